From an optimization exercise on the open Yosys and OpenROAD flow, aimed at small area, a short achievable clock period and few clock cycles; shortcuts taken in it are not production practice. The RTL was checked by simulation tests, not by an equivalence proof against the original design. Order is by start time. A run may have started before the one above it ended, and the first run may already hold edits. Not every run is shown, and edits may drop behaviour that the tests do not exercise. Power is estimated from default activity; no workload was simulated.

==> design/flow/design.v <==
`timescale 1ns/1ps
module vector_element_alu #(
        parameter BITS = 8,
        parameter N = 16,
        parameter MULT_SHIFT = 0
    )(
        input  logic [BITS*N-1:0] A,
        input  logic [BITS*N-1:0] B,
        input  logic [BITS-1:0]   scalar,
        input  logic [2:0]        op_sel,
        input  logic              scalar_sel,
        output logic [BITS*N-1:0] S
    );
    genvar i;
    generate
        for (i = 0; i < N; i++) begin : lane
            logic [BITS-1:0] b_inter;
            assign b_inter = scalar_sel ? scalar : B[i*BITS +: BITS];
            single_element_alu #(
                .BITS(BITS),
                .MULT_SHIFT(MULT_SHIFT)
            ) alu (
                .A(A[i*BITS +: BITS]),
                .B(b_inter),
                .sel(op_sel),
                .S(S[i*BITS +: BITS])
            );
        end
    endgenerate
endmodule
module single_element_alu #(
        parameter BITS = 8,
        parameter MULT_SHIFT = 0
    )(
        input  logic [BITS-1:0] A,
        input  logic [BITS-1:0] B,
        input  logic [2:0]      sel,
        output logic [BITS-1:0] S
    );
    logic [BITS-1:0] add_sub_out;
    logic [BITS-1:0] mult_out;
    logic [BITS-1:0] cmp_out;
    always_comb begin
        if (sel[2]) begin  
            case (sel[1:0])
                2'b00: S = A & B;
                2'b01: S = A | B;
                2'b10: S = A ^ B;
                2'b11: S = ~A;
            endcase
        end else begin  
            if (sel[1]) begin  
                if (sel[0])
                    S = cmp_out;
                else
                    S = mult_out;
            end else begin  
                S = add_sub_out;
            end
        end
    end
    assign cmp_out[BITS-1:1] = { (BITS-1) {add_sub_out[BITS-1]} };
    assign cmp_out[0] = |add_sub_out;
    single_add_sub #(
        .BITS(BITS)
    ) adder (
        .A(A),
        .B(B),
        .sub(sel[0]),
        .S(add_sub_out)
    );
    single_multiplier #(
        .BITS(BITS),
        .OUT_SHIFT(MULT_SHIFT)
    ) mult (
        .A(A),
        .B(B),
        .P(mult_out)
    );
endmodule
module single_add_sub #(
        parameter BITS = 8
    )(
        input  logic [BITS-1:0] A,
        input  logic [BITS-1:0] B,
        input  logic            sub,
        output logic [BITS-1:0] S
    );
    logic [BITS-1:0] B_int;
    assign B_int = B ^ {BITS{sub}};
    assign S = A + B_int + {{(BITS-1){1'b0}}, sub};
endmodule
module single_multiplier #(
        parameter BITS = 8,
        parameter OUT_SHIFT = 0
    )(
        input  logic signed [BITS-1:0] A,
        input  logic signed [BITS-1:0] B,
        output logic        [BITS-1:0] P
    );
    logic signed [2*BITS-1:0] temp_P;
    assign temp_P = A * B;
    assign P = temp_P[OUT_SHIFT +: BITS];
endmodule
`timescale 1ns/1ps
module vec_accel #(
        parameter N = 16,
        parameter MULT_SHIFT = 0
    )(
        input  logic       clk,
        input  logic       rst_l,
        input  logic [7:0] in_data,
        input  logic       in_valid,
        output logic       in_ready,
        output logic [7:0] out_data,
        output logic       out_valid
    );
    localparam W  = 8*N;
    localparam IW = $clog2(N) + 1;
    typedef enum logic [3:0] {
        FET_lo, FET_hi, DEC, IMM_len, IMM_scal, IMM_vec,
        EX, WB, RED, RED_done, RET
    } state_t;
    state_t state;
    logic [W-1:0] vreg  [15:0];
    logic [7:0]   vlen  [15:0];
    logic [7:0]   scal_acc;
    logic [15:0]  inst;
    logic [W-1:0] imm_vec;
    logic [7:0]   imm_len;
    logic [7:0]   imm_scal;
    logic [IW-1:0] index;
    logic [W-1:0] alu_res;
    logic [7:0]   alu_res_len;
    logic signed [7:0] red_sum, red_or, red_min, red_max;
    logic [3:0] sel_a, sel_b;
    logic [2:0] alu_op;
    assign sel_a  = inst[3:0];
    assign sel_b  = inst[11:8];
    assign alu_op = inst[6:4];
    logic nop_inst, ld_vec_inst, ld_scal_inst, ret_vec_inst, mov_inst;
    logic vv_imm_inst, vv_inst, vs_imm_inst, vs_acc_inst, red_ret_inst, red_acc_inst;
    assign nop_inst     = inst[7:0] == 8'h00;
    assign ld_vec_inst  = !inst[7] && inst[6:4] == 3'b001;
    assign ld_scal_inst = !inst[7] && inst[6:4] == 3'b010;
    assign ret_vec_inst = inst[7] && inst[15:12] == 4'b0001;
    assign mov_inst     = inst[7] && inst[15:12] == 4'b0010;
    assign vv_imm_inst  = inst[7] && inst[15:12] == 4'b1110;
    assign vv_inst      = inst[7] && inst[15:12] == 4'b1010;
    assign vs_imm_inst  = inst[7] && inst[15:12] == 4'b1111;
    assign vs_acc_inst  = inst[7] && inst[15:12] == 4'b1011;
    assign red_ret_inst = inst[7] && inst[15:12] == 4'b1001;
    assign red_acc_inst = inst[7] && inst[15:12] == 4'b1000;
    logic [W-1:0] vec_a, vec_b;
    logic [7:0]   len_a, len_b;
    assign vec_a = vreg[sel_a];
    assign vec_b = vreg[sel_b];
    assign len_a = vlen[sel_a];
    assign len_b = vlen[sel_b];
    logic [7:0] elem_a, elem_b;
    assign elem_a = vec_a[index[IW-2:0]*8 +: 8];
    assign elem_b = vec_b[index[IW-2:0]*8 +: 8];
    logic          alu_scal_sel;
    logic [W-1:0]  alu_b;
    logic [7:0]    alu_scal;
    logic [W-1:0]  alu_out;
    logic [7:0]    alu_b_len;
    assign alu_scal_sel = vs_imm_inst || vs_acc_inst;
    assign alu_b        = vv_imm_inst ? imm_vec : vec_b;
    assign alu_b_len    = vv_imm_inst ? imm_len : len_b;
    assign alu_scal     = vs_imm_inst ? imm_scal : scal_acc;
    vector_element_alu #(
        .BITS(8),
        .N(N),
        .MULT_SHIFT(MULT_SHIFT)
    ) VecAlu (
        .A(vec_a),
        .B(alu_b),
        .scalar(alu_scal),
        .op_sel(alu_op),
        .scalar_sel(alu_scal_sel),
        .S(alu_out)
    );
    logic [7:0] red_result;
    always_comb begin
        case (inst[5:4])
            2'b00: red_result = red_sum;
            2'b01: red_result = red_or;
            2'b10: red_result = red_min;
            2'b11: red_result = red_max;
        endcase
    end
    logic [W-1:0] wb_vec;
    logic [7:0]   wb_len;
    always_comb begin
        if (mov_inst) begin
            wb_vec = vec_b;
            wb_len = len_b;
        end else if (ld_vec_inst || ld_scal_inst) begin
            wb_vec = imm_vec;
            wb_len = imm_len;
        end else begin
            wb_vec = alu_res;
            wb_len = alu_res_len;
        end
    end
    assign in_ready = (state == FET_lo) || (state == FET_hi) || (state == IMM_len) ||
                      (state == IMM_scal) || (state == IMM_vec);
    logic in_take;
    assign in_take = in_valid && in_ready;
    always_ff @(posedge clk, negedge rst_l) begin
        if (!rst_l) begin
            state     <= FET_lo;
            inst      <= 16'h0000;
            index     <= '0;
            out_valid <= 1'b0;
            out_data  <= 8'h00;
        end else begin
            out_valid <= 1'b0;
            case (state)
                FET_lo: begin
                    if (in_take) begin
                        inst[7:0] <= in_data;
                        state <= FET_hi;
                    end
                end
                FET_hi: begin
                    if (in_take) begin
                        inst[15:8] <= in_data;
                        state <= DEC;
                    end
                end
                DEC: begin
                    index <= '0;
                    if (nop_inst)
                        state <= FET_lo;
                    else if (ld_vec_inst || ld_scal_inst || vv_imm_inst)
                        state <= IMM_len;
                    else if (vs_imm_inst)
                        state <= IMM_scal;
                    else if (vv_inst || vs_acc_inst)
                        state <= EX;
                    else if (mov_inst)
                        state <= WB;
                    else if (red_ret_inst || red_acc_inst)
                        state <= RED;
                    else if (ret_vec_inst)
                        state <= RET;
                    else
                        state <= FET_lo;
                end
                IMM_len: begin
                    if (in_take) begin
                        if (ld_scal_inst)
                            state <= IMM_scal;
                        else if (in_data == 8'h00)
                            state <= ld_vec_inst ? WB : EX;
                        else
                            state <= IMM_vec;
                    end
                end
                IMM_scal: begin
                    if (in_take)
                        state <= ld_scal_inst ? WB : EX;
                end
                IMM_vec: begin
                    if (in_take) begin
                        index <= index + 1'b1;
                        if ({{(8-IW){1'b0}}, index} == imm_len - 8'd1)
                            state <= ld_vec_inst ? WB : EX;
                    end
                end
                EX: begin
                    state <= WB;
                end
                WB: begin
                    state <= FET_lo;
                end
                RED: begin
                    if ({{(8-IW){1'b0}}, index} < len_a)
                        index <= index + 1'b1;
                    else
                        state <= RED_done;
                end
                RED_done: begin
                    if (red_ret_inst) begin
                        out_valid <= 1'b1;
                        out_data  <= red_result;
                    end
                    state <= FET_lo;
                end
                RET: begin
                    if ({{(8-IW){1'b0}}, index} < len_b) begin
                        out_valid <= 1'b1;
                        out_data  <= elem_b;
                        index <= index + 1'b1;
                    end else begin
                        state <= FET_lo;
                    end
                end
                default: state <= FET_lo;
            endcase
        end
    end
    always_ff @(posedge clk) begin
        if (state == IMM_len && in_take) begin
            imm_len <= in_data;
            imm_vec <= '0;
        end
        if (state == IMM_scal && in_take) begin
            imm_scal <= in_data;
            if (ld_scal_inst) begin
                for (int i = 0; i < N; i++)
                    if (i < imm_len)
                        imm_vec[i*8 +: 8] <= in_data;
            end
        end
        if (state == IMM_vec && in_take)
            imm_vec[index[IW-2:0]*8 +: 8] <= in_data;
        if (state == EX) begin
            alu_res     <= alu_out;
            alu_res_len <= alu_scal_sel ? len_a : ((len_a > alu_b_len) ? len_a : alu_b_len);
        end
        if (state == WB) begin
            vreg[sel_a] <= wb_vec;
            vlen[sel_a] <= wb_len;
        end
        if (state == DEC) begin
            red_sum <= 8'sh00;
            red_or  <= 8'sh00;
            red_min <= 8'sh7f;
            red_max <= 8'sh80;
        end else if (state == RED && {{(8-IW){1'b0}}, index} < len_a) begin
            red_sum <= red_sum + $signed(elem_a);
            red_or  <= red_or | $signed(elem_a);
            if ($signed(elem_a) < red_min) red_min <= elem_a;
            if ($signed(elem_a) > red_max) red_max <= elem_a;
        end
        if (state == RED_done && red_acc_inst)
            scal_acc <= red_result;
    end
endmodule
==> design/flow/run.sh <==
#!/bin/bash
# synth_recipe.tcl (not shown) runs the flow's synth.tcl, then flattens the netlist and writes it again
# the make line also repeats each setting of config.mk as NAME=value (left out here)
make -C /OpenROAD-flow-scripts/flow DESIGN_CONFIG=/design/flow/config.mk WORK_HOME=/design/flow/orfs CLKGATE_MAP_FILE= SYNTH_SCRIPT=/design/flow/synth_recipe.tcl finish
==> design/flow/config.mk <==
export PLATFORM = sky130hd
export DESIGN_NAME = vec_accel
export DESIGN_NICKNAME = vec_accel
export VERILOG_FILES = /design/flow/design.v
export SDC_FILE = /design/flow/constraint.sdc
export NUM_CORES = 4
export LEC_CHECK = 0
export CAP_MARGIN = 20
export CORE_MARGIN = 2
export CORE_UTILIZATION = 40
export PLACE_DENSITY = 0.6
export SLEW_MARGIN = 20
==> design/flow/constraint.sdc <==
create_clock -name core_clock -period 10.0 [get_ports {clk}]
set_input_delay 2.0000 -clock core_clock [delete_from_list [all_inputs] [get_ports {clk}]]
set_output_delay 2.0000 -clock core_clock [all_outputs]
set_load 0.01 [all_outputs]
==> flow_summary.ini, run 1 <==
[clock_tree]
insertion_delay_ns = 0.95
clock_path_buffers = 4
clock-sinks = 2530
clockRootBuffer = clkbuf_16
cts_tree = yes
h-tree-depth = 5
postCtsSetupBuffers = 0
cts_buffers = 290
post_cts_resized = 0
hold_buffers = 0
clkTransAtPathRegs_ns = 0.07

[setup_path]
crit_arrival_ns = 8.55
crit_buf_inv = 7
slowest_delay_ns = 0.98
slowest_stage = dfrtp_4
cp-startpoint = inst[8]
worstPathRequired_ns = 10.69
cp_common_cell = inv_1
end_kind = register
crit_fanout = 38
path_class = reg -> reg
crit_end = alu_res[71]
rrSetupSlack_ns = 2.14
worstRegToRegCells = 25
crit_family = adder cells
path_depth = 25
r2r-start = inst[8]
cp-start-kind = register
timing.rr.end = alu_res[71]

[layout]
fin_cells = 15538
area_growth_pct = 11.2
nets = 11222
drive_above_1_share_pct = 24.7
multiInputGateArea_um2 = 70200
final-seq-area_um2 = 74300
final_core_utilization_pct = 44.6
fillers = 32936

[die]
initial_core_util_pct = 40.1
dieArea_um2 = 381000
rows = 225
ios = 21
die_h_um = 618
core_um2 = 375000
die_w_um = 618

[routing]
detail_route.first_pass.iterations = 7
dr.first_iter.drc_count = 12292
vias = 97542
via_per_inst = 6.28
drc = 0
drtAntennaViolNets = 0
route.detailed.wl_per_inst_um = 33.4
routed_wirelength_um = 519000

[timing]
setup_viol = 0
grt_setup_unrepaired = no
fin_crit_sh_pct = 78.6
max_freq_mhz = 127
layout_min_cycle_time_ns = 7.86
tns_ns = 0
timing.final.ws_setup_ns = 2.14
drv_slew = 0
hold_viol_final = 0
tightest_slew_ns = 1.22
max_slew_margin_pct = 18.5
skew_ns = 0.0587

[logic_synthesis]
synthArstFlopShare_pct = 1.34
yosys_warnings = 2
synth_edf_count = 2336
synth_cell_types = 101
synth-seq-cells = 2530
synth_area_um2 = 151000
synth_cells = 10204
ys.flop_type = edfxtp_1
synth_fp_nets = 11124
syn_avg_cell_area_um2 = 14.8
yosysSeqAreaShare_pct = 49.3

[global_routing]
grt_pass1_wl_um = 737000
grt_max_degree = 109
grt.overflow.total = 0
track_usage_pct = 26.9
grt_pass1_vias = 99520
antenna_found_initial = 30

[outcome]
status = no timing/DRC/antenna violations

[worst_hold_path]
hold_class = reg -> reg
hold_depth = 2

[place]
place_ws_ns = 2.13
placed_cells = 14998
port_buffers = 20
hpwlAfterDp_um = 324000
gp_congestion = 0.965

[job]
drv_cap = 0
## final cells by class
type,count,area share [%]
diodes,13,0.0194
clock buffers,366,4.61
clock inverters,155,1.06
inverters,810,1.83
multi-input cells,6218,41.9
flip-flops and latches,2530,44.3
well taps,4994,3.73
repair buffers,452,2.45
## worst reg2reg max path, stage by stage (launching register included)
cell      delay, ns
dfrtp_4        0.98
buf_12         0.42
buf_4          0.52
mux4_2         0.56
mux2i_1        0.14
a21oi_1        0.30
a221oi_2       0.69
inv_1          0.15
ha_1           0.27
fa_1           0.42
inv_1          0.08
fa_1           0.41
inv_1          0.07
ha_1           0.23
inv_1          0.08
fa_1           0.44
inv_1          0.09
ha_1           0.23
a21o_1         0.18
a21oi_1        0.20
xnor2_1        0.20
xnor2_1        0.17
xnor2_1        0.16
xnor3_1        0.35
a21oi_1        0.20
o21ai_1        0.08
## cell usage in the layout (no fill, tap or decap), drive strengths merged, types with 14 or more instances in the layout
master	instances
a211o	16
a211oi	46
a21o	61
a21oi	182
a221o	29
a221oi	96
a222oi	20
a22o	17
a22oi	38
a31oi	32
and2	21
and3	16
buf	437
bufinv	23
clkbuf	369
clkinv	101
dfrtp	34
dfxtp	160
edfxtp	2336
fa	209
ha	700
inv	829
mux2	122
mux2i	380
mux4	1407
nand2	752
nand2b	23
nand3	63
nand4	18
nor2	713
nor2b	36
nor3	44
o211ai	14
o21ai	446
o21bai	32
o22ai	34
or2	14
xnor2	393
xor2	81
## state kept, by name, summed over array words and instances (netlist names)
signal / cells
vlen: 128
imm_vec: 128
alu_res: 128
red_sum: 8
index: 5
vreg: 2048
imm_len: 8
state: 4
red_min: 8
red_or: 8
out_valid: 1
alu_res_len: 8
red_max: 8
out_data: 8
imm_scal: 8
scal_acc: 8
inst: 16
## per-layer routing
layer / part of all wire [%] / wire length [um] / global-route usage [%]
met1: 38 / 199000 / 35.2
met2: 46 / 241000 / 42.8
met3: 9.4 / 49000 / 5.06
met4: 5.9 / 30400 / 13.8
met5: 0.070 / 363 / 0
## per-stage QoR
step / instance area (um^2) / hold WS, ns
finish: 167000 / 0.467
floorplan: 151000 / 0.429
global route: 167000 / 0.495
CTS: 167000 / 0.464
detailed placement: 158000 / 0.452
global placement: 158000 / 0.442
## synthesized netlist by cell type (71+ instances only)
master / count / area, um^2
xor2_1: 81 / 709
buf_4: 71 / 533
ha_1: 700 / 8760
a21oi_1: 181 / 906
dfxtp_1: 160 / 3200
xnor2_1: 390 / 3420
buf_2: 149 / 746
mux2i_1: 380 / 3800
clkbuf_1: 261 / 980
mux4_2: 1399 / 31500
nor2_1: 706 / 2650
edfxtp_1: 2336 / 70100
buf_1: 95 / 357
mux2_2: 122 / 1370
nand2_1: 752 / 2820
o21ai_1: 84 / 420
o21ai_0: 357 / 1790
inv_1: 798 / 3000
fa_1: 209 / 4180
## worst min path at each step
stage	end	slack, ns	from
finish	red_or[3]	0.47	red_or[3]
global placement	red_sum[7]	0.44	red_sum[7]
global route	red_sum[7]	0.49	red_sum[7]
CTS	red_sum[7]	0.46	red_sum[7]
floorplan	red_sum[7]	0.43	red_sum[7]
detailed placement	red_or[0]	0.45	red_or[0]
## kinds of logic (layout without fill, tap and decap cells)
group                    after synthesis  in the layout  share of synthesized area, %
other                                  0             13                             0
AND/OR/NAND/NOR                     1760           1760                          4.88
XOR/XNOR                             487            487                          2.97
AO/OA/AOI/OAI                       1153           1153                          5.48
adder cells (fa/ha/maj)              909            909                          8.60
buffers and inverters               1456           1783                          4.30
multiplexers                        1909           1909                          24.5
flip-flops                          2530           2530                          49.3
Testbench counts, summed over its fixed seeds: cycles 49,035.
Power of run 1 is left out: the tool's default activity adds up to more than one toggle a clock period on the data nets, which glitch-free logic cannot reach.
==> inputs of run 2 (changes only) <==
==> design/flow/design.v (replaced) <==
`timescale 1ns/1ps
module vector_element_alu (
        input  logic [7:0] A,
        input  logic [7:0] B,
        input  logic [2:0] sel,
        output logic [7:0] S
    );
    logic [7:0] add_sub_out;
    logic [7:0] mult_out;
    logic [7:0] cmp_out;
    assign add_sub_out = A + (B ^ {8{sel[0]}}) + {7'd0, sel[0]};
    assign mult_out    = A * B;
    assign cmp_out     = {{7{add_sub_out[7]}}, |add_sub_out};
    always_comb begin
        case (sel)
            3'b000, 3'b001: S = add_sub_out;
            3'b010:         S = mult_out;
            3'b011:         S = cmp_out;
            3'b100:         S = A & B;
            3'b101:         S = A | B;
            3'b110:         S = A ^ B;
            default:        S = ~A;
        endcase
    end
endmodule
`timescale 1ns/1ps
module vec_accel (
        input  logic       clk,
        input  logic       rst_l,
        input  logic [7:0] in_data,
        input  logic       in_valid,
        output logic       in_ready,
        output logic [7:0] out_data,
        output logic       out_valid
    );
    localparam int LANES = 4;               
    localparam int K     = 16 / LANES;      
    localparam int KB    = $clog2(K);
    localparam int LB    = $clog2(LANES);
    localparam int CW    = 8 * LANES;       
    localparam int D     = 2;               
    localparam int WS    = K - D;           
    localparam int Q     = 4;               
    localparam int QB    = $clog2(Q);
    localparam int NR    = 17;              
    logic [KB-1:0] phase;
    always_ff @(posedge clk, negedge rst_l)
        if (!rst_l) phase <= '0;
        else        phase <= phase + 1'b1;
    logic [NR-1:0][K-1:0][CW-1:0] ring;
    logic [NR-1:0] wr_en;
    logic [CW-1:0] wr_data;
    genvar gr, gs;
    generate
        for (gr = 0; gr < NR; gr++) begin : g_reg
            for (gs = 0; gs < K; gs++) begin : g_stage
                if (gs == WS) begin : g_w
                    always_ff @(posedge clk)
                        ring[gr][gs] <= wr_en[gr] ? wr_data : ring[gr][(gs + 1) % K];
                end else begin : g_s
                    always_ff @(posedge clk)
                        ring[gr][gs] <= ring[gr][(gs + 1) % K];
                end
            end
        end
    endgenerate
    typedef enum logic [2:0] {S_LO, S_HI, S_LEN, S_SCAL, S_VEC} fstate_t;
    typedef enum logic [3:0] {
        F_NOP, F_LOAD, F_BCAST, F_RET, F_MOV, F_VVI, F_VV, F_VSI, F_VSA, F_RED
    } fkind_t;
    fstate_t    fst;
    fkind_t     fk;
    logic [7:0] inst_lo, inst_hi;
    logic [4:0] len_r;
    logic [7:0] scal_r;
    logic [3:0] idx;
    logic       vec_last;
    logic [15:0][7:0] imm;
    logic       imm_we_q;
    logic [3:0] imm_idx_q;
    logic [7:0] imm_byte_q;
    logic       imm_owned;
    logic       imm_release;
    logic [QB:0] cnt_res;       
    logic        push_d;        
    logic        p_valid;       
    logic        pop;
    fkind_t hi_kind;
    always_comb begin
        hi_kind = F_NOP;
        if (!inst_lo[7]) begin
            if (inst_lo[6:4] == 3'b001)      hi_kind = F_LOAD;
            else if (inst_lo[6:4] == 3'b010) hi_kind = F_BCAST;
        end else begin
            case (in_data[7:4])
                4'b0001: hi_kind = F_RET;
                4'b0010: hi_kind = F_MOV;
                4'b1110: hi_kind = F_VVI;
                4'b1010: hi_kind = F_VV;
                4'b1111: hi_kind = F_VSI;
                4'b1011: hi_kind = F_VSA;
                4'b1001, 4'b1000: hi_kind = F_RED;
                default: hi_kind = F_NOP;
            endcase
        end
    end
    logic room_needed;
    assign room_needed = (fst != S_LO) && !(fst == S_VEC && !vec_last);
    assign in_ready = !(room_needed && cnt_res == Q[QB:0]) &&
                      !(fst == S_VEC && idx == 4'd0 && imm_owned);
    logic take;
    assign take = in_valid && in_ready;
    always_comb begin
        push_d = 1'b0;
        if (take) begin
            case (fst)
                S_HI:   push_d = hi_kind == F_RET || hi_kind == F_MOV || hi_kind == F_VV ||
                                 hi_kind == F_VSA || hi_kind == F_RED;
                S_LEN:  push_d = fk != F_BCAST && in_data[4:0] == 5'd0;
                S_SCAL: push_d = 1'b1;
                S_VEC:  push_d = vec_last;
                default: push_d = 1'b0;
            endcase
        end
    end
    always_ff @(posedge clk, negedge rst_l) begin
        if (!rst_l) begin
            fst       <= S_LO;
            fk        <= F_NOP;
            idx       <= '0;
            vec_last  <= 1'b0;
            imm_we_q  <= 1'b0;
            imm_owned <= 1'b0;
            p_valid   <= 1'b0;
            cnt_res   <= '0;
        end else begin
            imm_we_q <= take && fst == S_VEC;
            p_valid  <= push_d;
            cnt_res  <= cnt_res + push_d - pop;
            if (imm_release)
                imm_owned <= 1'b0;
            if (take) begin
                case (fst)
                    S_LO: fst <= S_HI;
                    S_HI: begin
                        fk <= hi_kind;
                        if (hi_kind == F_LOAD || hi_kind == F_BCAST || hi_kind == F_VVI)
                            fst <= S_LEN;
                        else if (hi_kind == F_VSI)
                            fst <= S_SCAL;
                        else
                            fst <= S_LO;
                    end
                    S_LEN: begin
                        idx      <= '0;
                        vec_last <= in_data[4:0] == 5'd1;
                        if (fk == F_BCAST)
                            fst <= S_SCAL;
                        else if (in_data[4:0] == 5'd0)
                            fst <= S_LO;
                        else
                            fst <= S_VEC;
                    end
                    S_SCAL: fst <= S_LO;
                    S_VEC: begin
                        if (idx == 4'd0)
                            imm_owned <= 1'b1;
                        idx      <= idx + 1'b1;
                        vec_last <= {1'b0, idx} + 5'd2 == len_r;
                        if (vec_last)
                            fst <= S_LO;
                    end
                    default: fst <= S_LO;
                endcase
            end
        end
    end
    always_ff @(posedge clk) begin
        if (take && fst == S_LO) inst_lo <= in_data;
        if (take && fst == S_HI) inst_hi <= in_data;
        if (take && fst == S_LEN) len_r <= in_data[4:0];
        if (take && fst == S_SCAL) scal_r <= in_data;
        imm_idx_q  <= idx;
        imm_byte_q <= in_data;
        if (imm_we_q)
            imm[imm_idx_q] <= imm_byte_q;
    end
    localparam logic [1:0] B_VB = 2'd0, B_IMM = 2'd1, B_SCAL = 2'd2, B_ACC = 2'd3;
    typedef struct packed {
        logic [3:0] a;
        logic [3:0] b;
        logic [2:0] op;         
        logic [1:0] bsel;
        logic       mask;       
        logic [4:0] len;
        logic [7:0] scal;
        logic       we;         
        logic       zero_a;
        logic       red;
        logic       red_ret;
        logic       own_imm;
        logic       ret;        
    } op_t;
    logic [15:0][4:0] vlen;
    logic [4:0] la, lb, lnew;
    op_t        pe;
    logic       lwe;
    assign la = vlen[inst_lo[3:0]];
    assign lb = vlen[inst_hi[3:0]];
    always_comb begin
        pe         = '0;
        pe.a       = inst_lo[3:0];
        pe.b       = inst_hi[3:0];
        pe.op      = inst_lo[6:4];
        pe.len     = len_r;
        pe.scal    = scal_r;
        lwe        = 1'b0;
        lnew       = len_r;
        case (fk)
            F_LOAD: begin
                pe.we = 1'b1; pe.zero_a = 1'b1; pe.op = 3'b101; pe.bsel = B_IMM; pe.mask = 1'b1;
                pe.own_imm = len_r != 5'd0;
                lwe = 1'b1; lnew = len_r;
            end
            F_BCAST: begin
                pe.we = 1'b1; pe.zero_a = 1'b1; pe.op = 3'b101; pe.bsel = B_SCAL; pe.mask = 1'b1;
                lwe = 1'b1; lnew = len_r;
            end
            F_MOV: begin
                pe.we = 1'b1; pe.zero_a = 1'b1; pe.op = 3'b101; pe.bsel = B_VB;
                lwe = 1'b1; lnew = lb;
            end
            F_RET: begin
                pe.ret = 1'b1; pe.zero_a = 1'b1; pe.op = 3'b101; pe.bsel = B_VB; pe.len = lb;
            end
            F_VVI: begin
                pe.we = 1'b1; pe.bsel = B_IMM; pe.mask = 1'b1;
                pe.own_imm = len_r != 5'd0;
                lwe = 1'b1; lnew = (la > len_r) ? la : len_r;
            end
            F_VV: begin
                pe.we = 1'b1; pe.bsel = B_VB;
                lwe = 1'b1; lnew = (la > lb) ? la : lb;
            end
            F_VSI: begin
                pe.we = 1'b1; pe.bsel = B_SCAL;
            end
            F_VSA: begin
                pe.we = 1'b1; pe.bsel = B_ACC;
            end
            F_RED: begin
                pe.red = 1'b1; pe.red_ret = inst_hi[4]; pe.len = la;
            end
            default: ;
        endcase
    end
    always_ff @(posedge clk)
        if (p_valid && lwe)
            vlen[inst_lo[3:0]] <= lnew;
    localparam int OPW = 33;             
    logic [Q-1:0][OPW-1:0] qmem;
    logic [QB-1:0] q_wp, q_rp;
    logic [QB:0]   q_cnt;
    always_ff @(posedge clk)
        if (p_valid)
            qmem[q_wp] <= pe;
    always_ff @(posedge clk, negedge rst_l) begin
        if (!rst_l) begin
            q_wp  <= '0;
            q_rp  <= '0;
            q_cnt <= '0;
        end else begin
            if (p_valid) q_wp <= q_wp + 1'b1;
            if (pop)     q_rp <= q_rp + 1'b1;
            q_cnt <= q_cnt + p_valid - pop;
        end
    end
    op_t qh;
    assign qh = qmem[q_rp];
    op_t           cur;
    logic          busy;
    logic [KB-1:0] scnt;
    logic [4:0] out_cnt;
    logic [3:0] out_idx;
    logic [3:0] out_dly;
    logic       red_pending;
    logic [7:0] red_byte;
    logic [7:0] acc;
    logic x_valid, x_first, x_last, x_red, x_red_ret;
    logic red_busy, hazard, start;
    assign red_busy = red_pending || (busy && cur.red_ret) || (x_valid && x_red_ret);
    always_comb begin
        hazard = 1'b0;
        if (qh.bsel == B_ACC && !qh.red && busy && cur.red && !cur.red_ret)
            hazard = 1'b1;
        if (qh.ret && (out_cnt != 5'd0 || red_busy))
            hazard = 1'b1;
        if (qh.red && qh.red_ret && red_busy)
            hazard = 1'b1;
    end
    assign start = q_cnt != '0 && (!busy || scnt == KB'(K - 1)) && !hazard;
    assign pop   = start;
    assign imm_release = busy && scnt == KB'(K - 1) && cur.own_imm;
    always_ff @(posedge clk, negedge rst_l) begin
        if (!rst_l) begin
            busy <= 1'b0;
            scnt <= '0;
        end else begin
            if (start) begin
                busy <= 1'b1;
                scnt <= '0;
            end else if (busy) begin
                scnt <= scnt + 1'b1;
                if (scnt == KB'(K - 1))
                    busy <= 1'b0;
            end
        end
    end
    always_ff @(posedge clk)
        if (start)
            cur <= qh;
    logic [CW-1:0] head_a, head_b, imm_c;
    logic [NR-1:0][CW-1:0] heads;
    logic [K-1:0][CW-1:0]  obuf;
    logic [3:0]            cur_a, cur_b;
    generate
        for (gr = 0; gr < NR; gr++) begin : g_head
            assign heads[gr] = ring[gr][0];
        end
        for (gs = 0; gs < K; gs++) begin : g_obuf
            assign obuf[gs] = ring[16][gs];
        end
    endgenerate
    assign cur_a  = cur.a;
    assign cur_b  = cur.b;
    assign head_a = heads[cur_a];
    assign head_b = heads[cur_b];
    logic [4:0] lane0;
    assign lane0 = 5'(phase) * 5'(LANES);
    always_comb
        for (int l = 0; l < LANES; l++)
            imm_c[l*8 +: 8] = imm[4'(lane0 + 5'(l))];
    logic [CW-1:0]    r_b, r_a;
    logic [LANES-1:0] r_in;
    always_comb begin
        for (int l = 0; l < LANES; l++) begin
            r_in[l] = lane0 + 5'(l) < cur.len;
            case (cur.bsel)
                B_VB:    r_b[l*8 +: 8] = head_b[l*8 +: 8];
                B_IMM:   r_b[l*8 +: 8] = imm_c[l*8 +: 8];
                B_SCAL:  r_b[l*8 +: 8] = cur.scal;
                default: r_b[l*8 +: 8] = acc;
            endcase
            if (cur.mask && !r_in[l])
                r_b[l*8 +: 8] = 8'h00;
            r_a[l*8 +: 8] = cur.zero_a ? 8'h00 : head_a[l*8 +: 8];
        end
    end
    logic [CW-1:0]    x_a, x_b;
    logic [2:0]       x_op;
    logic [NR-1:0]    x_we;
    logic [LANES-1:0] x_rmask;
    logic [1:0]       x_rop;
    always_ff @(posedge clk, negedge rst_l) begin
        if (!rst_l) begin
            x_valid   <= 1'b0;
            x_first   <= 1'b0;
            x_last    <= 1'b0;
            x_red     <= 1'b0;
            x_red_ret <= 1'b0;
            x_we      <= '0;
        end else begin
            x_valid   <= busy;
            x_first   <= busy && scnt == '0;
            x_last    <= busy && scnt == KB'(K - 1);
            x_red     <= busy && cur.red;
            x_red_ret <= busy && cur.red && cur.red_ret;
            x_we      <= '0;
            if (busy) begin
                if (cur.we)  x_we[cur.a] <= 1'b1;
                if (cur.ret) x_we[16]    <= 1'b1;
            end
        end
    end
    always_ff @(posedge clk) begin
        x_op  <= cur.op;
        x_rop <= cur.op[1:0];
        x_a     <= r_a;
        x_b     <= r_b;
        x_rmask <= r_in;
    end
    genvar gl;
    generate
        for (gl = 0; gl < LANES; gl++) begin : g_lane
            vector_element_alu alu (
                .A(x_a[gl*8 +: 8]),
                .B(x_b[gl*8 +: 8]),
                .sel(x_op),
                .S(wr_data[gl*8 +: 8])
            );
        end
    endgenerate
    assign wr_en = x_we;
    logic [7:0] racc, rnext;
    logic [LANES-1:0][7:0] v;
    logic [7:0] ident, m;
    always_comb begin
        case (x_rop)
            2'b00, 2'b01: ident = 8'h00;
            2'b10:        ident = 8'h7f;
            default:      ident = 8'h80;
        endcase
        for (int l = 0; l < LANES; l++)
            v[l] = x_rmask[l] ? x_a[l*8 +: 8] : ident;
        m = x_first ? ident : racc;
        case (x_rop)
            2'b00: begin
                for (int l = 0; l < LANES; l++) m = m + v[l];
            end
            2'b01: begin
                for (int l = 0; l < LANES; l++) m = m | v[l];
            end
            2'b10: begin
                for (int l = 0; l < LANES; l++)
                    if ($signed(v[l]) < $signed(m)) m = v[l];
            end
            default: begin
                for (int l = 0; l < LANES; l++)
                    if ($signed(v[l]) > $signed(m)) m = v[l];
            end
        endcase
        rnext = m;
    end
    always_ff @(posedge clk) begin
        if (x_red)
            racc <= rnext;
        if (x_red && x_last && !x_red_ret)
            acc <= rnext;
        if (x_red_ret && x_last)
            red_byte <= rnext;
    end
    logic [KB-1:0] out_stage;
    logic [CW-1:0] out_chunk;
    assign out_stage = KB'(out_idx >> LB) - phase;
    assign out_chunk = obuf[out_stage];
    always_ff @(posedge clk, negedge rst_l) begin
        if (!rst_l) begin
            out_cnt     <= '0;
            out_idx     <= '0;
            out_dly     <= '0;
            red_pending <= 1'b0;
            out_valid   <= 1'b0;
            out_data    <= 8'h00;
        end else begin
            out_valid <= 1'b0;
            if (out_dly != 4'd0)
                out_dly <= out_dly - 1'b1;
            if (out_cnt != 5'd0 && out_dly == 4'd0) begin
                out_valid <= 1'b1;
                out_data  <= out_chunk[out_idx[LB-1:0]*8 +: 8];
                out_idx   <= out_idx + 1'b1;
                out_cnt   <= out_cnt - 1'b1;
            end else if (out_cnt == 5'd0 && red_pending) begin
                out_valid   <= 1'b1;
                out_data    <= red_byte;
                red_pending <= 1'b0;
            end
            if (start && qh.ret) begin
                out_cnt <= qh.len;
                out_idx <= '0;
                out_dly <= 4'(K + 1);
            end
            if (x_red_ret && x_last)
                red_pending <= 1'b1;
        end
    end
endmodule
==> run 2 against run 1 <==
Net effect: still clean; non-clock buffer count is 299 lower; critical path depth is 11 higher; sequential share of layout area is 9.9 points higher; utilization is 1.3 points higher; design area is 34% lower; wire length is 51% lower; die area is 36% lower; final cell count is 34% lower; clock-buffer cell count is 32 higher.
==> flow_summary.ini, run 2 <==
[outcome]
status = no timing/DRC/antenna violations

[clock_tree]
h-tree-depth = 5
postCtsSetupBuffers = 0
insertion_delay_ns = 0.94
clockRootBuffer = clkbuf_16
cts_buffers = 293
clkTransAtPathRegs_ns = 0.07
clock-sinks = 2757
cts_tree = yes
clock_path_buffers = 4

[logic_synthesis]
synth_area_leaders = dfxtp_1 47%, edfxtp_1 13%, mux4_2 11%
synth_edf_count = 423
yosysMostFrequentCell = dfxtp_1
ys.flop_type = dfxtp_1
syn_avg_cell_area_um2 = 14.2
synth-seq-cells = 2757
synth_top_area_cell = dfxtp_1
synth_fp_nets = 7106
yosysSeqAreaShare_pct = 62.1
yosys_warnings = 2
yosys-top-cells-count = 2259 x dfxtp_1, 652 x mux2_2, 467 x mux4_2
synth_cell_types = 88
synth_cells = 6766
synthArstFlopShare_pct = 2.72
synth_top_area_share_pct = 47.0
synth_area_um2 = 96300

[setup_path]
r2r-start = x_a[2]
end_kind = register
cp-start-kind = register
path_depth = 36
worstPathRequired_ns = 10.73
crit_buf_inv = 3
rrSetupSlack_ns = 0.68
cp-startpoint = x_a[2]
timing.rr.end = racc[5]
worstRegToRegCells = 36
crit_fanout = 12
slowest_stage = mux2_2
path_class = reg -> reg
crit_family = compound AO/OA/AOI/OAI gates
crit_arrival_ns = 10.06
crit_end = racc[5]
slowest_delay_ns = 0.43

[global_routing]
grt.overflow.total = 0
grt_pass1_wl_um = 377000
antenna_found_initial = 18
grt_pass1_vias = 55676
track_usage_pct = 20.7
grt_max_degree = 90

[timing]
skew_ns = 0.0859
max_freq_mhz = 107
fin_crit_sh_pct = 93.2
max_slew_margin_pct = 25.5
hold_viol_final = 0
whs_ns = 0.273
layout_min_cycle_time_ns = 9.32
grt_setup_unrepaired = no
tightest_slew_ns = 1.11
drv_slew = 0
setup_viol = 0

[job]
drv_cap = 0

[layout]
area_growth_pct = 14.5
final_common_cell = dfxtp_1
drive_above_1_share_pct = 25.2
nets = 7221
top_register = ring
final_core_utilization_pct = 45.9
largestRegisters = ring x2176, qmem x132, imm x128
largest_reg_flops = 2176
layout_common_cells = 2255 x dfxtp_1, 652 x mux2_2, 467 x mux4_2

[die]
initial_core_util_pct = 40.1
dieArea_um2 = 245000
die_h_um = 495
rows = 180
die_w_um = 495
ios = 21
core_um2 = 240000

[worst_hold_path]
hold_class = reg -> reg
hold_depth = 0

[routing]
via_per_inst = 5.30
routed_wirelength_um = 255000
route.detailed.wl_per_inst_um = 24.8
drc = 0
drtAntennaViolNets = 0
dr.first_iter.drc_count = 4496
detail_route.first_pass.iterations = 6
vias = 54534

[place]
hpwlAfterDp_um = 162000
port_buffers = 20
gp_congestion = 0.932
[run 2: cell count changes in the layout (fill, tap and decap cells not counted), sizes merged, moves of 446 or more]
cell and delta:
nand2 -446, mux4 -940, inv -478, mux2 +533, nor2 -471, edfxtp -1913, dfxtp +2099
[run 2: stage by stage]
stage / cell area [um^2] / setup WS, ns / setup TNS, ns / cells
2_1_floorplan: 96300 / 0.333 / 0 / 6766
3_3_place_gp: 100000 / -0.0499 / -0.150 / 9769
3_5_place_dp: 100000 / 0.0129 / 0 / 9769
4_1_cts: 110000 / 0.0870 / 0 / 10276
5_1_grt: 110000 / 0.0686 / 0 / 10280
6_report: 110000 / 0.675 / 0 / 10282
[run 2: worst reg2reg max path: cells and delay by family, from the launching register on]
family / cells / cell delay [ns]
compound gates: 19 / 4.45
simple gates: 7 / 1.35
mux: 3 / 1.24
fa+ha+maj: 4 / 1.23
buf+inv: 3 / 0.54
flops: 1 / 0.41
[run 2: cell type report]
class	instances	area, um^2
fill	21162	130000
sequential	2757	59900
clock buffer	398	8350
antenna	4	10.0
timing repair buffer	153	1260
inverter	346	1300
tap	3185	3990
multi-input combinational	3330	34100
clock inverter	109	1410
[run 2: layer usage]
metal | vias up | part of all wire [%] | track usage [%]
li1 | 24518 | - | -
met1 | 27958 | 45 | 28.9
met2 | 1621 | 47 | 33.2
met3 | 433 | 5.5 | 3.25
met4 | 4 | 2.6 | 6.02
met5 | - | 0.011 | 0
[run 2: cell families after synthesis]
group	count (synthesis)	synth area share [%]
flip-flops	2757	62.1
multiplexers	1172	19.1
AND/OR/NAND/NOR	851	4.04
AO/OA/AOI/OAI	801	5.65
buffers and inverters	679	2.65
adder cells (fa/ha/maj)	330	4.84
XOR/XNOR	176	1.60
[run 2: worst min-delay path by stage]
stage | from | to | slack, ns
after detailed placement | ring[1473] | ring[1441] | 0.31
after global placement | ring[1994] | ring[1962] | 0.31
after floorplan | ring[32] | ring[0] | 0.31
after CTS | ring[712] | ring[680] | 0.27
after global routing | ring[712] | ring[680] | 0.28
final | ring[712] | ring[680] | 0.27
[run 2: timing repair]
action,4_1_cts,5_1_grt
hold buffers,0,0
resized for setup,2,10
endpoints found under the setup margin,4,24
gates cloned,0,0
Testbench counts for the RTL of run 2, summed over its fixed seeds: cycles 25,813.
Power of run 2 is not shown: the default activity estimate is doubtful for this run.
==> inputs of run 3 (changes only) <==
--- a/design/flow/design.v
+++ b/design/flow/design.v
@@ -1,3 +1,3 @@
 `timescale 1ns/1ps
-module vector_element_alu (
+module vector_element_alu_x1 (
         input  logic [7:0] A,
@@ -5,19 +5,32 @@
         input  logic [2:0] sel,
-        output logic [7:0] S
+        output logic [7:0] R,
+        output logic [3:0] MHI
     );
     logic [7:0] add_sub_out;
-    logic [7:0] mult_out;
-    logic [7:0] cmp_out;
+    logic [7:0] mlo;
     assign add_sub_out = A + (B ^ {8{sel[0]}}) + {7'd0, sel[0]};
-    assign mult_out    = A * B;
-    assign cmp_out     = {{7{add_sub_out[7]}}, |add_sub_out};
+    assign mlo         = A * {4'd0, B[3:0]};
+    assign MHI         = A[3:0] * B[7:4];
+    always_comb begin
+        case (sel)
+            3'b000, 3'b001, 3'b011: R = add_sub_out;
+            3'b010:                 R = mlo;
+            3'b100:                 R = A & B;
+            3'b101:                 R = A | B;
+            3'b110:                 R = A ^ B;
+            default:                R = ~A;
+        endcase
+    end
+endmodule
+module vector_element_alu_x2 (
+        input  logic [7:0] R,
+        input  logic [3:0] MHI,
+        input  logic [2:0] sel,
+        output logic [7:0] S
+    );
     always_comb begin
         case (sel)
-            3'b000, 3'b001: S = add_sub_out;
-            3'b010:         S = mult_out;
-            3'b011:         S = cmp_out;
-            3'b100:         S = A & B;
-            3'b101:         S = A | B;
-            3'b110:         S = A ^ B;
-            default:        S = ~A;
+            3'b010:  S = {R[7:4] + MHI, R[3:0]};
+            3'b011:  S = {{7{R[7]}}, |R};
+            default: S = R;
         endcase
@@ -40,3 +53,3 @@
     localparam int CW    = 8 * LANES;       
-    localparam int D     = 2;               
+    localparam int D     = 3;               
     localparam int WS    = K - D;           
@@ -106,20 +119,56 @@
     end
-    logic room_needed;
-    assign room_needed = (fst != S_LO) && !(fst == S_VEC && !vec_last);
-    assign in_ready = !(room_needed && cnt_res == Q[QB:0]) &&
-                      !(fst == S_VEC && idx == 4'd0 && imm_owned);
     logic take;
     assign take = in_valid && in_ready;
+    fstate_t     fst_n;
+    logic [3:0]  idx_n;
+    logic        vec_last_n, imm_owned_n;
+    logic [QB:0] cnt_res_n;
     always_comb begin
-        push_d = 1'b0;
+        push_d      = 1'b0;
+        fst_n       = fst;
+        idx_n       = idx;
+        vec_last_n  = vec_last;
+        imm_owned_n = imm_owned && !imm_release;
         if (take) begin
             case (fst)
-                S_HI:   push_d = hi_kind == F_RET || hi_kind == F_MOV || hi_kind == F_VV ||
-                                 hi_kind == F_VSA || hi_kind == F_RED;
-                S_LEN:  push_d = fk != F_BCAST && in_data[4:0] == 5'd0;
-                S_SCAL: push_d = 1'b1;
-                S_VEC:  push_d = vec_last;
-                default: push_d = 1'b0;
+                S_LO: fst_n = S_HI;
+                S_HI: begin
+                    push_d = hi_kind == F_RET || hi_kind == F_MOV || hi_kind == F_VV ||
+                             hi_kind == F_VSA || hi_kind == F_RED;
+                    if (hi_kind == F_LOAD || hi_kind == F_BCAST || hi_kind == F_VVI)
+                        fst_n = S_LEN;
+                    else if (hi_kind == F_VSI)
+                        fst_n = S_SCAL;
+                    else
+                        fst_n = S_LO;
+                end
+                S_LEN: begin
+                    idx_n      = '0;
+                    vec_last_n = in_data[4:0] == 5'd1;
+                    if (fk == F_BCAST)
+                        fst_n = S_SCAL;
+                    else if (in_data[4:0] == 5'd0) begin
+                        push_d = 1'b1;
+                        fst_n  = S_LO;
+                    end else
+                        fst_n = S_VEC;
+                end
+                S_SCAL: begin
+                    push_d = 1'b1;
+                    fst_n  = S_LO;
+                end
+                S_VEC: begin
+                    if (idx == 4'd0)
+                        imm_owned_n = 1'b1;
+                    idx_n      = idx + 1'b1;
+                    vec_last_n = {1'b0, idx} + 5'd2 == len_r;
+                    if (vec_last) begin
+                        push_d = 1'b1;
+                        fst_n  = S_LO;
+                    end
+                end
+                default: fst_n = S_LO;
             endcase
         end
+        cnt_res_n = cnt_res + push_d - pop;
     end
@@ -135,42 +184,16 @@
             cnt_res   <= '0;
+            in_ready  <= 1'b1;
         end else begin
-            imm_we_q <= take && fst == S_VEC;
-            p_valid  <= push_d;
-            cnt_res  <= cnt_res + push_d - pop;
-            if (imm_release)
-                imm_owned <= 1'b0;
-            if (take) begin
-                case (fst)
-                    S_LO: fst <= S_HI;
-                    S_HI: begin
-                        fk <= hi_kind;
-                        if (hi_kind == F_LOAD || hi_kind == F_BCAST || hi_kind == F_VVI)
-                            fst <= S_LEN;
-                        else if (hi_kind == F_VSI)
-                            fst <= S_SCAL;
-                        else
-                            fst <= S_LO;
-                    end
-                    S_LEN: begin
-                        idx      <= '0;
-                        vec_last <= in_data[4:0] == 5'd1;
-                        if (fk == F_BCAST)
-                            fst <= S_SCAL;
-                        else if (in_data[4:0] == 5'd0)
-                            fst <= S_LO;
-                        else
-                            fst <= S_VEC;
-                    end
-                    S_SCAL: fst <= S_LO;
-                    S_VEC: begin
-                        if (idx == 4'd0)
-                            imm_owned <= 1'b1;
-                        idx      <= idx + 1'b1;
-                        vec_last <= {1'b0, idx} + 5'd2 == len_r;
-                        if (vec_last)
-                            fst <= S_LO;
-                    end
-                    default: fst <= S_LO;
-                endcase
-            end
+            imm_we_q  <= take && fst == S_VEC;
+            p_valid   <= push_d;
+            cnt_res   <= cnt_res_n;
+            fst       <= fst_n;
+            idx       <= idx_n;
+            vec_last  <= vec_last_n;
+            imm_owned <= imm_owned_n;
+            if (take && fst == S_HI)
+                fk <= hi_kind;
+            in_ready  <= !(fst_n != S_LO && !(fst_n == S_VEC && !vec_last_n) &&
+                           cnt_res_n == Q[QB:0]) &&
+                         !(fst_n == S_VEC && idx_n == 4'd0 && imm_owned_n);
         end
@@ -289,7 +312,10 @@
     logic x_valid, x_first, x_last, x_red, x_red_ret;
+    logic y_valid, y_first, y_last, y_red, y_red_ret;
     logic red_busy, hazard, start;
-    assign red_busy = red_pending || (busy && cur.red_ret) || (x_valid && x_red_ret);
+    assign red_busy = red_pending || (busy && cur.red && cur.red_ret) ||
+                      (x_red && x_red_ret) || (y_red && y_red_ret);
     always_comb begin
         hazard = 1'b0;
-        if (qh.bsel == B_ACC && !qh.red && busy && cur.red && !cur.red_ret)
+        if (qh.bsel == B_ACC && !qh.red &&
+            ((busy && cur.red && !cur.red_ret) || (x_red && !x_red_ret)))
             hazard = 1'b1;
@@ -360,5 +386,4 @@
     logic [2:0]       x_op;
-    logic [NR-1:0]    x_we;
+    logic [NR-1:0]    x_we, y_we;
     logic [LANES-1:0] x_rmask;
-    logic [1:0]       x_rop;
     always_ff @(posedge clk, negedge rst_l) begin
@@ -371,2 +396,8 @@
             x_we      <= '0;
+            y_valid   <= 1'b0;
+            y_first   <= 1'b0;
+            y_last    <= 1'b0;
+            y_red     <= 1'b0;
+            y_red_ret <= 1'b0;
+            y_we      <= '0;
         end else begin
@@ -382,2 +413,8 @@
             end
+            y_valid   <= x_valid;
+            y_first   <= x_first;
+            y_last    <= x_last;
+            y_red     <= x_red;
+            y_red_ret <= x_red_ret;
+            y_we      <= x_we;
         end
@@ -385,4 +422,3 @@
     always_ff @(posedge clk) begin
-        x_op  <= cur.op;
-        x_rop <= cur.op[1:0];
+        x_op    <= cur.op;
         x_a     <= r_a;
@@ -391,2 +427,7 @@
     end
+    logic [2:0]                y_op;
+    logic [LANES-1:0][7:0]     y_res;
+    logic [LANES-1:0][3:0]     y_mhi;
+    logic [LANES-1:0][7:0]     x_res;
+    logic [LANES-1:0][3:0]     x_mhi;
     genvar gl;
@@ -394,3 +435,3 @@
         for (gl = 0; gl < LANES; gl++) begin : g_lane
-            vector_element_alu alu (
+            vector_element_alu_x1 alu1 (
                 .A(x_a[gl*8 +: 8]),
@@ -398,2 +439,9 @@
                 .sel(x_op),
+                .R(x_res[gl]),
+                .MHI(x_mhi[gl])
+            );
+            vector_element_alu_x2 alu2 (
+                .R(y_res[gl]),
+                .MHI(y_mhi[gl]),
+                .sel(y_op),
                 .S(wr_data[gl*8 +: 8])
@@ -402,7 +450,23 @@
     endgenerate
-    assign wr_en = x_we;
-    logic [7:0] racc, rnext;
-    logic [LANES-1:0][7:0] v;
-    logic [7:0] ident, m;
-    always_comb begin
+    always_ff @(posedge clk) begin
+        y_op  <= x_op;
+        y_res <= x_res;
+        y_mhi <= x_mhi;
+    end
+    assign wr_en = y_we;
+    logic [1:0] x_rop, y_rop;
+    assign x_rop = x_op[1:0];
+    function automatic logic [7:0] rcomb(input logic [1:0] op, input logic [7:0] p,
+                                         input logic [7:0] q);
+        logic lt;
+        lt = $signed(p) < $signed(q);
+        case (op)
+            2'b00:   rcomb = p + q;
+            2'b01:   rcomb = p | q;
+            2'b10:   rcomb = lt ? p : q;
+            default: rcomb = lt ? q : p;
+        endcase
+    endfunction
+    logic [7:0] ident;
+    always_comb
         case (x_rop)
@@ -412,29 +476,20 @@
         endcase
+    logic [LANES-1:0][7:0] rv;
+    logic [7:0] rpart, y_rpart, racc, rnext;
+    always_comb begin
         for (int l = 0; l < LANES; l++)
-            v[l] = x_rmask[l] ? x_a[l*8 +: 8] : ident;
-        m = x_first ? ident : racc;
-        case (x_rop)
-            2'b00: begin
-                for (int l = 0; l < LANES; l++) m = m + v[l];
-            end
-            2'b01: begin
-                for (int l = 0; l < LANES; l++) m = m | v[l];
-            end
-            2'b10: begin
-                for (int l = 0; l < LANES; l++)
-                    if ($signed(v[l]) < $signed(m)) m = v[l];
-            end
-            default: begin
-                for (int l = 0; l < LANES; l++)
-                    if ($signed(v[l]) > $signed(m)) m = v[l];
-            end
-        endcase
-        rnext = m;
+            rv[l] = x_rmask[l] ? x_a[l*8 +: 8] : ident;
+        rpart = rcomb(x_rop, rcomb(x_rop, rv[0], rv[1]), rcomb(x_rop, rv[2], rv[3]));
+    end
+    always_ff @(posedge clk) begin
+        y_rop   <= x_rop;
+        y_rpart <= rpart;
     end
+    assign rnext = y_first ? y_rpart : rcomb(y_rop, racc, y_rpart);
     always_ff @(posedge clk) begin
-        if (x_red)
+        if (y_red)
             racc <= rnext;
-        if (x_red && x_last && !x_red_ret)
+        if (y_red && y_last && !y_red_ret)
             acc <= rnext;
-        if (x_red_ret && x_last)
+        if (y_red && y_red_ret && y_last)
             red_byte <= rnext;
@@ -470,5 +525,5 @@
                 out_idx <= '0;
-                out_dly <= 4'(K + 1);
+                out_dly <= 4'(K + D - 1);
             end
-            if (x_red_ret && x_last)
+            if (y_red && y_red_ret && y_last)
                 red_pending <= 1'b1;
==> run 3 against run 2 <==
Net effect: synthesized cell count is 12% higher; maximum frequency is 32% higher; first-iteration DRC count is 12% higher; global-route usage hardly changed; die area is 2.0% higher; critical endpoint is now y_rpart[3]; sequential cell count is 80 higher; still clean; clock-buffer cell count is 13 higher; sequential share of layout area is 0.92 points higher; worst setup slack better by 2.3 ns; utilization is 0.15 points lower; critical path depth is 19 lower; via count is 7.3% higher.
==> flow_summary.ini, run 3 <==
[clock_tree]
hold_buffers = 0
insertion_delay_ns = 0.96
clock_path_buffers = 4
postCtsSetupBuffers = 0
cts_tree = yes
h-tree-depth = 5
clockRootBuffer = clkbuf_16
clkTransAtPathRegs_ns = 0.06
post_cts_resized = 0
cts_buffers = 293
clock-sinks = 2837

[timing]
timing.final.ws_setup_ns = 2.94
setup_viol = 0
layout_min_cycle_time_ns = 7.06
fin_crit_sh_pct = 70.6
drv_slew = 0
tightest_slew_ns = 1.31
grt_setup_unrepaired = no
skew_ns = 0.0973
max_freq_mhz = 142
whs_ns = 0.242
hold_viol_final = 0
max_slew_margin_pct = 12.5
tns_ns = 0

[pwr]
pwr-share-clk_pct = 25.8
leakagePower_nw = 44.4
p_sw_w = 0.0148
power.density_nw_per_um2 = 381
internal-power_w = 0.0277
pwr-share-comb_pct = 32.1
pwr-share-seq_pct = 42.1
p_sw_share_pct = 34.9
peakVddDrop_v = 0.000269

[place]
hpwlAfterDp_um = 167000
place_ws_ns = 2.90
gp_congestion = 0.930
port_buffers = 20

[logic_synthesis]
synth-seq-cells = 2837
syn_avg_cell_area_um2 = 13.0
synth_compound_area_share_pct = 7.98
synth_edf_count = 423
synthAdderAreaFrac_pct = 4.60
yosys-top-cells-count = 2318 x dfxtp_1, 704 x nor2_1, 571 x a21oi_1
yosysMostFrequentCell = dfxtp_1
synth_cells = 7553
synthMuxAreaShare_pct = 14.3
synth_top_family_by_area = multiplexers
yosys.area_share.simple_pct = 5.97
synth_top_area_cell = dfxtp_1
synth_top_area_share_pct = 47.2
ys.flop_type = dfxtp_1
yosysSeqAreaShare_pct = 62.6
synth_fp_nets = 7895
synth_area_um2 = 98300
synthArstFlopShare_pct = 3.38
synth_cell_types = 85
yosys_warnings = 3
synth-xor-area-share_pct = 1.48
synth_area_leaders = dfxtp_1 47%, edfxtp_1 13%, mux4_2 11%

[layout]
layout_common_cells = 2314 x dfxtp_1, 703 x nor2_1, 555 x a21oi_1
drive_above_1_share_pct = 16.7
largest_reg_flops = 2176
largestRegisters = ring x2176, qmem x132, imm x128
final_common_cell = dfxtp_1
area_growth_pct = 13.5
nets = 7914
top_register = ring
final_core_utilization_pct = 45.8

[setup_path]
cp-start-kind = register
crit_arrival_ns = 7.78
end_kind = register
path_class = reg -> reg
crit_fanout = 49
worstPathRequired_ns = 10.73

[die]
ios = 21
core_um2 = 244000
die_w_um = 500
initial_core_util_pct = 40.3
rows = 181
dieArea_um2 = 250000
die_h_um = 500

[global_routing]
grt_max_degree = 100
track_usage_pct = 20.7
antenna_found_initial = 9
grt.overflow.total = 0
grt_pass1_vias = 60112
grt_pass1_wl_um = 391000

[routing]
dr.first_iter.drc_count = 5031
routed_wirelength_um = 261000
vias = 58529
via_per_inst = 5.33
detail_route.first_pass.iterations = 6
drc = 0
route.detailed.wl_per_inst_um = 23.8
drtAntennaViolNets = 0

[job]
drv_cap = 0

[outcome]
status = no timing/DRC/antenna violations

[worst_hold_path]
hold_class = reg -> reg
==> run 3: cell count changes after synthesis, sizes merged, moves of 40 or more <==
cell    previous run  this run
a21oi            149       571
mux2i             50       102
nor2             242       704
dfxtp           2259      2318
inv              343       405
o22ai             58        99
a22o             121        71
nand2            306       349
mux2             655       203
o221ai             2        43
clkbuf           259       299
==> run 3: metrics by stage <==
| stage | instances | power (W) | instance area (um^2) |
|---|---|---|---|
| floorplan | 7553 | 0.0265 | 98300 |
| global placement | 10476 | 0.0313 | 102000 |
| detailed placement | 10476 | 0.0317 | 102000 |
| CTS | 10975 | 0.0427 | 112000 |
| global route | 10979 | 0.0447 | 112000 |
| finish | 10980 | 0.0425 | 112000 |
==> run 3: cells by family (layout without fill, tap and decap cells) <==
group / count (synthesis) / count (layout)
mux: 782 / 782
xor+xnor: 166 / 166
compound gates: 1276 / 1276
flops: 2837 / 2837
simple gates: 1366 / 1366
buf+inv: 795 / 1018
other cells: 0 / 2
fa+ha+maj: 331 / 331
==> run 3: cell type report <==
| class | count | area (um^2) |
|---|---|---|
| Antenna cell | 2 | 5.00 |
| Timing Repair Buffer | 111 | 937 |
| Fill cell | 21642 | 132000 |
| Sequential cell | 2837 | 61600 |
| Clock buffer | 411 | 8490 |
| Clock inverter | 88 | 1140 |
| Inverter | 408 | 1530 |
| Multi-Input combinational cell | 3921 | 33900 |
| Tap cell | 3202 | 4010 |
==> run 3: layer usage <==
metal	vias to the layer above	wire, um	global-route usage [%]
li1	26732	-	-
met1	29540	116000	28.1
met2	1815	122000	33.6
met3	440	14900	3.36
met4	2	8360	7.01
met5	-	13	0
==> run 3: critical path, stage by stage, from the launching register on <==
cell      delay (ns)
dfxtp_4         0.77
nand2b_2        0.79
buf_4           0.40
o21ai_0         0.19
ha_1            0.43
or3b_2          0.14
a31oi_1         0.12
a211oi_4        0.89
mux4_2          0.60
o21ai_1         0.26
inv_1           0.15
ha_1            0.22
o311ai_0        0.50
a211oi_1        0.23
o31ai_1         0.31
xnor2_1         0.20
nor2_1          0.49
a221oi_1        0.17
==> run 3: path summary, 6_finish.rpt <==
check                               start         end  slack, ns  cells past startpoint
worst max-delay path              x_op[0]  y_rpart[3]       2.94                     17
worst min-delay path            ring[293]   ring[261]       0.24                      0
worst max register to register    x_op[0]  y_rpart[3]       2.94                     17
worst min register to register  ring[293]   ring[261]       0.24                      0
max in group asynchronous           rst_l    y_we[14]       7.59                      2
min in group asynchronous           rst_l      fst[1]       1.19                      1
==> run 3: power by group through the flow <==
stage	combinational, W	sequential (W)	clock (W)
2_1_floorplan	0.00954	0.0169	0
3_3_place_gp	0.0134	0.0179	0
4_1_cts	0.0137	0.0179	0.0111
3_5_place_dp	0.0136	0.0181	0
6_report	0.0136	0.0179	0.0110
5_1_grt	0.0148	0.0183	0.0116
Testbench counts for the RTL of run 3, summed over its fixed seeds: cycles 25,990.
==> inputs of run 4 (changes only) <==
--- a/design/flow/config.mk
+++ b/design/flow/config.mk
@@ -7,2 +7,3 @@
 export LEC_CHECK = 0
+export ABC_CLOCK_PERIOD_IN_PS = 4000
 export CAP_MARGIN = 20
@@ -11,2 +12,3 @@
 export PLACE_DENSITY = 0.6
+export SETUP_SLACK_MARGIN = 5
 export SLEW_MARGIN = 20
==> run 4 against run 3 <==
Net effect: critical path depth is 6 higher; utilization is 0.58 points higher; sequential share of layout area is 0.68 points lower; final cell count is 0.71% higher; synthesized cell count stayed put; worst setup slack better by 2.2 ns; largest cell class unchanged.
==> flow_summary.ini, run 4 <==
[setup_path]
worstPathRequired_ns = 10.76
cp_common_cell = buf_4
cp-startpoint = x_op[1]
slowest_stage = or3b_4
path_cells = buf_12 -> nor3b_4 -> buf_4 -> a21oi_4 -> inv_1 -> ha_2 -> or3b_4 -> a31oi_4 -> a211oi_4 -> buf_6 -> buf_4 -> mux2i_1 -> a21oi_2 -> buf_4 -> buf_4 -> ha_2 -> nor2_2 -> o311ai_4 -> a211oi_4 -> o31ai_4 -> xnor2_4 -> and2_4 -> a221o_1
path_class = reg -> reg
end_kind = register
r2r-start = x_op[1]
cp-start-kind = register
slowest_delay_ns = 0.40
rrSetupSlack_ns = 5.13
crit_arrival_ns = 5.63
crit_fanout = 7

[timing]
grt_setup_unrepaired = no
max_freq_mhz = 205
fin_crit_sh_pct = 48.7
drv_slew = 0
max_slew_margin_pct = 20.9
tns_ns = 0
whs_ns = 0.234
hold_viol_final = 0
skew_ns = 0.116
setup_viol = 0
layout_min_cycle_time_ns = 4.87
tightest_slew_ns = 1.19

[logic_synthesis]
synth_top_area_cell = dfxtp_1
yosysMostFrequentCell = dfxtp_1
synth_edf_count = 423
yosys_warnings = 3
yosys-top-cells-count = 2318 x dfxtp_1, 704 x nor2_1, 571 x a21oi_1
synth_area_leaders = dfxtp_1 47%, edfxtp_1 13%, mux4_2 11%
synth_cells = 7553
yosysSeqAreaShare_pct = 62.6
synth_area_um2 = 98300
synth_cell_types = 85
synth_fp_nets = 7895
synth-seq-cells = 2837
synth_top_area_share_pct = 47.2
synthArstFlopShare_pct = 3.38
ys.flop_type = dfxtp_1
syn_avg_cell_area_um2 = 13.0

[routing]
via_per_inst = 5.33
detail_route.first_pass.iterations = 6
drc = 0
drtAntennaViolNets = 0
vias = 58974
dr.first_iter.drc_count = 5126
route.detailed.wl_per_inst_um = 23.8
routed_wirelength_um = 263000

[global_routing]
grt_pass1_vias = 60172
track_usage_pct = 20.8
grt_pass1_wl_um = 395000
grt.overflow.total = 0
antenna_found_initial = 16
grt_max_degree = 104

[die]
die_h_um = 500
core_um2 = 244000
rows = 181
ios = 21
initial_core_util_pct = 40.3
die_w_um = 500
dieArea_um2 = 250000

[job]
drv_cap = 0

[layout]
drive_above_1_share_pct = 18.8
largest_reg_flops = 2176
final_common_cell = dfxtp_1
final_core_utilization_pct = 46.4
area_growth_pct = 15.0
nets = 7983
layout_common_cells = 2310 x dfxtp_1, 697 x nor2_1, 534 x a21oi_1
largestRegisters = ring x2176, qmem x132, imm x128
fin_cells = 11058
top_register = ring

[clock_tree]
clockRootBuffer = clkbuf_16
clkTransAtPathRegs_ns = 0.06
cts_tree = yes
cts_buffers = 302
h-tree-depth = 5
clock-sinks = 2837
insertion_delay_ns = 0.97
clock_path_buffers = 4
hold_buffers = 0

[outcome]
status = no timing/DRC/antenna violations

[place]
hpwlAfterDp_um = 167000
gp_congestion = 0.891
port_buffers = 20
placed_cells = 10481

[worst_hold_path]
min_from = ring[120]
hold_class = reg -> reg
## run 4: cell count changes in the layout (fill, tap and decap cells not counted), moves of 8 or more
cell	delta
ha_1	-17
inv_2	+11
buf_4	+49
o21ai_0	-8
a21oi_1	-21
ha_4	+10
clkinv_2	+9
a21oi_4	+11
clkbuf_8	-8
inv_1	-11
a21oi_2	+10
## run 4: repair_timing
item                       CTS  global route
cloned                       3             1
pin swaps                   14            28
buffers inserted            40            13
setup endpoints to repair    9            19
gates resized for setup     88            74
hold endpoints to repair     0             0
## run 4: cell families (layout without fill, tap and decap cells)
family          count (synthesis)  after routing  share of synthesized area [%]
compound gates               1276           1276                           7.98
xor+xnor                      166            166                           1.48
fa+ha+maj                     331            331                           4.60
buf+inv                       795           1094                           3.10
flops                        2837           2837                           62.6
mux                           782            782                           14.3
other cells                     0              3                              0
simple gates                 1366           1367                           5.97
## run 4: per-layer routing
metal	vias up	GRT usage [%]	share of wire, %
met5	-	0	0.011
met3	411	3.13	5.5
li1	26857	-	-
met1	29918	28.6	44
met4	4	7.01	3.2
met2	1784	33.7	47
## run 4: cell type report
type | count | area, um^2
clock buffers | 406 | 8510
well taps | 3202 | 4010
inverters | 408 | 1530
multi-input cells | 3922 | 34600
fillers | 21408 | 131000
diodes | 3 | 7.51
clock inverters | 110 | 1230
flip-flops and latches | 2837 | 61600
repair buffers | 170 | 1520
## run 4: final timing paths
| kind | to | cells after the start |
|---|---|---|
| max in group asynchronous | phase[0] | 2 |
| worst min register to register | ring[88] | 0 |
| min in group asynchronous | idx[2] | 1 |
| worst max-delay path | y_rpart[1] | 23 |
| worst min-delay path | ring[88] | 0 |
| worst max register to register | y_rpart[1] | 23 |
## run 4: per-stage QoR
stage | instance area (um^2) | setup slack (ns)
after global placement | 102000 | 2.64
after CTS | 113000 | 4.99
after detailed placement | 102000 | 2.64
final | 113000 | 5.13
after global routing | 113000 | 4.99
after floorplan | 98300 | 5.10
## run 4: worst max-delay path, delay by kind of cell, from the launching register on
| family | cells | cell delay, ns |
|---|---|---|
| xor+xnor | 1 | 0.14 |
| flops | 1 | 0.36 |
| fa+ha+maj | 2 | 0.47 |
| buf+inv | 7 | 0.95 |
| mux | 1 | 0.12 |
| simple gates | 4 | 1.05 |
| compound gates | 8 | 1.66 |
Power of run 4 is not shown: the default activity estimate is doubtful for this run.
==> inputs of run 5 (changes only) <==
--- a/design/flow/design.v
+++ b/design/flow/design.v
@@ -230,4 +230,8 @@
     logic       lwe;
-    assign la = vlen[inst_lo[3:0]];
-    assign lb = vlen[inst_hi[3:0]];
+    always_ff @(posedge clk) begin
+        if (fst == S_HI) begin
+            la <= vlen[inst_lo[3:0]];
+            lb <= vlen[in_data[3:0]];
+        end
+    end
     always_comb begin
@@ -315,3 +319,4 @@
     assign red_busy = red_pending || (busy && cur.red && cur.red_ret) ||
-                      (x_red && x_red_ret) || (y_red && y_red_ret);
+                      (x_red && x_red_ret) || (y_red && y_red_ret) ||
+                      (z_red && z_red_ret);
     always_comb begin
@@ -319,3 +324,4 @@
         if (qh.bsel == B_ACC && !qh.red &&
-            ((busy && cur.red && !cur.red_ret) || (x_red && !x_red_ret)))
+            ((busy && cur.red && !cur.red_ret) || (x_red && !x_red_ret) ||
+             (y_red && !y_red_ret)))
             hazard = 1'b1;
@@ -370,2 +376,9 @@
     logic [LANES-1:0] r_in;
+    logic [7:0]       r_ident;      
+    always_comb
+        case (cur.op[1:0])
+            2'b00, 2'b01: r_ident = 8'h00;
+            2'b10:        r_ident = 8'h7f;
+            default:      r_ident = 8'h80;
+        endcase
     always_comb begin
@@ -381,3 +394,8 @@
                 r_b[l*8 +: 8] = 8'h00;
-            r_a[l*8 +: 8] = cur.zero_a ? 8'h00 : head_a[l*8 +: 8];
+            if (cur.zero_a)
+                r_a[l*8 +: 8] = 8'h00;
+            else if (cur.red && !r_in[l])
+                r_a[l*8 +: 8] = r_ident;
+            else
+                r_a[l*8 +: 8] = head_a[l*8 +: 8];
         end
@@ -456,4 +474,2 @@
     assign wr_en = y_we;
-    logic [1:0] x_rop, y_rop;
-    assign x_rop = x_op[1:0];
     function automatic logic [7:0] rcomb(input logic [1:0] op, input logic [7:0] p,
@@ -469,27 +485,34 @@
     endfunction
-    logic [7:0] ident;
-    always_comb
-        case (x_rop)
-            2'b00, 2'b01: ident = 8'h00;
-            2'b10:        ident = 8'h7f;
-            default:      ident = 8'h80;
-        endcase
-    logic [LANES-1:0][7:0] rv;
-    logic [7:0] rpart, y_rpart, racc, rnext;
-    always_comb begin
-        for (int l = 0; l < LANES; l++)
-            rv[l] = x_rmask[l] ? x_a[l*8 +: 8] : ident;
-        rpart = rcomb(x_rop, rcomb(x_rop, rv[0], rv[1]), rcomb(x_rop, rv[2], rv[3]));
-    end
+    logic [1:0] x_rop, y_rop, z_rop;
+    assign x_rop = x_op[1:0];
+    logic [LANES/2-1:0][7:0] y_pair;
+    logic [7:0] z_part, racc, rnext;
+    logic z_first, z_last, z_red, z_red_ret;
     always_ff @(posedge clk) begin
-        y_rop   <= x_rop;
-        y_rpart <= rpart;
+        for (int l = 0; l < LANES / 2; l++)
+            y_pair[l] <= rcomb(x_rop, x_a[16*l +: 8], x_a[16*l+8 +: 8]);
+        y_rop  <= x_rop;
+        z_part <= rcomb(y_rop, y_pair[0], y_pair[1]);
+        z_rop  <= y_rop;
+    end
+    always_ff @(posedge clk, negedge rst_l) begin
+        if (!rst_l) begin
+            z_first   <= 1'b0;
+            z_last    <= 1'b0;
+            z_red     <= 1'b0;
+            z_red_ret <= 1'b0;
+        end else begin
+            z_first   <= y_first;
+            z_last    <= y_last;
+            z_red     <= y_red;
+            z_red_ret <= y_red_ret;
+        end
     end
-    assign rnext = y_first ? y_rpart : rcomb(y_rop, racc, y_rpart);
+    assign rnext = z_first ? z_part : rcomb(z_rop, racc, z_part);
     always_ff @(posedge clk) begin
-        if (y_red)
+        if (z_red)
             racc <= rnext;
-        if (y_red && y_last && !y_red_ret)
+        if (z_red && z_last && !z_red_ret)
             acc <= rnext;
-        if (y_red && y_red_ret && y_last)
+        if (z_red && z_red_ret && z_last)
             red_byte <= rnext;
@@ -527,3 +550,3 @@
             end
-            if (y_red && y_red_ret && y_last)
+            if (z_red && z_red_ret && z_last)
                 red_pending <= 1'b1;
==> run 5 against run 4 <==
Net effect: largest cell class unchanged; sequential cell count increased by 28; sequential share of layout area increased by 0.63 points; final cell count increased by 2.9%; synthesized cell count increased by 3.8%; first-iteration DRC count increased by 7.7%; critical path depth decreased by 7; still clean on timing, DRC and antenna; area after synthesis increased by 0.94%.
==> flow_summary.ini, run 5 <==
[die]
dieArea_um2 = 252000
die_w_um = 502
ios = 21
core_um2 = 246000
die_h_um = 502
initial_core_util_pct = 40.3
rows = 182

[global_routing]
track_usage_pct = 20.7
grt_pass1_vias = 61804
grt_pass1_wl_um = 396000
antenna_found_initial = 12
grt.overflow.total = 0
grt_max_degree = 93

[clock_tree]
cts_buffers = 302
h-tree-depth = 5
clock_path_buffers = 4
clock-sinks = 2865
insertion_delay_ns = 0.95
clkTransAtPathRegs_ns = 0.06
postCtsSetupBuffers = 0
cts_tree = yes
clockRootBuffer = clkbuf_16

[timing]
max_slew_margin_pct = 24.4
layout_min_cycle_time_ns = 4.76
hold_viol_final = 0
drv_slew = 0
tns_ns = 0
setup_viol = 0
tightest_slew_ns = 1.13
grt_setup_unrepaired = no
max_freq_mhz = 210
skew_ns = 0.120
fin_crit_sh_pct = 47.6

[logic_synthesis]
synth_cell_types = 84
yosysMostFrequentCell = dfxtp_1
synth_area_leaders = dfxtp_1 47%, edfxtp_1 13%, mux4_2 9.9%
yosys.area_share.simple_pct = 7.15
synth_top_area_cell = dfxtp_1
synth_cells = 7842
synth_compound_area_share_pct = 8.69
syn_avg_cell_area_um2 = 12.7
yosysSeqAreaShare_pct = 62.7
synth_top_area_share_pct = 47.1
synth_edf_count = 433
synthArstFlopShare_pct = 3.49
synth_top_family_by_area = multiplexers
synthMuxAreaShare_pct = 12.4
ys.flop_type = dfxtp_1
synth-seq-cells = 2865
synth_area_um2 = 99200
synth_fp_nets = 8184
synthAdderAreaFrac_pct = 4.55
synth-xor-area-share_pct = 1.49
yosys-top-cells-count = 2332 x dfxtp_1, 652 x nor2_1, 586 x a21oi_1
yosys_warnings = 3

[layout]
top_register = ring
fillers = 21979
layout_common_cells = 2328 x dfxtp_1, 647 x nor2_1, 570 x a21oi_1
nets = 8192
area_growth_pct = 13.8
final_common_cell = dfxtp_1
finalInstanceArea_um2 = 113000
drive_above_1_share_pct = 15.7
largest_reg_flops = 2176
largestRegisters = ring x2176, qmem x132, imm x128

[routing]
drc = 0
drtAntennaViolNets = 0
route.detailed.wl_per_inst_um = 23.2
routed_wirelength_um = 264000
vias = 60915
dr.first_iter.drc_count = 5520
detail_route.first_pass.iterations = 6
via_per_inst = 5.35

[pwr]
leakagePower_nw = 44.7
peakVddDrop_v = 0.000297
power.density_nw_per_um2 = 369

[setup_path]
worstRegToRegCells = 8
end_kind = register
worstPathRequired_ns = 10.80
path_class = in -> reg
crit_fanout = 11
cp-start-kind = input pin
crit_arrival_ns = 5.56

[outcome]
status = no timing/DRC/antenna violations

[place]
hpwlAfterDp_um = 169000
postPlaceCellArea_um2 = 103000
port_buffers = 20
gp_congestion = 0.912

[job]
drv_cap = 0

[worst_hold_path]
hold_depth = 0
hold_class = reg -> reg
[run 5: through the flow]
step           setup slack, ns  std cells  total power, W  hold slack (ns)  util, %
2_1_floorplan             5.17       7842          0.0259            0.310        -
3_3_place_gp              4.06      10854          0.0303            0.310     41.8
3_5_place_dp              4.11      10856          0.0307            0.312     41.8
4_1_cts                   5.09      11377          0.0419            0.238     45.8
5_1_grt                   5.03      11379          0.0438            0.242     45.8
6_report                  5.24      11381          0.0417            0.244     45.8
[run 5: metal layers]
layer	track usage, %	vias up	part of all wire [%]
met4	6.27	0	2.7
met3	3.33	394	6.1
li1	-	27808	-
met1	29.4	30690	46
met2	32.6	2023	46
met5	0	-	0
[run 5: what timing repair did]
item / CTS / global route
hold buffers: 0 / 0
endpoints found under the setup margin: 0 / 1
gates resized for setup: 0 / 2
[run 5: cell families after synthesis]
group,Yosys count
DFF,2865
muxes,657
xor gates and xnor gates,162
AOI/OAI and AO/OA,1402
buffers and inverters,790
and+or+nand+nor,1635
adders and majority gates,331
[run 5: layout make-up]
| type | instances | area, um^2 | share of cell area, % |
|---|---|---|---|
| diodes | 2 | 5.00 | 0.00443 |
| clock buffers | 419 | 8760 | 7.76 |
| clock inverters | 102 | 1090 | 0.965 |
| inverters | 369 | 1390 | 1.23 |
| multi-input cells | 4187 | 34200 | 30.3 |
| flip-flops and latches | 2865 | 62300 | 55.1 |
| well taps | 3312 | 4140 | 3.67 |
| repair buffers | 125 | 1050 | 0.934 |
[run 5: final timing paths]
check | start | endpoint | slack, ns
max | in_data[6] | in_ready | 5.24
min | ring[104] | ring[72] | 0.24
max reg2reg | cur[25] | x_b[21] | 5.80
min reg2reg | ring[104] | ring[72] | 0.24
max in group asynchronous | rst_l | y_we[16] | 7.56
min in group asynchronous | rst_l | phase[1] | 1.07
[run 5: worst max-delay path: stages]
cell and delay (ns):
clkdlybuf4s50_1 0.58, or3_1 0.43, a21boi_0 0.33, nand2_1 0.11
nand3_1 0.11, and3_1 0.18, o311ai_1 0.15, ha_1 0.33
inv_1 0.06, ha_1 0.13, inv_1 0.06, fa_1 0.41
xnor2_1 0.19, xnor2_1 0.15, nor3b_1 0.24, a32oi_1 0.10
[run 5: power by group]
part           leakage (nW)  switching [W]  total, W  internal [W]
sequential             24.4        0.00233    0.0183        0.0160
combinational          15.4        0.00744    0.0123       0.00485
clock                  4.86        0.00447    0.0111       0.00660
Testbench counts for the RTL of run 5, summed over its fixed seeds: cycles 26,072.
==> inputs of run 6 (changes only) <==
==> design/flow/flow/run.sh (new file) <==
#!/bin/bash
set -euo pipefail
MARGIN=6.5
sed "s/CLKGATE_MAP_FILE= /CLKGATE_MAP_FILE= SETUP_SLACK_MARGIN=${MARGIN} /" standard.sh > standard_margin.sh
bash standard_margin.sh > flow.log 2>&1
==> design/flow/standard.sh (new file) <==
#!/bin/bash
# synth_recipe.tcl (not shown) runs the flow's synth.tcl, then flattens the netlist and writes it again
# the make line also repeats each setting of config.mk as NAME=value (left out here)
make -C /OpenROAD-flow-scripts/flow DESIGN_CONFIG=/design/flow/config.mk WORK_HOME=/design/flow/orfs CLKGATE_MAP_FILE= SYNTH_SCRIPT=/design/flow/synth_recipe.tcl "${@:-finish}"
--- a/design/flow/config.mk
+++ b/design/flow/config.mk
@@ -7,3 +7,3 @@
 export LEC_CHECK = 0
-export ABC_CLOCK_PERIOD_IN_PS = 4000
+export ABC_CLOCK_PERIOD_IN_PS = 3500
 export CAP_MARGIN = 20
@@ -12,3 +12,2 @@
 export PLACE_DENSITY = 0.6
-export SETUP_SLACK_MARGIN = 5
 export SLEW_MARGIN = 20
removed: design/flow/run.sh
==> run 6 against run 5 <==
Net effect: utilization is 0.070 points higher; final cell count about the same; sequential power is essentially flat; largest cell class unchanged.
==> flow_summary.ini, run 6 <==
[routing]
detail_route.first_pass.iterations = 6
vias = 61162
drc = 0
routed_wirelength_um = 266000
route.detailed.wl_per_inst_um = 23.4
via_per_inst = 5.37
drtAntennaViolNets = 0
dr.first_iter.drc_count = 5420

[timing]
layout_min_cycle_time_ns = 3.99
drv_slew = 0
max_slew_margin_pct = 22.4
max_freq_mhz = 251
skew_ns = 0.0918
timing.final.ws_setup_ns = 6.01
tns_ns = 0
grt_setup_unrepaired = yes
setup_viol = 0
fin_crit_sh_pct = 39.9
tightest_slew_ns = 1.16
hold_viol_final = 0

[die]
initial_core_util_pct = 40.3
dieArea_um2 = 252000
ios = 21
core_um2 = 246000
rows = 182
die_h_um = 502
die_w_um = 502

[clock_tree]
h-tree-depth = 5
clockRootBuffer = clkbuf_16
cts_tree = yes
clock-sinks = 2865
clkTransAtPathRegs_ns = 0.06
clock_path_buffers = 4
hold_buffers = 0
cts_buffers = 298
insertion_delay_ns = 0.94

[pwr]
total_power_w = 0.0418
internal-power_w = 0.0274
peakVddDrop_v = 0.000449
pwr-share-comb_pct = 30.1
leakagePower_nw = 44.7
pwr-share-seq_pct = 43.9
power.density_nw_per_um2 = 369
p_sw_w = 0.0144
pwr-share-clk_pct = 26.1
p_sw_share_pct = 34.5

[logic_synthesis]
yosys_warnings = 3
synth_top_area_share_pct = 47.1
synth_edf_count = 433
synth_area_um2 = 99200
synth_cell_types = 84
yosysMostFrequentCell = dfxtp_1
synth_fp_nets = 8184
ys.flop_type = dfxtp_1
yosysSeqAreaShare_pct = 62.7
synth-seq-cells = 2865
synth_area_leaders = dfxtp_1 47%, edfxtp_1 13%, mux4_2 9.9%
synthArstFlopShare_pct = 3.49
yosys-top-cells-count = 2332 x dfxtp_1, 652 x nor2_1, 586 x a21oi_1
syn_avg_cell_area_um2 = 12.7
synth_cells = 7842
synth_top_area_cell = dfxtp_1

[place]
postPlaceCellArea_um2 = 103000
port_buffers = 20
hpwlAfterDp_um = 167000
gp_congestion = 0.895
place_ws_ns = 4.18

[layout]
drive_above_1_share_pct = 16.4
nets = 8200
largestRegisters = ring x2176, qmem x132, imm x128
layout_common_cells = 2303 x dfxtp_1, 649 x nor2_1, 570 x a21oi_1
top_register = ring
final_common_cell = dfxtp_1
largest_reg_flops = 2176
finalInstanceArea_um2 = 113000
area_growth_pct = 14.0
final_core_utilization_pct = 45.9

[global_routing]
grt_pass1_vias = 61959
track_usage_pct = 20.8
grt_max_degree = 99
antenna_found_initial = 13
grt.overflow.total = 0
grt_pass1_wl_um = 397000

[setup_path]
path_class = in -> reg
crit_arrival_ns = 4.85
worstPathRequired_ns = 10.86
cp-start-kind = input pin
crit_fanout = 2
end_kind = register

[outcome]
status = no timing/DRC/antenna violations

[job]
drv_cap = 0

[worst_hold_path]
hold_class = reg -> reg
==> run 6: cell counts after synthesis <==
Identical to the previous run, type by type.
==> run 6: final cells by class <==
| cell class | count | area, um^2 |
|---|---|---|
| Tap cell | 3312 | 4140 |
| Antenna cell | 2 | 5.00 |
| Fill cell | 22071 | 133000 |
| Clock buffer | 422 | 8660 |
| Clock inverter | 96 | 972 |
| Timing Repair Buffer | 137 | 1270 |
| Sequential cell | 2865 | 62300 |
| Inverter | 369 | 1400 |
| Multi-Input combinational cell | 4187 | 34300 |
==> run 6: what timing repair did <==
action,in CTS,in global routing
cloned,1,3
setup buffers,4,12
pin swaps,11,1
resized for setup,130,34
endpoints found under the setup margin,113,47
==> run 6: kinds of logic after synthesis <==
logic type / count (synthesis) / synth area share (%)
adders and majority gates: 331 / 4.55
and+or+nand+nor: 1635 / 7.15
buffers and inverters: 790 / 3.06
muxes: 657 / 12.4
xor gates and xnor gates: 162 / 1.49
AOI/OAI and AO/OA: 1402 / 8.69
DFF: 2865 / 62.7
==> run 6: metrics by stage <==
stage / instances / hold WS [ns]
after floorplan: 7842 / 0.310
after global placement: 10849 / 0.310
after detailed placement: 10850 / 0.312
after CTS: 11373 / 0.260
after global routing: 11389 / 0.272
final: 11390 / 0.264
==> run 6: power by group through the flow <==
| stage | logic, W | registers [W] | clock network [W] |
|---|---|---|---|
| 2_1_floorplan | 0.00854 | 0.0173 | 0 |
| 3_3_place_gp | 0.0121 | 0.0183 | 0 |
| 3_5_place_dp | 0.0123 | 0.0184 | 0 |
| 4_1_cts | 0.0124 | 0.0183 | 0.0111 |
| 5_1_grt | 0.0136 | 0.0187 | 0.0115 |
| 6_report | 0.0126 | 0.0183 | 0.0109 |
==> run 6: per-layer routing <==
layer	part of all wire, %	up-vias	track usage [%]
li1	-	27803	-
met1	45	30879	29.2
met2	46	2037	32.6
met3	6.1	443	3.31
met4	3.1	0	7.14
met5	0	-	0
==> run 6: worst paths after layout <==
kind / depth (start not counted) / slack [ns] / from / to
setup reg to reg: 14 / 6.33 / fk[1] / in_ready
min in group asynchronous: 1 / 0.99 / rst_l / fk[1]
hold / removal: 0 / 0.26 / ring[698] / ring[666]
setup / recovery: 16 / 6.01 / in_data[2] / in_ready
max in group asynchronous: 2 / 7.52 / rst_l / y_we[1]
hold reg to reg: 0 / 0.26 / ring[698] / ring[666]
==> run 6: worst max-delay path: stages <==
cell and delay (ns):
buf_6 0.09, buf_12 0.11, or4_4 0.53, nor3_2 0.11
nor2_1 0.07, nor3_2 0.21, o311ai_4 0.13, ha_1 0.32
inv_1 0.06, ha_2 0.17, inv_2 0.04, fa_2 0.36
xnor2_2 0.15, xnor2_1 0.14, nor3b_2 0.16, a32oi_1 0.17
==> inputs of run 7 (changes only) <==
--- a/design/flow/design.v
+++ b/design/flow/design.v
@@ -91,4 +91,3 @@
     logic [15:0][7:0] imm;
-    logic       imm_we_q;
-    logic [3:0] imm_idx_q;
+    logic [15:0] imm_we_oh;
     logic [7:0] imm_byte_q;
@@ -125,2 +124,3 @@
     logic [QB:0] cnt_res_n;
+    logic        full_n;
     always_comb begin
@@ -172,3 +172,16 @@
         end
-        cnt_res_n = cnt_res + push_d - pop;
+        case ({push_d, pop})
+            2'b10: begin
+                cnt_res_n = cnt_res + 1'b1;
+                full_n    = cnt_res == QB'(Q - 1);
+            end
+            2'b01: begin
+                cnt_res_n = cnt_res - 1'b1;
+                full_n    = 1'b0;
+            end
+            default: begin
+                cnt_res_n = cnt_res;
+                full_n    = cnt_res == Q[QB:0];
+            end
+        endcase
     end
@@ -180,3 +193,3 @@
             vec_last  <= 1'b0;
-            imm_we_q  <= 1'b0;
+            imm_we_oh <= '0;
             imm_owned <= 1'b0;
@@ -186,3 +199,3 @@
         end else begin
-            imm_we_q  <= take && fst == S_VEC;
+            imm_we_oh <= (take && fst == S_VEC) ? 16'(1) << idx : '0;
             p_valid   <= push_d;
@@ -195,4 +208,3 @@
                 fk <= hi_kind;
-            in_ready  <= !(fst_n != S_LO && !(fst_n == S_VEC && !vec_last_n) &&
-                           cnt_res_n == Q[QB:0]) &&
+            in_ready  <= !(fst_n != S_LO && !(fst_n == S_VEC && !vec_last_n) && full_n) &&
                          !(fst_n == S_VEC && idx_n == 4'd0 && imm_owned_n);
@@ -205,6 +217,6 @@
         if (take && fst == S_SCAL) scal_r <= in_data;
-        imm_idx_q  <= idx;
         imm_byte_q <= in_data;
-        if (imm_we_q)
-            imm[imm_idx_q] <= imm_byte_q;
+        for (int i = 0; i < 16; i++)
+            if (imm_we_oh[i])
+                imm[i] <= imm_byte_q;
     end
@@ -290,2 +302,3 @@
     logic [QB:0]   q_cnt;
+    logic          q_ne;           
     always_ff @(posedge clk)
@@ -298,2 +311,3 @@
             q_cnt <= '0;
+            q_ne  <= 1'b0;
         end else begin
@@ -301,3 +315,13 @@
             if (pop)     q_rp <= q_rp + 1'b1;
-            q_cnt <= q_cnt + p_valid - pop;
+            case ({p_valid, pop})
+                2'b10: begin
+                    q_cnt <= q_cnt + 1'b1;
+                    q_ne  <= 1'b1;
+                end
+                2'b01: begin
+                    q_cnt <= q_cnt - 1'b1;
+                    q_ne  <= q_cnt != (QB+1)'(1);
+                end
+                default: ;
+            endcase
         end
@@ -310,2 +334,3 @@
     logic [4:0] out_cnt;
+    logic       out_nz;         
     logic [3:0] out_idx;
@@ -327,3 +352,3 @@
             hazard = 1'b1;
-        if (qh.ret && (out_cnt != 5'd0 || red_busy))
+        if (qh.ret && (out_nz || red_busy))
             hazard = 1'b1;
@@ -332,3 +357,3 @@
     end
-    assign start = q_cnt != '0 && (!busy || scnt == KB'(K - 1)) && !hazard;
+    assign start = q_ne && (!busy || scnt == KB'(K - 1)) && !hazard;
     assign pop   = start;
@@ -521,4 +546,5 @@
     logic [CW-1:0] out_chunk;
-    assign out_stage = KB'(out_idx >> LB) - phase;
+    logic          out_emit;
     assign out_chunk = obuf[out_stage];
+    assign out_emit  = out_nz && out_dly == 4'd0;
     always_ff @(posedge clk, negedge rst_l) begin
@@ -526,2 +552,4 @@
             out_cnt     <= '0;
+            out_nz      <= 1'b0;
+            out_stage   <= '0;
             out_idx     <= '0;
@@ -535,3 +563,5 @@
                 out_dly <= out_dly - 1'b1;
-            if (out_cnt != 5'd0 && out_dly == 4'd0) begin
+            out_stage <= out_stage - 1'b1 +
+                         KB'(out_emit && out_idx[LB-1:0] == LB'(LANES - 1));
+            if (out_emit) begin
                 out_valid <= 1'b1;
@@ -540,3 +570,4 @@
                 out_cnt   <= out_cnt - 1'b1;
-            end else if (out_cnt == 5'd0 && red_pending) begin
+                out_nz    <= out_cnt != 5'd1;
+            end else if (!out_nz && red_pending) begin
                 out_valid   <= 1'b1;
@@ -546,4 +577,6 @@
             if (start && qh.ret) begin
-                out_cnt <= qh.len;
-                out_idx <= '0;
+                out_cnt   <= qh.len;
+                out_nz    <= qh.len != 5'd0;
+                out_idx   <= '0;
+                out_stage <= ~phase;
                 out_dly <= 4'(K + D - 1);
==> design/flow/flow/run.sh (replaced) <==
#!/bin/bash
set -euo pipefail
MARGIN=6.7
sed "s/CLKGATE_MAP_FILE= /CLKGATE_MAP_FILE= SETUP_SLACK_MARGIN=${MARGIN} /" standard.sh > standard_margin.sh
bash standard_margin.sh > flow.log 2>&1
==> run 7 against run 6 <==
Net effect: critical path type is now reg -> out; die area down 1.7%; final cell count down 4.6%; total power up 2.3%; clock-buffer cell count up 22; highest routed layer is now met5; global-route usage down 0.36 points; non-clock buffer count up 53; area after synthesis down 1.7%; utilization up 0.40 points.
==> flow_summary.ini, run 7 <==
[outcome]
status = no timing/DRC/antenna violations

[setup_path]
worstPathRequired_ns = 8.00
r2r-start = inst_lo[4]
end_kind = primary output
crit_arrival_ns = 1.59
cp-start-kind = register
slowest_delay_ns = 0.55
slowest_stage = dfstp_2
timing.rr.end = in_ready
path_cells = buf_6
rrSetupSlack_ns = 6.64
crit_fanout = 2
worstRegToRegCells = 11
path_class = reg -> out
crit_family = flip-flops
crit_buf_inv = 1

[timing]
tightest_slew_ns = 1.12
max_freq_mhz = 279
tns_ns = 0
drv_slew = 0
setup_viol = 0
grt_setup_unrepaired = yes
hold_viol_final = 0
fin_crit_sh_pct = 35.9
timing.final.ws_setup_ns = 6.41
max_slew_margin_pct = 25.3
skew_ns = 0.105
layout_min_cycle_time_ns = 3.59

[layout]
final-seq-area_um2 = 62700
multiInputGateArea_um2 = 32500
final_common_cell = dfxtp_1
area_growth_pct = 15.3
top_register = ring
finalInstanceArea_um2 = 112000
layout_common_cells = 2295 x dfxtp_1, 644 x nor2_1, 593 x a21oi_1
largest_reg_flops = 2176
largestRegisters = ring x2176, qmem x132, imm x128
nets = 7788
fillers = 21262
drive_above_1_share_pct = 18.8

[global_routing]
antenna_found_initial = 18
grt_max_degree = 96
grt_pass1_vias = 58203
grt.overflow.total = 0
grt_pass1_wl_um = 382000
track_usage_pct = 20.4

[die]
core_um2 = 243000
rows = 181
initial_core_util_pct = 40.2
die_h_um = 498
die_w_um = 498
dieArea_um2 = 248000
ios = 21

[routing]
vias = 57520
drc = 0
dr.first_iter.drc_count = 5508
detail_route.first_pass.iterations = 6
drtAntennaViolNets = 0
routed_wirelength_um = 257000
via_per_inst = 5.29
route.detailed.wl_per_inst_um = 23.7

[place]
postPlaceCellArea_um2 = 101000
place_ws_ns = 4.79
port_buffers = 20
gp_congestion = 0.928
hpwlAfterDp_um = 160000

[logic_synthesis]
yosysMostFrequentCell = dfxtp_1
ys.flop_type = dfxtp_1
yosys_warnings = 3
synthArstFlopShare_pct = 4.07
synth_top_area_share_pct = 47.8
synth_area_um2 = 97500
synth_area_leaders = dfxtp_1 48%, edfxtp_1 13%, mux4_2 11%
syn_avg_cell_area_um2 = 13.3
synth_fp_nets = 7673
synth_top_area_cell = dfxtp_1
synth_edf_count = 433
synth_cells = 7327
yosys-top-cells-count = 2328 x dfxtp_1, 651 x nor2_1, 614 x a21oi_1
yosysSeqAreaShare_pct = 64.1
synth-seq-cells = 2878
synth_cell_types = 78

[clock_tree]
insertion_delay_ns = 0.99
hold_buffers = 0
clock_path_buffers = 4
clockRootBuffer = clkbuf_16
h-tree-depth = 5
cts_tree = yes
clkTransAtPathRegs_ns = 0.06
cts_buffers = 306
clock-sinks = 2878

[pwr]
power.density_nw_per_um2 = 380
leakagePower_nw = 44.7
total_power_w = 0.0428
peakVddDrop_v = 0.000266

[worst_hold_path]
min_to = ring[1049]
min_from = ring[1081]
hold_class = reg -> reg
hold_depth = 0

[job]
drv_cap = 0
[run 7: changes by cell type after synthesis, sizes merged, moves of 25 or more]
cell    delta
nand4     -25
nand2    -220
a22o      -45
o211ai    -42
mux2i     +31
o31ai     -27
o21ai     -39
clkbuf    -54
mux4      +40
a21oi     +28
nand3     -73
a32o      +36
[run 7: routing by layer]
| layer | global-route usage, % | part of all wire (%) |
|---|---|---|
| met1 | 28.2 | 45 |
| met2 | 32.4 | 46 |
| met3 | 3.35 | 5.9 |
| met4 | 7.39 | 3.5 |
| met5 | 0 | 0.0050 |
[run 7: worst max-delay path by stage]
stage / start / end / slack (ns) / cells past startpoint
after floorplan: p_valid / vlen[0] / 5.54 / 2
after global placement: in_data[3] / cnt_res[2] / 4.70 / 13
after detailed placement: in_data[3] / in_ready / 4.79 / 13
after CTS: in_ready / in_ready / 6.36 / 1
after global routing: in_data[5] / in_ready / 6.31 / 14
final: in_ready / in_ready / 6.41 / 1
[run 7: where the power goes]
group	leakage (nW)	switching (W)	total, W	internal [W]
combinational	15.3	0.00760	0.0130	0.00535
sequential	24.6	0.00238	0.0187	0.0163
clock	4.85	0.00446	0.0111	0.00667
[run 7: repair_timing]
item	CTS	global route
cloned	2	2
pin swaps	11	18
buffers inserted	46	24
resized for setup	176	80
endpoints found under the hold margin	0	0
endpoints found under the setup margin	232	122
[run 7: cell type report]
type / instances / area share (%)
Sequential cell: 2878 / 55.8
Multi-Input combinational cell: 3692 / 28.9
Clock buffer: 444 / 7.90
Tap cell: 3202 / 3.56
Timing Repair Buffer: 190 / 1.66
Inverter: 374 / 1.27
Clock inverter: 86 / 0.888
Antenna cell: 1 / 0.00223
[run 7: per-stage QoR]
| stage | instances | hold slack [ns] | utilization [%] |
|---|---|---|---|
| 2_1_floorplan | 7327 | 0.310 | - |
| 3_3_place_gp | 10262 | 0.310 | 41.7 |
| 3_5_place_dp | 10262 | 0.312 | 41.7 |
| 4_1_cts | 10840 | 0.251 | 46.1 |
| 5_1_grt | 10867 | 0.255 | 46.3 |
| 6_report | 10867 | 0.256 | 46.3 |
[run 7: cells by family (layout without fill, tap and decap cells)]
| group | after synthesis | in the layout | synth area share, % |
|---|---|---|---|
| other | 0 | 1 | 0 |
| XOR/XNOR | 185 | 185 | 1.68 |
| adder cells (fa/ha/maj) | 335 | 335 | 4.68 |
| buffers and inverters | 757 | 1094 | 3.03 |
| flip-flops | 2878 | 2878 | 64.1 |
| AO/OA/AOI/OAI | 1205 | 1205 | 7.31 |
| AND/OR/NAND/NOR | 1249 | 1249 | 5.46 |
| multiplexers | 718 | 718 | 13.7 |
Testbench counts for the RTL of run 7, summed over its fixed seeds: cycles 26,072.
==> inputs of run 8 (changes only) <==
--- a/design/flow/config.mk
+++ b/design/flow/config.mk
@@ -11,2 +11,3 @@
 export CORE_UTILIZATION = 40
+export CTS_BUF_LIST = sky130_fd_sc_hd__clkbuf_4 sky130_fd_sc_hd__clkbuf_8
 export PLACE_DENSITY = 0.6
==> run 8 against run 7 <==
Net effect: critical path depth is the same; sequential power about the same; die area is the same; final cell count increased by 2.2%; first-iteration DRC count down 9.0%; clock-buffer cell count up 259; worst setup slack lost 0.17 ns; maximum frequency shrank 4.5%; clock skew grew 0.028 ns; sequential cell count unchanged; non-clock buffer count is 38 lower; highest routed layer is now met4.
==> flow_summary.ini, run 8 <==
[logic_synthesis]
synth_edf_count = 433
synth-xor-area-share_pct = 1.68
synth_area_um2 = 97500
synth_top_area_cell = dfxtp_1
yosys.area_share.simple_pct = 5.46
synth_top_area_share_pct = 47.8
yosys_warnings = 3
ys.flop_type = dfxtp_1
synth_fp_nets = 7673
synth_cell_types = 78
yosysMostFrequentCell = dfxtp_1
yosys-top-cells-count = 2328 x dfxtp_1, 651 x nor2_1, 614 x a21oi_1
synthAdderAreaFrac_pct = 4.68
synth_cells = 7327
synth_area_leaders = dfxtp_1 48%, edfxtp_1 13%, mux4_2 11%
synth_top_family_by_area = multiplexers
synthArstFlopShare_pct = 4.07
yosysSeqAreaShare_pct = 64.1
syn_avg_cell_area_um2 = 13.3
synth_compound_area_share_pct = 7.31
synthMuxAreaShare_pct = 13.7
synth-seq-cells = 2878

[global_routing]
grt_max_degree = 96
grt_pass1_wl_um = 384000
track_usage_pct = 20.5
grt.overflow.total = 0
antenna_found_initial = 13
grt_pass1_vias = 59184

[routing]
vias = 58129
via_per_inst = 5.23
routed_wirelength_um = 259000
drtAntennaViolNets = 0
dr.first_iter.drc_count = 5011
drc = 0
route.detailed.wl_per_inst_um = 23.3
detail_route.first_pass.iterations = 6

[setup_path]
crit_buf_inv = 1
end_kind = primary output
cp-start-kind = register
slowest_delay_ns = 0.55
crit_fanout = 2
crit_arrival_ns = 1.76
path_cells = buf_6
slowest_stage = dfstp_2
worstPathRequired_ns = 8.00
path_class = reg -> out
crit_family = flip-flops

[clock_tree]
hold_buffers = 0
h-tree-depth = 5
clock-sinks = 2878
clock_path_buffers = 4
clkTransAtPathRegs_ns = 0.06
cts_tree = yes
cts_buffers = 449
insertion_delay_ns = 1.12
clockRootBuffer = clkbuf_8

[pwr]
power.density_nw_per_um2 = 376
leakagePower_nw = 44.9
peakVddDrop_v = 0.000266

[place]
postPlaceCellArea_um2 = 101000
placed_cells = 10262
port_buffers = 20
gp_congestion = 0.928
hpwlAfterDp_um = 160000

[timing]
drv_slew = 0
setup_viol = 0
tns_ns = 0
hold_viol_final = 0
fin_crit_sh_pct = 37.6
max_freq_mhz = 266
max_slew_margin_pct = 25.6
layout_min_cycle_time_ns = 3.76
skew_ns = 0.133
tightest_slew_ns = 1.12
grt_setup_unrepaired = yes

[layout]
fin_cells = 11104
finalInstanceArea_um2 = 112000
top_register = ring
drive_above_1_share_pct = 22.0
layout_common_cells = 2297 x dfxtp_1, 643 x nor2_1, 594 x a21oi_1
largest_reg_flops = 2176
largestRegisters = ring x2176, qmem x132, imm x128
final_common_cell = dfxtp_1
fillers = 21543
area_growth_pct = 14.7
nets = 7893

[job]
drv_cap = 0

[outcome]
status = no timing/DRC/antenna violations

[die]
ios = 21
dieArea_um2 = 248000
die_w_um = 498
core_um2 = 243000
rows = 181
initial_core_util_pct = 40.2
die_h_um = 498

[worst_hold_path]
hold_class = reg -> reg
==> run 8: logic make-up (layout without fill, tap and decap cells) <==
group,count (synthesis),after routing
compound gates,1205,1205
xor+xnor,185,185
fa+ha+maj,335,335
buf+inv,757,1330
flops,2878,2878
mux,718,718
other cells,0,2
simple gates,1249,1249
==> run 8: power by group <==
part	total, W	switching [W]	internal [W]
Combinational	0.0129	0.00761	0.00529
Sequential	0.0187	0.00239	0.0163
Clock	0.0105	0.00449	0.00597
==> run 8: metal layers <==
metal	global-route usage, %	up-vias	wire, um
met5	0	-	0
met4	7.93	0	9310
met3	3.72	501	16400
met2	32.4	1962	119000
met1	28.0	29359	114000
li1	-	26307	-
==> run 8: metrics by stage <==
stage                     total power (W)  setup WS (ns)  utilization [%]  hold WS, ns
final                              0.0420           6.24             46.1        0.265
after global routing               0.0442           6.16             46.1        0.273
after CTS                          0.0421           6.12             45.9        0.252
after detailed placement           0.0313           4.79             41.7        0.312
after global placement             0.0310           4.70             41.7        0.310
after floorplan                    0.0264           5.54                -        0.310
==> run 8: layout make-up <==
class / instances / area, um^2 / area share, %
Inverter: 374 / 1430 / 1.28
Clock inverter: 101 / 872 / 0.780
Multi-Input combinational cell: 3692 / 32500 / 29.1
Tap cell: 3202 / 4010 / 3.58
Timing Repair Buffer: 152 / 1500 / 1.34
Antenna cell: 2 / 5.00 / 0.00447
Clock buffer: 703 / 8850 / 7.91
Sequential cell: 2878 / 62700 / 56.1
==> run 8: timing repair <==
| item | 4_1_cts | 5_1_grt |
|---|---|---|
| pin swaps | 7 | 16 |
| gates cloned | 3 | 1 |
| endpoints found under the setup margin | 228 | 74 |
| buffers inserted | 11 | 21 |
| gates resized for setup | 171 | 68 |
==> run 8: path summary, 6_finish.rpt <==
check                           start           end  slack [ns]  cells after the start
setup / recovery             in_ready      in_ready        6.24                      1
hold / removal             ring[1724]    ring[1692]        0.26                      0
setup reg to reg           out_dly[0]   out_data[0]        6.78                      8
hold reg to reg            ring[1724]    ring[1692]        0.26                      0
max in group asynchronous       rst_l       q_rp[0]        7.79                      2
min in group asynchronous       rst_l  imm_we_oh[4]        0.93                      1
==> inputs of run 9 (changes only) <==
--- a/design/flow/design.v
+++ b/design/flow/design.v
@@ -57,3 +57,3 @@
     localparam int QB    = $clog2(Q);
-    localparam int NR    = 17;              
+    localparam int NR    = 16;              
     logic [KB-1:0] phase;
@@ -342,3 +342,9 @@
     logic y_valid, y_first, y_last, y_red, y_red_ret;
-    logic red_busy, hazard, start;
+    logic red_busy, hazard, start, start_ret, can_main, can_ret, ret_wait;
+    logic          rbusy;           
+    logic [KB-1:0] rcnt;
+    logic [3:0]    pb;              
+    logic          cur_uses_b, qh_uses_b;
+    assign cur_uses_b = cur.we && cur.bsel == B_VB;
+    assign qh_uses_b  = qh.we && qh.bsel == B_VB;
     assign red_busy = red_pending || (busy && cur.red && cur.red_ret) ||
@@ -354,2 +360,4 @@
             hazard = 1'b1;
+        if (!qh.ret && qh_uses_b && rbusy && rcnt != KB'(K - 1))
+            hazard = 1'b1;
         if (qh.red && qh.red_ret && red_busy)
@@ -357,4 +365,27 @@
     end
-    assign start = q_ne && (!busy || scnt == KB'(K - 1)) && !hazard;
-    assign pop   = start;
+    assign ret_wait  = busy && scnt != KB'(K - 1) &&
+                       (cur_uses_b || (cur.we && cur.a == qh.b));
+    assign can_main  = !busy || scnt == KB'(K - 1);
+    assign can_ret   = (!rbusy || rcnt == KB'(K - 1)) && !ret_wait;
+    assign start     = q_ne && !qh.ret && can_main && !hazard;
+    assign start_ret = q_ne && qh.ret && can_ret && !hazard;
+    assign pop       = start || start_ret;
+    always_ff @(posedge clk, negedge rst_l) begin
+        if (!rst_l) begin
+            rbusy <= 1'b0;
+            rcnt  <= '0;
+        end else begin
+            if (start_ret) begin
+                rbusy <= 1'b1;
+                rcnt  <= '0;
+            end else if (rbusy) begin
+                rcnt <= rcnt + 1'b1;
+                if (rcnt == KB'(K - 1))
+                    rbusy <= 1'b0;
+            end
+        end
+    end
+    always_ff @(posedge clk)
+        if (start_ret || (start && qh_uses_b))
+            pb <= qh.b;
     assign imm_release = busy && scnt == KB'(K - 1) && cur.own_imm;
@@ -381,3 +412,3 @@
     logic [K-1:0][CW-1:0]  obuf;
-    logic [3:0]            cur_a, cur_b;
+    logic [3:0]            cur_a;
     generate
@@ -386,10 +417,11 @@
         end
-        for (gs = 0; gs < K; gs++) begin : g_obuf
-            assign obuf[gs] = ring[16][gs];
-        end
     endgenerate
     assign cur_a  = cur.a;
-    assign cur_b  = cur.b;
     assign head_a = heads[cur_a];
-    assign head_b = heads[cur_b];
+    assign head_b = heads[pb];
+    always_ff @(posedge clk) begin
+        for (int i = 0; i < K - 1; i++)
+            obuf[i] <= obuf[i + 1];
+        obuf[K - 1] <= rbusy ? head_b : obuf[0];
+    end
     logic [4:0] lane0;
@@ -454,3 +486,2 @@
                 if (cur.we)  x_we[cur.a] <= 1'b1;
-                if (cur.ret) x_we[16]    <= 1'b1;
             end
@@ -576,3 +607,3 @@
             end
-            if (start && qh.ret) begin
+            if (start_ret) begin
                 out_cnt   <= qh.len;
@@ -581,3 +612,3 @@
                 out_stage <= ~phase;
-                out_dly <= 4'(K + D - 1);
+                out_dly <= 4'(K);
             end
--- a/design/flow/config.mk
+++ b/design/flow/config.mk
@@ -11,3 +11,2 @@
 export CORE_UTILIZATION = 40
-export CTS_BUF_LIST = sky130_fd_sc_hd__clkbuf_4 sky130_fd_sc_hd__clkbuf_8
 export PLACE_DENSITY = 0.6
==> run 9 against run 8 <==
Net effect: still clean on timing, DRC and antenna; global-route usage down 0.21 points; die area increased by 0.28%; maximum frequency up 4.5%; clock power grew 4%; sequential share of layout area down 0.28 points; combinational power fell by 5%; critical path type unchanged; highest routed layer is now met5.
==> flow_summary.ini, run 9 <==
[setup_path]
cp-start-kind = register
slowest_delay_ns = 0.58
worstRegToRegCells = 12
path_depth = 1
worstPathRequired_ns = 8.00
cp-startpoint = in_ready
path_class = reg -> out
crit_buf_inv = 1
timing.rr.end = y_res[31]
path_cells = buf_6
r2r-start = x_b[27]
crit_arrival_ns = 1.60
crit_fanout = 3
end_kind = primary output
crit_family = flip-flops
slowest_stage = dfstp_2
rrSetupSlack_ns = 6.74

[worst_hold_path]
min_to = ring[927]
min_from = ring[959]
hold_class = reg -> reg
hold_depth = 0

[clock_tree]
hold_buffers = 0
cts_tree = yes
clock-sinks = 2878
insertion_delay_ns = 0.94
clockRootBuffer = clkbuf_16
clock_path_buffers = 4
clkTransAtPathRegs_ns = 0.06
cts_buffers = 297
h-tree-depth = 5

[layout]
drive_above_1_share_pct = 18.4
top_register = ring
largest_reg_flops = 2048
finalInstanceArea_um2 = 112000
nets = 7894
layout_common_cells = 2290 x dfxtp_1, 641 x nor2_1, 597 x a21oi_1
area_growth_pct = 15.0
fillers = 21370
fin_cells = 10971
final_common_cell = dfxtp_1
largestRegisters = ring x2048, qmem x132

[timing]
max_slew_margin_pct = 20.8
tightest_slew_ns = 1.18
tns_ns = 0
fin_crit_sh_pct = 36.0
setup_viol = 0
grt_setup_unrepaired = yes
skew_ns = 0.0773
drv_slew = 0
whs_ns = 0.283
max_freq_mhz = 278
layout_min_cycle_time_ns = 3.60
timing.final.ws_setup_ns = 6.40
hold_viol_final = 0

[die]
die_h_um = 498
initial_core_util_pct = 40.2
ios = 21
rows = 181
core_um2 = 243000
dieArea_um2 = 248000
die_w_um = 498

[pwr]
pwr-share-seq_pct = 43.6
p_sw_share_pct = 34.0
p_sw_w = 0.0140
leakagePower_nw = 44.8
internal-power_w = 0.0271
pwr-share-clk_pct = 26.6
pwr-share-comb_pct = 29.8
peakVddDrop_v = 0.000228
power.density_nw_per_um2 = 365

[place]
postPlaceCellArea_um2 = 102000
port_buffers = 20
place_ws_ns = 4.84
hpwlAfterDp_um = 159000
placed_cells = 10383
gp_congestion = 0.892

[logic_synthesis]
yosysMostFrequentCell = dfxtp_1
synthArstFlopShare_pct = 4.10
ys.flop_type = dfxtp_1
synth_area_um2 = 97800
synth-seq-cells = 2878
synth_top_area_cell = dfxtp_1
yosys_warnings = 3
synth_area_leaders = dfxtp_1 48%, edfxtp_1 13%, mux4_2 10%
yosys-top-cells-count = 2328 x dfxtp_1, 643 x nor2_1, 612 x a21oi_1
synth_top_area_share_pct = 47.7
synth_cell_types = 86
synth_cells = 7434
syn_avg_cell_area_um2 = 13.2
synth_edf_count = 432
yosysSeqAreaShare_pct = 63.9
synth_fp_nets = 7781

[outcome]
status = no timing/DRC/antenna violations

[routing]
drtAntennaViolNets = 0
via_per_inst = 5.29
vias = 58042
dr.first_iter.drc_count = 4797
drc = 0
detail_route.first_pass.iterations = 6
routed_wirelength_um = 258000
route.detailed.wl_per_inst_um = 23.5

[job]
drv_cap = 0

[global_routing]
grt_pass1_wl_um = 383000
antenna_found_initial = 7
grt_pass1_vias = 59165
grt_max_degree = 95
track_usage_pct = 20.3
grt.overflow.total = 0
-- run 9: cell count changes after synthesis, moves of 9 or more --
| cell | delta |
|---|---|
| nand2_1 | +49 |
| mux4_2 | -45 |
| mux2i_1 | +39 |
| mux2_2 | +26 |
| nor3_1 | -24 |
| a221oi_1 | +17 |
| o31ai_1 | +13 |
| o21ai_1 | +12 |
| a32o_1 | +11 |
| a22oi_1 | +10 |
| a22o_1 | +9 |
-- run 9: worst max-delay path by stage --
stage	to	slack [ns]
2_1_floorplan	vlen[0]	5.56
3_3_place_gp	cnt_res[2]	4.76
3_5_place_dp	cnt_res[2]	4.84
4_1_cts	in_ready	6.34
5_1_grt	in_ready	6.35
6_report	in_ready	6.40
-- run 9: layout make-up --
cell class,instances,area (um^2),share of cell area (%)
antenna,4,10.0,0.00890
clock buffer,413,8620,7.66
clock inverter,104,1030,0.912
inverter,376,1440,1.28
multi-input combinational,3798,32700,29.1
sequential,2878,62700,55.8
tap,3202,4010,3.56
timing repair buffer,196,1930,1.71
-- run 9: power by group through the flow --
stage / registers, W / logic (W) / clock network, W
final: 0.0179 / 0.0122 / 0.0109
after global routing: 0.0183 / 0.0133 / 0.0116
after CTS: 0.0179 / 0.0120 / 0.0111
after detailed placement: 0.0181 / 0.0117 / 0
after global placement: 0.0179 / 0.0115 / 0
after floorplan: 0.0169 / 0.00832 / 0
-- run 9: per-stage QoR --
step           util, %  total power, W
5_1_grt           46.2          0.0431
6_report          46.2          0.0411
3_5_place_dp      41.8          0.0298
4_1_cts           45.9          0.0410
2_1_floorplan        -          0.0252
3_3_place_gp      41.8          0.0295
-- run 9: kinds of logic after synthesis --
| group | after synthesis | synth area share [%] |
|---|---|---|
| muxes | 745 | 13.4 |
| and+or+nand+nor | 1273 | 5.53 |
| adders and majority gates | 337 | 4.69 |
| DFF | 2878 | 63.9 |
| xor gates and xnor gates | 184 | 1.65 |
| buffers and inverters | 758 | 3.00 |
| AOI/OAI and AO/OA | 1259 | 7.77 |
-- run 9: what timing repair did --
action	in CTS	in global routing
setup buffers	16	42
cloned	4	4
pin swaps	8	37
endpoints found under the setup margin	145	134
gates resized for setup	169	96
-- run 9: layer usage --
layer	track usage [%]	vias to the layer above	routed length (um)
met1	27.1	29345	112000
met2	33.4	1776	122000
met5	0	-	20
met4	7.16	2	9310
li1	-	26405	-
met3	3.24	514	14400
Testbench counts for the RTL of run 9, summed over its fixed seeds: cycles 25,458.
==> inputs of run 10 (changes only) <==
--- a/design/flow/design.v
+++ b/design/flow/design.v
@@ -95,3 +95,3 @@
     logic       imm_release;
-    logic [QB:0] cnt_res;       
+    logic [Q-1:0] cnt_res;      
     logic        push_d;        
@@ -123,3 +123,3 @@
     logic        vec_last_n, imm_owned_n;
-    logic [QB:0] cnt_res_n;
+    logic [Q-1:0] cnt_res_n;
     logic        full_n;
@@ -174,7 +174,7 @@
             2'b10: begin
-                cnt_res_n = cnt_res + 1'b1;
-                full_n    = cnt_res == QB'(Q - 1);
+                cnt_res_n = {cnt_res[Q-2:0], 1'b1};
+                full_n    = cnt_res[Q-2];
             end
             2'b01: begin
-                cnt_res_n = cnt_res - 1'b1;
+                cnt_res_n = {1'b0, cnt_res[Q-1:1]};
                 full_n    = 1'b0;
@@ -183,3 +183,3 @@
                 cnt_res_n = cnt_res;
-                full_n    = cnt_res == Q[QB:0];
+                full_n    = cnt_res[Q-1];
             end
@@ -301,4 +301,5 @@
     logic [QB-1:0] q_wp, q_rp;
-    logic [QB:0]   q_cnt;
+    logic [Q-1:0]  q_cnt;          
     logic          q_ne;           
+    assign q_ne = q_cnt[0];
     always_ff @(posedge clk)
@@ -311,3 +312,2 @@
             q_cnt <= '0;
-            q_ne  <= 1'b0;
         end else begin
@@ -316,10 +316,4 @@
             case ({p_valid, pop})
-                2'b10: begin
-                    q_cnt <= q_cnt + 1'b1;
-                    q_ne  <= 1'b1;
-                end
-                2'b01: begin
-                    q_cnt <= q_cnt - 1'b1;
-                    q_ne  <= q_cnt != (QB+1)'(1);
-                end
+                2'b10: q_cnt <= {q_cnt[Q-2:0], 1'b1};
+                2'b01: q_cnt <= {1'b0, q_cnt[Q-1:1]};
                 default: ;
@@ -578,4 +572,5 @@
     logic          out_emit;
+    logic          out_dz;      
     assign out_chunk = obuf[out_stage];
-    assign out_emit  = out_nz && out_dly == 4'd0;
+    assign out_emit  = out_nz && out_dz;
     always_ff @(posedge clk, negedge rst_l) begin
@@ -587,2 +582,3 @@
             out_dly     <= '0;
+            out_dz      <= 1'b1;
             red_pending <= 1'b0;
@@ -594,2 +590,3 @@
                 out_dly <= out_dly - 1'b1;
+            out_dz <= out_dly <= 4'd1;
             out_stage <= out_stage - 1'b1 +
@@ -613,2 +610,3 @@
                 out_dly <= 4'(K);
+                out_dz  <= 1'b0;
             end
==> run 10 against run 9 <==
Net effect: still clean; via count is 0.19% lower; final cell count fell by 0.10%; critical path depth is the same; maximum frequency shrank 0.97%; wire length decreased by 1.6%; combinational power is 5% lower; highest routed layer unchanged; first-iteration DRC count fell by 8.4%.
==> flow_summary.ini, run 10 <==
[timing]
setup_viol = 0
hold_viol_final = 0
timing.final.ws_setup_ns = 6.37
tightest_slew_ns = 1.21
fin_crit_sh_pct = 36.3
tns_ns = 0
grt_setup_unrepaired = yes
layout_min_cycle_time_ns = 3.63
max_slew_margin_pct = 18.3
max_freq_mhz = 275
skew_ns = 0.0576
drv_slew = 0

[global_routing]
grt_max_degree = 102
track_usage_pct = 20.1
antenna_found_initial = 10
grt.overflow.total = 0
grt_pass1_vias = 59026
grt_pass1_wl_um = 380000

[place]
hpwlAfterDp_um = 158000
gp_congestion = 0.884
port_buffers = 20
place_ws_ns = 4.72

[layout]
drive_above_1_share_pct = 19.3
area_growth_pct = 15.1
largestRegisters = ring x2048, qmem x132
largest_reg_flops = 2048
top_register = ring
final_common_cell = dfxtp_1
nets = 7874
layout_common_cells = 2290 x dfxtp_1, 620 x nor2_1, 574 x a21oi_1

[clock_tree]
clkTransAtPathRegs_ns = 0.06
hold_buffers = 0
cts_tree = yes
clock_path_buffers = 4
clock-sinks = 2880
clockRootBuffer = clkbuf_16
cts_buffers = 295
insertion_delay_ns = 0.96
h-tree-depth = 5

[die]
ios = 21
initial_core_util_pct = 40.1
dieArea_um2 = 250000
rows = 182
die_w_um = 500
core_um2 = 245000
die_h_um = 500

[logic_synthesis]
yosysMostFrequentCell = dfxtp_1
synth_area_leaders = dfxtp_1 47%, edfxtp_1 13%, mux4_2 11%
synth_fp_nets = 7749
synth_cell_types = 86
synth_area_um2 = 98400
synth-seq-cells = 2880
yosys-top-cells-count = 2328 x dfxtp_1, 627 x nor2_1, 583 x a21oi_1
yosys_warnings = 3
synth_edf_count = 432
ys.flop_type = dfxtp_1
synth_top_area_cell = dfxtp_1
synth_top_area_share_pct = 47.4
synth_cells = 7405
yosysSeqAreaShare_pct = 63.6
syn_avg_cell_area_um2 = 13.3
synthArstFlopShare_pct = 4.17

[job]
drv_cap = 0

[routing]
drtAntennaViolNets = 0
dr.first_iter.drc_count = 4392
wl_met1_um = 114000
drc = 0
top_layer_used = met5
routed_wirelength_um = 254000
via_per_inst = 5.29
vias = 57934
route.detailed.wl_per_inst_um = 23.2
detail_route.first_pass.iterations = 6
met2WireLength_um = 119000
wl_met3_um = 12900

[outcome]
status = no timing/DRC/antenna violations

[setup_path]
crit_family = flip-flops
crit_arrival_ns = 1.63
crit_buf_inv = 1
path_class = reg -> out
slowest_stage = dfstp_2
end_kind = primary output
crit_fanout = 2
path_cells = buf_6
worstPathRequired_ns = 8.00
cp-start-kind = register
slowest_delay_ns = 0.59

[pwr]
leakagePower_nw = 45.0
power.density_nw_per_um2 = 354
peakVddDrop_v = 0.000175

[worst_hold_path]
hold_class = reg -> reg
-- run 10: layout make-up --
class                   count  area, um^2
inverters                 372        1450
well taps                3220        4030
clock buffers             404        8470
repair buffers            218        1930
flip-flops and latches   2880       62800
fillers                 21481      132000
multi-input cells        3763       33300
diodes                      4        10.0
clock inverters            99        1300
-- run 10: per-stage QoR --
stage | area [um^2] | std cells | total power (W) | util (%) | hold slack (ns)
floorplan | 98500 | 7405 | 0.0244 | - | 0.310
global placement | 102000 | 10357 | 0.0284 | 41.6 | 0.310
detailed placement | 102000 | 10359 | 0.0287 | 41.6 | 0.312
CTS | 112000 | 10887 | 0.0400 | 45.8 | 0.265
global route | 113000 | 10957 | 0.0420 | 46.2 | 0.267
finish | 113000 | 10960 | 0.0401 | 46.2 | 0.268
-- run 10: worst reg2reg max path: cells and delay by family (launching register included) --
| kind | cells | cell delay, ns |
|---|---|---|
| adder cells (fa/ha/maj) | 1 | 0.32 |
| flip-flops | 1 | 0.32 |
| multiplexers | 1 | 0.47 |
| AND/OR/NAND/NOR | 3 | 0.43 |
| buffers and inverters | 2 | 0.65 |
| AO/OA/AOI/OAI | 4 | 1.09 |
-- run 10: routing by layer --
metal  up-vias  track usage, %
met4         8            7.14
met1     29302            27.4
met3       499            2.85
li1      26489               -
met2      1636            32.6
met5         -               0
-- run 10: logic make-up (layout without fill, tap and decap cells) --
family / after synthesis / after routing / synth area share [%]
xor+xnor: 160 / 160 / 1.48
flops: 2880 / 2880 / 63.6
other cells: 0 / 4 / 0
buf+inv: 762 / 1093 / 3.00
simple gates: 1252 / 1252 / 5.45
fa+ha+maj: 333 / 333 / 4.60
compound gates: 1266 / 1266 / 8.05
mux: 752 / 752 / 13.8
-- run 10: what timing repair did --
action,CTS,global route
setup endpoints to repair,410,182
hold endpoints to repair,0,0
cloned,2,1
resized for setup,146,93
buffers inserted,23,68
pin swaps,10,26
-- run 10: report_power, final --
group	leakage [nW]	switching [W]	total (W)	internal, W
Sequential	24.5	0.00203	0.0174	0.0154
Combinational	15.7	0.00676	0.0116	0.00483
Clock	4.78	0.00443	0.0111	0.00664
Total	45.0	0.0132	0.0401	0.0268
-- run 10: path summary, 6_finish.rpt --
path                                  from           to  slack, ns  depth (start not counted)
worst max register to register     q_rp[1]     in_ready       6.64                         11
max in group asynchronous            rst_l      y_we[6]       7.45                          2
min in group asynchronous            rst_l  out_data[0]       1.01                          1
worst min-delay path            ring[1082]   ring[1050]       0.27                          0
worst max-delay path              in_ready     in_ready       6.37                          1
worst min register to register  ring[1082]   ring[1050]       0.27                          0
Testbench counts for the RTL of run 10, summed over its fixed seeds: cycles 25,458.
==> inputs of run 11 (changes only) <==
--- a/design/flow/design.v
+++ b/design/flow/design.v
@@ -384,3 +384,12 @@
             pb <= qh.b;
-    assign imm_release = busy && scnt == KB'(K - 1) && cur.own_imm;
+    logic imm_rel_done;     
+    assign imm_release = busy && cur.own_imm && !imm_rel_done &&
+                         (phase == '0 || scnt == KB'(K - 3));
+    always_ff @(posedge clk, negedge rst_l)
+        if (!rst_l)
+            imm_rel_done <= 1'b0;
+        else if (start)
+            imm_rel_done <= 1'b0;
+        else if (imm_release)
+            imm_rel_done <= 1'b1;
     always_ff @(posedge clk, negedge rst_l) begin
==> run 11 against run 10 <==
Net effect: via count decreased by 3.0%; first-iteration DRC count increased by 3.5%; utilization decreased by 0.27 points; worst setup slack improved by 0.0060 ns; critical path depth unchanged; total power increased by 1.9%; sequential power increased by 5%; critical path type unchanged.
==> flow_summary.ini, run 11 <==
[setup_path]
cp-start-kind = register
crit_family = flip-flops
worstPathRequired_ns = 8.00
end_kind = primary output
slowest_delay_ns = 0.61
crit_buf_inv = 1
crit_arrival_ns = 1.63
path_class = reg -> out
slowest_stage = dfstp_2
crit_fanout = 3
path_cells = buf_6

[global_routing]
grt.overflow.total = 0
antenna_found_initial = 13
grt_pass1_wl_um = 374000
grt_util_met2_pct = 32.6
grt_max_degree = 90
use_met1_pct = 27.4
gr-usage-met3_pct = 2.88
grt_pass1_vias = 57171
track_usage_pct = 20.0
gr-max-usage-layer = met2

[logic_synthesis]
synth_cell_types = 83
syn_avg_cell_area_um2 = 13.4
synth_area_leaders = dfxtp_1 48%, edfxtp_1 13%, mux4_2 11%
yosysSeqAreaShare_pct = 64.3
yosys.area_share.simple_pct = 5.12
synth_cells = 7247
synthAdderAreaFrac_pct = 4.67
yosysMostFrequentCell = dfxtp_1
synth_top_area_cell = dfxtp_1
synth_area_um2 = 97400
synth_fp_nets = 7593
yosys-top-cells-count = 2328 x dfxtp_1, 598 x nor2_1, 592 x a21oi_1
ys.flop_type = dfxtp_1
synth-xor-area-share_pct = 1.64
synth_top_family_by_area = multiplexers
yosys_warnings = 3
synth_compound_area_share_pct = 7.27
synth_edf_count = 432
synthMuxAreaShare_pct = 14.2
synth_top_area_share_pct = 47.8
synth-seq-cells = 2881
synthArstFlopShare_pct = 4.20

[clock_tree]
cts_buffers = 295
h-tree-depth = 5
cts_tree = yes
hold_buffers = 0
clockRootBuffer = clkbuf_16
clock-sinks = 2881
insertion_delay_ns = 0.95
clock_path_buffers = 4
clkTransAtPathRegs_ns = 0.06

[timing]
timing.final.ws_setup_ns = 6.37
fin_crit_sh_pct = 36.3
hold_viol_final = 0
grt_setup_unrepaired = yes
tightest_slew_ns = 1.09
max_slew_margin_pct = 27.0
skew_ns = 0.0850
tns_ns = 0
layout_min_cycle_time_ns = 3.63
max_freq_mhz = 276
setup_viol = 0
drv_slew = 0

[layout]
nets = 7684
finalInstanceArea_um2 = 111000
top_register = ring
drive_above_1_share_pct = 18.7
largest_reg_flops = 2048
area_growth_pct = 14.4
final_core_utilization_pct = 45.9
layout_common_cells = 2290 x dfxtp_1, 596 x nor2_1, 582 x a21oi_1
final_common_cell = dfxtp_1
largestRegisters = ring x2048, qmem x132

[routing]
via_per_inst = 5.23
dr.first_iter.drc_count = 4546
vias = 56221
drc = 0
detail_route.first_pass.iterations = 6
drtAntennaViolNets = 0
route.detailed.wl_per_inst_um = 23.4
routed_wirelength_um = 251000

[place]
port_buffers = 20
postPlaceCellArea_um2 = 101000
gp_congestion = 0.923
hpwlAfterDp_um = 157000
place_ws_ns = 5.08

[die]
dieArea_um2 = 248000
die_w_um = 498
die_h_um = 498
initial_core_util_pct = 40.1
rows = 181
core_um2 = 243000
ios = 21

[job]
drv_cap = 0

[pwr]
power.density_nw_per_um2 = 366
leakagePower_nw = 44.4
peakVddDrop_v = 0.000161
total_power_w = 0.0408

[outcome]
status = no timing/DRC/antenna violations

[worst_hold_path]
hold_class = reg -> reg
-- run 11: cell type report --
class / instances / area, um^2
Clock inverter: 90 / 881
Inverter: 343 / 1300
Multi-Input combinational cell: 3648 / 32400
Fill cell: 21367 / 131000
Clock buffer: 407 / 8480
Antenna cell: 4 / 10.0
Tap cell: 3202 / 4010
Timing Repair Buffer: 169 / 1590
Sequential cell: 2881 / 62800
-- run 11: metrics by stage --
step | hold slack [ns] | instances
2_1_floorplan | 0.310 | 7247
3_3_place_gp | 0.310 | 10194
3_5_place_dp | 0.312 | 10194
4_1_cts | 0.260 | 10704
5_1_grt | 0.267 | 10741
6_report | 0.263 | 10744
-- run 11: cell families after synthesis --
family,count (synthesis)
muxes,764
and+or+nand+nor,1183
xor gates and xnor gates,182
DFF,2881
adders and majority gates,335
buffers and inverters,718
AOI/OAI and AO/OA,1184
-- run 11: layer usage --
metal  routed length, um  share of wire [%]  vias up
met4                8170                3.3        6
met5                  34              0.014        -
met1              113000                 45    28510
li1                    -                  -    25750
met2              118000                 47     1499
met3               12200                4.9      456
-- run 11: report_power, final --
part	total [W]	switching [W]	leakage, nW	internal (W)
registers	0.0183	0.00234	24.7	0.0160
logic	0.0118	0.00678	15.1	0.00504
clock network	0.0107	0.00441	4.61	0.00628
total	0.0408	0.0135	44.4	0.0273
-- run 11: what timing repair did --
item | CTS | global route
gates cloned | 3 | 1
gates resized for setup | 130 | 58
pin swaps | 5 | 11
endpoints found under the setup margin | 237 | 120
setup buffers | 10 | 35
-- run 11: final timing paths --
kind	slack, ns	depth (start not counted)	end	startpoint
max reg2reg	6.75	6	x_b[2]	pb[1]
min in group asynchronous	1.02	1	out_data[5]	rst_l
min	0.26	0	ring[1238]	ring[1270]
min reg2reg	0.26	0	ring[1238]	ring[1270]
max in group asynchronous	7.74	2	y_we[15]	rst_l
max	6.37	1	in_ready	in_ready
-- run 11: worst register-to-register path: stages (launching register included) --
cell	delay, ns
edfxtp_1	0.35
buf_6	0.44
buf_16	0.58
mux4_2	0.54
mux4_2	0.64
mux2_2	0.35
o211a_1	0.23
Testbench counts for the RTL of run 11, summed over its fixed seeds: cycles 24,800.
==> inputs of run 12 (changes only) <==
--- a/design/flow/design.v
+++ b/design/flow/design.v
@@ -90,2 +90,3 @@
     logic       vec_last;
+    logic       vec_last2;      
     logic [15:0][7:0] imm;
@@ -163,3 +164,3 @@
                     idx_n      = idx + 1'b1;
-                    vec_last_n = {1'b0, idx} + 5'd2 == len_r;
+                    vec_last_n = vec_last2;
                     if (vec_last) begin
@@ -193,2 +194,3 @@
             vec_last  <= 1'b0;
+            vec_last2 <= 1'b0;
             imm_we_oh <= '0;
@@ -205,2 +207,6 @@
             vec_last  <= vec_last_n;
+            if (take && fst == S_LEN)
+                vec_last2 <= in_data[4:0] == 5'd2;
+            else if (take && fst == S_VEC)
+                vec_last2 <= {1'b0, idx} + 5'd3 == len_r;
             imm_owned <= imm_owned_n;
@@ -336,3 +342,3 @@
     logic y_valid, y_first, y_last, y_red, y_red_ret;
-    logic red_busy, hazard, start, start_ret, can_main, can_ret, ret_wait;
+    logic red_busy, hazard, start, pop_ret, rgo, rgo_pend, rgo_direct;
     logic          rbusy;           
@@ -341,2 +347,6 @@
     logic          cur_uses_b, qh_uses_b;
+    logic          rpend;
+    logic [3:0]    rp_b;
+    logic [4:0]    rp_len;
+    logic          go_free;         
     assign cur_uses_b = cur.we && cur.bsel == B_VB;
@@ -346,2 +356,7 @@
                       (z_red && z_red_ret);
+    assign go_free  = !out_nz && !red_busy && (!rbusy || rcnt == KB'(K - 1));
+    logic cur_reading;
+    assign cur_reading = busy && scnt != KB'(K - 1);
+    assign rgo_pend = rpend && go_free &&
+                      !(cur_reading && (cur_uses_b || (cur.we && cur.a == rp_b)));
     always_comb begin
@@ -352,5 +367,5 @@
             hazard = 1'b1;
-        if (qh.ret && (out_nz || red_busy))
+        if (qh_uses_b && ((rbusy && rcnt != KB'(K - 1)) || rgo_pend))
             hazard = 1'b1;
-        if (!qh.ret && qh_uses_b && rbusy && rcnt != KB'(K - 1))
+        if (rpend && ((qh.we && qh.a == rp_b) || qh.ret || (qh.red && qh.red_ret)))
             hazard = 1'b1;
@@ -359,9 +374,8 @@
     end
-    assign ret_wait  = busy && scnt != KB'(K - 1) &&
-                       (cur_uses_b || (cur.we && cur.a == qh.b));
-    assign can_main  = !busy || scnt == KB'(K - 1);
-    assign can_ret   = (!rbusy || rcnt == KB'(K - 1)) && !ret_wait;
-    assign start     = q_ne && !qh.ret && can_main && !hazard;
-    assign start_ret = q_ne && qh.ret && can_ret && !hazard;
-    assign pop       = start || start_ret;
+    assign start      = q_ne && !qh.ret && (!busy || scnt == KB'(K - 1)) && !hazard;
+    assign pop_ret    = q_ne && qh.ret && !hazard;
+    assign rgo_direct = pop_ret && qh.len != 5'd0 && go_free &&
+                        !(cur_reading && (cur_uses_b || (cur.we && cur.a == qh.b)));
+    assign rgo        = rgo_pend || rgo_direct;
+    assign pop        = start || pop_ret;
     always_ff @(posedge clk, negedge rst_l) begin
@@ -370,4 +384,5 @@
             rcnt  <= '0;
+            rpend <= 1'b0;
         end else begin
-            if (start_ret) begin
+            if (rgo) begin
                 rbusy <= 1'b1;
@@ -379,7 +394,18 @@
             end
+            if (rgo_pend)
+                rpend <= 1'b0;
+            if (pop_ret && qh.len != 5'd0 && !rgo_direct)
+                rpend <= 1'b1;
         end
     end
-    always_ff @(posedge clk)
-        if (start_ret || (start && qh_uses_b))
+    always_ff @(posedge clk) begin
+        if (pop_ret) begin
+            rp_b   <= qh.b;
+            rp_len <= qh.len;
+        end
+        if (rgo)
+            pb <= rgo_pend ? rp_b : qh.b;
+        else if (start && qh_uses_b)
             pb <= qh.b;
+    end
     logic imm_rel_done;     
@@ -613,5 +639,5 @@
             end
-            if (start_ret) begin
-                out_cnt   <= qh.len;
-                out_nz    <= qh.len != 5'd0;
+            if (rgo) begin
+                out_cnt   <= rgo_pend ? rp_len : qh.len;
+                out_nz    <= 1'b1;
                 out_idx   <= '0;
==> run 12 against run 11 <==
Net effect: sequential power hardly changed; sequential cell count grew 11; critical path depth unchanged; register-to-register slack worse by 0.02 ns; worst hold slack better by 0.0090 ns; global-route usage rose by 0.12 points; worst setup slack improved by 0.035 ns; still clean; clock-buffer cell count shrank 5.
==> flow_summary.ini, run 12 <==
[logic_synthesis]
yosys-top-cells-count = 2328 x dfxtp_1, 618 x nor2_1, 601 x a21oi_1
ys.flop_type = dfxtp_1
yosys.area_share.simple_pct = 5.58
synth_top_area_cell = dfxtp_1
yosysMostFrequentCell = dfxtp_1
synth_area_um2 = 98600
synth_cells = 7428
synth_top_family_by_area = multiplexers
yosysSeqAreaShare_pct = 63.8
synth_area_leaders = dfxtp_1 47%, edfxtp_1 13%, mux4_2 11%
synthAdderAreaFrac_pct = 4.63
synth_compound_area_share_pct = 7.78
yosys_warnings = 3
synthMuxAreaShare_pct = 13.7
syn_avg_cell_area_um2 = 13.3
synth_edf_count = 441
synth-xor-area-share_pct = 1.64
synth_fp_nets = 7775
synth_top_area_share_pct = 47.3
synthArstFlopShare_pct = 4.25
synth-seq-cells = 2892
synth_cell_types = 86

[place]
place_ws_ns = 4.97
port_buffers = 20
hpwlAfterDp_um = 161000
gp_congestion = 0.891
postPlaceCellArea_um2 = 102000

[pwr]
pwr-share-seq_pct = 44.8
leakagePower_nw = 44.6
peakVddDrop_v = 0.000189
pwr-share-comb_pct = 28.5
pwr-share-clk_pct = 26.7
internal-power_w = 0.0269
p_sw_w = 0.0134
p_sw_share_pct = 33.3
power.density_nw_per_um2 = 358

[setup_path]
crit_family = flip-flops
path_cells = buf_6
worstRegToRegCells = 7
crit_fanout = 3
crit_arrival_ns = 1.59
cp-start-kind = register
worstPathRequired_ns = 8.00
end_kind = primary output
slowest_stage = dfstp_2
slowest_delay_ns = 0.57
crit_buf_inv = 1
path_class = reg -> out
path_depth = 1

[clock_tree]
clkTransAtPathRegs_ns = 0.07
hold_buffers = 0
clock-sinks = 2892
cts_buffers = 296
clock_path_buffers = 4
insertion_delay_ns = 0.93
cts_tree = yes
clockRootBuffer = clkbuf_16
h-tree-depth = 5

[timing]
drv_slew = 0
hold_viol_final = 0
fin_crit_sh_pct = 35.9
tns_ns = 0
max_freq_mhz = 278
setup_viol = 0
whs_ns = 0.272
skew_ns = 0.0828
layout_min_cycle_time_ns = 3.59
tightest_slew_ns = 1.15
timing.final.ws_setup_ns = 6.41
max_slew_margin_pct = 23.4
grt_setup_unrepaired = yes

[die]
core_um2 = 245000
die_w_um = 500
initial_core_util_pct = 40.2
dieArea_um2 = 250000
ios = 21
die_h_um = 500
rows = 182

[routing]
routed_wirelength_um = 254000
via_per_inst = 5.30
vias = 57897
route.detailed.wl_per_inst_um = 23.3
drc = 0
dr.first_iter.drc_count = 4669
detail_route.first_pass.iterations = 7
drtAntennaViolNets = 0

[global_routing]
grt_pass1_wl_um = 382000
grt.overflow.total = 0
track_usage_pct = 20.1
antenna_found_initial = 10
grt_pass1_vias = 59320
grt_max_degree = 87

[worst_hold_path]
hold_depth = 0
hold_class = reg -> reg

[layout]
layout_common_cells = 2293 x dfxtp_1, 613 x nor2_1, 596 x a21oi_1
drive_above_1_share_pct = 18.2
nets = 7833
final_core_utilization_pct = 45.8
top_register = ring
largest_reg_flops = 2048
area_growth_pct = 14.0
largestRegisters = ring x2048, qmem x132
finalInstanceArea_um2 = 112000
final_common_cell = dfxtp_1

[outcome]
status = no timing/DRC/antenna violations

[job]
drv_cap = 0
==> run 12: cell types whose count changed after synthesis, sizes merged, moves of 9 or more <==
cell    change
nand2      +74
o21ai      -62
o221ai     +51
clkbuf     +40
buf        -25
nor2       +20
a31oi      +18
nand3      +13
mux2i      -11
a221oi     -10
a21oi       +9
edfxtp      +9
mux2        -9
==> run 12: cells by family (layout without fill, tap and decap cells) <==
kind of cell / after synthesis / after routing
compound gates: 1236 / 1236
fa+ha+maj: 336 / 336
other cells: 0 / 3
flops: 2892 / 2892
simple gates: 1308 / 1308
buf+inv: 733 / 1002
mux: 738 / 738
xor+xnor: 185 / 185
==> run 12: per-layer routing <==
layer / routed length (um) / track usage, %
met5: 8 / 0
met4: 7910 / 6.58
met3: 13000 / 3.00
met2: 120000 / 33.0
met1: 113000 / 27.3
==> run 12: power by group through the flow <==
stage	Sequential (W)	Clock, W	Combinational [W]
after floorplan	0.0171	0	0.00802
after global placement	0.0181	0	0.0110
after detailed placement	0.0182	0	0.0112
after CTS	0.0181	0.0109	0.0114
after global routing	0.0184	0.0114	0.0124
final	0.0181	0.0108	0.0115
==> run 12: stage by stage <==
stage | power (W) | cells
after detailed placement | 0.0294 | 10384
after CTS | 0.0404 | 10901
after floorplan | 0.0251 | 7428
final | 0.0403 | 10920
after global placement | 0.0291 | 10384
after global routing | 0.0423 | 10918
==> run 12: final timing paths <==
path	startpoint	slack (ns)	endpoint
worst max-delay path	in_ready	6.41	in_ready
worst min-delay path	ring[1578]	0.27	ring[1546]
worst max register to register	pb[1]	6.73	x_b[5]
worst min register to register	ring[1578]	0.27	ring[1546]
max in group asynchronous	rst_l	7.48	y_we[5]
min in group asynchronous	rst_l	1.07	rcnt[0]
==> run 12: area by class of cell <==
class	instances	area, um^2
clock buffer	402	8490
tap	3220	4030
inverter	343	1310
clock inverter	107	972
multi-input combinational	3803	33100
fill	21573	133000
timing repair buffer	150	1390
sequential	2892	63100
antenna	3	7.51
==> run 12: repair_timing <==
item	CTS	global route
cloned	3	0
buffers inserted	5	16
endpoints found under the setup margin	192	164
resized for setup	127	52
pin swaps	3	4
Testbench counts for the RTL of run 12, summed over its fixed seeds: cycles 24,302.
==> inputs of run 13 (changes only) <==
--- a/design/flow/config.mk
+++ b/design/flow/config.mk
@@ -10,4 +10,4 @@
 export CORE_MARGIN = 2
-export CORE_UTILIZATION = 40
-export PLACE_DENSITY = 0.6
+export CORE_UTILIZATION = 55
+export PLACE_DENSITY = 0.7
 export SLEW_MARGIN = 20
==> run 13 against run 12 <==
Net effect: still clean on timing, DRC and antenna; total power up 0.84%; via count increased by 1.6%; clock-buffer cell count down 14; sequential share of layout area is 0.39 points higher; clock power about the same; sequential power hardly changed; wire length is 2.6% lower; largest power group unchanged; highest routed layer unchanged.
==> flow_summary.ini, run 13 <==
[outcome]
status = no timing/DRC/antenna violations

[layout]
final_common_cell = dfxtp_1
area_growth_pct = 13.2
drive_above_1_share_pct = 18.3
largestRegisters = ring x2048, qmem x132
fin_cells = 10047
layout_common_cells = 2296 x dfxtp_1, 613 x nor2_1, 596 x a21oi_1
top_register = ring
largest_reg_flops = 2048
nets = 7826

[timing]
tightest_slew_ns = 1.20
max_slew_margin_pct = 19.1
drv_slew = 0
hold_viol_final = 0
fin_crit_sh_pct = 35.8
timing.final.ws_setup_ns = 6.42
grt_setup_unrepaired = yes
layout_min_cycle_time_ns = 3.58
setup_viol = 0
tns_ns = 0
max_freq_mhz = 279
skew_ns = 0.0836

[place]
place_ws_ns = 5.01
hpwlAfterDp_um = 155000
gp_congestion = 0.909
port_buffers = 20
placed_cells = 9510

[routing]
dr.first_iter.drc_count = 5310
route.detailed.wl_per_inst_um = 24.7
drtAntennaViolNets = 0
vias = 58805
via_per_inst = 5.85
routed_wirelength_um = 248000
drc = 0
detail_route.first_pass.iterations = 6

[die]
dieArea_um2 = 183000
die_h_um = 427
ios = 21
die_w_um = 427
core_um2 = 178000
rows = 155
initial_core_util_pct = 55.3

[pwr]
total_power_w = 0.0406
leakagePower_nw = 44.7
power.density_nw_per_um2 = 364
peakVddDrop_v = 0.000189

[global_routing]
grt.overflow.total = 0
grt_max_degree = 94
antenna_found_initial = 7
grt_pass1_vias = 58844
track_usage_pct = 27.0
grt_pass1_wl_um = 369000

[job]
drv_cap = 0

[setup_path]
crit_buf_inv = 1
crit_arrival_ns = 1.58
path_cells = buf_6
path_class = reg -> out
cp-start-kind = register
slowest_delay_ns = 0.59
crit_family = flip-flops
end_kind = primary output
crit_fanout = 3
slowest_stage = dfstp_2
worstPathRequired_ns = 8.00

[worst_hold_path]
hold_class = reg -> reg

[logic_synthesis]
synth_top_area_share_pct = 47.3
synth-seq-cells = 2892
synth_area_um2 = 98600
yosys-top-cells-count = 2328 x dfxtp_1, 618 x nor2_1, 601 x a21oi_1
syn_avg_cell_area_um2 = 13.3
synth_cells = 7428
synth_fp_nets = 7775
yosysMostFrequentCell = dfxtp_1
yosys_warnings = 3
synth_top_area_cell = dfxtp_1
synth_edf_count = 441
synthArstFlopShare_pct = 4.25
yosysSeqAreaShare_pct = 63.8
synth_cell_types = 86
synth_area_leaders = dfxtp_1 47%, edfxtp_1 13%, mux4_2 11%
ys.flop_type = dfxtp_1

[clock_tree]
cts_buffers = 289
insertion_delay_ns = 0.94
cts_tree = yes
clkTransAtPathRegs_ns = 0.06
hold_buffers = 0
clock_path_buffers = 4
clockRootBuffer = clkbuf_16
clock-sinks = 2892
h-tree-depth = 5
## run 13: final timing paths
check                      slack [ns]          end       start  depth (start not counted)
min                              0.25   ring[1754]  ring[1786]                          0
max reg2reg                      6.71        pb[0]     q_rp[0]                          7
min reg2reg                      0.25   ring[1754]  ring[1786]                          0
max in group asynchronous        7.54     y_we[15]       rst_l                          2
min in group asynchronous        1.07  out_data[5]       rst_l                          1
max                              6.42     in_ready    in_ready                          1
## run 13: cells by family after synthesis
logic type               share of synthesized area [%]
multiplexers                                      13.7
AO/OA/AOI/OAI                                     7.78
XOR/XNOR                                          1.64
adder cells (fa/ha/maj)                           4.63
buffers and inverters                             2.86
flip-flops                                        63.8
AND/OR/NAND/NOR                                   5.58
## run 13: layer usage
metal,GRT usage [%],part of all wire (%)
met1,37.4,43
met2,42.9,46
met3,3.96,6.5
met4,10.7,4.1
met5,0,0.016
## run 13: layout make-up
type	count	area [um^2]
Fill cell	12939	66600
Inverter	343	1320
Clock buffer	388	8330
Timing Repair Buffer	150	1370
Sequential cell	2892	63100
Tap cell	2355	2950
Multi-Input combinational cell	3803	33200
Clock inverter	113	1400
Antenna cell	3	7.51
## run 13: timing repair
| item | 4_1_cts | 5_1_grt |
|---|---|---|
| endpoints found under the setup margin | 416 | 184 |
| pin swaps | 4 | 6 |
| resized for setup | 122 | 62 |
| cloned | 3 | 0 |
| buffers inserted | 4 | 26 |
## run 13: power breakdown
group	internal (W)	total (W)	switching, W
clock	0.00662	0.0110	0.00443
combinational	0.00476	0.0115	0.00670
sequential	0.0158	0.0181	0.00229
## run 13: per-stage QoR
step | util (%) | hold slack (ns) | area, um^2
2_1_floorplan | - | 0.310 | 98700
3_3_place_gp | 56.8 | 0.310 | 101000
3_5_place_dp | 56.8 | 0.312 | 101000
4_1_cts | 62.4 | 0.250 | 111000
5_1_grt | 62.6 | 0.260 | 112000
6_report | 62.6 | 0.252 | 112000
==> inputs of run 14 (changes only) <==
--- a/design/flow/design.v
+++ b/design/flow/design.v
@@ -304,4 +304,20 @@
             vlen[inst_lo[3:0]] <= lnew;
-    localparam int OPW = 33;             
-    logic [Q-1:0][OPW-1:0] qmem;
+    typedef struct packed {
+        logic [3:0] kind;
+        logic [3:0] a;
+        logic [2:0] op;
+        logic [4:0] len;
+        logic [7:0] pay;
+    } qent_t;
+    localparam int QEW = 24;             
+    logic [Q-1:0][QEW-1:0] qmem;
+    qent_t ce, qc;
+    always_comb begin
+        ce      = '0;
+        ce.kind = fk;
+        ce.a    = inst_lo[3:0];
+        ce.op   = (fk == F_RED) ? {inst_hi[4], inst_lo[5:4]} : inst_lo[6:4];
+        ce.len  = pe.len;
+        ce.pay  = (fk == F_BCAST || fk == F_VSI) ? scal_r : {4'd0, inst_hi[3:0]};
+    end
     logic [QB-1:0] q_wp, q_rp;
@@ -312,3 +328,3 @@
         if (p_valid)
-            qmem[q_wp] <= pe;
+            qmem[q_wp] <= ce;
     always_ff @(posedge clk, negedge rst_l) begin
@@ -319,4 +335,4 @@
         end else begin
-            if (p_valid) q_wp <= q_wp + 1'b1;
-            if (pop)     q_rp <= q_rp + 1'b1;
+            if (p_valid) q_wp <= (q_wp == QB'(Q - 1)) ? '0 : q_wp + 1'b1;
+            if (pop)     q_rp <= (q_rp == QB'(Q - 1)) ? '0 : q_rp + 1'b1;
             case ({p_valid, pop})
@@ -329,3 +345,37 @@
     op_t qh;
-    assign qh = qmem[q_rp];
+    assign qc = qmem[q_rp];
+    always_comb begin
+        qh      = '0;
+        qh.a    = qc.a;
+        qh.b    = qc.pay[3:0];
+        qh.op   = qc.op;
+        qh.len  = qc.len;
+        qh.scal = qc.pay;
+        case (qc.kind)
+            F_LOAD: begin
+                qh.we = 1'b1; qh.zero_a = 1'b1; qh.op = 3'b101; qh.bsel = B_IMM; qh.mask = 1'b1;
+                qh.own_imm = qc.len != 5'd0;
+            end
+            F_BCAST: begin
+                qh.we = 1'b1; qh.zero_a = 1'b1; qh.op = 3'b101; qh.bsel = B_SCAL; qh.mask = 1'b1;
+            end
+            F_MOV: begin
+                qh.we = 1'b1; qh.zero_a = 1'b1; qh.op = 3'b101; qh.bsel = B_VB;
+            end
+            F_RET: begin
+                qh.ret = 1'b1; qh.zero_a = 1'b1; qh.op = 3'b101; qh.bsel = B_VB;
+            end
+            F_VVI: begin
+                qh.we = 1'b1; qh.bsel = B_IMM; qh.mask = 1'b1;
+                qh.own_imm = qc.len != 5'd0;
+            end
+            F_VV:  begin qh.we = 1'b1; qh.bsel = B_VB; end
+            F_VSI: begin qh.we = 1'b1; qh.bsel = B_SCAL; end
+            F_VSA: begin qh.we = 1'b1; qh.bsel = B_ACC; end
+            F_RED: begin
+                qh.red = 1'b1; qh.red_ret = qc.op[2]; qh.op = {1'b0, qc.op[1:0]};
+            end
+            default: ;
+        endcase
+    end
     op_t           cur;
--- a/design/flow/config.mk
+++ b/design/flow/config.mk
@@ -10,4 +10,4 @@
 export CORE_MARGIN = 2
-export CORE_UTILIZATION = 55
-export PLACE_DENSITY = 0.7
+export CORE_UTILIZATION = 40
+export PLACE_DENSITY = 0.6
 export SLEW_MARGIN = 20
==> run 14 against run 13 <==
Net effect: sequential share of layout area decreased by 0.98 points; sequential power about the same; still clean; clock skew decreased by 0.021 ns; non-clock buffer count increased by 20; wire length increased by 1.4%; largest cell class unchanged; die area increased by 36%; total power increased by 1.7%; global-route usage decreased by 7.1 points; maximum frequency increased by 0.91%; worst setup slack improved by 0.032 ns.
==> flow_summary.ini, run 14 <==
[outcome]
status = no timing/DRC/antenna violations

[job]
drv_cap = 0

[logic_synthesis]
synth_top_family_by_area = multiplexers
synth_top_area_share_pct = 47.8
yosys-top-cells-count = 2328 x dfxtp_1, 628 x nor2_1, 601 x a21oi_1
synth-seq-cells = 2856
synth_cells = 7352
synth_edf_count = 405
yosys_warnings = 3
synthArstFlopShare_pct = 4.31
synth_cell_types = 85
syn_avg_cell_area_um2 = 13.3
synthAdderAreaFrac_pct = 4.71
ys.flop_type = dfxtp_1
synthMuxAreaShare_pct = 14.0
synth_fp_nets = 7701
synth-xor-area-share_pct = 1.61
yosys.area_share.simple_pct = 5.50
synth_top_area_cell = dfxtp_1
synth_area_um2 = 97500
yosysMostFrequentCell = dfxtp_1
synth_area_leaders = dfxtp_1 48%, edfxtp_1 12%, mux4_2 10%
yosysSeqAreaShare_pct = 63.4
synth_compound_area_share_pct = 8.07

[clock_tree]
insertion_delay_ns = 0.93
cts_buffers = 293
h-tree-depth = 5
clockRootBuffer = clkbuf_16
clock_path_buffers = 4
clock-sinks = 2856
cts_tree = yes
clkTransAtPathRegs_ns = 0.06
hold_buffers = 0

[setup_path]
slowest_delay_ns = 0.57
end_kind = primary output
slowest_stage = dfstp_2
crit_fanout = 2
crit_buf_inv = 1
cp-start-kind = register
path_cells = buf_6
crit_arrival_ns = 1.55
worstPathRequired_ns = 8.00
path_class = reg -> out
crit_family = flip-flops

[place]
hpwlAfterDp_um = 156000
gp_congestion = 0.864
port_buffers = 20

[timing]
hold_viol_final = 0
layout_min_cycle_time_ns = 3.55
grt_setup_unrepaired = yes
drv_slew = 0
fin_crit_sh_pct = 35.5
skew_ns = 0.0630
setup_viol = 0
tightest_slew_ns = 1.13
max_slew_margin_pct = 24.5
tns_ns = 0
max_freq_mhz = 282

[layout]
nets = 7764
top_register = ring
final_common_cell = dfxtp_1
largest_reg_flops = 2048
largestRegisters = ring x2048, imm x128, obuf x128
layout_common_cells = 2290 x dfxtp_1, 622 x nor2_1, 593 x a21oi_1
drive_above_1_share_pct = 18.7
area_growth_pct = 14.5

[die]
initial_core_util_pct = 40.2
core_um2 = 243000
die_h_um = 498
ios = 21
dieArea_um2 = 248000
rows = 181
die_w_um = 498

[routing]
routed_wirelength_um = 251000
drtAntennaViolNets = 0
vias = 57134
dr.first_iter.drc_count = 4255
route.detailed.wl_per_inst_um = 23.2
drc = 0
via_per_inst = 5.27
detail_route.first_pass.iterations = 7

[global_routing]
use_met1_pct = 27.4
gr-usage-met3_pct = 2.74
grt_max_degree = 81
grt_pass1_vias = 57878
grt_util_met2_pct = 32.4
grt_pass1_wl_um = 375000
gr-max-usage-layer = met2
antenna_found_initial = 6
track_usage_pct = 19.9
grt.overflow.total = 0

[pwr]
peakVddDrop_v = 0.000223
leakagePower_nw = 44.3
total_power_w = 0.0413
power.density_nw_per_um2 = 370

[worst_hold_path]
hold_class = reg -> reg
-- run 14: layer usage --
metal	vias to the layer above	wire (um)
met5	-	13
met4	2	7410
met3	430	12100
met2	1547	118000
met1	28870	114000
li1	26285	-
-- run 14: layout make-up --
class / count / area [um^2]
Antenna cell: 3 / 7.51
Clock buffer: 430 / 8670
Clock inverter: 79 / 956
Fill cell: 21319 / 131000
Inverter: 291 / 1110
Multi-Input combinational cell: 3802 / 33400
Sequential cell: 2856 / 62000
Tap cell: 3202 / 4010
Timing Repair Buffer: 170 / 1550
Timing Repair inverter: 1 / 5.00
-- run 14: power breakdown --
part	internal (W)	switching [W]
sequential	0.0158	0.00227
clock	0.00647	0.00441
combinational	0.00511	0.00724
total	0.0274	0.0139
-- run 14: kinds of logic after synthesis --
logic type               after synthesis
adder cells (fa/ha/maj)              338
AO/OA/AOI/OAI                       1256
flip-flops                          2856
XOR/XNOR                             179
multiplexers                         778
AND/OR/NAND/NOR                     1250
buffers and inverters                695
-- run 14: through the flow --
step                setup slack [ns]  instance area, um^2  util (%)  hold slack [ns]  cells
finish                          6.45               112000      46.0            0.279  10834
detailed placement              4.92               101000      41.7            0.312  10268
CTS                             6.37               111000      45.8            0.275  10795
floorplan                       5.65                97700         -            0.310   7352
global route                    6.37               112000      46.0            0.287  10831
global placement                4.86               101000      41.7            0.310  10266
-- run 14: what timing repair did --
action,4_1_cts,5_1_grt
cloned,4,3
endpoints found under the setup margin,308,191
pin swaps,7,13
setup buffers,14,33
gates resized for setup,137,70
-- run 14: worst paths after layout --
kind,start,to,slack [ns],cells past startpoint
setup reg to reg,q_rp[0],cnt_res[0],6.75,10
hold / removal,ring[492],ring[460],0.28,0
hold reg to reg,ring[492],ring[460],0.28,0
min in group asynchronous,rst_l,out_valid,1.05,1
max in group asynchronous,rst_l,y_we[10],7.46,2
setup / recovery,in_ready,in_ready,6.45,1
Testbench counts for the RTL of run 14, summed over its fixed seeds: cycles 24,302.
==> inputs of run 15 (changes only) <==
--- a/design/flow/config.mk
+++ b/design/flow/config.mk
@@ -11,2 +11,4 @@
 export CORE_UTILIZATION = 40
+export CTS_CLUSTER_DIAMETER = 106
+export CTS_CLUSTER_SIZE = 22
 export PLACE_DENSITY = 0.6
==> run 15 against run 14 <==
Net effect: still clean; sequential cell count did not move; wire length fell by 1.8%; sequential power about the same; clock power down 41%; maximum frequency up 1.6%; utilization fell by 2.2 points; design area is 4.8% lower; sequential share of layout area rose by 2.8 points; critical endpoint unchanged; largest cell class unchanged.
==> flow_summary.ini, run 15 <==
[outcome]
status = no timing/DRC/antenna violations

[global_routing]
track_usage_pct = 19.5
grt_max_degree = 81
grt_pass1_vias = 56376
grt.overflow.total = 0
antenna_found_initial = 11
grt_pass1_wl_um = 368000

[routing]
drc = 0
drtAntennaViolNets = 0
routed_wirelength_um = 247000
via_per_inst = 5.32
route.detailed.wl_per_inst_um = 23.4
vias = 55991
dr.first_iter.drc_count = 4340
detail_route.first_pass.iterations = 5

[setup_path]
slowest_delay_ns = 0.58
path_cells = buf_6
crit_buf_inv = 1
crit_family = flip-flops
end_kind = primary output
slowest_stage = dfstp_2
crit_fanout = 2
crit_arrival_ns = 1.50
path_class = reg -> out
worstPathRequired_ns = 8.00
cp-start-kind = register

[layout]
final_common_cell = dfxtp_1
largestRegisters = ring x2048, imm x128, obuf x128
layout_common_cells = 2290 x dfxtp_1, 622 x nor2_1, 593 x a21oi_1
final-seq-area_um2 = 62000
fillers = 21753
multiInputGateArea_um2 = 33400
drive_above_1_share_pct = 15.8
largest_reg_flops = 2048
top_register = ring
nets = 7624
area_growth_pct = 9.04

[timing]
setup_viol = 0
hold_viol_final = 0
timing.final.ws_setup_ns = 6.50
fin_crit_sh_pct = 35.0
tightest_slew_ns = 1.14
grt_setup_unrepaired = yes
tns_ns = 0
skew_ns = 0.0607
layout_min_cycle_time_ns = 3.50
drv_slew = 0
max_freq_mhz = 286
max_slew_margin_pct = 23.8

[clock_tree]
insertion_delay_ns = 0.85
cts_buffers = 149
cts_tree = yes
hold_buffers = 0
clkTransAtPathRegs_ns = 0.09
clock_path_buffers = 3
h-tree-depth = 4
clockRootBuffer = clkbuf_16
clock-sinks = 2856

[die]
core_um2 = 243000
dieArea_um2 = 248000
rows = 181
die_w_um = 498
ios = 21
initial_core_util_pct = 40.2
die_h_um = 498

[logic_synthesis]
synth_cell_types = 85
synthArstFlopShare_pct = 4.31
synth_area_leaders = dfxtp_1 48%, edfxtp_1 12%, mux4_2 10%
synth_cells = 7352
synth_edf_count = 405
synth_top_area_share_pct = 47.8
yosys_warnings = 3
synth_area_um2 = 97500
yosys-top-cells-count = 2328 x dfxtp_1, 628 x nor2_1, 601 x a21oi_1
yosysMostFrequentCell = dfxtp_1
synth_top_area_cell = dfxtp_1
syn_avg_cell_area_um2 = 13.3
yosysSeqAreaShare_pct = 63.4
synth-seq-cells = 2856
ys.flop_type = dfxtp_1
synth_fp_nets = 7701

[worst_hold_path]
hold_class = reg -> reg

[place]
hpwlAfterDp_um = 156000
place_ws_ns = 4.92
port_buffers = 20
gp_congestion = 0.864

[pwr]
peakVddDrop_v = 0.000212
power.density_nw_per_um2 = 347
leakagePower_nw = 41.6

[job]
drv_cap = 0
## run 15: cell counts after synthesis
Identical to the previous run, type by type.
## run 15: repair_timing
action | 4_1_cts | 5_1_grt
setup buffers | 21 | 30
gates resized for setup | 146 | 64
endpoints found under the setup margin | 319 | 189
gates cloned | 4 | 3
pin swaps | 11 | 13
## run 15: kinds of logic after synthesis
family,Yosys count,synth area share [%]
flops,2856,63.4
xor+xnor,179,1.61
compound gates,1256,8.07
buf+inv,695,2.72
fa+ha+maj,338,4.71
mux,778,14.0
simple gates,1250,5.50
## run 15: area by class of cell
| type | instances | share of cell area (%) |
|---|---|---|
| Tap cell | 3202 | 3.77 |
| Timing Repair inverter | 1 | 0.00471 |
| Timing Repair Buffer | 174 | 1.49 |
| Inverter | 291 | 1.05 |
| Clock buffer | 175 | 3.60 |
| Multi-Input combinational cell | 3802 | 31.4 |
| Sequential cell | 2856 | 58.3 |
| Clock inverter | 19 | 0.394 |
| Antenna cell | 2 | 0.00471 |
## run 15: worst register-to-register path, delay by kind of cell (launching register included)
kind                     cells  cell delay, ns
AO/OA/AOI/OAI                4            1.04
multiplexers                 1            0.61
AND/OR/NAND/NOR              2            0.44
flip-flops                   1            0.44
buffers and inverters        3            0.44
adder cells (fa/ha/maj)      1            0.29
## run 15: path summary, 6_finish.rpt
kind | endpoint | cells after the start | slack [ns] | start
max in group asynchronous | y_we[15] | 2 | 7.39 | rst_l
setup reg to reg | cnt_res[0] | 11 | 6.61 | q_rp[0]
min in group asynchronous | out_valid | 1 | 1.10 | rst_l
setup / recovery | in_ready | 1 | 6.50 | in_ready
hold reg to reg | ring[1812] | 0 | 0.30 | ring[1844]
hold / removal | ring[1812] | 0 | 0.30 | ring[1844]
## run 15: report_power, final
| group | internal, W | switching (W) |
|---|---|---|
| clock network | 0.00278 | 0.00369 |
| logic | 0.00513 | 0.00724 |
| registers | 0.0158 | 0.00226 |
| total | 0.0237 | 0.0132 |
## run 15: stage by stage
stage	utilization [%]	cell area (um^2)	hold slack, ns	total power [W]	instances
3_3_place_gp	41.7	101000	0.310	0.0298	10266
3_5_place_dp	41.7	101000	0.312	0.0302	10268
4_1_cts	43.6	106000	0.297	0.0369	10487
2_1_floorplan	-	97700	0.310	0.0256	7352
6_report	43.8	106000	0.297	0.0369	10522
5_1_grt	43.8	106000	0.301	0.0388	10520
## run 15: layer usage
layer,vias up,track usage (%),wire length [um]
met5,-,0,45
met4,6,5.34,6370
met3,297,2.68,11900
met2,1351,31.9,116000
met1,28505,27.1,112000
li1,25832,-,-
==> inputs of run 16 (changes only) <==
--- a/design/flow/design.v
+++ b/design/flow/design.v
@@ -215,3 +215,4 @@
             in_ready  <= !(fst_n != S_LO && !(fst_n == S_VEC && !vec_last_n) && full_n) &&
-                         !(fst_n == S_VEC && idx_n == 4'd0 && imm_owned_n);
+                         !(fst_n == S_VEC && imm_owned_n &&
+                           ((take && fst == S_LEN) || (!take && idx == 4'd0)));
         end
==> run 16 against run 15 <==
Net effect: sequential share of layout area hardly changed; combinational power hardly changed; critical path depth stayed put; worst hold slack worse by 0.015 ns; via count is 0.82% higher; critical path type unchanged; largest cell class unchanged.
==> flow_summary.ini, run 16 <==
[outcome]
status = no timing/DRC/antenna violations

[logic_synthesis]
yosys.area_share.simple_pct = 5.26
synth_top_family_by_area = multiplexers
syn_avg_cell_area_um2 = 13.3
synth_area_leaders = dfxtp_1 48%, edfxtp_1 13%, mux4_2 10%
synth_compound_area_share_pct = 8.20
synth_area_um2 = 97100
synth_fp_nets = 7641
yosys_warnings = 3
synth_cells = 7293
synth_cell_types = 88
yosysSeqAreaShare_pct = 63.7
synthMuxAreaShare_pct = 13.9
yosysMostFrequentCell = dfxtp_1
synth_edf_count = 405
synthArstFlopShare_pct = 4.31
synth-seq-cells = 2856
yosys-top-cells-count = 2328 x dfxtp_1, 622 x a21oi_1, 615 x nor2_1
synth_top_area_cell = dfxtp_1
ys.flop_type = dfxtp_1
synth-xor-area-share_pct = 1.59
synthAdderAreaFrac_pct = 4.71
synth_top_area_share_pct = 48.0

[clock_tree]
clkTransAtPathRegs_ns = 0.09
clockRootBuffer = clkbuf_16
clock-sinks = 2856
hold_buffers = 0
cts_tree = yes
h-tree-depth = 4
cts_buffers = 150
insertion_delay_ns = 0.87
clock_path_buffers = 3

[die]
dieArea_um2 = 247000
die_h_um = 497
ios = 21
die_w_um = 497
rows = 180
initial_core_util_pct = 40.3
core_um2 = 241000

[timing]
setup_viol = 0
grt_setup_unrepaired = yes
fin_crit_sh_pct = 34.9
layout_min_cycle_time_ns = 3.49
hold_viol_final = 0
skew_ns = 0.0743
tns_ns = 0
drv_slew = 0
max_freq_mhz = 286
tightest_slew_ns = 1.14
max_slew_margin_pct = 24.0

[setup_path]
end_kind = primary output
rrSetupSlack_ns = 6.78
worstRegToRegCells = 7
slowest_stage = dfstp_2
path_class = reg -> out
crit_family = flip-flops
crit_fanout = 2
path_cells = buf_6
slowest_delay_ns = 0.56
cp-start-kind = register
crit_buf_inv = 1
r2r-start = pb[1]
crit_arrival_ns = 1.49
worstPathRequired_ns = 8.00
timing.rr.end = x_b[27]
path_depth = 1

[worst_hold_path]
min_from = ring[1831]
hold_depth = 0
min_to = ring[1799]
hold_class = reg -> reg

[global_routing]
antenna_found_initial = 10
grt_pass1_wl_um = 378000
track_usage_pct = 20.3
use_met1_pct = 28.4
grt_max_degree = 81
gr-usage-met3_pct = 3.04
grt_pass1_vias = 56515
grt_util_met2_pct = 32.5
gr-max-usage-layer = met2
grt.overflow.total = 0

[place]
port_buffers = 20
hpwlAfterDp_um = 163000
gp_congestion = 0.934
postPlaceCellArea_um2 = 101000

[layout]
final_common_cell = dfxtp_1
drive_above_1_share_pct = 15.7
top_register = ring
finalInstanceArea_um2 = 106000
area_growth_pct = 9.39
fillers = 21601
layout_common_cells = 2294 x dfxtp_1, 612 x a21oi_1, 606 x nor2_1
largestRegisters = ring x2048, imm x128, obuf x128
largest_reg_flops = 2048
nets = 7603
final_core_utilization_pct = 44.1

[routing]
route.detailed.wl_per_inst_um = 24.3
drc = 0
detail_route.first_pass.iterations = 6
via_per_inst = 5.38
vias = 56452
drtAntennaViolNets = 0
dr.first_iter.drc_count = 5136
routed_wirelength_um = 255000

[pwr]
peakVddDrop_v = 0.000220
power.density_nw_per_um2 = 351
leakagePower_nw = 41.8

[job]
drv_cap = 0
[run 16: cell types whose count changed after synthesis, moves of 11 or more]
cell | before | now
nor3_1 | 57 | 32
o2bb2ai_1 | 30 | 68
o21ai_0 | 179 | 167
o221ai_1 | 21 | 8
a31oi_1 | 17 | 39
clkbuf_1 | 331 | 307
a32o_1 | 52 | 3
a21o_1 | 34 | 51
nand3_1 | 46 | 34
nor2_1 | 628 | 615
a211o_1 | 2 | 13
a211oi_1 | 16 | 31
a21oi_1 | 601 | 622
[run 16: layout make-up]
type                            count  area, um^2  area share (%)
Sequential cell                  2856       62000            58.3
Multi-Input combinational cell   3759       33100            31.1
Tap cell                         3185        3990            3.75
Clock buffer                      180        3940            3.71
Timing Repair Buffer              190        1720            1.62
Inverter                          297        1130            1.07
Clock inverter                     19         395           0.372
Antenna cell                        4        10.0         0.00942
Timing Repair inverter              1        5.00         0.00471
[run 16: worst reg2reg max path, delay by kind of cell (launching register included)]
| kind | cells | cell delay, ns |
|---|---|---|
| AO/OA/AOI/OAI | 1 | 0.20 |
| buffers and inverters | 3 | 1.21 |
| flip-flops | 1 | 0.38 |
| multiplexers | 3 | 1.33 |
[run 16: worst max path at each step]
stage / slack (ns) / start / endpoint
6_report: 6.51 / in_ready / in_ready
5_1_grt: 6.45 / in_ready / in_ready
4_1_cts: 6.44 / in_ready / in_ready
3_5_place_dp: 5.06 / in_data[2] / in_ready
3_3_place_gp: 5.02 / in_data[2] / in_ready
2_1_floorplan: 5.65 / p_valid / vlen[0]
[run 16: logic make-up (layout without fill, tap and decap cells)]
kind of cell	Yosys count	count (layout)
flip-flops	2856	2856
AO/OA/AOI/OAI	1288	1288
AND/OR/NAND/NOR	1191	1191
multiplexers	767	767
buffers and inverters	678	687
adder cells (fa/ha/maj)	337	337
XOR/XNOR	176	176
other	0	4
[run 16: routing by layer]
| layer | vias to the layer above | wire length (um) |
|---|---|---|
| met5 | - | 13 |
| met1 | 28721 | 114000 |
| li1 | 25664 | - |
| met4 | 2 | 8700 |
| met2 | 1660 | 117000 |
| met3 | 405 | 14800 |
[run 16: what timing repair did]
item,4_1_cts,5_1_grt
endpoints found under the setup margin,303,232
setup buffers,23,41
gates cloned,3,1
pin swaps,9,19
resized for setup,140,79
[run 16: power by group]
part / internal [W] / leakage [nW] / switching (W)
Clock: 0.00288 / 2.09 / 0.00370
Sequential: 0.0159 / 24.4 / 0.00230
Combinational: 0.00513 / 15.3 / 0.00743
[run 16: metrics by stage]
step	hold slack (ns)	cells	worst slack, ns	total power, W
floorplan	0.310	7293	5.65	0.0257
global placement	0.310	10219	5.02	0.0301
global route	0.286	10489	6.45	0.0393
CTS	0.279	10445	6.44	0.0372
detailed placement	0.312	10220	5.06	0.0305
finish	0.282	10491	6.51	0.0373
Testbench counts for the RTL of run 16, summed over its fixed seeds: cycles 24,302.
==> inputs of run 17 (changes only) <==
--- a/design/flow/config.mk
+++ b/design/flow/config.mk
@@ -12,3 +12,3 @@
 export CTS_CLUSTER_DIAMETER = 106
-export CTS_CLUSTER_SIZE = 22
+export CTS_CLUSTER_SIZE = 25
 export PLACE_DENSITY = 0.6
==> run 17 against run 16 <==
Net effect: worst hold slack improved by 0.020 ns; wire length decreased by 0.22%; die area unchanged; design area decreased by 0.33%; non-clock buffer count increased by 9; worst setup slack about the same.
==> flow_summary.ini, run 17 <==
[outcome]
status = no timing/DRC/antenna violations

[layout]
top_register = ring
largest_reg_flops = 2048
nets = 7597
area_growth_pct = 9.03
final_core_utilization_pct = 44.0
layout_common_cells = 2293 x dfxtp_1, 612 x a21oi_1, 606 x nor2_1
final_common_cell = dfxtp_1
fillers = 21628
drive_above_1_share_pct = 15.6
largestRegisters = ring x2048, imm x128, obuf x128

[setup_path]
crit_family = flip-flops
end_kind = primary output
path_cells = buf_6
crit_buf_inv = 1
slowest_stage = dfstp_2
path_class = reg -> out
worstPathRequired_ns = 8.00
cp-start-kind = register
crit_fanout = 2
slowest_delay_ns = 0.56
crit_arrival_ns = 1.49

[logic_synthesis]
synthArstFlopShare_pct = 4.31
synth-xor-area-share_pct = 1.59
ys.flop_type = dfxtp_1
synthMuxAreaShare_pct = 13.9
synth_edf_count = 405
synth_cell_types = 88
synth-seq-cells = 2856
synth_top_area_share_pct = 48.0
yosys_warnings = 3
yosysSeqAreaShare_pct = 63.7
syn_avg_cell_area_um2 = 13.3
yosys-top-cells-count = 2328 x dfxtp_1, 622 x a21oi_1, 615 x nor2_1
synth_top_family_by_area = multiplexers
synth_top_area_cell = dfxtp_1
synth_area_um2 = 97100
synth_cells = 7293
synth_fp_nets = 7641
yosys.area_share.simple_pct = 5.26
synth_compound_area_share_pct = 8.20
synthAdderAreaFrac_pct = 4.71
synth_area_leaders = dfxtp_1 48%, edfxtp_1 13%, mux4_2 10%
yosysMostFrequentCell = dfxtp_1

[clock_tree]
clock_path_buffers = 3
insertion_delay_ns = 0.87
clock-sinks = 2856
hold_buffers = 0
cts_buffers = 135
h-tree-depth = 4
clkTransAtPathRegs_ns = 0.10
clockRootBuffer = clkbuf_16
cts_tree = yes

[worst_hold_path]
hold_class = reg -> reg

[routing]
detail_route.first_pass.iterations = 6
dr.first_iter.drc_count = 4894
vias = 56515
route.detailed.wl_per_inst_um = 24.3
via_per_inst = 5.39
drtAntennaViolNets = 0
routed_wirelength_um = 255000
drc = 0

[place]
place_ws_ns = 5.06
hpwlAfterDp_um = 163000
port_buffers = 20
gp_congestion = 0.934

[die]
die_w_um = 497
ios = 21
core_um2 = 241000
initial_core_util_pct = 40.3
rows = 180
die_h_um = 497
dieArea_um2 = 247000

[global_routing]
grt.overflow.total = 0
grt_pass1_wl_um = 377000
grt_max_degree = 81
antenna_found_initial = 3
track_usage_pct = 20.3
grt_pass1_vias = 56477

[timing]
max_freq_mhz = 286
drv_slew = 0
hold_viol_final = 0
skew_ns = 0.0711
max_slew_margin_pct = 23.3
tightest_slew_ns = 1.15
tns_ns = 0
layout_min_cycle_time_ns = 3.49
timing.final.ws_setup_ns = 6.51
setup_viol = 0
grt_setup_unrepaired = yes
fin_crit_sh_pct = 34.9

[pwr]
power.density_nw_per_um2 = 349
leakagePower_nw = 41.6
peakVddDrop_v = 0.000216

[job]
drv_cap = 0
-- run 17: cell counts after synthesis --
Identical to the previous run, type by type.
-- run 17: final timing paths --
check / start / end / slack [ns] / cells after the start
max in group asynchronous: rst_l / p_valid / 7.41 / 2
min in group asynchronous: rst_l / out_valid / 1.08 / 1
min reg2reg: ring[1405] / ring[1373] / 0.30 / 0
max reg2reg: pb[1] / x_b[27] / 6.77 / 7
min: ring[1405] / ring[1373] / 0.30 / 0
max: in_ready / in_ready / 6.51 / 1
-- run 17: final cells by class --
class | instances | area (um^2) | area share [%]
Sequential cell | 2856 | 62000 | 58.5
Multi-Input combinational cell | 3759 | 33100 | 31.2
Tap cell | 3185 | 3990 | 3.76
Clock buffer | 160 | 3490 | 3.30
Timing Repair Buffer | 199 | 1770 | 1.67
Inverter | 297 | 1140 | 1.07
Clock inverter | 22 | 422 | 0.398
Antenna cell | 6 | 15.0 | 0.0142
Timing Repair inverter | 1 | 5.00 | 0.00473
-- run 17: where the power goes --
group,internal (W),switching (W)
Clock,0.00257,0.00364
Combinational,0.00514,0.00743
Sequential,0.0159,0.00229
Total,0.0236,0.0134
-- run 17: per-stage QoR --
step                cell area, um^2  power (W)  instances  hold slack, ns
floorplan                     97300     0.0257       7293           0.310
global route                 106000     0.0389      10481           0.301
CTS                          105000     0.0369      10432           0.303
finish                       106000     0.0370      10485           0.302
detailed placement           101000     0.0305      10220           0.312
global placement             101000     0.0301      10219           0.310
-- run 17: logic make-up after synthesis --
family,Yosys count
flip-flops,2856
AO/OA/AOI/OAI,1288
AND/OR/NAND/NOR,1191
multiplexers,767
buffers and inverters,678
adder cells (fa/ha/maj),337
XOR/XNOR,176
-- run 17: layer usage --
layer  GRT usage [%]  up-vias  part of all wire (%)
met5               0        -                     0
met4            6.49        0                   3.4
met3            2.97      372                   6.1
met2            32.4     1666                    46
met1            28.4    28829                    44
li1                -    25648                     -
-- run 17: repair_timing --
action,CTS,global route
endpoints found under the setup margin,302,231
cloned,3,1
gates resized for setup,140,79
hold endpoints to repair,0,0
buffers inserted,27,46
pin swaps,8,18
==> inputs of run 18 (changes only) <==
--- a/design/flow/design.v
+++ b/design/flow/design.v
@@ -388,4 +388,9 @@
     logic [3:0] out_dly;
-    logic       red_pending;
-    logic [7:0] red_byte;
+    logic [3:0] tok;
+    logic [1:0] tok_wp, tok_rp;
+    logic [2:0] tok_cnt;
+    logic [1:0][7:0] rbf;             
+    logic       rbf_wp, rbf_rp;
+    logic [1:0] rbf_cnt;
+    logic [1:0] red_out;              
     logic [7:0] acc;
@@ -404,6 +409,4 @@
     assign qh_uses_b  = qh.we && qh.bsel == B_VB;
-    assign red_busy = red_pending || (busy && cur.red && cur.red_ret) ||
-                      (x_red && x_red_ret) || (y_red && y_red_ret) ||
-                      (z_red && z_red_ret);
-    assign go_free  = !out_nz && !red_busy && (!rbusy || rcnt == KB'(K - 1));
+    assign red_busy = red_out == 2'd2;
+    assign go_free  = !out_nz && (!rbusy || rcnt == KB'(K - 1));
     logic cur_reading;
@@ -420,3 +423,3 @@
             hazard = 1'b1;
-        if (rpend && ((qh.we && qh.a == rp_b) || qh.ret || (qh.red && qh.red_ret)))
+        if (rpend && ((qh.we && qh.a == rp_b) || qh.ret))
             hazard = 1'b1;
@@ -653,3 +656,3 @@
         if (z_red && z_red_ret && z_last)
-            red_byte <= rnext;
+            rbf[rbf_wp] <= rnext;
     end
@@ -661,2 +664,11 @@
     assign out_emit  = out_nz && out_dz;
+    logic tok_head, tok_ne, emit_ring, emit_red, push_tok;
+    assign tok_ne    = tok_cnt != 3'd0;
+    assign tok_head  = tok[tok_rp];
+    assign emit_ring = tok_ne && tok_head && out_emit;
+    assign emit_red  = tok_ne && !tok_head && rbf_cnt != 2'd0;
+    assign push_tok  = (pop_ret && qh.len != 5'd0) || (start && qh.red && qh.red_ret);
+    always_ff @(posedge clk)
+        if (push_tok)
+            tok[tok_wp] <= qh.ret;
     always_ff @(posedge clk, negedge rst_l) begin
@@ -669,3 +681,9 @@
             out_dz      <= 1'b1;
-            red_pending <= 1'b0;
+            tok_wp      <= '0;
+            tok_rp      <= '0;
+            tok_cnt     <= '0;
+            rbf_wp      <= 1'b0;
+            rbf_rp      <= 1'b0;
+            rbf_cnt     <= '0;
+            red_out     <= '0;
             out_valid   <= 1'b0;
@@ -678,4 +696,4 @@
             out_stage <= out_stage - 1'b1 +
-                         KB'(out_emit && out_idx[LB-1:0] == LB'(LANES - 1));
-            if (out_emit) begin
+                         KB'(emit_ring && out_idx[LB-1:0] == LB'(LANES - 1));
+            if (emit_ring) begin
                 out_valid <= 1'b1;
@@ -685,6 +703,6 @@
                 out_nz    <= out_cnt != 5'd1;
-            end else if (!out_nz && red_pending) begin
-                out_valid   <= 1'b1;
-                out_data    <= red_byte;
-                red_pending <= 1'b0;
+            end else if (emit_red) begin
+                out_valid <= 1'b1;
+                out_data  <= rbf[rbf_rp];
+                rbf_rp    <= !rbf_rp;
             end
@@ -698,4 +716,11 @@
             end
+            if (push_tok)
+                tok_wp <= tok_wp + 1'b1;
+            if ((emit_ring && out_cnt == 5'd1) || emit_red)
+                tok_rp <= tok_rp + 1'b1;
+            tok_cnt <= tok_cnt + push_tok - ((emit_ring && out_cnt == 5'd1) || emit_red);
             if (z_red && z_red_ret && z_last)
-                red_pending <= 1'b1;
+                rbf_wp <= !rbf_wp;
+            rbf_cnt <= rbf_cnt + (z_red && z_red_ret && z_last) - emit_red;
+            red_out <= red_out + (start && qh.red && qh.red_ret) - emit_red;
         end
==> run 18 against run 17 <==
Net effect: still clean; synthesized cell count rose by 2.2%; sequential power barely moved; global-route usage fell by 0.48 points; utilization fell by 0.12 points; sequential cell count rose by 24; via count rose by 0.50%.
==> flow_summary.ini, run 18 <==
[global_routing]
track_usage_pct = 19.8
grt_pass1_vias = 57295
grt_max_degree = 117
antenna_found_initial = 9
grt.overflow.total = 0
grt_pass1_wl_um = 375000

[setup_path]
slowest_delay_ns = 0.57
crit_buf_inv = 1
worstPathRequired_ns = 8.00
crit_arrival_ns = 1.49
rrSetupSlack_ns = 6.61
slowest_stage = dfstp_2
path_class = reg -> out
end_kind = primary output
cp-startpoint = in_ready
cp-start-kind = register
r2r-start = q_rp[0]
crit_fanout = 2
path_cells = buf_6
crit_family = flip-flops

[die]
die_h_um = 501
initial_core_util_pct = 40.2
core_um2 = 246000
rows = 182
die_w_um = 501
dieArea_um2 = 251000
ios = 21

[logic_synthesis]
synth_area_leaders = dfxtp_1 47%, edfxtp_1 13%, mux4_2 10%
synth_edf_count = 417
yosysSeqAreaShare_pct = 63.3
yosys_warnings = 3
synth_top_area_share_pct = 47.2
ys.flop_type = dfxtp_1
synth_cells = 7451
synth-seq-cells = 2880
syn_avg_cell_area_um2 = 13.3
synthArstFlopShare_pct = 4.69
synth_fp_nets = 7810
yosys-top-cells-count = 2328 x dfxtp_1, 659 x nor2_1, 596 x a21oi_1
synth_area_um2 = 98800
synth_top_area_cell = dfxtp_1
yosysMostFrequentCell = dfxtp_1
synth_cell_types = 93

[clock_tree]
clock-sinks = 2880
clockRootBuffer = clkbuf_16
cts_buffers = 135
h-tree-depth = 4
cts_tree = yes
clkTransAtPathRegs_ns = 0.10
insertion_delay_ns = 0.85
clock_path_buffers = 3

[place]
gp_congestion = 0.879
port_buffers = 20
hpwlAfterDp_um = 160000

[timing]
max_freq_mhz = 286
tightest_slew_ns = 1.09
layout_min_cycle_time_ns = 3.49
grt_setup_unrepaired = yes
tns_ns = 0
drv_slew = 0
max_slew_margin_pct = 26.8
setup_viol = 0
fin_crit_sh_pct = 34.9
whs_ns = 0.302
skew_ns = 0.0533
hold_viol_final = 0

[layout]
largestRegisters = ring x2048, imm x128, obuf x128
layout_common_cells = 2288 x dfxtp_1, 649 x nor2_1, 591 x a21oi_1
final_common_cell = dfxtp_1
final-seq-area_um2 = 62700
final_core_utilization_pct = 43.8
multiInputGateArea_um2 = 34000
area_growth_pct = 9.04
top_register = ring
drive_above_1_share_pct = 16.1
largest_reg_flops = 2048
nets = 7762
fillers = 22000

[routing]
route.detailed.wl_per_inst_um = 23.5
detail_route.first_pass.iterations = 7
dr.first_iter.drc_count = 4986
via_per_inst = 5.32
vias = 56799
drtAntennaViolNets = 0
routed_wirelength_um = 251000
drc = 0

[pwr]
power.density_nw_per_um2 = 344
peakVddDrop_v = 0.000219
leakagePower_nw = 42.5
total_power_w = 0.0371

[worst_hold_path]
hold_class = reg -> reg
min_from = ring[959]

[outcome]
status = no timing/DRC/antenna violations

[job]
drv_cap = 0
## run 18: per-layer routing
layer | routed length, um | up-vias | global-route usage, %
met5 | 13 | - | 0
met4 | 6890 | 2 | 5.67
met3 | 13900 | 306 | 3.17
met2 | 118000 | 1497 | 32.3
met1 | 113000 | 28874 | 27.1
li1 | - | 26120 | -
## run 18: area by class of cell
class	instances	area share [%]
timing repair buffer	206	1.75
tap	3220	3.74
multi-input combinational	3875	31.5
antenna	4	0.00929
sequential	2880	58.2
clock buffer	158	3.24
clock inverter	20	0.422
timing repair inverter	1	0.00697
inverter	304	1.09
## run 18: stage by stage
| step | std cells | setup WS [ns] | instance area, um^2 |
|---|---|---|---|
| final | 10668 | 6.51 | 108000 |
| after global routing | 10667 | 6.43 | 108000 |
| after CTS | 10619 | 6.44 | 107000 |
| after detailed placement | 10396 | 4.90 | 102000 |
| after global placement | 10394 | 4.83 | 102000 |
| after floorplan | 7451 | 5.82 | 98900 |
## run 18: logic make-up (layout without fill, tap and decap cells)
kind of cell             count (synthesis)  after routing  synth area share (%)
adder cells (fa/ha/maj)                348            348                  4.78
buffers and inverters                  696            689                  2.70
AO/OA/AOI/OAI                         1248           1248                  7.88
flip-flops                            2880           2880                  63.3
AND/OR/NAND/NOR                       1307           1307                  5.73
multiplexers                           781            781                  13.9
other                                    0              4                     0
XOR/XNOR                               191            191                  1.69
## run 18: worst paths after layout
check | to | depth (start not counted)
setup / recovery | in_ready | 1
max in group asynchronous | y_we[6] | 2
setup reg to reg | tok_cnt[1] | 12
min in group asynchronous | out_valid | 1
hold / removal | ring[927] | 0
hold reg to reg | ring[927] | 0
## run 18: report_power, final
part / leakage [nW] / switching (W) / internal, W
clock: 1.89 / 0.00366 / 0.00257
sequential: 24.7 / 0.00232 / 0.0159
combinational: 15.9 / 0.00735 / 0.00531
## run 18: timing repair
action,in CTS,in global routing
resized for setup,158,81
hold buffers,0,0
cloned,4,1
endpoints found under the setup margin,299,166
hold endpoints to repair,0,0
buffers inserted,41,44
pin swaps,11,22
## run 18: worst reg2reg max path, stage by stage (launching register included)
cell and delay (ns):
dfrtp_2 0.44, buf_12 0.15, mux4_2 0.60, buf_6 0.17
a21boi_4 0.14, o41ai_4 0.42, or4_4 0.21, inv_4 0.04
a31oi_4 0.18, ha_1 0.26, inv_1 0.06, ha_2 0.16
fa_2 0.42
Testbench counts for the RTL of run 18, summed over its fixed seeds: cycles 23,948.
==> inputs of run 19 (changes only) <==
==> design/flow/flow/run.sh (replaced) <==
#!/bin/bash
set -euo pipefail
MARGIN=6.5
sed "s/CLKGATE_MAP_FILE= /CLKGATE_MAP_FILE= SETUP_SLACK_MARGIN=${MARGIN} /" standard.sh > standard_margin.sh
bash standard_margin.sh > flow.log 2>&1
==> run 19 against run 18 <==
Net effect: total power decreased by 0.35%; clock power about the same; via count increased by 0.27%; non-clock buffer count decreased by 26.
==> flow_summary.ini, run 19 <==
[outcome]
status = no timing/DRC/antenna violations

[timing]
drv_slew = 0
fin_crit_sh_pct = 35.1
tightest_slew_ns = 1.22
max_freq_mhz = 285
max_slew_margin_pct = 18.5
skew_ns = 0.0541
tns_ns = 0
grt_setup_unrepaired = yes
hold_viol_final = 0
setup_viol = 0
layout_min_cycle_time_ns = 3.51

[setup_path]
path_cells = buf_6
slowest_delay_ns = 0.59
worstRegToRegCells = 14
crit_arrival_ns = 1.51
crit_buf_inv = 1
crit_family = flip-flops
worstPathRequired_ns = 8.00
slowest_stage = dfstp_2
path_depth = 1
crit_fanout = 2
cp-start-kind = register
end_kind = primary output
path_class = reg -> out

[clock_tree]
h-tree-depth = 4
clock_path_buffers = 3
clockRootBuffer = clkbuf_16
cts_buffers = 136
hold_buffers = 0
clock-sinks = 2880
cts_tree = yes
insertion_delay_ns = 0.84
clkTransAtPathRegs_ns = 0.09

[die]
dieArea_um2 = 251000
die_h_um = 501
core_um2 = 246000
rows = 182
ios = 21
die_w_um = 501
initial_core_util_pct = 40.2

[logic_synthesis]
yosys_warnings = 3
synth_cells = 7451
yosysSeqAreaShare_pct = 63.3
synth-seq-cells = 2880
syn_avg_cell_area_um2 = 13.3
synth_cell_types = 93
ys.flop_type = dfxtp_1
synth_fp_nets = 7810
synth_top_area_share_pct = 47.2
synth_area_leaders = dfxtp_1 47%, edfxtp_1 13%, mux4_2 10%
synthArstFlopShare_pct = 4.69
synth_area_um2 = 98800
synth_edf_count = 417
yosys-top-cells-count = 2328 x dfxtp_1, 659 x nor2_1, 596 x a21oi_1
yosysMostFrequentCell = dfxtp_1
synth_top_area_cell = dfxtp_1

[global_routing]
track_usage_pct = 19.8
grt_max_degree = 81
grt.overflow.total = 0
antenna_found_initial = 7
grt_pass1_wl_um = 375000
grt_pass1_vias = 57323

[worst_hold_path]
hold_class = reg -> reg
hold_depth = 0

[layout]
fillers = 22010
nets = 7736
layout_common_cells = 2302 x dfxtp_1, 652 x nor2_1, 591 x a21oi_1
final_common_cell = dfxtp_1
drive_above_1_share_pct = 15.3
largest_reg_flops = 2048
largestRegisters = ring x2048, imm x128, obuf x128
top_register = ring
finalInstanceArea_um2 = 107000
area_growth_pct = 8.61

[routing]
vias = 56952
dr.first_iter.drc_count = 4921
route.detailed.wl_per_inst_um = 23.6
via_per_inst = 5.35
detail_route.first_pass.iterations = 7
drc = 0
drtAntennaViolNets = 0
routed_wirelength_um = 251000

[place]
port_buffers = 20
gp_congestion = 0.875
postPlaceCellArea_um2 = 102000
hpwlAfterDp_um = 161000

[pwr]
peakVddDrop_v = 0.000222
power.density_nw_per_um2 = 345
leakagePower_nw = 42.4

[job]
drv_cap = 0
-- run 19: worst paths after layout --
path                                start          to  slack [ns]
worst min-delay path            ring[571]   ring[539]        0.30
min in group asynchronous           rst_l   out_valid        1.17
max in group asynchronous           rst_l     y_we[9]        7.31
worst min register to register  ring[571]   ring[539]        0.30
worst max register to register    q_rp[0]  tok_cnt[2]        6.57
worst max-delay path             in_ready    in_ready        6.49
-- run 19: final cells by class --
type / count / area (um^2) / share of cell area [%]
clock inverter: 24 / 474 / 0.442
antenna: 4 / 10.0 / 0.00933
inverter: 304 / 1160 / 1.08
tap: 3220 / 4030 / 3.76
sequential: 2880 / 62600 / 58.4
multi-input combinational: 3875 / 33900 / 31.6
timing repair buffer: 180 / 1550 / 1.44
clock buffer: 159 / 3510 / 3.27
-- run 19: cell families (layout without fill, tap and decap cells) --
| family | Yosys count | after routing | share of synthesized area, % |
|---|---|---|---|
| AND/OR/NAND/NOR | 1307 | 1307 | 5.73 |
| buffers and inverters | 696 | 667 | 2.70 |
| adder cells (fa/ha/maj) | 348 | 348 | 4.78 |
| other | 0 | 4 | 0 |
| flip-flops | 2880 | 2880 | 63.3 |
| XOR/XNOR | 191 | 191 | 1.69 |
| AO/OA/AOI/OAI | 1248 | 1248 | 7.88 |
| multiplexers | 781 | 781 | 13.9 |
-- run 19: timing repair --
action	4_1_cts	5_1_grt
setup buffers	30	19
gates cloned	4	0
setup endpoints to repair	186	90
gates resized for setup	106	56
pin swaps	6	10
-- run 19: power breakdown --
part / leakage (nW) / internal, W / switching [W]
logic: 15.8 / 0.00521 / 0.00730
clock network: 1.91 / 0.00259 / 0.00368
registers: 24.7 / 0.0159 / 0.00231
total: 42.4 / 0.0237 / 0.0133
-- run 19: through the flow --
step                cells  worst slack [ns]  hold WS, ns  utilization, %  power, W
global placement    10405              4.90        0.310            41.7    0.0302
global route        10645              6.41        0.304            43.7    0.0389
detailed placement  10405              4.88        0.312            41.7    0.0305
CTS                 10622              6.42        0.287            43.5    0.0370
floorplan            7451              5.82        0.310               -    0.0259
finish              10646              6.49        0.299            43.7    0.0370
-- run 19: per-layer routing --
metal	GRT usage [%]	part of all wire, %
met2	32.8	48
met5	0	0.015
met4	4.70	2.2
met3	2.37	4.6
met1	27.6	46
==> inputs of run 20 (changes only) <==
--- a/design/flow/design.v
+++ b/design/flow/design.v
@@ -199,3 +199,3 @@
             cnt_res   <= '0;
-            in_ready  <= 1'b1;
+            in_ready  <= 1'b0;
         end else begin
@@ -388,9 +388,4 @@
     logic [3:0] out_dly;
-    logic [3:0] tok;
-    logic [1:0] tok_wp, tok_rp;
-    logic [2:0] tok_cnt;
-    logic [1:0][7:0] rbf;             
-    logic       rbf_wp, rbf_rp;
-    logic [1:0] rbf_cnt;
-    logic [1:0] red_out;              
+    logic       red_pending;
+    logic [7:0] red_byte;
     logic [7:0] acc;
@@ -409,4 +404,6 @@
     assign qh_uses_b  = qh.we && qh.bsel == B_VB;
-    assign red_busy = red_out == 2'd2;
-    assign go_free  = !out_nz && (!rbusy || rcnt == KB'(K - 1));
+    assign red_busy = red_pending || (busy && cur.red && cur.red_ret) ||
+                      (x_red && x_red_ret) || (y_red && y_red_ret) ||
+                      (z_red && z_red_ret);
+    assign go_free  = !out_nz && !red_busy && (!rbusy || rcnt == KB'(K - 1));
     logic cur_reading;
@@ -423,3 +420,3 @@
             hazard = 1'b1;
-        if (rpend && ((qh.we && qh.a == rp_b) || qh.ret))
+        if (rpend && ((qh.we && qh.a == rp_b) || qh.ret || (qh.red && qh.red_ret)))
             hazard = 1'b1;
@@ -656,3 +653,3 @@
         if (z_red && z_red_ret && z_last)
-            rbf[rbf_wp] <= rnext;
+            red_byte <= rnext;
     end
@@ -664,11 +661,2 @@
     assign out_emit  = out_nz && out_dz;
-    logic tok_head, tok_ne, emit_ring, emit_red, push_tok;
-    assign tok_ne    = tok_cnt != 3'd0;
-    assign tok_head  = tok[tok_rp];
-    assign emit_ring = tok_ne && tok_head && out_emit;
-    assign emit_red  = tok_ne && !tok_head && rbf_cnt != 2'd0;
-    assign push_tok  = (pop_ret && qh.len != 5'd0) || (start && qh.red && qh.red_ret);
-    always_ff @(posedge clk)
-        if (push_tok)
-            tok[tok_wp] <= qh.ret;
     always_ff @(posedge clk, negedge rst_l) begin
@@ -681,9 +669,3 @@
             out_dz      <= 1'b1;
-            tok_wp      <= '0;
-            tok_rp      <= '0;
-            tok_cnt     <= '0;
-            rbf_wp      <= 1'b0;
-            rbf_rp      <= 1'b0;
-            rbf_cnt     <= '0;
-            red_out     <= '0;
+            red_pending <= 1'b0;
             out_valid   <= 1'b0;
@@ -696,4 +678,4 @@
             out_stage <= out_stage - 1'b1 +
-                         KB'(emit_ring && out_idx[LB-1:0] == LB'(LANES - 1));
-            if (emit_ring) begin
+                         KB'(out_emit && out_idx[LB-1:0] == LB'(LANES - 1));
+            if (out_emit) begin
                 out_valid <= 1'b1;
@@ -703,6 +685,6 @@
                 out_nz    <= out_cnt != 5'd1;
-            end else if (emit_red) begin
-                out_valid <= 1'b1;
-                out_data  <= rbf[rbf_rp];
-                rbf_rp    <= !rbf_rp;
+            end else if (!out_nz && red_pending) begin
+                out_valid   <= 1'b1;
+                out_data    <= red_byte;
+                red_pending <= 1'b0;
             end
@@ -716,11 +698,4 @@
             end
-            if (push_tok)
-                tok_wp <= tok_wp + 1'b1;
-            if ((emit_ring && out_cnt == 5'd1) || emit_red)
-                tok_rp <= tok_rp + 1'b1;
-            tok_cnt <= tok_cnt + push_tok - ((emit_ring && out_cnt == 5'd1) || emit_red);
             if (z_red && z_red_ret && z_last)
-                rbf_wp <= !rbf_wp;
-            rbf_cnt <= rbf_cnt + (z_red && z_red_ret && z_last) - emit_red;
-            red_out <= red_out + (start && qh.red && qh.red_ret) - emit_red;
+                red_pending <= 1'b1;
         end
==> design/flow/flow/run.sh (replaced) <==
#!/bin/bash
set -euo pipefail
MARGIN=6.7
sed "s/CLKGATE_MAP_FILE= /CLKGATE_MAP_FILE= SETUP_SLACK_MARGIN=${MARGIN} /" standard.sh > standard_margin.sh
bash standard_margin.sh > flow.log 2>&1
==> run 20 against run 19 <==
Net effect: clock-buffer cell count shrank 5; via count shrank 1.5%; critical path depth is the same; largest cell class unchanged; largest power group unchanged.
==> flow_summary.ini, run 20 <==
[pwr]
peakVddDrop_v = 0.000203
leakagePower_nw = 41.6
power.density_nw_per_um2 = 348

[logic_synthesis]
syn_avg_cell_area_um2 = 13.3
synth_cells = 7293
ys.flop_type = dfxtp_1
synth_top_area_share_pct = 48.0
yosys-top-cells-count = 2328 x dfxtp_1, 622 x a21oi_1, 615 x nor2_1
synth_fp_nets = 7641
synthArstFlopShare_pct = 4.31
synth_edf_count = 405
synth_area_leaders = dfxtp_1 48%, edfxtp_1 13%, mux4_2 10%
synth_cell_types = 88
synth_area_um2 = 97100
synth-seq-cells = 2856
synth_top_area_cell = dfxtp_1
yosysMostFrequentCell = dfxtp_1
yosys_warnings = 3
yosysSeqAreaShare_pct = 63.7

[routing]
via_per_inst = 5.36
route.detailed.wl_per_inst_um = 24.1
drtAntennaViolNets = 0
vias = 56090
dr.first_iter.drc_count = 4948
drc = 0
detail_route.first_pass.iterations = 6
routed_wirelength_um = 252000

[layout]
largest_reg_flops = 2048
final_core_utilization_pct = 43.9
drive_above_1_share_pct = 15.3
fillers = 21727
nets = 7583
largestRegisters = ring x2048, imm x128, obuf x128
final_common_cell = dfxtp_1
area_growth_pct = 8.85
top_register = ring
layout_common_cells = 2293 x dfxtp_1, 616 x a21oi_1, 610 x nor2_1

[setup_path]
cp-start-kind = register
crit_fanout = 2
slowest_delay_ns = 0.42
crit_arrival_ns = 1.41
path_cells = buf_2
worstPathRequired_ns = 8.00
path_class = reg -> out
crit_family = flip-flops
slowest_stage = dfrtp_1
crit_buf_inv = 1
end_kind = primary output

[global_routing]
track_usage_pct = 20.0
grt_max_degree = 120
gr-max-usage-layer = met2
antenna_found_initial = 13
grt_pass1_wl_um = 373000
gr-usage-met3_pct = 2.50
grt_util_met2_pct = 32.7
grt_pass1_vias = 56199
use_met1_pct = 28.1
grt.overflow.total = 0

[die]
die_w_um = 497
ios = 21
rows = 180
dieArea_um2 = 247000
core_um2 = 241000
die_h_um = 497
initial_core_util_pct = 40.3

[clock_tree]
clock_path_buffers = 3
clkTransAtPathRegs_ns = 0.09
clock-sinks = 2856
cts_buffers = 135
insertion_delay_ns = 0.86
h-tree-depth = 4
clockRootBuffer = clkbuf_16
hold_buffers = 0
cts_tree = yes

[job]
drv_cap = 0

[worst_hold_path]
hold_class = reg -> reg

[place]
gp_congestion = 0.910
port_buffers = 20
hpwlAfterDp_um = 162000

[timing]
skew_ns = 0.0498
fin_crit_sh_pct = 34.1
tightest_slew_ns = 1.11
max_freq_mhz = 293
hold_viol_final = 0
tns_ns = 0
grt_setup_unrepaired = yes
drv_slew = 0
layout_min_cycle_time_ns = 3.41
max_slew_margin_pct = 25.5
setup_viol = 0

[outcome]
status = no timing/DRC/antenna violations
## run 20: cell count changes in the layout (fill, tap and decap cells not counted), sizes merged, moves of 12 or more
cell | previous run | this run
o21ai | 152 | 168
or2 | 18 | 4
o2bb2ai | 17 | 68
a22o | 39 | 24
edfxtp | 417 | 405
nor3 | 55 | 32
o22ai | 96 | 61
nor2b | 39 | 19
a21oi | 596 | 622
a31oi | 12 | 39
nor2 | 659 | 616
nand3 | 52 | 35
## run 20: kinds of logic after synthesis
group / Yosys count / synth area share (%)
AOI/OAI and AO/OA: 1288 / 8.20
xor gates and xnor gates: 176 / 1.59
adders and majority gates: 337 / 4.71
buffers and inverters: 678 / 2.66
DFF: 2856 / 63.7
muxes: 767 / 13.9
and+or+nand+nor: 1191 / 5.26
## run 20: worst paths after layout
check,cells past startpoint,endpoint,slack [ns],start
hold reg to reg,0,ring[399],0.29,ring[431]
hold / removal,0,ring[399],0.29,ring[431]
min in group asynchronous,1,out_valid,1.14,rst_l
setup reg to reg,12,y_res[7],6.79,x_b[3]
max in group asynchronous,2,y_we[1],7.48,rst_l
setup / recovery,1,out_data[0],6.59,out_data[0]
## run 20: report_power, final
part,total [W],switching [W],internal [W]
combinational,0.0124,0.00723,0.00513
clock,0.00618,0.00364,0.00255
sequential,0.0182,0.00234,0.0159
total,0.0368,0.0132,0.0236
## run 20: cell type report
type | count | area [um^2] | area share (%)
antenna | 2 | 5.00 | 0.00473
clock buffer | 154 | 3450 | 3.26
clock inverter | 22 | 418 | 0.395
inverter | 297 | 1130 | 1.07
multi-input combinational | 3759 | 33000 | 31.2
sequential | 2856 | 62000 | 58.6
tap | 3185 | 3990 | 3.77
timing repair buffer | 185 | 1730 | 1.63
timing repair inverter | 1 | 5.00 | 0.00473
## run 20: per-layer routing
| metal | vias to the layer above | share of wire, % |
|---|---|---|
| met2 | 1543 | 47 |
| met3 | 345 | 5.3 |
| met1 | 28610 | 45 |
| met4 | 2 | 2.7 |
| met5 | - | 0.0052 |
| li1 | 25590 | - |
## run 20: worst reg2reg max path, stage by stage, from the launching register on
cell      delay (ns)
dfxtp_2         0.52
nand2_1         0.12
fa_1            0.47
fa_1            0.53
inv_1           0.05
ha_1            0.26
a21o_1          0.17
a21oi_1         0.24
o21bai_1        0.10
a21oi_1         0.18
xnor2_1         0.11
a21oi_1         0.21
a22oi_1         0.10
## run 20: per-stage QoR
stage               area (um^2)  hold slack (ns)  power (W)  worst slack (ns)  cells
floorplan                 97300            0.310     0.0258              5.65   7293
detailed placement       101000            0.312     0.0304              4.99  10226
CTS                      105000            0.289     0.0368              6.52  10428
global route             106000            0.293     0.0388              6.52  10460
global placement         101000            0.310     0.0301              4.99  10226
finish                   106000            0.287     0.0368              6.59  10461
## run 20: timing repair
action                     CTS  global route
buffers inserted            20            30
setup endpoints to repair  252           128
pin swaps                    8             7
resized for setup          153            58
cloned                       6             1
Testbench counts for the RTL of run 20, summed over its fixed seeds: cycles 24,302.
==> inputs of run 21 (changes only) <==
--- a/design/flow/design.v
+++ b/design/flow/design.v
@@ -388,4 +388,9 @@
     logic [3:0] out_dly;
-    logic       red_pending;
-    logic [7:0] red_byte;
+    logic [3:0] tok;
+    logic [1:0] tok_wp, tok_rp;
+    logic [2:0] tok_cnt;
+    logic [1:0][7:0] rbf;             
+    logic       rbf_wp, rbf_rp;
+    logic [1:0] rbf_cnt;
+    logic [1:0] red_out;              
     logic [7:0] acc;
@@ -404,6 +409,4 @@
     assign qh_uses_b  = qh.we && qh.bsel == B_VB;
-    assign red_busy = red_pending || (busy && cur.red && cur.red_ret) ||
-                      (x_red && x_red_ret) || (y_red && y_red_ret) ||
-                      (z_red && z_red_ret);
-    assign go_free  = !out_nz && !red_busy && (!rbusy || rcnt == KB'(K - 1));
+    assign red_busy = red_out == 2'd2;
+    assign go_free  = !out_nz && (!rbusy || rcnt == KB'(K - 1));
     logic cur_reading;
@@ -420,3 +423,3 @@
             hazard = 1'b1;
-        if (rpend && ((qh.we && qh.a == rp_b) || qh.ret || (qh.red && qh.red_ret)))
+        if (rpend && ((qh.we && qh.a == rp_b) || qh.ret))
             hazard = 1'b1;
@@ -653,3 +656,3 @@
         if (z_red && z_red_ret && z_last)
-            red_byte <= rnext;
+            rbf[rbf_wp] <= rnext;
     end
@@ -661,2 +664,11 @@
     assign out_emit  = out_nz && out_dz;
+    logic tok_head, tok_ne, emit_ring, emit_red, push_tok;
+    assign tok_ne    = tok_cnt != 3'd0;
+    assign tok_head  = tok[tok_rp];
+    assign emit_ring = tok_ne && tok_head && out_emit;
+    assign emit_red  = tok_ne && !tok_head && rbf_cnt != 2'd0;
+    assign push_tok  = (pop_ret && qh.len != 5'd0) || (start && qh.red && qh.red_ret);
+    always_ff @(posedge clk)
+        if (push_tok)
+            tok[tok_wp] <= qh.ret;
     always_ff @(posedge clk, negedge rst_l) begin
@@ -669,3 +681,9 @@
             out_dz      <= 1'b1;
-            red_pending <= 1'b0;
+            tok_wp      <= '0;
+            tok_rp      <= '0;
+            tok_cnt     <= '0;
+            rbf_wp      <= 1'b0;
+            rbf_rp      <= 1'b0;
+            rbf_cnt     <= '0;
+            red_out     <= '0;
             out_valid   <= 1'b0;
@@ -678,4 +696,4 @@
             out_stage <= out_stage - 1'b1 +
-                         KB'(out_emit && out_idx[LB-1:0] == LB'(LANES - 1));
-            if (out_emit) begin
+                         KB'(emit_ring && out_idx[LB-1:0] == LB'(LANES - 1));
+            if (emit_ring) begin
                 out_valid <= 1'b1;
@@ -685,6 +703,6 @@
                 out_nz    <= out_cnt != 5'd1;
-            end else if (!out_nz && red_pending) begin
-                out_valid   <= 1'b1;
-                out_data    <= red_byte;
-                red_pending <= 1'b0;
+            end else if (emit_red) begin
+                out_valid <= 1'b1;
+                out_data  <= rbf[rbf_rp];
+                rbf_rp    <= !rbf_rp;
             end
@@ -698,4 +716,11 @@
             end
+            if (push_tok)
+                tok_wp <= tok_wp + 1'b1;
+            if ((emit_ring && out_cnt == 5'd1) || emit_red)
+                tok_rp <= tok_rp + 1'b1;
+            tok_cnt <= tok_cnt + push_tok - ((emit_ring && out_cnt == 5'd1) || emit_red);
             if (z_red && z_red_ret && z_last)
-                red_pending <= 1'b1;
+                rbf_wp <= !rbf_wp;
+            rbf_cnt <= rbf_cnt + (z_red && z_red_ret && z_last) - emit_red;
+            red_out <= red_out + (start && qh.red && qh.red_ret) - emit_red;
         end
==> run 21 against run 20 <==
Net effect: utilization is essentially flat; largest power group unchanged; total power increased by 0.58%; final cell count up 2.1%; first-iteration DRC count fell by 1.4%; design area grew 1.9%; non-clock buffer count is 35 higher; global-route usage about the same; largest cell class unchanged; clock skew increased by 0.0014 ns; area after synthesis increased by 1.7%; worst hold slack improved by 0.021 ns.
==> flow_summary.ini, run 21 <==
[routing]
drc = 0
route.detailed.wl_per_inst_um = 23.9
dr.first_iter.drc_count = 4877
routed_wirelength_um = 256000
detail_route.first_pass.iterations = 5
via_per_inst = 5.36
drtAntennaViolNets = 0
vias = 57210

[outcome]
status = no timing/DRC/antenna violations

[worst_hold_path]
hold_depth = 0
min_from = ring[1571]
hold_class = reg -> reg
min_to = ring[1539]

[die]
core_um2 = 246000
rows = 182
die_w_um = 501
die_h_um = 501
dieArea_um2 = 251000
ios = 21
initial_core_util_pct = 40.2

[setup_path]
timing.rr.end = tok_cnt[2]
crit_buf_inv = 1
crit_arrival_ns = 1.42
slowest_delay_ns = 0.44
r2r-start = q_rp[0]
path_cells = buf_6
path_class = reg -> out
crit_family = flip-flops
crit_fanout = 3
cp-start-kind = register
slowest_stage = dfrtp_2
rrSetupSlack_ns = 6.62
end_kind = primary output
worstPathRequired_ns = 8.00
worstRegToRegCells = 14

[logic_synthesis]
synth_area_um2 = 98800
ys.flop_type = dfxtp_1
synthMuxAreaShare_pct = 13.9
synth_compound_area_share_pct = 7.88
synth-xor-area-share_pct = 1.69
synthArstFlopShare_pct = 4.69
yosysMostFrequentCell = dfxtp_1
synth_area_leaders = dfxtp_1 47%, edfxtp_1 13%, mux4_2 10%
synth_top_area_share_pct = 47.2
syn_avg_cell_area_um2 = 13.3
yosys-top-cells-count = 2328 x dfxtp_1, 659 x nor2_1, 596 x a21oi_1
synth-seq-cells = 2880
yosys_warnings = 3
synth_fp_nets = 7810
yosys.area_share.simple_pct = 5.73
synth_top_area_cell = dfxtp_1
synth_cell_types = 93
yosysSeqAreaShare_pct = 63.3
synthAdderAreaFrac_pct = 4.78
synth_top_family_by_area = multiplexers
synth_edf_count = 417
synth_cells = 7451

[pwr]
power.density_nw_per_um2 = 343
peakVddDrop_v = 0.000217
leakagePower_nw = 42.5

[layout]
layout_common_cells = 2290 x dfxtp_1, 648 x nor2_1, 587 x a21oi_1
fillers = 21869
drive_above_1_share_pct = 16.4
fin_cells = 10678
largest_reg_flops = 2048
top_register = ring
nets = 7775
largestRegisters = ring x2048, imm x128, obuf x128
final_core_utilization_pct = 43.9
finalInstanceArea_um2 = 108000
final_common_cell = dfxtp_1
area_growth_pct = 9.10

[clock_tree]
clockRootBuffer = clkbuf_16
clkTransAtPathRegs_ns = 0.10
cts_buffers = 134
hold_buffers = 0
clock_path_buffers = 3
h-tree-depth = 4
insertion_delay_ns = 0.85
cts_tree = yes
clock-sinks = 2880

[global_routing]
antenna_found_initial = 8
track_usage_pct = 20.0
grt.overflow.total = 0
grt_pass1_vias = 57100
grt_pass1_wl_um = 377000
grt_max_degree = 81

[timing]
setup_viol = 0
hold_viol_final = 0
max_slew_margin_pct = 24.3
max_freq_mhz = 292
tns_ns = 0
timing.final.ws_setup_ns = 6.58
skew_ns = 0.0513
fin_crit_sh_pct = 34.2
grt_setup_unrepaired = yes
layout_min_cycle_time_ns = 3.42
drv_slew = 0
tightest_slew_ns = 1.13

[place]
placed_cells = 10401
gp_congestion = 0.867
hpwlAfterDp_um = 166000
port_buffers = 20
place_ws_ns = 4.77
postPlaceCellArea_um2 = 102000

[job]
drv_cap = 0
==> run 21: where the power goes <==
part / leakage, nW / total (W) / internal [W] / switching, W
clock: 1.83 / 0.00613 / 0.00255 / 0.00358
combinational: 16.0 / 0.0126 / 0.00533 / 0.00727
sequential: 24.7 / 0.0183 / 0.0159 / 0.00241
==> run 21: metal layers <==
layer / GRT usage [%] / vias to the layer above / part of all wire, %
li1: - / 26169 / -
met1: 27.7 / 29060 / 45
met2: 32.9 / 1617 / 47
met3: 2.58 / 362 / 5.1
met4: 5.80 / 2 / 2.9
met5: 0 / - / 0.0051
==> run 21: through the flow <==
step                total power [W]  hold slack (ns)
floorplan                    0.0259            0.310
global placement             0.0301            0.310
detailed placement           0.0305            0.312
CTS                          0.0370            0.299
global route                 0.0390            0.312
finish                       0.0370            0.309
==> run 21: final cells by class <==
type	count	area (um^2)	share of cell area (%)
inverter	304	1180	1.10
sequential	2880	62700	58.2
antenna	3	7.51	0.00697
clock inverter	15	277	0.257
timing repair inverter	1	7.51	0.00697
tap	3220	4030	3.74
multi-input combinational	3875	34000	31.6
timing repair buffer	220	2010	1.86
clock buffer	160	3510	3.26
==> run 21: worst max-delay path by stage <==
stage	start	to	slack, ns	depth (start not counted)
2_1_floorplan	p_valid	vlen[0]	5.82	2
3_3_place_gp	phase[1]	x_a[0]	4.74	8
3_5_place_dp	phase[1]	x_a[1]	4.77	8
4_1_cts	in_ready	in_ready	6.49	1
5_1_grt	in_ready	in_ready	6.52	1
6_report	in_ready	in_ready	6.58	1
==> run 21: repair_timing <==
item / CTS / global route
endpoints found under the setup margin: 331 / 215
buffers inserted: 47 / 47
cloned: 4 / 1
pin swaps: 16 / 23
gates resized for setup: 207 / 85
==> run 21: cells by family (layout without fill, tap and decap cells) <==
group	after synthesis	in the layout
AO/OA/AOI/OAI	1248	1248
adder cells (fa/ha/maj)	348	348
buffers and inverters	696	700
flip-flops	2880	2880
AND/OR/NAND/NOR	1307	1307
other	0	3
XOR/XNOR	191	191
multiplexers	781	781
Testbench counts for the RTL of run 21, summed over its fixed seeds: cycles 23,948.
==> inputs of run 22 (changes only) <==
==> design/flow/design.v: back to that of run 20 <==
==> design/flow/flow/run.sh (replaced) <==
#!/bin/bash
set -euo pipefail
MARGIN=6.65
sed "s/CLKGATE_MAP_FILE= /CLKGATE_MAP_FILE= SETUP_SLACK_MARGIN=${MARGIN} /" standard.sh > standard_margin.sh
bash standard_margin.sh > flow.log 2>&1
==> run 22 against run 21 <==
Net effect: clock skew increased by 0.011 ns; wire length decreased by 3.2%; sequential share of layout area grew 0.59 points; combinational power about the same; critical path depth up 10; worst setup slack better by 0.029 ns; global-route usage shrank 0.36 points; synthesized cell count is 2.1% lower.
==> flow_summary.ini, run 22 <==
[outcome]
status = no timing/DRC/antenna violations

[logic_synthesis]
synth_cell_types = 88
synthArstFlopShare_pct = 4.31
synth-seq-cells = 2856
yosys-top-cells-count = 2328 x dfxtp_1, 622 x a21oi_1, 615 x nor2_1
synth_cells = 7293
synth_top_area_cell = dfxtp_1
yosysSeqAreaShare_pct = 63.7
yosys_warnings = 3
yosysMostFrequentCell = dfxtp_1
syn_avg_cell_area_um2 = 13.3
synth_top_area_share_pct = 48.0
synth_area_leaders = dfxtp_1 48%, edfxtp_1 13%, mux4_2 10%
synth_edf_count = 405
synth_fp_nets = 7641
ys.flop_type = dfxtp_1
synth_area_um2 = 97100

[die]
core_um2 = 241000
rows = 180
ios = 21
die_w_um = 497
initial_core_util_pct = 40.3
die_h_um = 497
dieArea_um2 = 247000

[setup_path]
crit_arrival_ns = 4.09
crit_buf_inv = 1
crit_family = compound AO/OA/AOI/OAI gates
path_cells = buf_4 -> xnor2_2 -> a22oi_1 -> mux2_4 -> a32o_1 -> o311ai_4 -> ha_4 -> nor2b_4 -> a22o_1 -> nand3_1 -> o311a_1
cp-start-kind = input pin
end_kind = register
worstRegToRegCells = 6
crit_fanout = 10
slowest_stage = o311ai_4
worstPathRequired_ns = 10.69
rrSetupSlack_ns = 6.71
r2r-start = pb[1]
slowest_delay_ns = 0.36
timing.rr.end = x_b[17]
path_class = in -> reg

[clock_tree]
clockRootBuffer = clkbuf_16
clkTransAtPathRegs_ns = 0.10
h-tree-depth = 4
insertion_delay_ns = 0.83
hold_buffers = 0
clock-sinks = 2856
cts_tree = yes
cts_buffers = 134
clock_path_buffers = 3

[global_routing]
grt_max_degree = 101
grt_pass1_wl_um = 368000
grt_pass1_vias = 55914
grt.overflow.total = 0
antenna_found_initial = 16
track_usage_pct = 19.7

[place]
hpwlAfterDp_um = 159000
gp_congestion = 0.910
placed_cells = 10230
port_buffers = 20

[layout]
multiInputGateArea_um2 = 33000
largestRegisters = ring x2048, imm x128, obuf x128
largest_reg_flops = 2048
top_register = ring
final_common_cell = dfxtp_1
fin_cells = 10465
nets = 7581
final-seq-area_um2 = 62000
fillers = 21681
layout_common_cells = 2295 x dfxtp_1, 617 x a21oi_1, 608 x nor2_1
area_growth_pct = 8.60
drive_above_1_share_pct = 15.2

[pwr]
p_sw_share_pct = 35.9
pwr-share-clk_pct = 16.7
peakVddDrop_v = 0.000216
leakagePower_nw = 41.5
p_sw_w = 0.0132
internal-power_w = 0.0235
pwr-share-comb_pct = 33.9
power.density_nw_per_um2 = 348
pwr-share-seq_pct = 49.5

[timing]
layout_min_cycle_time_ns = 3.39
tightest_slew_ns = 1.09
skew_ns = 0.0627
max_slew_margin_pct = 27.3
setup_viol = 0
grt_setup_unrepaired = yes
tns_ns = 0
fin_crit_sh_pct = 33.9
drv_slew = 0
max_freq_mhz = 295
hold_viol_final = 0

[job]
drv_cap = 0

[routing]
drc = 0
detail_route.first_pass.iterations = 8
dr.first_iter.drc_count = 4639
drtAntennaViolNets = 0
vias = 55849
routed_wirelength_um = 247000
via_per_inst = 5.34
route.detailed.wl_per_inst_um = 23.6

[worst_hold_path]
hold_depth = 0
min_from = ring[61]
hold_class = reg -> reg
min_to = ring[29]
## run 22: cell types whose count changed after synthesis, sizes merged, moves of 16 or more
cell,before,now
o2bb2ai,17,68
nor2,659,616
o22ai,96,61
a31oi,12,39
a21oi,596,622
nor3,55,32
nor2b,39,19
nand3,52,35
buf,90,74
o21ai,152,168
## run 22: worst max path at each step
stage | from | endpoint | slack, ns | cells after the start
after floorplan | p_valid | vlen[0] | 5.65 | 2
after global placement | in_data[2] | in_ready | 4.98 | 10
after detailed placement | in_data[2] | in_ready | 5.06 | 10
after CTS | q_rp[0] | in_ready | 6.52 | 13
after global routing | in_data[5] | in_ready | 6.55 | 11
final | in_data[6] | in_ready | 6.61 | 11
## run 22: worst reg2reg max path: stages, from the launching register on
cell and delay, ns:
edfxtp_1 0.39, buf_6 0.51, buf_6 0.64, mux4_2 0.43, mux4_2 0.66, mux2_2 0.35
o211a_1 0.21
## run 22: power groups by stage
stage	logic (W)	clock network, W	registers [W]
floorplan	0.00850	0	0.0172
global placement	0.0119	0	0.0182
detailed placement	0.0121	0	0.0183
CTS	0.0123	0.00626	0.0181
global route	0.0134	0.00667	0.0186
finish	0.0124	0.00611	0.0181
## run 22: what timing repair did
item | in CTS | in global routing
gates resized for setup | 105 | 78
buffers inserted | 9 | 37
pin swaps | 2 | 8
cloned | 3 | 2
endpoints found under the setup margin | 228 | 138
## run 22: per-layer routing
metal	track usage (%)	up-vias	routed length (um)
li1	-	25618	-
met1	27.3	28310	112000
met2	31.7	1582	115000
met3	3.28	335	13500
met4	5.73	4	6920
met5	0	-	26
## run 22: area by class of cell
class                   count  area share (%)
clock buffers             160            3.29
repair inverters            1         0.00474
repair buffers            184            1.53
well taps                3185            3.78
flip-flops and latches   2856            58.8
diodes                      4         0.00949
multi-input cells        3759            31.3
inverters                 297            1.07
clock inverters            19           0.283
## run 22: cell families (layout without fill, tap and decap cells)
family	after synthesis	after routing	synth area share [%]
buf+inv	678	661	2.66
fa+ha+maj	337	337	4.71
flops	2856	2856	63.7
xor+xnor	176	176	1.59
mux	767	767	13.9
compound gates	1288	1288	8.20
other cells	0	4	0
simple gates	1191	1191	5.26
## run 22: metrics by stage
| step | util, % | hold WS (ns) | worst slack, ns | total power, W | cell area (um^2) |
|---|---|---|---|---|---|
| 6_report | 43.8 | 0.277 | 6.61 | 0.0367 | 105000 |
| 5_1_grt | 43.8 | 0.294 | 6.55 | 0.0387 | 105000 |
| 3_5_place_dp | 41.9 | 0.312 | 5.06 | 0.0304 | 101000 |
| 2_1_floorplan | - | 0.310 | 5.65 | 0.0257 | 97300 |
| 3_3_place_gp | 41.9 | 0.310 | 4.98 | 0.0300 | 101000 |
| 4_1_cts | 43.6 | 0.292 | 6.52 | 0.0367 | 105000 |
Testbench counts for the RTL of run 22, summed over its fixed seeds: cycles 24,302.
==> inputs of run 23 (changes only) <==
==> design/flow/flow/run.sh (replaced) <==
#!/bin/bash
set -euo pipefail
MARGIN=6.7
sed "s/CLKGATE_MAP_FILE= /CLKGATE_MAP_FILE= SETUP_SLACK_MARGIN=${MARGIN} /" standard.sh > standard_margin.sh
bash standard_margin.sh > flow.log 2>&1
--- a/design/flow/config.mk
+++ b/design/flow/config.mk
@@ -11,3 +11,3 @@
 export CORE_UTILIZATION = 40
-export CTS_CLUSTER_DIAMETER = 106
+export CTS_CLUSTER_DIAMETER = 150
 export CTS_CLUSTER_SIZE = 25
==> run 23 against run 22 <==
Net effect: sequential power is essentially flat; wire length up 1.7%; clock power shrank 1%; sequential share of layout area decreased by 0.067 points; design area grew 0.12%; global-route usage increased by 0.33 points; area after synthesis unchanged; combinational power about the same.
==> flow_summary.ini, run 23 <==
[outcome]
status = no timing/DRC/antenna violations

[timing]
setup_viol = 0
hold_viol_final = 0
skew_ns = 0.0537
tns_ns = 0
max_freq_mhz = 295
tightest_slew_ns = 1.10
drv_slew = 0
max_slew_margin_pct = 26.3
layout_min_cycle_time_ns = 3.39
grt_setup_unrepaired = yes
fin_crit_sh_pct = 33.9

[die]
ios = 21
initial_core_util_pct = 40.3
die_h_um = 497
dieArea_um2 = 247000
core_um2 = 241000
rows = 180
die_w_um = 497

[layout]
layout_common_cells = 2294 x dfxtp_1, 616 x a21oi_1, 609 x nor2_1
multiInputGateArea_um2 = 33000
area_growth_pct = 8.73
nets = 7587
fillers = 21733
top_register = ring
finalInstanceArea_um2 = 106000
drive_above_1_share_pct = 15.3
largestRegisters = ring x2048, imm x128, obuf x128
largest_reg_flops = 2048
final_common_cell = dfxtp_1
final-seq-area_um2 = 62000

[logic_synthesis]
yosys_warnings = 3
syn_avg_cell_area_um2 = 13.3
yosys-top-cells-count = 2328 x dfxtp_1, 622 x a21oi_1, 615 x nor2_1
ys.flop_type = dfxtp_1
synth-seq-cells = 2856
synth_area_leaders = dfxtp_1 48%, edfxtp_1 13%, mux4_2 10%
synth_cell_types = 88
synth_cells = 7293
synth_edf_count = 405
yosysMostFrequentCell = dfxtp_1
yosysSeqAreaShare_pct = 63.7
synth_area_um2 = 97100
synth_top_area_share_pct = 48.0
synth_top_area_cell = dfxtp_1
synth_fp_nets = 7641
synthArstFlopShare_pct = 4.31

[routing]
routed_wirelength_um = 252000
via_per_inst = 5.37
vias = 56172
detail_route.first_pass.iterations = 9
dr.first_iter.drc_count = 4909
drtAntennaViolNets = 0
route.detailed.wl_per_inst_um = 24.1
drc = 0

[pwr]
p_sw_share_pct = 35.8
peakVddDrop_v = 0.000199
p_sw_w = 0.0131
pwr-share-clk_pct = 16.4
pwr-share-seq_pct = 49.8
leakagePower_nw = 41.5
internal-power_w = 0.0235
power.density_nw_per_um2 = 347
pwr-share-comb_pct = 33.8

[worst_hold_path]
hold_depth = 0
min_from = ring[759]
hold_class = reg -> reg

[clock_tree]
clock_path_buffers = 3
insertion_delay_ns = 0.84
h-tree-depth = 4
clock-sinks = 2856
cts_buffers = 132
cts_tree = yes
clockRootBuffer = clkbuf_16
clkTransAtPathRegs_ns = 0.09

[global_routing]
track_usage_pct = 20.0
grt.overflow.total = 0
grt_pass1_vias = 56211
grt_pass1_wl_um = 373000
grt_max_degree = 120
antenna_found_initial = 12

[setup_path]
crit_family = flip-flops
crit_buf_inv = 1
crit_arrival_ns = 1.39
worstRegToRegCells = 12
timing.rr.end = y_res[7]
path_depth = 1
path_class = reg -> out
slowest_delay_ns = 0.42
crit_fanout = 2
r2r-start = x_b[3]
cp-start-kind = register
cp-startpoint = out_data[0]
rrSetupSlack_ns = 6.79
path_cells = buf_2
crit_end = out_data[0]
end_kind = primary output
slowest_stage = dfrtp_1
worstPathRequired_ns = 8.00

[job]
drv_cap = 0

[place]
hpwlAfterDp_um = 162000
gp_congestion = 0.910
postPlaceCellArea_um2 = 101000
port_buffers = 20
run 23: changes by cell type in the layout (fill, tap and decap cells not counted), sizes merged:
| cell | previous run | this run |
|---|---|---|
| buf | 174 | 184 |
| bufbuf | 2 | 4 |
| clkbuf | 166 | 157 |
| clkdlybuf4s15 | 0 | 1 |
| diode | 4 | 2 |
| dlygate4sd2 | 0 | 1 |
| dlymetal6s2s | 1 | 0 |
| inv | 301 | 295 |
run 23: through the flow:
step	hold WS, ns	power [W]	instances	utilization (%)	setup slack [ns]
after CTS	0.304	0.0367	10424	43.6	6.52
final	0.301	0.0366	10461	43.8	6.61
after global routing	0.309	0.0386	10460	43.8	6.53
after floorplan	0.310	0.0258	7293	-	5.65
after detailed placement	0.312	0.0304	10226	41.9	4.99
after global placement	0.310	0.0301	10226	41.9	4.99
run 23: logic make-up after synthesis:
logic type | synth area share, %
flops | 63.7
compound gates | 8.20
simple gates | 5.26
mux | 13.9
buf+inv | 2.66
fa+ha+maj | 4.71
xor+xnor | 1.59
run 23: timing repair:
| action | in CTS | in global routing |
|---|---|---|
| setup endpoints to repair | 245 | 166 |
| setup buffers | 23 | 34 |
| hold buffers | 0 | 0 |
| pin swaps | 9 | 7 |
| cloned | 6 | 1 |
| gates resized for setup | 151 | 61 |
run 23: final cells by class:
class	instances	share of cell area, %
diodes	2	0.00474
clock buffers	156	3.25
clock inverters	13	0.239
inverters	297	1.07
multi-input cells	3759	31.3
flip-flops and latches	2856	58.7
well taps	3185	3.77
repair buffers	192	1.70
repair inverters	1	0.00474
run 23: per-layer routing:
| layer | vias up | wire [um] | GRT usage, % |
|---|---|---|---|
| met5 | - | 13 | 0 |
| met4 | 2 | 6640 | 5.47 |
| met3 | 339 | 13600 | 2.60 |
| met2 | 1586 | 118000 | 32.6 |
| met1 | 28646 | 114000 | 28.0 |
| li1 | 25599 | - | - |
run 23: how the worst min path moves through the flow:
| stage | to |
|---|---|
| floorplan | ring[0] |
| global placement | ring[1943] |
| detailed placement | ring[1557] |
| CTS | ring[1546] |
| global route | ring[1546] |
| finish | ring[727] |
run 23: power by group through the flow:
stage                     registers (W)  clock network [W]  logic [W]
after floorplan                  0.0172                  0    0.00850
after global placement           0.0183                  0     0.0117
after detailed placement         0.0185                  0     0.0120
after CTS                        0.0183            0.00617     0.0122
after global routing             0.0186            0.00657     0.0134
final                            0.0182            0.00603     0.0124

static timing again, ports no longer ideal:
The results above use ideal ports. As a check the final layouts listed here were re-extracted and re-timed, cells and wires unchanged.
Step 1, drivers: a clkbuf_16 drives clk and a buf_2 each remaining input, both assumed.
Step 2 adds t to the input delays and takes it off the output delays; t is the mean of the earliest and latest rising clock arrival at the registers after step 1. Input paths then give back, and output paths get back, about the clock's delay inside the block.
Three values: ideal, step 1, step 2; two values: the first two.
| run | t, ns | slack for setup (ns) | latest minus earliest clock arrival (ns) |
|---|---|---|---|
| run 1 | 1.035 | 2.137 / 2.137 / 2.137 | 0.082 / 0.083 |
| run 2 | 0.992 | 0.675 / 0.675 / 0.675 | 0.101 / 0.101 |
| run 3 | 1.001 | 2.945 / 2.945 / 2.945 | 0.100 / 0.100 |
| run 4 | 0.997 | 5.126 / 5.126 / 4.372 | 0.116 / 0.116 |
| run 5 | 0.986 | 5.237 / 5.314 / 4.328 | 0.130 / 0.130 |
| run 6 | 0.994 | 6.010 / 6.070 / 5.075 | 0.107 / 0.107 |
| run 7 | 1.020 | 6.411 / 6.320 / 5.320 | 0.129 / 0.128 |
| run 8 | 1.143 | 6.243 / 6.153 / 5.491 | 0.143 / 0.142 |
| run 9 | 0.990 | 6.404 / 6.317 / 5.832 | 0.084 / 0.084 |
| run 10 | 1.004 | 6.368 / 6.291 / 5.493 | 0.067 / 0.067 |
| run 11 | 0.995 | 6.374 / 6.290 / 5.713 | 0.091 / 0.091 |
| run 12 | 0.977 | 6.409 / 6.323 / 5.732 | 0.091 / 0.091 |
| run 13 | 0.987 | 6.416 / 6.329 / 5.652 | 0.100 / 0.100 |
| run 14 | 0.986 | 6.448 / 6.357 / 5.718 | 0.081 / 0.082 |
| run 15 | 0.911 | 6.502 / 6.410 / 5.742 | 0.061 / 0.062 |
| run 16 | 0.923 | 6.509 / 6.421 / 5.868 | 0.075 / 0.074 |
| run 17 | 0.922 | 6.509 / 6.420 / 5.844 | 0.076 / 0.076 |
| run 18 | 0.912 | 6.509 / 6.419 / 5.819 | 0.057 / 0.056 |
| run 19 | 0.903 | 6.488 / 6.402 / 5.667 | 0.062 / 0.062 |
| run 20 | 0.919 | 6.592 / 6.507 / 5.859 | 0.051 / 0.052 |
| run 21 | 0.907 | 6.578 / 6.493 / 5.858 | 0.051 / 0.051 |
| run 22 | 0.889 | 6.608 / 6.541 / 5.781 | 0.075 / 0.075 |
| run 23 | 0.905 | 6.611 / 6.524 / 5.832 | 0.055 / 0.055 |
After both steps setup and hold are still met in every run listed. The setup slack of run 7, which loses most, moves by -0.091 ns with the drivers and by -1.091 ns with both steps.
